Background: an optimization exercise with open tools, aiming at small area. Do not read the settings as production practice. At most, simulation tests tie the RTL to the original design; equivalence was not proved. Order is by start time. A run may have started before the one above it ended, and the first run may already hold edits. Not every run is shown, and edits may drop behaviour that the tests do not exercise. The RTL of runs 3 to 5, 10, 11 and 18 was laid out without a check of its function. Power and IR drop assume default switching activity.

File: flow/design.v
module register (r, rst, data, clk);
	output reg r;
	input rst,clk;
	input data;
    always @(posedge clk or negedge rst)
    begin
      if (rst==0)
	       begin
 	        r<=0;
         end
      else
        begin
          r<=data;
        end
    end
endmodule
module register3b (r, rst, data, clk);
	output reg [2:0] r;
	input rst,clk;
	input [2:0] data;
    always @(posedge clk or negedge rst)
    begin
      if (rst==0)
	       begin
 	        r[2:0]<= 3'b0;
         end
      else
        begin
          r[2:0]<=data[2:0];
        end
    end
endmodule
module register4b (r, rst, data, clk);
	output reg [3:0] r;
	input rst,clk;
	input [3:0] data;
   always @(posedge clk or negedge rst)
    begin
      if (rst==0)
	       begin
 	        r[3:0]<= 4'b0;
         end
      else
        begin
          r[3:0]<=data[3:0];
        end
    end
endmodule
module register32b (r, rst, data, clk);
	output reg [31:0] r;
	input rst,clk;
	input [31:0] data;
    always @(posedge clk or negedge rst)
    begin
      if (rst==0)
	       begin
 	        r[31:0]<= 32'b0;
         end
      else
        begin
          r[31:0]<=data[31:0];
        end
    end
endmodule
module ALU (alu_out, zero, funct, data1, data2);
	output zero;
	output reg [31:0] alu_out;
	input [31:0] data1,data2;
	input [2:0] funct;
assign zero=~(|alu_out);
always @(funct,data1,data2)
begin
  case (funct)
    3'b001: alu_out=data1+data2;
    3'B010: alu_out=data1-data2;
    3'b011: alu_out=data1&data2;
    3'b100:  alu_out=data1|data2;
    3'b101: alu_out=~data1;
    3'b110: alu_out=data1^data2;
    default:alu_out=32'b0;
  endcase
end
endmodule
module signextend (entrada,salida,tipo);
  input [27:0] entrada;
  input [1:0] tipo;
  output reg [31:0] salida;
  always @(entrada,tipo)   
  begin                    
    case (tipo)
      2'b00:   
			salida=entrada[16]?{15'b111111111111111,entrada[16:0]}:{15'b0,entrada[16:0]};
      2'b01:   
			salida=entrada[19]?{12'b111111111111,entrada[19:0]}:{12'b0,entrada[19:0]};
      2'b10:   
			salida=entrada[23]?{8'b11111111,entrada[23:0]}:{8'b0,entrada[23:0]};
      2'b11:   
			salida=entrada[27]?{4'b1111,entrada[27:0]}:{4'b0,entrada[27:0]};
    endcase
  end
endmodule
module decoder (mbs,negar,functout,RegWrite,MemtoReg,MemWrite,Branch,tipo,ALUsrc,opcode,functin);
input [2:0] functin;
input [3:0] opcode;
output reg RegWrite,MemtoReg,MemWrite,Branch,ALUsrc,mbs,negar;
output reg [2:0] functout;
output reg [1:0] tipo;
always @(opcode,functin)
begin
  case (opcode)
    4'b0000: begin
            RegWrite<=0;MemtoReg<=0;MemWrite<=0;Branch<=1;functout<=3'b010;tipo<=2'b00;ALUsrc<=0;mbs<=1;negar<=1;
          end
    4'b0001: begin
            RegWrite<=0;MemtoReg<=0;MemWrite<=0;Branch<=1;functout<=3'b010;tipo<=2'b00;ALUsrc<=0;mbs<=1;negar<=1;  
          end
    4'b0010: begin
            RegWrite<=0;MemtoReg<=0;MemWrite<=0;Branch<=1;functout<=3'b010;tipo<=2'b00;ALUsrc<=0;mbs<=1;negar<=0;  
          end
    4'b0011: begin
            RegWrite<=0;MemtoReg<=0;MemWrite<=0;Branch<=1;functout<=3'b010;tipo<=2'b00;ALUsrc<=0;mbs<=1;negar<=0;  
          end
    4'b0100: begin
            RegWrite<=0;MemtoReg<=0;MemWrite<=0;Branch<=1;functout<=3'b010;tipo<=2'b00;ALUsrc<=0;mbs<=0;negar<=1;
          end
    4'b0101: begin
            RegWrite<=0;MemtoReg<=0;MemWrite<=0;Branch<=1;functout<=3'b010;tipo<=2'b00;ALUsrc<=0;mbs<=0;negar<=1;
          end
    4'b0110: begin
            RegWrite<=0;MemtoReg<=0;MemWrite<=0;Branch<=1;functout<=3'b010;tipo<=2'b00;ALUsrc<=0;mbs<=0;negar<=0;
          end
    4'b0111: begin
            RegWrite<=0;MemtoReg<=0;MemWrite<=0;Branch<=1;functout<=3'b010;tipo<=2'b00;ALUsrc<=0;mbs<=0;negar<=0;
          end
    4'b1000: begin
            RegWrite<=1;MemtoReg<=0;MemWrite<=0;Branch<=0;functout<=functin;tipo<=2'b00;ALUsrc<=0;mbs<=0;negar<=0;
          end 
    4'b1001: begin
            RegWrite<=1;MemtoReg<=0;MemWrite<=0;Branch<=0;functout<=functin;tipo<=2'b00;ALUsrc<=1;mbs<=0;negar<=0;
          end
    4'b1010: begin
            RegWrite<=1;MemtoReg<=1;MemWrite<=0;Branch<=0;functout<=3'b001;tipo<=2'b00;ALUsrc<=1;mbs<=0;negar<=0;
          end
    4'b1011: begin
            RegWrite<=0;MemtoReg<=0;MemWrite<=1;Branch<=0;functout<=3'b001;tipo<=2'b00;ALUsrc<=1;mbs<=0;negar<=0;
          end
    4'b1100: begin
            RegWrite<=0;MemtoReg<=0;MemWrite<=0;Branch<=0;functout<=3'b000;tipo<=2'b00;ALUsrc<=1;mbs<=0;negar<=0;
          end
    4'b1101: begin
            RegWrite<=0;MemtoReg<=0;MemWrite<=0;Branch<=0;functout<=3'b000;tipo<=2'b00;ALUsrc<=1;mbs<=0;negar<=0;
          end
    4'b1110: begin
            RegWrite<=0;MemtoReg<=0;MemWrite<=0;Branch<=1;functout<=3'b001;tipo<=2'b01;ALUsrc<=1;mbs<=0;negar<=0;  
          end
    4'b1111: begin
            RegWrite<=0;MemtoReg<=0;MemWrite<=0;Branch<=1;functout<=3'b001;tipo<=2'b10;ALUsrc<=0;mbs<=0;negar<=0;  
          end
  endcase    
end
endmodule
module bancoreg (addrr, addrw, write, datain, dataout,rst,clk);    
	input [3:0] addrr,addrw;
	input write,rst,clk;
	input [31:0] datain;
	output reg [31:0] dataout;
	reg [511:0] memo;
	 always @(posedge clk or negedge rst)
	   begin
	     if (rst==0)
	       memo <= 512'b0;
	     else if (write==1)
	       memo[addrw*32 +: 32] <= datain[31:0];
	   end
	 always @(posedge clk)
	   begin
	     if (rst==1)
	       dataout[31:0] <= (write==1 && addrw==addrr) ? datain[31:0] : memo[addrr*32 +: 32];
	   end
endmodule
module IF (PCout,PCin);  
  input [31:0] PCin;
  output reg [31:0] PCout; 
  always @(PCin)
  begin
    PCout=PCin+1;
  end
endmodule
module ID (mbs,negar,jump,dato1,dato2,destinoWrOut,inm_ext,RegWriteout,MemtoReg,MemWrite,Branch,ALUsrc,funct,PCout,Instruccion,PCin,RegWritein,dataWr,destinoWrIn,rst,clk);
  input RegWritein,rst,clk;
  input [3:0] destinoWrIn;
  input [31:0] Instruccion,PCin,dataWr;
  output [31:0] dato1,dato2,inm_ext,PCout;
  output [3:0] destinoWrOut;
  output RegWriteout,MemtoReg,MemWrite,Branch,ALUsrc,mbs,negar;
  output jump;  
  output [2:0] funct;
  wire [1:0] tipo;
  decoder decodificador (
  .mbs(mbs),
  .negar(negar),
  .functout(funct),
  .RegWrite(RegWriteout),
  .MemtoReg(MemtoReg),
  .MemWrite(MemWrite),
  .Branch(Branch),
  .tipo(tipo),
  .ALUsrc(ALUsrc),
  .opcode(Instruccion[31:28]),
  .functin(Instruccion[19:17]));
  bancoreg rs (
  .addrr((Instruccion[31:28]==4'b1110)?Instruccion[27:24]:Instruccion[23:20]), 
  .addrw(destinoWrIn), 
  .write(RegWritein), 
  .datain(dataWr), 
  .dataout(dato1),
  .rst(rst),
  .clk(clk));
  bancoreg rt (
  .addrr(((Instruccion[31:28]==4'b1011)||(~Instruccion[31]))?Instruccion[27:24]:Instruccion[16:13]),
  .addrw(destinoWrIn), 
  .write(RegWritein), 
  .datain(dataWr), 
  .dataout(dato2),
  .rst(rst),
  .clk(clk));
  signextend extensor (
  .entrada(Instruccion[27:0]),
  .salida(inm_ext),
  .tipo(tipo));
  assign jump=Instruccion[31];  
  assign destinoWrOut=Instruccion[27:24];
  assign PCout=PCin;
endmodule
module EX (PCout,dataWrMem,destinoWrOut,zeroOut,alu_out,RegWriteOut,MemtoRegOut,MemWriteOut,BranchOut,RegWriteIn,MemtoRegIn,MemWriteIn,BranchIn,funct,ALUsrc,dato1,dato2,destinoWrIn,inm_ext,jump,negar,mbs,PCin);
input [31:0] dato1,dato2,inm_ext,PCin;
input [3:0] destinoWrIn;
output [3:0] destinoWrOut; 
input negar,mbs,jump,RegWriteIn,MemtoRegIn,MemWriteIn,BranchIn,ALUsrc;
input [2:0] funct;
output RegWriteOut,MemtoRegOut,MemWriteOut,BranchOut;
output zeroOut;
output [31:0] alu_out,dataWrMem,PCout;
wire zero;
ALU alu (
.alu_out(alu_out), 
.zero(zero), 
.funct(funct), 
.data1(MemWriteIn?dato2:dato1), 
.data2(ALUsrc?inm_ext:dato2));
assign PCout=jump?(ALUsrc?(dato1+inm_ext):inm_ext):(PCin+inm_ext);  
assign dataWrMem=dato1;  
assign RegWriteOut=RegWriteIn;
assign MemtoRegOut=MemtoRegIn;
assign MemWriteOut=MemWriteIn;
assign BranchOut=BranchIn;
assign destinoWrOut=destinoWrIn;
assign zeroOut=mbs?(zero?~zero:(negar?~mbs:mbs)):(negar?~zero:zero);
endmodule
module MEM (PCout,alu_outWB,PCsrc,RegWriteOut,MemtoRegOut,destinoWrOut,zero,alu_outMEM,destinoWrIn,RegWriteIn,MemtoRegIn,BranchIn,PCin,jump);
  input jump,zero,RegWriteIn,MemtoRegIn,BranchIn;
  input [31:0] alu_outMEM,PCin;
  input [3:0] destinoWrIn;
  output RegWriteOut,MemtoRegOut,PCsrc;
  output [3:0] destinoWrOut;
  output [31:0] PCout,alu_outWB;
  assign alu_outWB=alu_outMEM;
  assign PCout=jump?alu_outMEM:PCin;
  assign PCsrc=jump?BranchIn:(BranchIn&zero);
  assign RegWriteOut=RegWriteIn;
  assign MemtoRegOut=MemtoRegIn;
  assign destinoWrOut=destinoWrIn;
endmodule
module WB (RegWriteOut,destinoWrOut,res,data_mem,alu_out,destinoWrIn,RegWriteIn,MemtoRegIn);
  input [31:0] alu_out,data_mem;
  input RegWriteIn,MemtoRegIn;
  input [3:0] destinoWrIn;
  output RegWriteOut;
  output [31:0] res;
  output [3:0] destinoWrOut;
  assign RegWriteOut=RegWriteIn;
  assign destinoWrOut=destinoWrIn;
  assign res=MemtoRegIn?data_mem:alu_out;
endmodule
module RISC (destinoWrWB,escribir,PCsrc,result,PCoutMEM,NReset,clk,alu_outMEM,WriteDataInMEM,datoMemOut,InstruccionIn,PCinIF,MemWriteInMEM);
  input [31:0] datoMemOut,InstruccionIn;
  input NReset,clk;
  output escribir,PCsrc,MemWriteInMEM;
  output [3:0] destinoWrWB;
  output [31:0] result,PCoutMEM,alu_outMEM,PCinIF,WriteDataInMEM;
  wire [31:0] InstruccionIn,PCoutIF,PCinIF;
  wire [31:0] InstruccionOut,inm_extID,PCinID,PCoutID;
  wire [3:0] destinoWrOutID;
  wire mbsID,negarID,jumpID,RegWriteoutID,MemtoRegID,MemWriteID,BranchID,ALUsrcID;
  wire [2:0] functID;
  wire [31:0] dato1EX,dato2EX,inm_extEX,PCinEX,PCoutEX,dataWrMemEX,alu_outEX;
  wire [3:0] destinoWrInEX,destinoWrOutEX;
  wire [2:0] functEX;
  wire RegWriteOutEX,RegWriteInEX,MemtoRegOutEX,MemtoRegInEX,MemWriteOutEX,MemWriteInEX,BranchOutEX,BranchInEX,ALUsrcEX,zeroEX,jumpEX,negarEX,mbsEX;
  wire BranchInMEM,jumpMEM,zeroMEM,MemWriteInMEM,MemWriteOutMEM,RegWriteInMEM,RegWriteOutMEM,MemtoRegInMEM,MemtoRegOutMEM;
  wire [3:0] destinoWrInMEM,destinoWrOutMEM;
  wire [31:0] datoMemOut,PCinMEM,WriteDataInMEM,alu_outWB1;
  wire [31:0] data_mem,alu_outWB2;
  wire [3:0] destinoWrInWB;
  wire RegWriteInWB,MemtoRegInWB;
  IF IF (
  .PCout(PCoutIF),
  .PCin(PCinIF));
  ID ID (
  .mbs(mbsID),
  .negar(negarID),
  .jump(jumpID),
  .dato1(dato1EX),
  .dato2(dato2EX),
  .destinoWrOut(destinoWrOutID),
  .inm_ext(inm_extID),
  .RegWriteout(RegWriteoutID),
  .MemtoReg(MemtoRegID),
  .MemWrite(MemWriteID),
  .Branch(BranchID),
  .ALUsrc(ALUsrcID),
  .funct(functID),
  .PCout(PCoutID),
  .Instruccion(InstruccionOut),
  .PCin(PCinID),
  .RegWritein(escribir),
  .dataWr(result),
  .destinoWrIn(destinoWrWB),
  .rst(NReset),
  .clk(clk));
  EX EX (
  .PCout(PCoutEX),
  .dataWrMem(dataWrMemEX),
  .destinoWrOut(destinoWrOutEX),
  .zeroOut(zeroEX),
  .alu_out(alu_outEX),
  .RegWriteOut(RegWriteOutEX),
  .MemtoRegOut(MemtoRegOutEX),
  .MemWriteOut(MemWriteOutEX),
  .BranchOut(BranchOutEX),
  .RegWriteIn(RegWriteInEX),
  .MemtoRegIn(MemtoRegInEX),
  .MemWriteIn(MemWriteInEX),
  .BranchIn(BranchInEX),
  .funct(functEX),
  .ALUsrc(ALUsrcEX),
  .dato1(dato1EX),
  .dato2(dato2EX),
  .destinoWrIn(destinoWrInEX),
  .inm_ext(inm_extEX),
  .jump(jumpEX),
  .negar(negarEX),
  .mbs(mbsEX),
  .PCin(PCinEX));
  MEM MEM(
  .PCout(PCoutMEM),
  .alu_outWB(alu_outWB1),
  .PCsrc(PCsrc),
  .RegWriteOut(RegWriteOutMEM),
  .MemtoRegOut(MemtoRegOutMEM),
  .destinoWrOut(destinoWrOutMEM),
  .zero(zeroMEM),
  .alu_outMEM(alu_outMEM),
  .destinoWrIn(destinoWrInMEM),
  .RegWriteIn(RegWriteInMEM),
  .MemtoRegIn(MemtoRegInMEM),
  .BranchIn(BranchInMEM),
  .PCin(PCinMEM),
  .jump(jumpMEM));
  WB WB(
  .RegWriteOut(escribir),
  .destinoWrOut(destinoWrWB),
  .res(result),
  .data_mem(data_mem),
  .alu_out(alu_outWB2),
  .destinoWrIn(destinoWrInWB),
  .RegWriteIn(RegWriteInWB),
  .MemtoRegIn(MemtoRegInWB));
  register32b regPC_IFtoIF(
  .r(PCinIF), 
  .rst(NReset),
  .data(PCsrc?PCoutMEM:PCoutIF), 
  .clk(clk));
  register32b regPC_IFtoID(
  .r(PCinID), 
  .rst(NReset),
  .data(PCoutIF), 
  .clk(clk));
  register32b regInstr_IFtoID(
  .r(InstruccionOut), 
  .rst(NReset),
  .data(InstruccionIn), 
  .clk(clk));
  register4b regdestinoWr_IDtoEX(
  .r(destinoWrInEX), 
  .rst(NReset),
  .data(destinoWrOutID), 
  .clk(clk));
  register32b regInmediato_IDtoEX(
  .r(inm_extEX), 
  .rst(NReset),
  .data(inm_extID), 
  .clk(clk));
  register32b regPC_IDtoEX(
  .r(PCinEX), 
  .rst(NReset),
  .data(PCoutID), 
  .clk(clk));
  register regmbs_IDtoEX(
  .r(mbsEX), 
  .rst(NReset),
  .data(mbsID), 
  .clk(clk));
  register regnegar_IDtoEX(
  .r(negarEX), 
  .rst(NReset),
  .data(negarID), 
  .clk(clk));
  register regjump_IDtoEX(
  .r(jumpEX), 
  .rst(NReset),
  .data(jumpID), 
  .clk(clk));
  register regRegWrite_IDtoEX(
  .r(RegWriteInEX), 
  .rst(NReset),
  .data(RegWriteoutID), 
  .clk(clk));
  register regMemtoReg_IDtoEX(
  .r(MemtoRegInEX), 
  .rst(NReset),
  .data(MemtoRegID), 
  .clk(clk));
  register regMemWrite_IDtoEX(
  .r(MemWriteInEX), 
  .rst(NReset),
  .data(MemWriteID), 
  .clk(clk));
  register regBranch_IDtoEX(
  .r(BranchInEX), 
  .rst(NReset),
  .data(BranchID), 
  .clk(clk));
  register regALUsrc_IDtoEX(
  .r(ALUsrcEX), 
  .rst(NReset),
  .data(ALUsrcID), 
  .clk(clk));
  register3b regfunct_IDtoEX(
  .r(functEX), 
  .rst(NReset),
  .data(functID), 
  .clk(clk));
  register32b regPC_EXtoMEM(
  .r(PCinMEM), 
  .rst(NReset),
  .data(PCoutEX), 
  .clk(clk));
  register32b regdataWrMem_EXtoMEM(
  .r(WriteDataInMEM), 
  .rst(NReset),
  .data(dataWrMemEX), 
  .clk(clk));
  register4b regdestinoWr_EXtoMEM(
  .r(destinoWrInMEM), 
  .rst(NReset),
  .data(destinoWrOutEX), 
  .clk(clk));
  register regJump_EXtoMEM(
  .r(jumpMEM), 
  .rst(NReset),
  .data(jumpEX), 
  .clk(clk));
  register regzero_EXtoMEM(
  .r(zeroMEM), 
  .rst(NReset),
  .data(zeroEX), 
  .clk(clk));
  register regRegWrite_EXtoMEM(
  .r(RegWriteInMEM), 
  .rst(NReset),
  .data(RegWriteOutEX), 
  .clk(clk));
  register regMemtoReg_EXtoMEM(
  .r(MemtoRegInMEM), 
  .rst(NReset),
  .data(MemtoRegOutEX), 
  .clk(clk));
  register regMemWrite_EXtoMEM(
  .r(MemWriteInMEM), 
  .rst(NReset),
  .data(MemWriteOutEX), 
  .clk(clk));
  register regBranch_EXtoMEM(
  .r(BranchInMEM), 
  .rst(NReset),
  .data(BranchOutEX), 
  .clk(clk));
  register32b regalu_out_EXtoMEM(
  .r(alu_outMEM), 
  .rst(NReset),
  .data(alu_outEX), 
  .clk(clk));
  register32b regALU_out_MEMtoWB(
  .r(alu_outWB2), 
  .rst(NReset),
  .data(alu_outWB1), 
  .clk(clk));
  register32b regData_mem_out_MEMtoWB(
  .r(data_mem), 
  .rst(NReset),
  .data(datoMemOut), 
  .clk(clk));
  register regRegWrite_MEMtoWB(
  .r(RegWriteInWB), 
  .rst(NReset),
  .data(RegWriteOutMEM), 
  .clk(clk));
  register regMemtoReg_MEMtoWB(
  .r(MemtoRegInWB), 
  .rst(NReset),
  .data(MemtoRegOutMEM), 
  .clk(clk));
  register4b regdestinoWr_MEMtoWB(
  .r(destinoWrInWB), 
  .rst(NReset),
  .data(destinoWrOutMEM), 
  .clk(clk));
endmodule
File: flow/run.sh
#!/bin/bash
# synth_recipe.tcl (not shown) runs the flow's synth.tcl, then flattens the netlist and writes it again
# the make line also repeats each setting of config.mk as NAME=value (left out here)
make -C /OpenROAD-flow-scripts/flow DESIGN_CONFIG=/design/flow/config.mk WORK_HOME=/design/flow/orfs CLKGATE_MAP_FILE= SYNTH_SCRIPT=/design/flow/synth_recipe.tcl finish
File: flow/config.mk
export PLATFORM = sky130hd
export DESIGN_NAME = RISC
export DESIGN_NICKNAME = RISC
export VERILOG_FILES = /design/flow/design.v
export SDC_FILE = /design/flow/constraint.sdc
export NUM_CORES = 4
export LEC_CHECK = 0
export CAP_MARGIN = 20
export CORE_MARGIN = 2
export CORE_UTILIZATION = 40
export SLEW_MARGIN = 20
File: flow/constraint.sdc
create_clock -name core_clock -period 8.0 [get_ports {clk}]
set_input_delay 1.6000 -clock core_clock [delete_from_list [all_inputs] [get_ports {clk}]]
set_output_delay 1.6000 -clock core_clock [all_outputs]
set_load 0.01 [all_outputs]
==> key figures, run 1 <==
Status
  • Status: timing/DRC/antenna clean

GRT
  • Initial antenna violation count: 9
  • Global routing usage summed across all routing layers: between 20% and 30%
  • Largest net degree at the start of global routing: 180
  • Wire length of the first global-routing pass: around 300000 um
  • Number of global-route vias before repair: between 40000 and 50000
  • Congestion Overflow GR: 0

Setup path
  • Crit-path slowest cell: sky130_fd_sc_hd__dfrtp_2
  • Largest driver fanout on the critical path: 20
  • Most used cell, CP: sky130_fd_sc_hd__o211ai_1
  • CP Capture Type: flip-flop
  • Highest cell delay on the worst timing path: about 0.74 ns
  • CP bufs+invs: 1
  • Cell breakdown of the critical path: mux2i_1, inv_2, nor2_1, nand3_1, nor3_1, nand2_1, o21ai_0, xnor2_1, ha_1, and4_1, nand2_1, o211ai_1, o31ai_1, o211ai_1, a221oi_1, xor2_1, o211ai_1, or3_1, nor3_2, mux2i_1, nor3_2
  • Required arrival time at the worst endpoint: just under 9 ns
  • Kind of cell adding the most delay to the critical path: simple AND/OR/NAND/NOR gates
  • Category of the critical setup timing path: flip-flop to flip-flop
  • Signal arrival time at the worst endpoint: approximately 7.2 ns
  • Type of origin of the critical path: flip-flop

Floorplan
  • I/O Pins: ~230
  • Die Footprint: ~170000 um^2
  • Site row count: between 100 and 150
  • Initial Utilization: about two fifths
  • Die extent in y: slightly above 400 um
  • Core area: 164000 um^2
  • Die X-Extent: 410 um

Clock network
  • Clock-pin slew reported for the worst setup and hold paths after clock tree synthesis: 0.06 ns
  • Cell at the root of the clock tree: sky130_fd_sc_hd__clkbuf_16
  • Resize count post-CTS: 0
  • CTS tree: done
  • Maximum level of the CTS H-tree: 4
  • Count of hold buffers inserted by post-cts repair: 0
  • Worst-skew pair later-pin latency: 0.80 ns
  • TritonCTS Buffers: around 160
  • Maximum clock path buffer count: 3
  • Setup bufs post-CTS: 0
  • Clock sinks: about 1400

Final layout
  • Finished Layout Cells: roughly 8600
  • Area added between synthesis and finish: 15.6%
  • Proportion of layout cells with a drive suffix above 1: a little under an eighth
  • Post-layout net count: between 6000 and 7000
  • Fillers: between 15000 and 20000

Logic synthesis
  • FFs w/ async S/R, synth: between 90% and 100%
  • Simple-gate area share of the yosys netlist: 11.8%
  • Dominant combinational cell family by area after synthesis: compound AO/OA/AOI/OAI gates
  • Top post-synthesis cells by count: sky130_fd_sc_hd__dfrtp_1, sky130_fd_sc_hd__nor2_1, sky130_fd_sc_hd__a21oi_1
  • Multiplexer fraction of the synthesized cell area: between 10% and 20%
  • Cell count after synthesis: 6279
  • Post-Syn Area: 66000 um^2
  • Biggest area consumer among synthesized cells: sky130_fd_sc_hd__dfrtp_1
  • Top FF cell, synth: sky130_fd_sc_hd__dfrtp_1
  • Register bit count reported by yosys: 1435
  • Sequential area share after synthesis: 54.9%
  • Post-Synth XOR/XNOR Area: 1.82%
  • Mapped Nets: between 6000 and 7000
  • Warning count from the yosys run: 9
  • Cell with the most instances after synthesis: sky130_fd_sc_hd__dfrtp_1
  • Top cells by area in the synthesized netlist: sky130_fd_sc_hd__dfrtp_1, sky130_fd_sc_hd__a21oi_1, sky130_fd_sc_hd__mux4_2, sky130_fd_sc_hd__nor2_1, sky130_fd_sc_hd__ha_1
  • Synthesized area per cell: ~11 um^2
  • Post-synth EDFFs: 64
  • Area fraction of the dominant cell type after synthesis: roughly 52%
  • Synthesized-area fraction occupied by ao, oa, aoi and oai cells: 13.5%
  • Count of unique library cells instantiated by Yosys: a little over 80
  • Share of synthesized cell area in full adder, half adder and majority cells: roughly 3.1%

Timing
  • Worst slew pin tran: between 1 and 1.5 ns
  • Sum of negative setup slack: 0 ns
  • Setup repair after global routing missed its margin: false
  • Final-report hold violation count: 0
  • Time the final worst path needs with I/O delays and setup: between 6 and 7 ns
  • Final setup vio count: 0
  • Fin Clk Skew: 0.0253 ns
  • Number of pins with negative max-slew slack in the final report: 0
  • Relative slew slack: between 20% and 30%
  • Maximum clock rate: between 150 and 200 MHz
  • Fin crit share: approximately four fifths
  • Minimum setup slack in the final design: 1.49 ns

Drt
  • Routed wire length: 205000 um
  • Residual antenna-violating net count after detailed routing: 0
  • Count of routing violations after the opening detailed-route iteration: between 4000 and 5000
  • Remaining DRCs: 0
  • Pre-Repair DR Iteration Count: 8
  • Number of vias per cell after detailed routing: 5.56
  • Routed length per placed instance: 23.7 um
  • Via count: roughly 48000

Power and ir drop
  • Highest ir drop seen on vdd: around 0.25 mV
  • Static Leak: 33.3 nW
  • Pwr per Cell Area: 331 nW/um^2

Placement
  • Worst setup timing slack at the placement stage: approximately 1.5 ns
  • DP Wirelength: approximately 130000 um
  • Cell count after placement: 8327
  • Placer congestion estimate: ~0.96
  • Count of input and output buffers: about 230

Min path
  • Worst min-delay path category: flip-flop to flip-flop

Flow run
  • MaxCap Viol Count: 0
[path summary, 6_finish.rpt]
path                                              startpoint  slack, ns                                 endpoint  cells after the start
worst max-delay path            regALUsrc_IDtoEX.r$_DFF_PN0_       1.49              regzero_EXtoMEM.r$_DFF_PN0_                     21
worst max register to register  regALUsrc_IDtoEX.r$_DFF_PN0_       1.49              regzero_EXtoMEM.r$_DFF_PN0_                     21
min in group asynchronous                             NReset       0.72  regData_mem_out_MEMtoWB.r[10]$_DFF_PN0_                      1
worst min register to register  regPC_IFtoID.r[19]$_DFF_PN0_       0.34             regPC_IDtoEX.r[19]$_DFF_PN0_                      0
max in group asynchronous                             NReset       5.29              ID.rt.memo[155]$_DFFE_PN0P_                      3
worst min-delay path            regPC_IFtoID.r[19]$_DFF_PN0_       0.34             regPC_IDtoEX.r[19]$_DFF_PN0_                      0
[layout make-up]
class | count | area (um^2) | share of cell area (%)
antenna | 6 | 15.0 | 0.0197
clock buffer | 230 | 4610 | 6.04
clock inverter | 57 | 694 | 0.910
inverter | 155 | 582 | 0.762
multi-input combinational | 4192 | 27900 | 36.6
sequential | 1435 | 36200 | 47.5
tap | 2189 | 2740 | 3.59
timing repair buffer | 359 | 3520 | 4.62
[flip-flops by register name, summed over array words and instances, names as in the netlist, 28 cells and up]
signal	flops
ID.rt.dataout	32
regData_mem_out_MEMtoWB.r	32
ID.rs.memo	512
regInstr_IFtoID.r	32
regPC_IFtoIF.r	32
regalu_out_EXtoMEM.r	32
regPC_IDtoEX.r	32
regPC_IFtoID.r	32
regdataWrMem_EXtoMEM.r	32
regInmediato_IDtoEX.r	28
ID.rs.dataout	32
regPC_EXtoMEM.r	32
regALU_out_MEMtoWB.r	32
ID.rt.memo	512
[report_power, final]
part / total [mW] / switching (mW) / internal [mW]
clock: 7.45 / 3.07 / 4.37
sequential: 10.7 / 1.33 / 9.36
combinational: 7.11 / 3.91 / 3.20
[layout by cell type, fill, tap and decap left out, types with 38 or more instances in the layout]
master                               n
sky130_fd_sc_hd__clkdlybuf4s50_1   231
sky130_fd_sc_hd__mux2i_1            53
sky130_fd_sc_hd__o21ai_0           116
sky130_fd_sc_hd__buf_4             110
sky130_fd_sc_hd__a21oi_1          1153
sky130_fd_sc_hd__clkbuf_16         163
sky130_fd_sc_hd__a211oi_1           49
sky130_fd_sc_hd__nor2_1           1221
sky130_fd_sc_hd__clkbuf_1           39
sky130_fd_sc_hd__edfxtp_1           64
sky130_fd_sc_hd__ha_1              161
sky130_fd_sc_hd__mux4_2            256
sky130_fd_sc_hd__xor2_1             47
sky130_fd_sc_hd__and2_1             42
sky130_fd_sc_hd__mux2_2             52
sky130_fd_sc_hd__dfrtp_1          1368
sky130_fd_sc_hd__a21o_1             64
sky130_fd_sc_hd__mux2i_4            38
sky130_fd_sc_hd__xnor2_1            90
sky130_fd_sc_hd__nand2_1           310
sky130_fd_sc_hd__nand3_1           130
sky130_fd_sc_hd__inv_1             145
[per-stage QoR]
stage	cell area (um^2)	power, mW	utilization [%]	hold slack, ns
2_1_floorplan	66000	15.0	-	0.331
3_3_place_gp	70900	17.6	43.1	0.332
3_5_place_dp	70900	17.8	43.1	0.335
4_1_cts	76200	25.3	46.4	0.339
5_1_grt	76300	26.6	46.4	0.355
6_report	76300	25.3	46.4	0.337
[logic make-up after synthesis]
| group | after synthesis |
|---|---|
| AOI/OAI and AO/OA | 1601 |
| xor gates and xnor gates | 137 |
| adders and majority gates | 164 |
| buffers and inverters | 652 |
| DFF | 1435 |
| muxes | 402 |
| and+or+nand+nor | 1888 |
[routing by layer]
| layer | GRT usage [%] | wire (um) |
|---|---|---|
| met1 | 34.7 | 91500 |
| met4 | 8.05 | 6720 |
| met2 | 37.4 | 92800 |
| met5 | 0 | 14 |
| met3 | 4.26 | 13700 |
==> run 2: changes to the inputs <==
==> flow/design.v (replaced) <==
module RISC (destinoWrWB,escribir,PCsrc,result,PCoutMEM,NReset,clk,alu_outMEM,WriteDataInMEM,datoMemOut,InstruccionIn,PCinIF,MemWriteInMEM);
  input  [31:0] datoMemOut,InstruccionIn;
  input         NReset,clk;
  output        escribir,PCsrc,MemWriteInMEM;
  output [3:0]  destinoWrWB;
  output [31:0] result,PCoutMEM,alu_outMEM,PCinIF,WriteDataInMEM;
  reg [31:0] pc;                  
  reg [3:0]  opD;                 
  reg [27:0] insD;                
  reg [31:0] pcD;                 
  reg [3:0]  opE;                 
  reg [27:0] insE;
  reg [31:0] pcE;
  reg [31:0] aluM;                
  reg [31:0] xM;                  
  reg        jumpM,pcsrcM,memwM,regwM,ldM;
  reg [3:0]  dstM;
  reg [31:0] resW;                
  reg        wrW;
  reg [3:0]  dstW;
  reg [31:0]  rf [0:15];          
  reg [15:0]  rfv;                
  reg [15:0]  selA, selB;         
  wire [31:0] pc1 = pc + 32'd1;
  assign PCinIF   = pc;
  assign PCsrc    = pcsrcM;
  assign PCoutMEM = jumpM ? aluM : xM;
  always @(posedge clk or negedge NReset)
    if (!NReset) pc <= 32'd0;
    else         pc <= pcsrcM ? PCoutMEM : pc1;
  always @(posedge clk or negedge NReset)
    if (!NReset) begin
      opD <= 4'b1100;
      opE <= 4'b1100;
    end else begin
      opD <= InstruccionIn[31:28];
      opE <= opD;
    end
  wire       isStD = (opD == 4'b1011);
  wire       isJiD = (opD == 4'b1110);
  wire [3:0] aA = (isStD | isJiD) ? insD[27:24] : insD[23:20];
  wire [3:0] aB = isStD ? insD[23:20] : (opD[3] ? insD[16:13] : insD[27:24]);
  wire [15:0] rfvN = rfv | ({15'd0, wrW} << dstW);
  always @(posedge clk) begin
    insD <= InstruccionIn[27:0];
    pcD  <= pc1;
    insE <= insD;
    pcE  <= pcD;
    selA <= (16'd1 << aA) & rfvN;
    selB <= (16'd1 << aB) & rfvN;
  end
  wire [3:0] rd = insE[27:24];
  wire isSt  = (opE == 4'b1011);
  wire isJi  = (opE == 4'b1110);
  reg [31:0] A, B;
  integer i;
  always @(*) begin
    A = 32'd0; B = 32'd0;
    for (i = 0; i < 16; i = i + 1) begin
      A = A | ({32{selA[i]}} & rf[i]);
      B = B | ({32{selB[i]}} & rf[i]);
    end
  end
  wire [31:0] imm17 = {{15{insE[16]}}, insE[16:0]};
  wire [31:0] imm   = isJi ? {{12{insE[19]}}, insE[19:0]} : imm17;
  wire useImm = opE[3] & ~(opE[2:0] == 3'b000) & ~(opE[2:0] == 3'b111);
  wire [31:0] d2 = useImm ? imm : B;
  reg [2:0] funct;
  always @(*)
    case (opE[3:1])
      3'b100:        funct = insE[19:17];
      3'b101, 3'b111: funct = 3'b001;
      3'b110:        funct = 3'b000;
      default:       funct = 3'b010;
    endcase
  reg [31:0] alu;
  always @(*)
    case (funct)
      3'b001:  alu = A + d2;
      3'b010:  alu = A - d2;
      3'b011:  alu = A & d2;
      3'b100:  alu = A | d2;
      3'b101:  alu = ~A;
      3'b110:  alu = A ^ d2;
      default: alu = 32'd0;
    endcase
  wire zero = ~|alu;
  wire taken = opE[3] ? (opE[2:1] == 2'b11)
                      : ((opE[2:1] == 2'b11) ? zero : ((opE[2:1] != 2'b00) & ~zero));
  wire [31:0] target = pcE + imm17;
  always @(posedge clk or negedge NReset)
    if (!NReset) begin
      pcsrcM <= 1'b0;
      memwM  <= 1'b0;
      regwM  <= 1'b0;
    end else begin
      pcsrcM <= taken;
      memwM  <= isSt;
      regwM  <= (opE[3:2] == 2'b10) & (opE[1:0] != 2'b11);
    end
  always @(posedge clk) begin
    aluM  <= alu;
    xM    <= opE[3] ? B : target;
    jumpM <= opE[3];
    ldM   <= (opE == 4'b1010);
    dstM  <= rd;
  end
  assign alu_outMEM     = aluM;
  assign MemWriteInMEM  = memwM;
  assign WriteDataInMEM = xM;
  always @(posedge clk or negedge NReset)
    if (!NReset) wrW <= 1'b0;
    else         wrW <= regwM;
  always @(posedge clk) begin
    resW <= ldM ? datoMemOut : aluM;
    dstW <= dstM;
  end
  assign escribir    = wrW;
  assign destinoWrWB = dstW;
  assign result      = resW;
  genvar g;
  generate
    for (g = 0; g < 16; g = g + 1) begin : RF
      always @(posedge clk)
        if (wrW && dstW == g) rf[g] <= resW;
    end
  endgenerate
  always @(posedge clk or negedge NReset)
    if (!NReset) rfv <= 16'd0;
    else         rfv <= rfvN;
endmodule
==> key figures, run 2 <==
Status
  • Status: timing/DRC/antenna clean

Drt
  • Remaining DRCs: 0 (unchanged)
  • Pre-Repair DR Iteration Count: 8 (unchanged)
  • Number of vias per cell after detailed routing: 6.51 (+17%)
  • Routed length per placed instance: 31.7 um (+34%)
  • Routed wire length: 141000 um (-31%)
  • Via count: 28916 (-40%)
  • Count of routing violations after the opening detailed-route iteration: 4122 (-7.1%)
  • Residual antenna-violating net count after detailed routing: 0 (unchanged)

Clock network
  • CTS tree: done
  • TritonCTS Buffers: 85 (-46%)
  • Clock sinks: 826 (-42%)
  • Resize count post-CTS: 0 (unchanged)
  • Maximum clock path buffer count: 3 (unchanged)
  • Clock-pin slew reported for the worst setup and hold paths after clock tree synthesis: 0.07 ns (about the same)
  • Setup bufs post-CTS: 0 (unchanged)
  • Worst-skew pair later-pin latency: 0.66 ns (-0.14 ns)
  • Maximum level of the CTS H-tree: 3 (-1)
  • Cell at the root of the clock tree: sky130_fd_sc_hd__clkbuf_16
  • Count of hold buffers inserted by post-cts repair: 0 (unchanged)

Power and ir drop
  • Fraction of power spent switching nets: 31.7% (-1.3 points)
  • Psw: 4.53 mW (-46%)
  • Static Leak: 16.0 nW (-52%)
  • Power after layout: 14.3 mW (-43%)
  • Pwr per Cell Area: 327 nW/um^2 (-1.3%)
  • P_int: 9.77 mW (-42%)
  • Clock network fraction of design power: 30.6% (+1.1 points)
  • Highest ir drop seen on vdd: 0.175 mV (-29%)
  • Gate power share: 26.0% (-2.1 points)
  • Flop pwr share: 43.4% (+1.0 points)

Setup path
  • Most used cell, CP: sky130_fd_sc_hd__buf_4
  • Type of origin of the critical path: flip-flop
  • Signal arrival time at the worst endpoint: 8.25 ns (+1.07 ns)
  • Largest driver fanout on the critical path: 14 (-30%)
  • CP Capture Type: flip-flop
  • Category of the critical setup timing path: flip-flop to flip-flop
  • Cell breakdown of the critical path: buf_4, a22o_1, a221oi_1, and4_1, a21oi_1, nor4_1, buf_4, nand2_1, buf_4, o41ai_1, xnor2_1, ha_1, nand2_1, or4_1, o22ai_1, buf_4, xnor2_1, o21ai_0, nand4bb_1, nor4_1, nand4_1, or4_1, a211o_1, a211oi_1
  • Crit-path slowest cell: sky130_fd_sc_hd__dfxtp_1
  • Required arrival time at the worst endpoint: 8.54 ns (-0.13 ns)
  • Highest cell delay on the worst timing path: 0.66 ns (-0.08 ns)

Floorplan
  • Core area: 90300 um^2 (-45%)
  • Site row count: 110 (-26%)
  • Die extent in y: 306 um (-25%)
  • Die X-Extent: 306 um (-25%)
  • Initial Utilization: 40.5% (+0.29 points)
  • I/O Pins: 233 (unchanged)
  • Die Footprint: 93800 um^2 (-44%)

Timing
  • Relative slew slack: 16.3% (-6.3 points)
  • Sum of negative setup slack: 0 ns (unchanged)
  • Final-report hold violation count: 0 (unchanged)
  • Maximum clock rate: 130 MHz (-16%)
  • Fin crit share: 96.4% (+15 points)
  • Time the final worst path needs with I/O delays and setup: 7.71 ns (+1.20 ns)
  • Fin Clk Skew: 0.0219 ns (-0.00346 ns)
  • Worst slew pin tran: 1.25 ns (+0.100 ns)
  • Setup repair after global routing missed its margin: false
  • Number of pins with negative max-slew slack in the final report: 0 (unchanged)
  • Final setup vio count: 0 (unchanged)
  • Worst Hold Slack: 0.321 ns (-0.0162 ns)

Flow run
  • MaxCap Viol Count: 0 (unchanged)

Final layout
  • Multi-input gate area: 13700 um^2 (-51%)
  • Register ranked first by flip-flop count: rf
  • Combined flip-flop and latch cell area: 22000 um^2 (-39%)
  • Most common cell after layout, fill and taps aside: sky130_fd_sc_hd__edfxtp_1
  • Commonest cells after routing, fill and taps aside: sky130_fd_sc_hd__edfxtp_1, sky130_fd_sc_hd__dfxtp_1, sky130_fd_sc_hd__clkdlybuf4s50_1, sky130_fd_sc_hd__a22oi_1, sky130_fd_sc_hd__a221oi_1
  • Proportion of layout cells with a drive suffix above 1: 11.9% (about the same)
  • Post-layout net count: 3392 (-48%)
  • Area added between synthesis and finish: 19.9%
  • Largest register FFs: a little over 500
  • Fillers: 7758 (-49%)

Logic synthesis
  • Synthesized area per cell: 12.5 um^2 (+19%)
  • Sequential area share after synthesis: 60.1% (+5.3 points)
  • Top post-synthesis cells by count: sky130_fd_sc_hd__edfxtp_1, sky130_fd_sc_hd__dfxtp_1, sky130_fd_sc_hd__a22oi_1
  • Post-Syn Area: 36500 um^2 (-45%)
  • Top cells by area in the synthesized netlist: sky130_fd_sc_hd__edfxtp_1, sky130_fd_sc_hd__dfxtp_1, sky130_fd_sc_hd__ha_1, sky130_fd_sc_hd__a22oi_1, sky130_fd_sc_hd__a221oi_1
  • Cell with the most instances after synthesis: sky130_fd_sc_hd__edfxtp_1
  • Warning count from the yosys run: 2 (-7)
  • Post-synth EDFFs: 512 (+700%)
  • FFs w/ async S/R, synth: 7.26% (-88 points)
  • Register bit count reported by yosys: 826 (-42%)
  • Cell count after synthesis: 2925 (-53%)
  • Area fraction of the dominant cell type after synthesis: 42.1% (-9.9 points)
  • Biggest area consumer among synthesized cells: sky130_fd_sc_hd__edfxtp_1
  • Top FF cell, synth: sky130_fd_sc_hd__edfxtp_1
  • Mapped Nets: 3127 (-52%)
  • Count of unique library cells instantiated by Yosys: 80 (-1.2%)

GRT
  • Initial antenna violation count: 3 (-6)
  • Wire length of the first global-routing pass: 200000 um (-35%)
  • Number of global-route vias before repair: 28411 (-40%)
  • Congestion Overflow GR: 0 (unchanged)
  • Global routing usage summed across all routing layers: 29.3% (+5.0 points)
  • Largest net degree at the start of global routing: 61 (-66%)

Min path
  • Worst min-delay path category: flip-flop to flip-flop

Placement
  • Count of input and output buffers: 232 (unchanged)
  • DP Wirelength: 92200 um (-30%)
  • Placer congestion estimate: 1.00 (+4.4%)
## run 2: cell types whose count changed after synthesis, sizes merged, moves of 49 or more
cell,change
nand2,-192
inv,-49
a221oi,+169
edfxtp,+448
a22oi,+196
mux4,-256
nand3,-55
dfrtp,-1315
clkbuf,-317
mux2i,-75
nor2,-1069
a22o,+144
a21oi,-1042
dfxtp,+254
## run 2: final cells by class
class,count,share of cell area [%]
Clock buffer,111,5.49
Multi-Input combinational cell,1839,31.3
Tap cell,1176,3.36
Sequential cell,826,50.2
Inverter,106,0.908
Antenna cell,2,0.0114
Clock inverter,47,1.64
Timing Repair Buffer,332,7.12
## run 2: power groups by stage
| stage | clock network [mW] | logic (mW) | registers, mW |
|---|---|---|---|
| finish | 4.38 | 3.72 | 6.20 |
| global route | 4.62 | 3.98 | 6.29 |
| global placement | 0 | 3.63 | 6.25 |
| floorplan | 0 | 1.86 | 6.06 |
| CTS | 4.43 | 3.68 | 6.20 |
| detailed placement | 0 | 3.65 | 6.28 |
## run 2: final timing paths
path / from / end / slack, ns / cells after the start
worst max-delay path: selB[5]$_DFF_P_ / pcsrcM$_DFF_PN0_ / 0.29 / 24
worst min-delay path: pcD[1]$_DFF_P_ / pcE[1]$_DFF_P_ / 0.32 / 0
worst max register to register: selB[5]$_DFF_P_ / pcsrcM$_DFF_PN0_ / 0.29 / 24
worst min register to register: pcD[1]$_DFF_P_ / pcE[1]$_DFF_P_ / 0.32 / 0
max in group asynchronous: NReset / rfv[0]$_DFF_PN0_ / 6.31 / 1
min in group asynchronous: NReset / pc[4]$_DFF_PN0_ / 1.08 / 1
## run 2: kinds of logic after synthesis
logic type	share of synthesized area, %
AND/OR/NAND/NOR	8.21
multiplexers	3.58
buffers and inverters	2.72
adder cells (fa/ha/maj)	4.70
XOR/XNOR	2.40
AO/OA/AOI/OAI	18.3
flip-flops	60.1
## run 2: layer usage
| metal | vias up | wire length [um] | GRT usage, % |
|---|---|---|---|
| li1 | 12022 | - | - |
| met2 | 2181 | 64100 | 46.6 |
| met1 | 14166 | 53800 | 37.6 |
| met3 | 545 | 15900 | 7.52 |
| met4 | 2 | 7060 | 13.0 |
| met5 | - | 10 | 0 |
## run 2: per-stage QoR
| step | setup slack [ns] | std cells | util (%) | area [um^2] |
|---|---|---|---|---|
| CTS | 0.507 | 4436 | 48.5 | 43800 |
| global route | 0.309 | 4437 | 48.5 | 43800 |
| global placement | 0.625 | 4278 | 45.0 | 40700 |
| finish | 0.291 | 4439 | 48.5 | 43800 |
| detailed placement | 0.577 | 4278 | 45.0 | 40700 |
| floorplan | 1.93 | 2925 | - | 36500 |
## run 2: critical path: cells and delay by family (launching register included)
kind,cells,cell delay [ns]
fa+ha+maj,1,0.38
buf+inv,4,0.92
compound gates,8,2.24
xor+xnor,2,0.31
simple gates,9,3.09
flops,1,0.66
==> run 3: changes to the inputs <==
--- a/flow/design.v
+++ b/flow/design.v
@@ -75,2 +75,4 @@
     endcase
+  wire        sub = (funct == 3'b010);
+  wire [32:0] sum = {A, 1'b1} + {d2 ^ {32{sub}}, sub};
   reg [31:0] alu;
@@ -78,4 +80,4 @@
     case (funct)
-      3'b001:  alu = A + d2;
-      3'b010:  alu = A - d2;
+      3'b001,
+      3'b010:  alu = sum[32:1];
       3'b011:  alu = A & d2;
--- a/flow/config.mk
+++ b/flow/config.mk
@@ -9,3 +9,4 @@
 export CORE_MARGIN = 2
-export CORE_UTILIZATION = 40
+export CORE_UTILIZATION = 60
+export CTS_BUF_LIST = sky130_fd_sc_hd__clkbuf_4 sky130_fd_sc_hd__clkbuf_8
 export SLEW_MARGIN = 20
==> key figures, run 3 <==
Drt
  • Count of routing violations after the opening detailed-route iteration: 4914 (+19%)
  • Remaining DRCs: 0 (unchanged)
  • Via count: 29509 (+2.1%)
  • Routed length per placed instance: 32.4 um (+2.1%)
  • Number of vias per cell after detailed routing: 7.17 (+10%)
  • Pre-Repair DR Iteration Count: 9 (+1)
  • Residual antenna-violating net count after detailed routing: 0 (unchanged)
  • Routed wire length: 133000 um (-5.4%)

Clock network
  • Maximum level of the CTS H-tree: 4 (+1)
  • CTS tree: done
  • TritonCTS Buffers: 133 (+56%)
  • Worst-skew pair later-pin latency: 0.81 ns (+0.15 ns)
  • Setup bufs post-CTS: 0 (unchanged)
  • Count of hold buffers inserted by post-cts repair: 0 (unchanged)
  • Maximum clock path buffer count: 3 (unchanged)
  • Resize count post-CTS: 0 (unchanged)
  • Clock-pin slew reported for the worst setup and hold paths after clock tree synthesis: 0.06 ns (about the same)
  • Clock sinks: 826 (unchanged)
  • Cell at the root of the clock tree: sky130_fd_sc_hd__clkbuf_8

Min path
  • Worst hold path cell count: 0 (unchanged)
  • HP Start: pcD[13]$_DFF_P_
  • Worst min-delay path category: flip-flop to flip-flop
  • Worst Hold Endpoint: pcE[13]$_DFF_P_

Timing
  • Setup repair after global routing missed its margin: false
  • Fin crit share: 82.8% (-14 points)
  • Number of pins with negative max-slew slack in the final report: 0 (unchanged)
  • Worst slew pin tran: 1.11 ns (-0.147 ns)
  • Final-report hold violation count: 0 (unchanged)
  • Fin Clk Skew: 0.0447 ns (+0.0228 ns)
  • Time the final worst path needs with I/O delays and setup: 6.63 ns (-1.08 ns)
  • Relative slew slack: 26.1% (+9.8 points)
  • Worst Hold Slack: 0.320 ns (-0.000791 ns)
  • Maximum clock rate: 151 MHz (+16%)
  • Sum of negative setup slack: 0 ns (unchanged)
  • Final setup vio count: 0 (unchanged)

Status
  • Status: timing/DRC/antenna clean

Floorplan
  • Core area: 60200 um^2 (-33%)
  • Die extent in y: 250 um (-18%)
  • Die Footprint: 62700 um^2 (-33%)
  • Initial Utilization: 60.5% (+20 points)
  • I/O Pins: 233 (unchanged)
  • Site row count: 90 (-18%)
  • Die X-Extent: 250 um (-18%)

Setup path
  • Highest cell delay on the worst timing path: 1.05 ns (+0.39 ns)
  • Largest driver fanout on the critical path: 20 (+6)
  • CP Capture Type: flip-flop
  • Startpoint of the worst-slack reg-to-reg timing path: selB[9]$_DFF_P_
  • Crit-path slowest cell: sky130_fd_sc_hd__dfxtp_1
  • Type of origin of the critical path: flip-flop
  • Required arrival time at the worst endpoint: 8.66 ns (+0.12 ns)
  • Capturing point of the worst reg2reg path: pcsrcM$_DFF_PN0_
  • Reg2Reg Depth: 20 (-17%)
  • Signal arrival time at the worst endpoint: 7.29 ns (-0.96 ns)
  • Reg-to-reg slack, setup: 1.37 ns (+1.08 ns)
  • Category of the critical setup timing path: flip-flop to flip-flop
  • Cell breakdown of the critical path: buf_4, a22oi_1, nand3_1, nor2_1, nand2_1, o21ai_0, xnor2_1, ha_1, or2_1, a31oi_2, a21oi_1, a32o_1, o31ai_2, a211oi_1, nand3b_1, or4_1, or4_1, or4_4, o31ai_2, nor3b_2

GRT
  • Wire length of the first global-routing pass: 190000 um (-5.3%)
  • Largest net degree at the start of global routing: 66 (+8.2%)
  • Congestion Overflow GR: 0 (unchanged)
  • Initial antenna violation count: 5 (+2)
  • Number of global-route vias before repair: 28861 (+1.6%)
  • Global routing usage summed across all routing layers: 41.8% (+13 points)

Logic synthesis
  • Top post-synthesis cells by count: sky130_fd_sc_hd__edfxtp_1, sky130_fd_sc_hd__a22oi_1, sky130_fd_sc_hd__dfxtp_1
  • Biggest area consumer among synthesized cells: sky130_fd_sc_hd__edfxtp_1
  • Top FF cell, synth: sky130_fd_sc_hd__edfxtp_1
  • Cell count after synthesis: 2951 (+0.89%)
  • Top cells by area in the synthesized netlist: sky130_fd_sc_hd__edfxtp_1, sky130_fd_sc_hd__dfxtp_1, sky130_fd_sc_hd__a22oi_1, sky130_fd_sc_hd__ha_1, sky130_fd_sc_hd__dfrtp_1
  • Register bit count reported by yosys: 826 (unchanged)
  • Mapped Nets: 3145 (+0.58%)
  • Post-Syn Area: 36400 um^2 (-0.25%)
  • Sequential area share after synthesis: 60.3% (+0.15 points)
  • Cell with the most instances after synthesis: sky130_fd_sc_hd__edfxtp_1
  • Warning count from the yosys run: 2 (unchanged)
  • Count of unique library cells instantiated by Yosys: 80 (unchanged)
  • FFs w/ async S/R, synth: 7.26% (unchanged)
  • Area fraction of the dominant cell type after synthesis: 42.2% (+0.11 points)
  • Synthesized area per cell: 12.3 um^2 (-1.1%)
  • Post-synth EDFFs: 512 (unchanged)

Final layout
  • Fin area: 42700 um^2 (-2.5%)
  • Most common cell after layout, fill and taps aside: sky130_fd_sc_hd__edfxtp_1
  • Register ranked first by flip-flop count: rf
  • Area added between synthesis and finish: 17.2%
  • Commonest cells after routing, fill and taps aside: sky130_fd_sc_hd__edfxtp_1, sky130_fd_sc_hd__a22oi_1, sky130_fd_sc_hd__dfxtp_1, sky130_fd_sc_hd__clkdlybuf4s50_1, sky130_fd_sc_hd__clkbuf_8
  • Finished Layout Cells: 4113 (-7.3%)
  • Proportion of layout cells with a drive suffix above 1: 13.6% (+1.7 points)
  • Largest register FFs: 512 (unchanged)
  • Post-layout net count: 3414 (+0.65%)

Power and ir drop
  • Pwr per Cell Area: 320 nW/um^2 (-2.1%)
  • Power after layout: 13.6 mW (-4.6%)
  • Highest ir drop seen on vdd: 0.236 mV (+35%)
  • Static Leak: 15.9 nW (-0.51%)

Placement
  • Placer congestion estimate: 0.957 (-4.8%)
  • DP Wirelength: 81400 um (-12%)
  • Cell count after placement: 3867 (-9.6%)
  • Count of input and output buffers: 232 (unchanged)
  • Placed cell areas: 39800 um^2 (-2.2%)

Flow run
  • MaxCap Viol Count: 0 (unchanged)
## run 3: metrics by stage
step | util (%) | setup slack [ns]
floorplan | - | 2.47
global placement | 66.0 | 1.82
detailed placement | 66.0 | 1.72
CTS | 70.9 | 1.68
global route | 70.9 | 1.21
finish | 70.9 | 1.37
## run 3: how the worst max path moves through the flow
stage                                start          endpoint  slack [ns]  cells after the start
after detailed placement  opE[1]$_DFF_PN0_  pcsrcM$_DFF_PN0_        1.72                     18
after CTS                  selB[9]$_DFF_P_  pcsrcM$_DFF_PN0_        1.68                     20
after floorplan           opE[1]$_DFF_PN0_  pcsrcM$_DFF_PN0_        2.47                     21
after global routing       selB[9]$_DFF_P_  pcsrcM$_DFF_PN0_        1.21                     20
final                      selB[9]$_DFF_P_  pcsrcM$_DFF_PN0_        1.37                     20
after global placement     selB[9]$_DFF_P_  pcsrcM$_DFF_PN0_        1.82                     20
## run 3: routing by layer
metal | vias to the layer above | share of wire (%) | global-route usage [%]
met4 | 4 | 7.7 | 28.2
li1 | 12137 | - | -
met2 | 2673 | 43 | 61.3
met5 | - | 0.020 | 0
met1 | 14066 | 35 | 53.2
met3 | 629 | 14 | 13.4
## run 3: cell type report
class / instances / area, um^2
sequential: 826 / 22000
fill: 4146 / 17600
multi-input combinational: 1841 / 13500
timing repair buffer: 305 / 2870
clock buffer: 198 / 2400
tap: 782 / 978
clock inverter: 46 / 504
inverter: 113 / 424
antenna: 2 / 5.00
## run 3: cell families after synthesis
family | share of synthesized area (%)
buf+inv | 2.93
compound gates | 18.0
xor+xnor | 2.43
mux | 3.58
fa+ha+maj | 4.42
flops | 60.3
simple gates | 8.35
## run 3: worst max-delay path, delay by kind of cell, from the launching register on
kind	cells	cell delay [ns]
and+or+nand+nor	9	2.32
AOI/OAI and AO/OA	8	1.87
DFF	1	1.05
buffers and inverters	1	0.56
adders and majority gates	1	0.45
xor gates and xnor gates	1	0.20
## run 3: power breakdown
group / internal (mW) / switching (mW)
Sequential: 5.42 / 0.743
Combinational: 1.63 / 1.94
Clock: 2.18 / 1.73
==> run 4: changes to the inputs <==
--- a/flow/design.v
+++ b/flow/design.v
@@ -9,9 +9,9 @@
   reg [27:0] insD;                
-  reg [31:0] pcD;                 
+  reg [11:0] extD;                
   reg [3:0]  opE;                 
   reg [27:0] insE;
-  reg [31:0] pcE;
+  reg [11:0] extE;
   reg [31:0] aluM;                
   reg [31:0] xM;                  
-  reg        jumpM,pcsrcM,memwM,regwM,ldM;
+  reg        jumpM,brJM,brEqM,brNeM,memwM,regwM,ldM;
   reg [3:0]  dstM;
@@ -23,3 +23,7 @@
   reg [15:0]  selA, selB;         
+  wire zeroM  = ~|aluM;
+  wire pcsrcM = brJM | (brEqM & zeroM) | (brNeM & ~zeroM);
   wire [31:0] pc1 = pc + 32'd1;
+  wire [31:0] tgtF = pc1 + {{15{InstruccionIn[16]}}, InstruccionIn[16:0]};
+  wire        brF  = ~InstruccionIn[31];
   assign PCinIF   = pc;
@@ -44,6 +48,6 @@
   always @(posedge clk) begin
-    insD <= InstruccionIn[27:0];
-    pcD  <= pc1;
+    insD <= {InstruccionIn[27:20], brF ? tgtF[19:0] : InstruccionIn[19:0]};
+    extD <= tgtF[31:20];
     insE <= insD;
-    pcE  <= pcD;
+    extE <= extD;
     selA <= (16'd1 << aA) & rfvN;
@@ -88,9 +92,11 @@
     endcase
-  wire zero = ~|alu;
-  wire taken = opE[3] ? (opE[2:1] == 2'b11)
-                      : ((opE[2:1] == 2'b11) ? zero : ((opE[2:1] != 2'b00) & ~zero));
-  wire [31:0] target = pcE + imm17;
+  wire brJ  = opE[3] & (opE[2:1] == 2'b11);
+  wire brEq = ~opE[3] & (opE[2:1] == 2'b11);
+  wire brNe = ~opE[3] & (opE[2:1] != 2'b11) & (opE[2:1] != 2'b00);
+  wire [31:0] target = {extE, insE[19:0]};
   always @(posedge clk or negedge NReset)
     if (!NReset) begin
-      pcsrcM <= 1'b0;
+      brJM   <= 1'b0;
+      brEqM  <= 1'b0;
+      brNeM  <= 1'b0;
       memwM  <= 1'b0;
@@ -98,3 +104,5 @@
     end else begin
-      pcsrcM <= taken;
+      brJM   <= brJ;
+      brEqM  <= brEq;
+      brNeM  <= brNe;
       memwM  <= isSt;
==> flow/flow/run.sh (new file) <==
#!/bin/bash
# Own flow: the standard layout, with its output logged here.
set -e
bash standard.sh > standard.log 2>&1
==> flow/standard.sh (new file) <==
#!/bin/bash
# synth_recipe.tcl (not shown) runs the flow's synth.tcl, then flattens the netlist and writes it again
# the make line also repeats each setting of config.mk as NAME=value (left out here)
make -C /OpenROAD-flow-scripts/flow DESIGN_CONFIG=/design/flow/config.mk WORK_HOME=/design/flow/orfs CLKGATE_MAP_FILE= SYNTH_SCRIPT=/design/flow/synth_recipe.tcl "${@:-finish}"
--- a/flow/config.mk
+++ b/flow/config.mk
@@ -10,3 +10,2 @@
 export CORE_UTILIZATION = 60
-export CTS_BUF_LIST = sky130_fd_sc_hd__clkbuf_4 sky130_fd_sc_hd__clkbuf_8
 export SLEW_MARGIN = 20
removed: flow/run.sh
==> key figures, run 4 <==
Drt
  • Routed wire length: 128000 um (-3.9%)
  • Pre-Repair DR Iteration Count: 10 (+1)
  • Remaining DRCs: 0 (unchanged)
  • Met1 wire length: 44900 um (-2.8%)
  • Met3 wire length: 18100 um (-5.9%)
  • Number of vias per cell after detailed routing: 7.21 (+0.51%)
  • Total length of routed met2 wires: 55000 um (-4.3%)
  • Via count: 28274 (-4.2%)
  • Count of routing violations after the opening detailed-route iteration: 4707 (-4.2%)
  • Residual antenna-violating net count after detailed routing: 0 (unchanged)
  • Routed length per placed instance: 32.7 um (+0.77%)
  • Top Layer Used: met4

Logic synthesis
  • Biggest area consumer among synthesized cells: sky130_fd_sc_hd__edfxtp_1
  • Sequential area share after synthesis: 60.3% (about the same)
  • Cell with the most instances after synthesis: sky130_fd_sc_hd__edfxtp_1
  • Top FF cell, synth: sky130_fd_sc_hd__edfxtp_1
  • Count of unique library cells instantiated by Yosys: 71 (-11%)
  • Warning count from the yosys run: 2 (unchanged)
  • Post-Syn Area: 35200 um^2 (-3.4%)
  • Post-synth EDFFs: 512 (unchanged)
  • FFs w/ async S/R, synth: 7.87% (+0.60 points)
  • Top post-synthesis cells by count: sky130_fd_sc_hd__edfxtp_1, sky130_fd_sc_hd__a22oi_1, sky130_fd_sc_hd__dfxtp_1
  • Area fraction of the dominant cell type after synthesis: 43.7% (+1.5 points)
  • Register bit count reported by yosys: 788 (-4.6%)
  • Mapped Nets: 3065 (-2.5%)
  • Synthesized area per cell: 12.3 um^2 (-0.73%)
  • Top cells by area in the synthesized netlist: sky130_fd_sc_hd__edfxtp_1, sky130_fd_sc_hd__dfxtp_1, sky130_fd_sc_hd__a22oi_1, sky130_fd_sc_hd__ha_1, sky130_fd_sc_hd__dfrtp_1
  • Cell count after synthesis: 2871 (-2.7%)

Clock network
  • Count of hold buffers inserted by post-cts repair: 0 (unchanged)
  • Clock-pin slew reported for the worst setup and hold paths after clock tree synthesis: 0.07 ns (about the same)
  • Resize count post-CTS: 0 (unchanged)
  • Setup bufs post-CTS: 0 (unchanged)
  • Maximum clock path buffer count: 3 (unchanged)
  • Cell at the root of the clock tree: sky130_fd_sc_hd__clkbuf_16
  • CTS tree: done
  • Maximum level of the CTS H-tree: 3 (-1)
  • Clock sinks: 788 (-4.6%)
  • Worst-skew pair later-pin latency: 0.65 ns (-0.16 ns)
  • TritonCTS Buffers: 79 (-41%)

Setup path
  • CP Capture Type: flip-flop
  • Signal arrival time at the worst endpoint: 6.05 ns (-1.24 ns)
  • Type of origin of the critical path: flip-flop
  • Crit-path slowest cell: sky130_fd_sc_hd__dfxtp_1
  • Required arrival time at the worst endpoint: 8.52 ns (-0.14 ns)
  • Largest driver fanout on the critical path: 19 (-5.0%)
  • Category of the critical setup timing path: flip-flop to flip-flop
  • Highest cell delay on the worst timing path: 1.10 ns (+0.05 ns)
  • Cell breakdown of the critical path: buf_4, a221oi_1, nand3_1, nor2_1, nand2_1, o21ai_0, xnor2_1, ha_1, a211o_1, a21o_1, a41oi_1, a31oi_1, a21oi_1, o21ai_1, a21o_1, a221oi_1, mux2i_1, nand3_1

Floorplan
  • Die extent in y: 246 um (-1.7%)
  • Die Footprint: 60600 um^2 (-3.4%)
  • Site row count: 88 (-2.2%)
  • Die X-Extent: 246 um (-1.7%)
  • Initial Utilization: 60.9% (+0.39 points)
  • I/O Pins: 233 (unchanged)
  • Core area: 57800 um^2 (-4.0%)

Flow run
  • MaxCap Viol Count: 0 (unchanged)

Timing
  • Worst slew pin tran: 1.17 ns (+0.0636 ns)
  • Time the final worst path needs with I/O delays and setup: 5.54 ns (-1.09 ns)
  • Final setup vio count: 0 (unchanged)
  • Maximum clock rate: 181 MHz (+20%)
  • Number of pins with negative max-slew slack in the final report: 0 (unchanged)
  • Sum of negative setup slack: 0 ns (unchanged)
  • Fin crit share: 69.2% (-14 points)
  • Setup repair after global routing missed its margin: false
  • Fin Clk Skew: 0.0258 ns (-0.0189 ns)
  • Minimum setup slack in the final design: 2.46 ns (+1.09 ns)
  • Final-report hold violation count: 0 (unchanged)
  • Relative slew slack: 21.8% (-4.3 points)

Final layout
  • Finished Layout Cells: 3921 (-4.7%)
  • Proportion of layout cells with a drive suffix above 1: 10.2% (-3.4 points)
  • Register ranked first by flip-flop count: rf
  • Fillers: 4043 (-2.5%)
  • Largest register FFs: 512 (unchanged)
  • Diodes inserted: 0 (-2)
  • Most common cell after layout, fill and taps aside: sky130_fd_sc_hd__edfxtp_1
  • Multi-input gate area: 13100 um^2 (-3.1%)
  • Commonest cells after routing, fill and taps aside: sky130_fd_sc_hd__edfxtp_1, sky130_fd_sc_hd__a22oi_1, sky130_fd_sc_hd__clkdlybuf4s50_1, sky130_fd_sc_hd__dfxtp_1, sky130_fd_sc_hd__nor2_1
  • Area added between synthesis and finish: 17.0% (about the same)
  • Post-layout net count: 3283 (-3.8%)
  • Fin area: 41200 um^2 (-3.5%)
  • Combined flip-flop and latch cell area: 21200 um^2 (-3.4%)

Min path
  • Worst min-delay path category: flip-flop to flip-flop

GRT
  • Number of global-route vias before repair: 27408 (-5.0%)
  • Global routing usage summed across all routing layers: 41.5% (-0.30 points)
  • Largest net degree at the start of global routing: 64 (-3.0%)
  • Wire length of the first global-routing pass: 180000 um (-4.8%)
  • Initial antenna violation count: 2 (-3)
  • Congestion Overflow GR: 0 (unchanged)

Power and ir drop
  • Static Leak: 15.1 nW (-5.0%)
  • Clock network fraction of design power: 26.7% (-1.9 points)
  • Gate power share: 29.9% (+3.7 points)
  • Flop pwr share: 43.4% (-1.8 points)
  • Highest ir drop seen on vdd: 0.272 mV (+15%)
  • Pwr per Cell Area: 345 nW/um^2 (+7.9%)
  • Fraction of power spent switching nets: 34.6% (+2.2 points)
  • Psw: 4.91 mW (+11%)
  • P_int: 9.29 mW (+0.69%)

Placement
  • Cell count after placement: 3773 (-2.4%)
  • Placed cell areas: 38500 um^2 (-3.2%)
  • Worst setup timing slack at the placement stage: 2.58 ns (+0.861 ns)
  • DP Wirelength: 77300 um (-5.1%)
  • Count of input and output buffers: 232 (unchanged)
  • Placer congestion estimate: 0.955 (-0.17%)

Status
  • Status: timing/DRC/antenna clean
==> run 4: cell count changes in the layout (fill, tap and decap cells not counted), sizes merged, moves of 16 or more <==
cell,before,now
clkbuf,198,109
xnor2,62,78
a22o,118,85
nand2,125,101
dfxtp,254,214
a22oi,283,369
a222oi,27,2
a221oi,119,90
o21ai,88,111
a21oi,98,121
==> run 4: logic make-up (layout without fill, tap and decap cells) <==
group	count (synthesis)	count (layout)	synth area share (%)
and+or+nand+nor	577	577	7.91
buffers and inverters	264	549	2.83
adders and majority gates	128	128	4.57
muxes	107	107	3.38
AOI/OAI and AO/OA	891	891	18.1
xor gates and xnor gates	116	116	2.89
DFF	788	788	60.3
==> run 4: worst max-delay path, delay by kind of cell (launching register included) <==
family,cells,cell delay [ns]
adder cells (fa/ha/maj),1,0.38
flip-flops,1,1.10
multiplexers,1,0.24
AND/OR/NAND/NOR,4,0.33
XOR/XNOR,1,0.19
buffers and inverters,1,0.52
AO/OA/AOI/OAI,10,2.61
==> run 4: power groups by stage <==
stage,combinational (mW),sequential [mW],clock (mW)
final,4.25,6.17,3.79
after global routing,4.53,6.22,3.97
after CTS,4.17,6.14,3.80
after detailed placement,4.14,6.22,0
after global placement,4.07,6.18,0
after floorplan,2.30,5.93,0
==> run 4: cell type report <==
type                            instances  share of cell area (%)
Sequential cell                       788                    51.5
Multi-Input combinational cell       1819                    31.9
Timing Repair Buffer                  297                    6.82
Clock buffer                          109                    5.44
Tap cell                              765                    2.32
Clock inverter                         39                    1.08
Inverter                              104                   0.948
==> run 4: metal layers <==
| metal | vias up | track usage (%) |
|---|---|---|
| met5 | - | 0.245 |
| met4 | 0 | 26.4 |
| met3 | 564 | 11.1 |
| met2 | 2452 | 61.0 |
| met1 | 13598 | 54.6 |
| li1 | 11660 | - |
==> run 4: through the flow <==
step / hold slack [ns] / utilization (%) / total power, mW
finish: 0.314 / 71.3 / 14.2
detailed placement: 0.312 / 66.6 / 10.4
floorplan: 0.310 / - / 8.23
CTS: 0.310 / 71.3 / 14.1
global route: 0.316 / 71.3 / 14.7
global placement: 0.310 / 66.6 / 10.3
==> run 4: final timing paths <==
path                             startpoint          endpoint  slack [ns]  cells past startpoint
max in group asynchronous            NReset  rfv[4]$_DFF_PN0_        6.17                      2
hold reg to reg            insD[18]$_DFF_P_  insE[18]$_DFF_P_        0.31                      0
setup / recovery            selB[2]$_DFF_P_  aluM[30]$_DFF_P_        2.46                     18
min in group asynchronous            NReset  pc[27]$_DFF_PN0_        0.79                      1
hold / removal             insD[18]$_DFF_P_  insE[18]$_DFF_P_        0.31                      0
setup reg to reg            selB[2]$_DFF_P_  aluM[30]$_DFF_P_        2.46                     18
==> run 5: changes to the inputs <==
==> flow/flow/run.sh (replaced) <==
#!/bin/bash
# Own flow: the standard layout (standard.sh), with two changes:
#  - the port buffers use the smallest buffer cell (buf_1) instead of the one
#    buffer_ports picks by default;
#  - clock tree synthesis does not add dummy loads.
# Each tool's output goes to the ORFS logs; standard.sh's output to standard.log.
set -e
export BUFFER_PORTS_ARGS="-buffer_cell sky130_fd_sc_hd__buf_1"
export CTS_ARGS="-sink_clustering_enable -repair_clock_nets -dont_use_dummy_load"
bash standard.sh > standard.log 2>&1
==> key figures, run 5 <==
Setup path
  • Category of the critical setup timing path: flip-flop to flip-flop
  • Most used cell, CP: sky130_fd_sc_hd__a21o_1
  • Required arrival time at the worst endpoint: 8.46 ns (-0.06 ns)
  • Crit-path slowest cell: sky130_fd_sc_hd__dfxtp_1
  • Type of origin of the critical path: flip-flop
  • Startpoint of the worst-slack reg-to-reg timing path: selB[14]$_DFF_P_
  • Largest driver fanout on the critical path: 17 (-2)
  • Cell breakdown of the critical path: buf_4, a22oi_1, nand4_1, nor2_1, nand2_1, o21ai_0, xnor2_1, ha_1, a211o_1, a21o_1, a41oi_1, a31oi_1, a21oi_1, o21ai_1, a21o_1, a221oi_1, mux2i_1, nand3_1
  • Highest cell delay on the worst timing path: 1.14 ns (+0.04 ns)
  • CP Launch Point: selB[14]$_DFF_P_
  • Reg-to-reg slack, setup: 2.29 ns (-0.17 ns)
  • CP Capture Type: flip-flop
  • Signal arrival time at the worst endpoint: 6.16 ns (+0.11 ns)

Final layout
  • Finished Layout Cells: 3851 (-1.8%)
  • Fin area: 39000 um^2 (-5.2%)
  • Largest register FFs: 512 (unchanged)
  • Commonest cells after routing, fill and taps aside: sky130_fd_sc_hd__edfxtp_1, sky130_fd_sc_hd__a22oi_1, sky130_fd_sc_hd__buf_1, sky130_fd_sc_hd__dfxtp_1, sky130_fd_sc_hd__nor2_1
  • Post-layout net count: 3281 (-0.061%)
  • Combined flip-flop and latch cell area: 21200 um^2 (unchanged)
  • Proportion of layout cells with a drive suffix above 1: 8.88% (-1.4 points)
  • Area added between synthesis and finish: 11.0%
  • Most common cell after layout, fill and taps aside: sky130_fd_sc_hd__edfxtp_1
  • Post-layout utilization of the core: 67.6% (-3.7 points)
  • Register ranked first by flip-flop count: rf
  • Multi-input gate area: 13100 um^2 (about the same)
  • Fillers: 4253 (+5.2%)

Power and ir drop
  • P_int: 8.42 mW (-9.4%)
  • Gate power share: 28.7% (-1.2 points)
  • Flop pwr share: 47.1% (+3.7 points)
  • Fraction of power spent switching nets: 35.7% (+1.2 points)
  • Psw: 4.68 mW (-4.7%)
  • Pwr per Cell Area: 335 nW/um^2 (-2.7%)
  • Static Leak: 14.2 nW (-6.4%)
  • Clock network fraction of design power: 24.2% (-2.5 points)
  • Highest ir drop seen on vdd: 0.273 mV (+0.49%)

Clock network
  • Setup bufs post-CTS: 0 (unchanged)
  • TritonCTS Buffers: 80 (+1.3%)
  • Cell at the root of the clock tree: sky130_fd_sc_hd__clkbuf_16
  • Count of hold buffers inserted by post-cts repair: 0 (unchanged)
  • Maximum clock path buffer count: 3 (unchanged)
  • Clock-pin slew reported for the worst setup and hold paths after clock tree synthesis: 0.06 ns (about the same)
  • Clock sinks: 788 (unchanged)
  • CTS tree: done
  • Worst-skew pair later-pin latency: 0.65 ns (about the same)
  • Maximum level of the CTS H-tree: 3 (unchanged)
  • Resize count post-CTS: 0 (unchanged)

Drt
  • Remaining DRCs: 0 (unchanged)
  • Via count: 28035 (-0.85%)
  • Pre-Repair DR Iteration Count: 9 (-1)
  • Routed wire length: 127000 um (-0.61%)
  • Routed length per placed instance: 33.0 um (+1.2%)
  • Number of vias per cell after detailed routing: 7.28 (+0.96%)
  • Residual antenna-violating net count after detailed routing: 0 (unchanged)
  • Count of routing violations after the opening detailed-route iteration: 4711 (+0.085%)

Placement
  • Placer congestion estimate: 0.973 (+1.9%)
  • Placed cell areas: 37000 um^2 (-3.8%)
  • Count of input and output buffers: 232 (unchanged)
  • DP Wirelength: 76900 um (-0.45%)
  • Cell count after placement: 3770 (-0.080%)

Floorplan
  • Die Footprint: 60600 um^2 (unchanged)
  • Core area: 57800 um^2 (unchanged)
  • Die X-Extent: 246 um (unchanged)
  • Site row count: 88 (unchanged)
  • I/O Pins: 233 (unchanged)
  • Initial Utilization: 60.9% (unchanged)
  • Die extent in y: 246 um (unchanged)

GRT
  • Number of global-route vias before repair: 27126 (-1.0%)
  • Wire length of the first global-routing pass: 180000 um (-0.19%)
  • Largest net degree at the start of global routing: 63 (-1.6%)
  • Initial antenna violation count: 3 (+1)
  • Congestion Overflow GR: 0 (unchanged)
  • Global routing usage summed across all routing layers: 41.5% (+0.045 points)

Timing
  • Fin crit share: 71.4% (+2.1 points)
  • Setup repair after global routing missed its margin: false
  • Number of pins with negative max-slew slack in the final report: 0 (unchanged)
  • Maximum clock rate: 175 MHz (-3.0%)
  • Worst slew pin tran: 1.24 ns (+0.0646 ns)
  • Final-report hold violation count: 0 (unchanged)
  • Final setup vio count: 0 (unchanged)
  • Time the final worst path needs with I/O delays and setup: 5.71 ns (+0.171 ns)
  • Relative slew slack: 17.5% (-4.3 points)
  • Sum of negative setup slack: 0 ns (unchanged)
  • Fin Clk Skew: 0.0726 ns (+0.0467 ns)

Logic synthesis
  • Cell with the most instances after synthesis: sky130_fd_sc_hd__edfxtp_1
  • Area fraction of the dominant cell type after synthesis: 43.7% (unchanged)
  • Top post-synthesis cells by count: sky130_fd_sc_hd__edfxtp_1, sky130_fd_sc_hd__a22oi_1, sky130_fd_sc_hd__dfxtp_1
  • Top FF cell, synth: sky130_fd_sc_hd__edfxtp_1
  • Simple-gate area share of the yosys netlist: 7.91% (unchanged)
  • Post-Syn Area: 35200 um^2 (unchanged)
  • Post-synth EDFFs: 512 (unchanged)
  • FFs w/ async S/R, synth: 7.87% (unchanged)
  • Post-Synth XOR/XNOR Area: 2.89% (unchanged)
  • Count of unique library cells instantiated by Yosys: 71 (unchanged)
  • Biggest area consumer among synthesized cells: sky130_fd_sc_hd__edfxtp_1
  • Multiplexer fraction of the synthesized cell area: 3.38% (unchanged)
  • Mapped Nets: 3065 (unchanged)
  • Dominant combinational cell family by area after synthesis: compound AO/OA/AOI/OAI gates
  • Top cells by area in the synthesized netlist: sky130_fd_sc_hd__edfxtp_1, sky130_fd_sc_hd__dfxtp_1, sky130_fd_sc_hd__a22oi_1, sky130_fd_sc_hd__ha_1, sky130_fd_sc_hd__dfrtp_1
  • Synthesized area per cell: 12.3 um^2 (unchanged)
  • Warning count from the yosys run: 2 (unchanged)
  • Sequential area share after synthesis: 60.3% (unchanged)
  • Cell count after synthesis: 2871 (unchanged)
  • Register bit count reported by yosys: 788 (unchanged)
  • Share of synthesized cell area in full adder, half adder and majority cells: 4.57% (unchanged)
  • Synthesized-area fraction occupied by ao, oa, aoi and oai cells: 18.1% (unchanged)

Min path
  • Worst min-delay path category: flip-flop to flip-flop
  • HP Start: insD[11]$_DFF_P_

Flow run
  • MaxCap Viol Count: 0 (unchanged)

Status
  • Status: timing/DRC/antenna clean
[run 5: power by group through the flow]
stage / Clock (mW) / Combinational (mW) / Sequential [mW]
floorplan: 0 / 2.30 / 5.93
global placement: 0 / 3.60 / 6.19
detailed placement: 0 / 3.66 / 6.22
CTS: 3.18 / 3.69 / 6.15
global route: 3.33 / 4.05 / 6.24
finish: 3.17 / 3.76 / 6.17
[run 5: worst paths after layout]
kind | to | depth (start not counted)
worst max-delay path | aluM[30]$_DFF_P_ | 18
worst min-delay path | insE[11]$_DFF_P_ | 0
worst max register to register | aluM[30]$_DFF_P_ | 18
worst min register to register | insE[11]$_DFF_P_ | 0
max in group asynchronous | opD[0]$_DFF_PN0_ | 2
min in group asynchronous | rfv[3]$_DFF_PN0_ | 1
[run 5: per-layer routing]
| metal | share of wire [%] | track usage (%) | vias to the layer above |
|---|---|---|---|
| met1 | 36 | 56.1 | 13475 |
| met5 | 0.0063 | 0 | - |
| met3 | 14 | 11.3 | 513 |
| li1 | - | - | 11574 |
| met2 | 43 | 60.4 | 2471 |
| met4 | 6.9 | 24.5 | 2 |
[run 5: kinds of logic after synthesis]
family,count (synthesis)
DFF,788
buffers and inverters,264
AOI/OAI and AO/OA,891
and+or+nand+nor,577
adders and majority gates,128
xor gates and xnor gates,116
muxes,107
[run 5: cell type report]
cell class | instances | area share [%]
Sequential cell | 788 | 54.3
Multi-Input combinational cell | 1819 | 33.6
Clock buffer | 80 | 5.13
Timing Repair Buffer | 294 | 3.43
Tap cell | 765 | 2.45
Inverter | 104 | 1.00
Antenna cell | 1 | 0.00641
[run 5: worst max-delay path, delay by kind of cell, from the launching register on]
family	cells	cell delay [ns]
AOI/OAI and AO/OA	10	2.65
DFF	1	1.14
buffers and inverters	1	0.52
and+or+nand+nor	4	0.37
adders and majority gates	1	0.37
muxes	1	0.24
xor gates and xnor gates	1	0.19
[run 5: per-stage QoR]
stage / hold slack [ns] / setup WS (ns) / total power [mW]
6_report: 0.315 / 2.29 / 13.1
5_1_grt: 0.330 / 2.18 / 13.6
4_1_cts: 0.320 / 2.61 / 13.0
3_5_place_dp: 0.312 / 2.70 / 9.88
3_3_place_gp: 0.310 / 2.78 / 9.79
2_1_floorplan: 0.310 / 3.63 / 8.23
==> run 6: changes to the inputs <==
--- a/flow/design.v
+++ b/flow/design.v
@@ -26,3 +26,42 @@
   wire [31:0] pc1 = pc + 32'd1;
-  wire [31:0] tgtF = pc1 + {{15{InstruccionIn[16]}}, InstruccionIn[16:0]};
+  wire [16:0] im  = InstruccionIn[16:0];
+  wire [16:0] tp  = pc[16:0] ^ im;
+  wire [16:0] tg  = pc[16:0] & im;
+  wire [16:0] ts0, tsm;
+  wire [4:0]  tbc;
+  assign tbc[0] = 1'b1;
+  genvar tk, tj;
+  generate
+    for (tk = 0; tk < 4; tk = tk + 1) begin : TBLK
+      localparam integer LO = 4*tk;
+      localparam integer W  = (tk == 3) ? 5 : 4;
+      wire [W:0] cc;
+      wire [W:0] t;
+      assign cc[0] = (tk == 0) ? 1'b1 : 1'b0;
+      assign t[0]  = (tk == 0) ? 1'b0 : tbc[tk];
+      for (tj = 0; tj < W; tj = tj + 1) begin : TBIT
+        assign ts0[LO+tj] = tp[LO+tj] ^ cc[tj];
+        assign cc[tj+1]   = tg[LO+tj] | (cc[tj] & tp[LO+tj]);
+        assign tsm[LO+tj] = ts0[LO+tj] ^ t[tj];
+        assign t[tj+1]    = t[tj] & ts0[LO+tj];
+      end
+      if (tk == 0) begin : C0
+        assign tbc[tk+1] = cc[W];
+      end else begin : CK
+        assign tbc[tk+1] = cc[W] | (tbc[tk] & (&ts0[LO+W-1:LO]));
+      end
+    end
+  endgenerate
+  wire        tinc = tbc[4] & ~im[16];
+  wire        tdec = ~tbc[4] & im[16];
+  wire [15:0] pa, pb;
+  assign pa[0] = 1'b1;
+  assign pb[0] = 1'b1;
+  generate
+    for (tk = 0; tk < 15; tk = tk + 1) begin : THI
+      assign pa[tk+1] = pa[tk] & pc[17+tk];
+      assign pb[tk+1] = pb[tk] & ~pc[17+tk];
+    end
+  endgenerate
+  wire [31:0] tgtF = {pc[31:17] ^ ({15{tinc}} & pa[14:0]) ^ ({15{tdec}} & pb[14:0]), tsm};
   wire        brF  = ~InstruccionIn[31];
@@ -79,15 +118,34 @@
     endcase
-  wire        sub = (funct == 3'b010);
-  wire [32:0] sum = {A, 1'b1} + {d2 ^ {32{sub}}, sub};
-  reg [31:0] alu;
-  always @(*)
-    case (funct)
-      3'b001,
-      3'b010:  alu = sum[32:1];
-      3'b011:  alu = A & d2;
-      3'b100:  alu = A | d2;
-      3'b101:  alu = ~A;
-      3'b110:  alu = A ^ d2;
-      default: alu = 32'd0;
-    endcase
+  wire sub = (funct == 3'b010);
+  wire fS  = (funct == 3'b001) | sub;                  
+  wire fP  = (funct == 3'b110) | (funct == 3'b100);    
+  wire fG  = (funct == 3'b011) | (funct == 3'b100);    
+  wire fN  = (funct == 3'b101);                        
+  wire [31:0] bx = d2 ^ {32{sub}};
+  wire [31:0] p  = A ^ bx;
+  wire [31:0] g  = A & bx;
+  wire [31:0] s0, sm;
+  wire [8:0]  bc;                 
+  assign bc[0] = sub;
+  genvar k, j;
+  generate
+    for (k = 0; k < 8; k = k + 1) begin : BLK
+      wire [4:0] cc;              
+      wire [4:0] t;               
+      assign cc[0] = (k == 0) ? sub : 1'b0;
+      assign t[0]  = (k == 0) ? 1'b0 : bc[k];
+      for (j = 0; j < 4; j = j + 1) begin : BIT
+        assign s0[4*k+j] = p[4*k+j] ^ cc[j];
+        assign cc[j+1]   = g[4*k+j] | (cc[j] & p[4*k+j]);
+        assign sm[4*k+j] = s0[4*k+j] ^ t[j];
+        assign t[j+1]    = t[j] & s0[4*k+j];
+      end
+      if (k == 0) begin : C0
+        assign bc[k+1] = cc[4];
+      end else begin : CK
+        assign bc[k+1] = cc[4] | (bc[k] & (&s0[4*k+3:4*k]));
+      end
+    end
+  endgenerate
+  wire [31:0] alu = ({32{fS}} & sm) | ({32{fP}} & p) | ({32{fG}} & g) | ({32{fN}} & ~A);
   wire brJ  = opE[3] & (opE[2:1] == 2'b11);
@@ -130,7 +188,7 @@
   assign result      = resW;
-  genvar g;
+  genvar r;
   generate
-    for (g = 0; g < 16; g = g + 1) begin : RF
+    for (r = 0; r < 16; r = r + 1) begin : RF
       always @(posedge clk)
-        if (wrW && dstW == g) rf[g] <= resW;
+        if (wrW && dstW == r) rf[r] <= resW;
     end
==> flow/flow/run.sh (replaced) <==
#!/bin/bash
# Own flow: the standard layout (standard.sh), with two changes:
#  - the port buffers use the smallest buffer cell (buf_1) instead of the one
#    buffer_ports picks by default;
#  - clock tree synthesis clusters more sinks per leaf buffer and adds no dummy loads.
# Each tool's output goes to the ORFS logs; standard.sh's output to standard.log.
set -e
export BUFFER_PORTS_ARGS="-buffer_cell sky130_fd_sc_hd__buf_1"
export CTS_ARGS="-sink_clustering_enable -repair_clock_nets -dont_use_dummy_load -sink_clustering_size 30 -sink_clustering_max_diameter 60"
bash standard.sh > standard.log 2>&1
==> key figures, run 6 <==
Status
  • Status: timing/DRC/antenna clean

Drt
  • Pre-Repair DR Iteration Count: 9 (unchanged)
  • Count of routing violations after the opening detailed-route iteration: 4124 (-12%)
  • Remaining DRCs: 0 (unchanged)
  • Routed length per placed instance: 34.9 um (+5.6%)
  • Number of vias per cell after detailed routing: 7.36 (+1.0%)
  • Routed wire length: 119000 um (-6.4%)
  • Residual antenna-violating net count after detailed routing: 0 (unchanged)
  • Via count: 25129 (-10%)

Timing
  • Maximum clock rate: 154 MHz (-12%)
  • Fin Clk Skew: 0.0647 ns (-0.00789 ns)
  • Time the final worst path needs with I/O delays and setup: 6.49 ns (+0.783 ns)
  • Worst Hold Slack: 0.302 ns (-0.0123 ns)
  • Sum of negative setup slack: 0 ns (unchanged)
  • Number of pins with negative max-slew slack in the final report: 0 (unchanged)
  • Relative slew slack: 19.3% (+1.8 points)
  • Fin crit share: 81.1% (+9.8 points)
  • Final-report hold violation count: 0 (unchanged)
  • Worst slew pin tran: 1.21 ns (-0.0272 ns)
  • Setup repair after global routing missed its margin: false
  • Final setup vio count: 0 (unchanged)

Logic synthesis
  • Area fraction of the dominant cell type after synthesis: 45.7% (+2.1 points)
  • Cell with the most instances after synthesis: sky130_fd_sc_hd__edfxtp_1
  • Top post-synthesis cells by count: sky130_fd_sc_hd__edfxtp_1, sky130_fd_sc_hd__dfxtp_1, sky130_fd_sc_hd__a221oi_1
  • Post-synth EDFFs: 512 (unchanged)
  • Top cells by area in the synthesized netlist: sky130_fd_sc_hd__edfxtp_1, sky130_fd_sc_hd__dfxtp_1, sky130_fd_sc_hd__a221oi_1, sky130_fd_sc_hd__a22o_1, sky130_fd_sc_hd__dfrtp_1
  • Mapped Nets: 2637 (-14%)
  • Top FF cell, synth: sky130_fd_sc_hd__edfxtp_1
  • Register bit count reported by yosys: 788 (unchanged)
  • Biggest area consumer among synthesized cells: sky130_fd_sc_hd__edfxtp_1
  • Post-Syn Area: 33600 um^2 (-4.5%)
  • FFs w/ async S/R, synth: 7.87% (unchanged)
  • Sequential area share after synthesis: 63.1% (+2.8 points)
  • Cell count after synthesis: 2466 (-14%)
  • Warning count from the yosys run: 2 (unchanged)
  • Synthesized area per cell: 13.6 um^2 (+11%)
  • Count of unique library cells instantiated by Yosys: 72 (+1.4%)

Power and ir drop
  • Pwr per Cell Area: 312 nW/um^2 (-6.9%)
  • Highest ir drop seen on vdd: 0.261 mV (-4.3%)
  • Static Leak: 12.9 nW (-8.7%)

Floorplan
  • Die extent in y: 241 um (-2.2%)
  • I/O Pins: 233 (unchanged)
  • Core area: 55200 um^2 (-4.5%)
  • Die Footprint: 57900 um^2 (-4.4%)
  • Initial Utilization: 60.9% (about the same)
  • Site row count: 86 (-2.3%)
  • Die X-Extent: 241 um (-2.2%)

Placement
  • Count of input and output buffers: 232 (unchanged)
  • Placer congestion estimate: 0.976 (+0.27%)
  • DP Wirelength: 74100 um (-3.7%)
  • Placed cell areas: 35500 um^2 (-4.1%)

Min path
  • Worst hold path cell count: 0 (unchanged)
  • Worst min-delay path category: flip-flop to flip-flop
  • HP Start: dstM[3]$_DFF_P_
  • Worst Hold Endpoint: dstW[3]$_DFF_P_

Clock network
  • Count of hold buffers inserted by post-cts repair: 0 (unchanged)
  • Maximum clock path buffer count: 3 (unchanged)
  • Clock sinks: 788 (unchanged)
  • Cell at the root of the clock tree: sky130_fd_sc_hd__clkbuf_16
  • Clock-pin slew reported for the worst setup and hold paths after clock tree synthesis: 0.10 ns (+0.04 ns)
  • Worst-skew pair later-pin latency: 0.65 ns (about the same)
  • Maximum level of the CTS H-tree: 2 (-1)
  • CTS tree: done
  • TritonCTS Buffers: 48 (-40%)
  • Setup bufs post-CTS: 0 (unchanged)
  • Resize count post-CTS: 0 (unchanged)

Flow run
  • MaxCap Viol Count: 0 (unchanged)

Final layout
  • Area added between synthesis and finish: 9.23%
  • Post-layout net count: 2841 (-13%)
  • Commonest cells after routing, fill and taps aside: sky130_fd_sc_hd__edfxtp_1, sky130_fd_sc_hd__buf_1, sky130_fd_sc_hd__dfxtp_1, sky130_fd_sc_hd__a221oi_1, sky130_fd_sc_hd__a22o_1
  • Register ranked first by flip-flop count: rf
  • Diodes inserted: 0 (-1)
  • Largest register FFs: 512 (unchanged)
  • Fin area: 36700 um^2 (-6.0%)
  • Proportion of layout cells with a drive suffix above 1: 10.4% (+1.5 points)
  • Most common cell after layout, fill and taps aside: sky130_fd_sc_hd__edfxtp_1

GRT
  • Largest net degree at the start of global routing: 63 (unchanged)
  • Initial antenna violation count: 0 (-3)
  • Global routing usage summed across all routing layers: 40.9% (-0.63 points)
  • Most utilized layer in the global route result: met2
  • Met3 Resource Use GR: 10.3% (-1.0 points)
  • Number of global-route vias before repair: 23989 (-12%)
  • Global-route met1 utilization: 56.0% (about the same)
  • Wire length of the first global-routing pass: 167000 um (-7.5%)
  • Congestion Overflow GR: 0 (unchanged)
  • Grt met2 use: 59.9% (-0.49 points)

Setup path
  • Startpoint of the worst-slack reg-to-reg timing path: selB[8]$_DFF_P_
  • Required arrival time at the worst endpoint: 8.49 ns (+0.03 ns)
  • Capturing point of the worst reg2reg path: aluM[31]$_DFF_P_
  • Signal arrival time at the worst endpoint: 6.98 ns (+0.82 ns)
  • Category of the critical setup timing path: flip-flop to flip-flop
  • Type of origin of the critical path: flip-flop
  • Reg-to-reg slack, setup: 1.51 ns (-0.78 ns)
  • CP Capture Type: flip-flop
  • Largest driver fanout on the critical path: 14 (-3)
  • Reg2Reg Depth: 24 (+6)
-- run 6: stage by stage --
step	util (%)	std cells	power, mW	setup slack, ns
after floorplan	-	2466	7.71	2.52
after global placement	64.3	3368	9.04	1.81
after detailed placement	64.3	3368	9.14	1.75
after CTS	66.5	3416	11.4	1.67
after global routing	66.5	3416	12.0	1.21
final	66.5	3416	11.5	1.51
-- run 6: cell type report --
class                   count  area, um^2
flip-flops and latches    788       21200
fillers                  4040       18500
multi-input cells        1433       11500
repair buffers            311        1490
clock buffers              48        1200
well taps                 748         936
inverters                  88         330
-- run 6: worst max-delay path: stages (launching register included) --
cell and delay (ns):
sky130_fd_sc_hd__dfxtp_1 1.12, sky130_fd_sc_hd__buf_4 0.41, sky130_fd_sc_hd__a221oi_1 0.13, sky130_fd_sc_hd__nand3_1 0.10
sky130_fd_sc_hd__nor2_1 0.07, sky130_fd_sc_hd__a21oi_1 0.17, sky130_fd_sc_hd__xor2_1 0.18, sky130_fd_sc_hd__ha_1 0.19
sky130_fd_sc_hd__inv_1 0.06, sky130_fd_sc_hd__fa_1 0.47, sky130_fd_sc_hd__fa_1 0.46, sky130_fd_sc_hd__fa_1 0.52
sky130_fd_sc_hd__or4b_1 0.55, sky130_fd_sc_hd__o21ai_0 0.17, sky130_fd_sc_hd__a21oi_1 0.12, sky130_fd_sc_hd__o21ai_1 0.26
sky130_fd_sc_hd__a21boi_1 0.16, sky130_fd_sc_hd__o21ai_1 0.18, sky130_fd_sc_hd__ha_1 0.16, sky130_fd_sc_hd__ha_1 0.15
sky130_fd_sc_hd__ha_1 0.16, sky130_fd_sc_hd__xnor2_1 0.14, sky130_fd_sc_hd__nor2_1 0.06, sky130_fd_sc_hd__a221oi_1 0.23
sky130_fd_sc_hd__o21ai_0 0.12
-- run 6: cells by family after synthesis --
kind of cell	Yosys count	synth area share [%]
multiplexers	114	3.80
AND/OR/NAND/NOR	411	6.33
adder cells (fa/ha/maj)	105	4.71
XOR/XNOR	102	2.66
buffers and inverters	245	2.93
AO/OA/AOI/OAI	701	16.4
flip-flops	788	63.1
-- run 6: power breakdown --
| part | internal [mW] | switching (mW) | total, mW |
|---|---|---|---|
| Combinational | 1.21 | 1.80 | 3.01 |
| Clock | 1.06 | 1.26 | 2.32 |
| Sequential | 5.21 | 0.923 | 6.13 |
-- run 6: worst max-delay path by stage --
stage	startpoint	to	depth (start not counted)
final	selB[8]$_DFF_P_	aluM[31]$_DFF_P_	24
after global routing	opE[3]$_DFF_PN1_	aluM[31]$_DFF_P_	22
after CTS	opE[3]$_DFF_PN1_	aluM[31]$_DFF_P_	22
after detailed placement	opE[3]$_DFF_PN1_	aluM[31]$_DFF_P_	22
after global placement	opE[3]$_DFF_PN1_	aluM[31]$_DFF_P_	22
after floorplan	opE[2]$_DFF_PN1_	aluM[31]$_DFF_P_	25
-- run 6: routing by layer --
| metal | up-vias | part of all wire (%) |
|---|---|---|
| met1 | 12320 | 36 |
| met5 | - | 0 |
| met3 | 419 | 14 |
| met4 | 0 | 6.7 |
| met2 | 2241 | 43 |
| li1 | 10149 | - |
==> run 7: changes to the inputs <==
--- a/flow/flow/run.sh
+++ b/flow/flow/run.sh
@@ -8,3 +8,3 @@
 export BUFFER_PORTS_ARGS="-buffer_cell sky130_fd_sc_hd__buf_1"
-export CTS_ARGS="-sink_clustering_enable -repair_clock_nets -dont_use_dummy_load -sink_clustering_size 30 -sink_clustering_max_diameter 60"
+export CTS_ARGS="-sink_clustering_enable -repair_clock_nets -dont_use_dummy_load -sink_clustering_size 35 -sink_clustering_max_diameter 70"
 bash standard.sh > standard.log 2>&1
--- a/flow/config.mk
+++ b/flow/config.mk
@@ -7,5 +7,5 @@
 export LEC_CHECK = 0
-export CAP_MARGIN = 20
+export CAP_MARGIN = 0
 export CORE_MARGIN = 2
 export CORE_UTILIZATION = 60
-export SLEW_MARGIN = 20
+export SLEW_MARGIN = 0
==> key figures, run 7 <==
Floorplan
  • Initial Utilization: 60.9% (unchanged)
  • Core area: 55200 um^2 (unchanged)
  • Site row count: 86 (unchanged)
  • I/O Pins: 233 (unchanged)
  • Die extent in y: 241 um (unchanged)
  • Die Footprint: 57900 um^2 (unchanged)
  • Die X-Extent: 241 um (unchanged)

Min path
  • Worst min-delay path category: flip-flop to flip-flop
  • HP Start: extD[0]$_DFF_P_
  • Worst Hold Endpoint: extE[0]$_DFF_P_
  • Worst hold path cell count: 0 (unchanged)

Setup path
  • Capturing point of the worst reg2reg path: aluM[31]$_DFF_P_
  • Type of origin of the critical path: flip-flop
  • Largest driver fanout on the critical path: 14 (unchanged)
  • Required arrival time at the worst endpoint: 8.49 ns (about the same)
  • Reg2Reg Depth: 24 (unchanged)
  • CP Capture Type: flip-flop
  • Startpoint of the worst-slack reg-to-reg timing path: selB[8]$_DFF_P_
  • Reg-to-reg slack, setup: 1.54 ns (+0.03 ns)
  • CP Launch Point: selB[8]$_DFF_P_
  • Category of the critical setup timing path: flip-flop to flip-flop
  • Signal arrival time at the worst endpoint: 6.95 ns (-0.03 ns)

Logic synthesis
  • Area fraction of the dominant cell type after synthesis: 45.7% (unchanged)
  • Post-synth EDFFs: 512 (unchanged)
  • FFs w/ async S/R, synth: 7.87% (unchanged)
  • Sequential area share after synthesis: 63.1% (unchanged)
  • Cell with the most instances after synthesis: sky130_fd_sc_hd__edfxtp_1
  • Cell count after synthesis: 2466 (unchanged)
  • Biggest area consumer among synthesized cells: sky130_fd_sc_hd__edfxtp_1
  • Top FF cell, synth: sky130_fd_sc_hd__edfxtp_1
  • Post-Syn Area: 33600 um^2 (unchanged)
  • Mapped Nets: 2637 (unchanged)
  • Synthesized area per cell: 13.6 um^2 (unchanged)
  • Warning count from the yosys run: 2 (unchanged)
  • Top post-synthesis cells by count: sky130_fd_sc_hd__edfxtp_1, sky130_fd_sc_hd__dfxtp_1, sky130_fd_sc_hd__a221oi_1
  • Count of unique library cells instantiated by Yosys: 72 (unchanged)
  • Top cells by area in the synthesized netlist: sky130_fd_sc_hd__edfxtp_1, sky130_fd_sc_hd__dfxtp_1, sky130_fd_sc_hd__a221oi_1, sky130_fd_sc_hd__a22o_1, sky130_fd_sc_hd__dfrtp_1
  • Register bit count reported by yosys: 788 (unchanged)

Final layout
  • Multi-input gate area: 11500 um^2 (unchanged)
  • Area added between synthesis and finish: 8.56%
  • Post-layout net count: 2832 (-0.32%)
  • Proportion of layout cells with a drive suffix above 1: 10.0% (-0.34 points)
  • Fillers: 4075 (+0.87%)
  • Finished Layout Cells: 3407 (-0.26%)
  • Most common cell after layout, fill and taps aside: sky130_fd_sc_hd__edfxtp_1
  • Register ranked first by flip-flop count: rf
  • Commonest cells after routing, fill and taps aside: sky130_fd_sc_hd__edfxtp_1, sky130_fd_sc_hd__buf_1, sky130_fd_sc_hd__dfxtp_1, sky130_fd_sc_hd__a221oi_1, sky130_fd_sc_hd__a22o_1
  • Diodes inserted: 0 (unchanged)
  • Largest register FFs: 512 (unchanged)
  • Combined flip-flop and latch cell area: 21200 um^2 (unchanged)

Clock network
  • Count of hold buffers inserted by post-cts repair: 0 (unchanged)
  • Clock sinks: 788 (unchanged)
  • Worst-skew pair later-pin latency: 0.61 ns (-0.04 ns)
  • Maximum level of the CTS H-tree: 2 (unchanged)
  • Setup bufs post-CTS: 0 (unchanged)
  • Clock-pin slew reported for the worst setup and hold paths after clock tree synthesis: 0.12 ns (+0.02 ns)
  • Resize count post-CTS: 0 (unchanged)
  • CTS tree: done
  • Maximum clock path buffer count: 3 (unchanged)
  • Cell at the root of the clock tree: sky130_fd_sc_hd__clkbuf_16
  • TritonCTS Buffers: 39 (-19%)

GRT
  • Wire length of the first global-routing pass: 166000 um (-0.17%)
  • Largest net degree at the start of global routing: 63 (unchanged)
  • Congestion Overflow GR: 0 (unchanged)
  • Number of global-route vias before repair: 23850 (-0.58%)
  • Global routing usage summed across all routing layers: 40.8% (-0.078 points)
  • Initial antenna violation count: 0 (unchanged)

Placement
  • Placer congestion estimate: 0.976 (unchanged)
  • Cell count after placement: 3368 (unchanged)
  • Count of input and output buffers: 232 (unchanged)
  • DP Wirelength: 74100 um (unchanged)

Timing
  • Maximum clock rate: 155 MHz (+0.40%)
  • Sum of negative setup slack: 0 ns (unchanged)
  • Worst slew pin tran: 1.26 ns (+0.0470 ns)
  • Final-report hold violation count: 0 (unchanged)
  • Final setup vio count: 0 (unchanged)
  • Time the final worst path needs with I/O delays and setup: 6.46 ns (-0.0261 ns)
  • Fin crit share: 80.8% (-0.33 points)
  • Fin Clk Skew: 0.0444 ns (-0.0203 ns)
  • Setup repair after global routing missed its margin: false
  • Relative slew slack: 16.3% (-3.0 points)
  • Number of pins with negative max-slew slack in the final report: 0 (unchanged)

Flow run
  • MaxCap Viol Count: 0 (unchanged)

Power and ir drop
  • Pwr per Cell Area: 308 nW/um^2 (-1.4%)
  • Power after layout: 11.2 mW (-2.1%)
  • Highest ir drop seen on vdd: 0.218 mV (-17%)
  • Static Leak: 12.8 nW (-0.86%)

Drt
  • Routed length per placed instance: 34.9 um (about the same)
  • Pre-Repair DR Iteration Count: 8 (-1)
  • Residual antenna-violating net count after detailed routing: 0 (unchanged)
  • Routed wire length: 119000 um (-0.21%)
  • Count of routing violations after the opening detailed-route iteration: 4328 (+4.9%)
  • Number of vias per cell after detailed routing: 7.32 (-0.55%)
  • Via count: 24924 (-0.82%)
  • Remaining DRCs: 0 (unchanged)

Status
  • Status: timing/DRC/antenna clean
run 7: cell counts after synthesis:
No cell type changed its count.
run 7: cells by family after synthesis:
kind of cell	count (synthesis)	synth area share, %
flip-flops	788	63.1
buffers and inverters	245	2.93
multiplexers	114	3.80
XOR/XNOR	102	2.66
AO/OA/AOI/OAI	701	16.4
AND/OR/NAND/NOR	411	6.33
adder cells (fa/ha/maj)	105	4.71
run 7: metrics by stage:
step	util (%)	setup slack, ns	instance area (um^2)	hold slack, ns
floorplan	-	2.52	33600	0.310
global placement	64.3	1.81	35500	0.314
detailed placement	64.3	1.75	35500	0.313
CTS	66.1	1.67	36500	0.330
global route	66.1	1.17	36500	0.337
finish	66.1	1.54	36500	0.328
run 7: routing by layer:
layer | vias to the layer above | track usage, % | share of wire, %
met2 | 2183 | 60.3 | 44
met3 | 438 | 9.49 | 14
met5 | - | 0 | 0
met1 | 12183 | 56.3 | 36
li1 | 10120 | - | -
met4 | 0 | 22.5 | 6.6
run 7: worst max-delay path, cell delays in order (launching register included):
cell                       delay, ns
sky130_fd_sc_hd__dfxtp_1        1.11
sky130_fd_sc_hd__buf_4          0.41
sky130_fd_sc_hd__a221oi_1       0.13
sky130_fd_sc_hd__nand3_1        0.10
sky130_fd_sc_hd__nor2_1         0.07
sky130_fd_sc_hd__a21oi_1        0.17
sky130_fd_sc_hd__xor2_1         0.18
sky130_fd_sc_hd__ha_1           0.19
sky130_fd_sc_hd__inv_1          0.06
sky130_fd_sc_hd__fa_1           0.47
sky130_fd_sc_hd__fa_1           0.46
sky130_fd_sc_hd__fa_1           0.52
sky130_fd_sc_hd__or4b_1         0.56
sky130_fd_sc_hd__o21ai_0        0.17
sky130_fd_sc_hd__a21oi_1        0.12
sky130_fd_sc_hd__o21ai_1        0.26
sky130_fd_sc_hd__a21boi_1       0.15
sky130_fd_sc_hd__o21ai_1        0.17
sky130_fd_sc_hd__ha_1           0.16
sky130_fd_sc_hd__ha_1           0.15
sky130_fd_sc_hd__ha_1           0.16
sky130_fd_sc_hd__xnor2_1        0.14
sky130_fd_sc_hd__nor2_1         0.06
sky130_fd_sc_hd__a221oi_1       0.23
sky130_fd_sc_hd__o21ai_0        0.12
run 7: worst max-delay path by stage:
stage	end	cells after the start	slack, ns
2_1_floorplan	aluM[31]$_DFF_P_	25	2.52
3_3_place_gp	aluM[31]$_DFF_P_	22	1.81
3_5_place_dp	aluM[31]$_DFF_P_	22	1.75
4_1_cts	aluM[31]$_DFF_P_	22	1.67
5_1_grt	aluM[26]$_DFF_P_	20	1.17
6_report	aluM[31]$_DFF_P_	24	1.54
run 7: area by class of cell:
type / count / share of cell area (%)
multi-input cells: 1433 / 31.6
flip-flops and latches: 788 / 58.1
repair buffers: 311 / 4.08
inverters: 88 / 0.905
well taps: 748 / 2.56
clock buffers: 39 / 2.67
run 7: power by group:
part,leakage [nW],switching [mW],total (mW),internal (mW)
clock network,0.481,1.22,2.10,0.876
logic,5.14,1.80,3.01,1.21
registers,7.20,0.915,6.12,5.21
==> run 8: changes to the inputs <==
--- a/flow/flow/run.sh
+++ b/flow/flow/run.sh
@@ -8,3 +8,3 @@
 export BUFFER_PORTS_ARGS="-buffer_cell sky130_fd_sc_hd__buf_1"
-export CTS_ARGS="-sink_clustering_enable -repair_clock_nets -dont_use_dummy_load -sink_clustering_size 35 -sink_clustering_max_diameter 70"
+export CTS_ARGS="-sink_clustering_enable -repair_clock_nets -dont_use_dummy_load -buf_list sky130_fd_sc_hd__clkbuf_8 -sink_clustering_size 20 -sink_clustering_max_diameter 50"
 bash standard.sh > standard.log 2>&1
==> key figures, run 8 <==
Floorplan
  • Die extent in y: 241 um (unchanged)
  • Core area: 55200 um^2 (unchanged)
  • Site row count: 86 (unchanged)
  • Die X-Extent: 241 um (unchanged)
  • Initial Utilization: 60.9% (unchanged)
  • Die Footprint: 57900 um^2 (unchanged)
  • I/O Pins: 233 (unchanged)

GRT
  • Initial antenna violation count: 2 (+2)
  • Wire length of the first global-routing pass: 167000 um (+0.38%)
  • Global routing usage summed across all routing layers: 41.1% (+0.23 points)
  • Largest net degree at the start of global routing: 63 (unchanged)
  • Congestion Overflow GR: 0 (unchanged)
  • Number of global-route vias before repair: 24086 (+0.99%)

Logic synthesis
  • Cell with the most instances after synthesis: sky130_fd_sc_hd__edfxtp_1
  • Mapped Nets: 2637 (unchanged)
  • Warning count from the yosys run: 2 (unchanged)
  • Post-Syn Area: 33600 um^2 (unchanged)
  • Area fraction of the dominant cell type after synthesis: 45.7% (unchanged)
  • Biggest area consumer among synthesized cells: sky130_fd_sc_hd__edfxtp_1
  • Count of unique library cells instantiated by Yosys: 72 (unchanged)
  • Top cells by area in the synthesized netlist: sky130_fd_sc_hd__edfxtp_1, sky130_fd_sc_hd__dfxtp_1, sky130_fd_sc_hd__a221oi_1, sky130_fd_sc_hd__a22o_1, sky130_fd_sc_hd__dfrtp_1
  • Top FF cell, synth: sky130_fd_sc_hd__edfxtp_1
  • Top post-synthesis cells by count: sky130_fd_sc_hd__edfxtp_1, sky130_fd_sc_hd__dfxtp_1, sky130_fd_sc_hd__a221oi_1
  • Synthesized area per cell: 13.6 um^2 (unchanged)
  • Register bit count reported by yosys: 788 (unchanged)
  • Cell count after synthesis: 2466 (unchanged)
  • FFs w/ async S/R, synth: 7.87% (unchanged)
  • Post-synth EDFFs: 512 (unchanged)
  • Sequential area share after synthesis: 63.1% (unchanged)

Setup path
  • CP Capture Type: flip-flop
  • CP bufs+invs: 2 (unchanged)
  • Crit-path slowest cell: sky130_fd_sc_hd__dfxtp_1
  • Kind of cell adding the most delay to the critical path: adder cells
  • Type of origin of the critical path: flip-flop
  • Largest driver fanout on the critical path: 14 (unchanged)
  • Required arrival time at the worst endpoint: 8.55 ns (+0.06 ns)
  • Most used cell, CP: sky130_fd_sc_hd__ha_1
  • Signal arrival time at the worst endpoint: 7.03 ns (+0.08 ns)
  • Highest cell delay on the worst timing path: 1.13 ns (+0.02 ns)
  • Category of the critical setup timing path: flip-flop to flip-flop
  • Reg-to-reg slack, setup: 1.51 ns (-0.02 ns)
  • Cell breakdown of the critical path: buf_4, a221oi_1, nand3_1, nor2_1, a21oi_1, xor2_1, ha_1, inv_1, fa_1, fa_1, fa_1, or4b_1, o21ai_0, a21oi_1, o21ai_1, a21boi_1, o21ai_1, ha_1, ha_1, ha_1, xnor2_1, nor2_1, a221oi_1, o21ai_0

Min path
  • Worst min-delay path category: flip-flop to flip-flop

Power and ir drop
  • Pwr per Cell Area: 307 nW/um^2 (-0.36%)
  • Highest ir drop seen on vdd: 0.284 mV (+30%)
  • Static Leak: 12.9 nW (+0.29%)

Timing
  • Relative slew slack: 15.4% (-0.92 points)
  • Setup repair after global routing missed its margin: false
  • Time the final worst path needs with I/O delays and setup: 6.49 ns (+0.0203 ns)
  • Worst slew pin tran: 1.27 ns (+0.0138 ns)
  • Final-report hold violation count: 0 (unchanged)
  • Final setup vio count: 0 (unchanged)
  • Worst Hold Slack: 0.306 ns (-0.0220 ns)
  • Sum of negative setup slack: 0 ns (unchanged)
  • Fin Clk Skew: 0.0734 ns (+0.0290 ns)
  • Maximum clock rate: 154 MHz (-0.31%)
  • Number of pins with negative max-slew slack in the final report: 0 (unchanged)
  • Fin crit share: 81.1% (+0.25 points)

Drt
  • Pre-Repair DR Iteration Count: 7 (-1)
  • Residual antenna-violating net count after detailed routing: 0 (unchanged)
  • Routed wire length: 119000 um (+0.49%)
  • Via count: 25282 (+1.4%)
  • Number of vias per cell after detailed routing: 7.35 (+0.40%)
  • Routed length per placed instance: 34.7 um (-0.53%)
  • Count of routing violations after the opening detailed-route iteration: 4301 (-0.62%)
  • Remaining DRCs: 0 (unchanged)

Placement
  • Cell count after placement: 3368 (unchanged)
  • Count of input and output buffers: 232 (unchanged)
  • Placer congestion estimate: 0.976 (unchanged)
  • DP Wirelength: 74100 um (unchanged)
  • Placed cell areas: 35500 um^2 (unchanged)

Clock network
  • Setup bufs post-CTS: 0 (unchanged)
  • Maximum level of the CTS H-tree: 3 (+1)
  • TritonCTS Buffers: 72 (+85%)
  • Cell at the root of the clock tree: sky130_fd_sc_hd__clkbuf_8
  • CTS tree: done
  • Count of hold buffers inserted by post-cts repair: 0 (unchanged)
  • Maximum clock path buffer count: 3 (unchanged)
  • Resize count post-CTS: 0 (unchanged)
  • Clock sinks: 788 (unchanged)
  • Clock-pin slew reported for the worst setup and hold paths after clock tree synthesis: 0.10 ns (-0.02 ns)
  • Worst-skew pair later-pin latency: 0.70 ns (+0.09 ns)

Final layout
  • Register ranked first by flip-flop count: rf
  • Most common cell after layout, fill and taps aside: sky130_fd_sc_hd__edfxtp_1
  • Fin area: 36500 um^2 (about the same)
  • Area added between synthesis and finish: 8.62% (about the same)
  • Largest register FFs: 512 (unchanged)
  • Commonest cells after routing, fill and taps aside: sky130_fd_sc_hd__edfxtp_1, sky130_fd_sc_hd__buf_1, sky130_fd_sc_hd__dfxtp_1, sky130_fd_sc_hd__a221oi_1, sky130_fd_sc_hd__a22o_1
  • Post-layout net count: 2865 (+1.2%)
  • Finished Layout Cells: 3442 (+1.0%)
  • Proportion of layout cells with a drive suffix above 1: 11.1% (+1.1 points)

Status
  • Status: timing/DRC/antenna clean

Flow run
  • MaxCap Viol Count: 0 (unchanged)
==> run 8: cell count changes in the layout (fill, tap and decap cells not counted) <==
| cell | change |
|---|---|
| sky130_fd_sc_hd__clkbuf_8 | +72 |
| sky130_fd_sc_hd__diode_2 | +2 |
| sky130_fd_sc_hd__clkbuf_16 | -39 |
==> run 8: area by class of cell <==
class	instances	area [um^2]
diodes	2	5.00
clock buffers	72	991
fillers	4088	18700
inverters	88	330
multi-input cells	1433	11500
flip-flops and latches	788	21200
well taps	748	936
repair buffers	311	1490
==> run 8: cells by family (layout without fill, tap and decap cells) <==
family / Yosys count / in the layout / share of synthesized area [%]
other: 0 / 2 / 0
XOR/XNOR: 102 / 102 / 2.66
adder cells (fa/ha/maj): 105 / 105 / 4.71
multiplexers: 114 / 114 / 3.80
buffers and inverters: 245 / 471 / 2.93
flip-flops: 788 / 788 / 63.1
AO/OA/AOI/OAI: 701 / 701 / 16.4
AND/OR/NAND/NOR: 411 / 411 / 6.33
==> run 8: worst reg2reg max path, stage by stage, from the launching register on <==
cell and delay (ns):
sky130_fd_sc_hd__dfxtp_1 1.13, sky130_fd_sc_hd__buf_4 0.42, sky130_fd_sc_hd__a221oi_1 0.13, sky130_fd_sc_hd__nand3_1 0.10, sky130_fd_sc_hd__nor2_1 0.07, sky130_fd_sc_hd__a21oi_1 0.17
sky130_fd_sc_hd__xor2_1 0.18, sky130_fd_sc_hd__ha_1 0.20, sky130_fd_sc_hd__inv_1 0.06, sky130_fd_sc_hd__fa_1 0.47, sky130_fd_sc_hd__fa_1 0.46, sky130_fd_sc_hd__fa_1 0.52
sky130_fd_sc_hd__or4b_1 0.55, sky130_fd_sc_hd__o21ai_0 0.17, sky130_fd_sc_hd__a21oi_1 0.12, sky130_fd_sc_hd__o21ai_1 0.25, sky130_fd_sc_hd__a21boi_1 0.15, sky130_fd_sc_hd__o21ai_1 0.18
sky130_fd_sc_hd__ha_1 0.16, sky130_fd_sc_hd__ha_1 0.15, sky130_fd_sc_hd__ha_1 0.17, sky130_fd_sc_hd__xnor2_1 0.15, sky130_fd_sc_hd__nor2_1 0.06, sky130_fd_sc_hd__a221oi_1 0.22
sky130_fd_sc_hd__o21ai_0 0.11
==> run 8: stage by stage <==
stage               power [mW]  util [%]  setup WS, ns
floorplan                 7.71         -          2.52
global placement          9.04      64.3          1.81
detailed placement        9.14      64.3          1.75
CTS                       11.2      66.1          1.67
global route              11.7      66.1          1.13
finish                    11.2      66.1          1.51
==> run 8: report_power, final <==
part	total, mW	switching, mW	leakage, nW	internal [mW]
sequential	6.13	0.920	7.20	5.21
combinational	3.01	1.80	5.14	1.20
clock	2.05	1.25	0.518	0.804
==> run 8: final timing paths <==
kind	end	cells after the start	startpoint
worst max-delay path	aluM[31]$_DFF_P_	24	selB[8]$_DFF_P_
worst min-delay path	insE[1]$_DFF_P_	0	insD[1]$_DFF_P_
worst max register to register	aluM[31]$_DFF_P_	24	selB[8]$_DFF_P_
worst min register to register	insE[1]$_DFF_P_	0	insD[1]$_DFF_P_
max in group asynchronous	pc[18]$_DFF_PN0_	2	NReset
min in group asynchronous	pc[8]$_DFF_PN0_	2	NReset
==> run 8: metal layers <==
layer  wire, um  share of wire [%]  vias to the layer above  global-route usage [%]
li1           -                  -                    10176                       -
met1      42600                 36                    12354                    55.8
met2      51400                 43                     2299                    59.9
met3      17300                 15                      453                    11.5
met4       8170                6.8                        0                    23.0
met5          0                  0                        -                       0
==> run 9: changes to the inputs <==
--- a/flow/flow/run.sh
+++ b/flow/flow/run.sh
@@ -8,3 +8,3 @@
 export BUFFER_PORTS_ARGS="-buffer_cell sky130_fd_sc_hd__buf_1"
-export CTS_ARGS="-sink_clustering_enable -repair_clock_nets -dont_use_dummy_load -buf_list sky130_fd_sc_hd__clkbuf_8 -sink_clustering_size 20 -sink_clustering_max_diameter 50"
+export CTS_ARGS="-sink_clustering_enable -repair_clock_nets -dont_use_dummy_load -sink_clustering_size 45 -sink_clustering_max_diameter 70"
 bash standard.sh > standard.log 2>&1
==> key figures, run 9 <==
Setup path
  • Reg2Reg Depth: 24 (unchanged)
  • Kind of cell adding the most delay to the critical path: adder cells
  • Type of origin of the critical path: flip-flop
  • Cell breakdown of the critical path: buf_4, a221oi_1, nand3_1, nor2_1, a21oi_1, xor2_1, ha_1, inv_1, fa_1, fa_1, fa_1, or4b_1, o21ai_0, a21oi_1, o21ai_1, a21boi_1, o21ai_1, ha_1, ha_1, ha_1, xnor2_1, nor2_1, a221oi_1, o21ai_0
  • Required arrival time at the worst endpoint: 8.49 ns (-0.06 ns)
  • Highest cell delay on the worst timing path: 1.11 ns (-0.02 ns)
  • Most used cell, CP: sky130_fd_sc_hd__ha_1
  • Crit-path slowest cell: sky130_fd_sc_hd__dfxtp_1
  • Largest driver fanout on the critical path: 14 (unchanged)
  • CP Capture Type: flip-flop
  • Signal arrival time at the worst endpoint: 6.95 ns (-0.08 ns)
  • Startpoint of the worst-slack reg-to-reg timing path: selB[8]$_DFF_P_
  • Reg-to-reg slack, setup: 1.54 ns (+0.02 ns)
  • Category of the critical setup timing path: flip-flop to flip-flop
  • Capturing point of the worst reg2reg path: aluM[31]$_DFF_P_
  • CP bufs+invs: 2 (unchanged)

Power and ir drop
  • Static Leak: 12.8 nW (-0.29%)
  • Power after layout: 11.2 mW (+0.31%)
  • Highest ir drop seen on vdd: 0.218 mV (-23%)
  • Pwr per Cell Area: 308 nW/um^2 (+0.37%)

Timing
  • Fin crit share: 80.8% (-0.25 points)
  • Time the final worst path needs with I/O delays and setup: 6.46 ns (-0.0203 ns)
  • Worst slew pin tran: 1.26 ns (-0.0138 ns)
  • Fin Clk Skew: 0.0444 ns (-0.0290 ns)
  • Relative slew slack: 16.3% (+0.92 points)
  • Maximum clock rate: 155 MHz (+0.31%)
  • Number of pins with negative max-slew slack in the final report: 0 (unchanged)
  • Final-report hold violation count: 0 (unchanged)
  • Setup repair after global routing missed its margin: false
  • Final setup vio count: 0 (unchanged)
  • Sum of negative setup slack: 0 ns (unchanged)
  • Worst Hold Slack: 0.328 ns (+0.0220 ns)

Logic synthesis
  • Top FF cell, synth: sky130_fd_sc_hd__edfxtp_1
  • Mapped Nets: 2637 (unchanged)
  • Biggest area consumer among synthesized cells: sky130_fd_sc_hd__edfxtp_1
  • Sequential area share after synthesis: 63.1% (unchanged)
  • Top post-synthesis cells by count: sky130_fd_sc_hd__edfxtp_1, sky130_fd_sc_hd__dfxtp_1, sky130_fd_sc_hd__a221oi_1
  • Synthesized area per cell: 13.6 um^2 (unchanged)
  • Cell with the most instances after synthesis: sky130_fd_sc_hd__edfxtp_1
  • Post-Syn Area: 33600 um^2 (unchanged)
  • Top cells by area in the synthesized netlist: sky130_fd_sc_hd__edfxtp_1, sky130_fd_sc_hd__dfxtp_1, sky130_fd_sc_hd__a221oi_1, sky130_fd_sc_hd__a22o_1, sky130_fd_sc_hd__dfrtp_1
  • Cell count after synthesis: 2466 (unchanged)
  • Warning count from the yosys run: 2 (unchanged)
  • Area fraction of the dominant cell type after synthesis: 45.7% (unchanged)
  • Count of unique library cells instantiated by Yosys: 72 (unchanged)
  • FFs w/ async S/R, synth: 7.87% (unchanged)
  • Post-synth EDFFs: 512 (unchanged)
  • Register bit count reported by yosys: 788 (unchanged)

Final layout
  • Register ranked first by flip-flop count: rf
  • Largest register FFs: 512 (unchanged)
  • Diodes inserted: 0 (-2)
  • Most common cell after layout, fill and taps aside: sky130_fd_sc_hd__edfxtp_1
  • Proportion of layout cells with a drive suffix above 1: 10.0% (-1.1 points)
  • Post-layout net count: 2832 (-1.2%)
  • Commonest cells after routing, fill and taps aside: sky130_fd_sc_hd__edfxtp_1, sky130_fd_sc_hd__buf_1, sky130_fd_sc_hd__dfxtp_1, sky130_fd_sc_hd__a221oi_1, sky130_fd_sc_hd__a22o_1
  • Fin area: 36500 um^2 (about the same)
  • Area added between synthesis and finish: 8.56% (about the same)
  • Post-layout utilization of the core: 66.1% (about the same)
  • Fillers: 4075 (-0.32%)

Placement
  • Placed cell areas: 35500 um^2 (unchanged)
  • Placer congestion estimate: 0.976 (unchanged)
  • DP Wirelength: 74100 um (unchanged)
  • Count of input and output buffers: 232 (unchanged)

Drt
  • Via count: 24924 (-1.4%)
  • Number of vias per cell after detailed routing: 7.32 (-0.40%)
  • Routed length per placed instance: 34.9 um (+0.54%)
  • Remaining DRCs: 0 (unchanged)
  • Count of routing violations after the opening detailed-route iteration: 4328 (+0.63%)
  • Residual antenna-violating net count after detailed routing: 0 (unchanged)
  • Routed wire length: 119000 um (-0.49%)
  • Pre-Repair DR Iteration Count: 8 (+1)

Floorplan
  • Initial Utilization: 60.9% (unchanged)
  • Die Footprint: 57900 um^2 (unchanged)
  • Site row count: 86 (unchanged)
  • Core area: 55200 um^2 (unchanged)
  • Die X-Extent: 241 um (unchanged)
  • I/O Pins: 233 (unchanged)
  • Die extent in y: 241 um (unchanged)

Clock network
  • TritonCTS Buffers: 39 (-46%)
  • Clock-pin slew reported for the worst setup and hold paths after clock tree synthesis: 0.12 ns (+0.02 ns)
  • Setup bufs post-CTS: 0 (unchanged)
  • Clock sinks: 788 (unchanged)
  • CTS tree: done
  • Count of hold buffers inserted by post-cts repair: 0 (unchanged)
  • Maximum level of the CTS H-tree: 2 (-1)
  • Worst-skew pair later-pin latency: 0.61 ns (-0.09 ns)
  • Resize count post-CTS: 0 (unchanged)
  • Maximum clock path buffer count: 3 (unchanged)
  • Cell at the root of the clock tree: sky130_fd_sc_hd__clkbuf_16

GRT
  • Largest net degree at the start of global routing: 63 (unchanged)
  • Congestion Overflow GR: 0 (unchanged)
  • Initial antenna violation count: 0 (-2)
  • Wire length of the first global-routing pass: 166000 um (-0.38%)
  • Global routing usage summed across all routing layers: 40.8% (-0.23 points)
  • Number of global-route vias before repair: 23850 (-0.98%)

Min path
  • HP Start: extD[0]$_DFF_P_
  • Worst min-delay path category: flip-flop to flip-flop
  • Worst Hold Endpoint: extE[0]$_DFF_P_
  • Worst hold path cell count: 0 (unchanged)

Flow run
  • MaxCap Viol Count: 0 (unchanged)

Status
  • Status: timing/DRC/antenna clean
-- run 9: cell counts after synthesis --
Identical to the previous run, type by type.
-- run 9: routing by layer --
| layer | vias to the layer above | track usage [%] | wire length [um] |
|---|---|---|---|
| met5 | - | 0 | 0 |
| met4 | 0 | 22.5 | 7860 |
| met3 | 438 | 9.49 | 16400 |
| met2 | 2183 | 60.3 | 51900 |
| met1 | 12183 | 56.3 | 42800 |
| li1 | 10120 | - | - |
-- run 9: cell families (layout without fill, tap and decap cells) --
family                   Yosys count  in the layout  synth area share [%]
multiplexers                     114            114                  3.80
flip-flops                       788            788                  63.1
AO/OA/AOI/OAI                    701            701                  16.4
XOR/XNOR                         102            102                  2.66
buffers and inverters            245            438                  2.93
AND/OR/NAND/NOR                  411            411                  6.33
adder cells (fa/ha/maj)          105            105                  4.71
-- run 9: area by class of cell --
cell class	instances	area, um^2	area share [%]
clock buffers	39	976	2.67
inverters	88	330	0.905
multi-input cells	1433	11500	31.6
flip-flops and latches	788	21200	58.1
well taps	748	936	2.56
repair buffers	311	1490	4.08
-- run 9: worst max path at each step --
stage                        to  cells past startpoint  slack, ns              from
6_report       aluM[31]$_DFF_P_                     24       1.54   selB[8]$_DFF_P_
5_1_grt        aluM[26]$_DFF_P_                     20       1.17  opE[3]$_DFF_PN1_
4_1_cts        aluM[31]$_DFF_P_                     22       1.67  opE[3]$_DFF_PN1_
3_5_place_dp   aluM[31]$_DFF_P_                     22       1.75  opE[3]$_DFF_PN1_
3_3_place_gp   aluM[31]$_DFF_P_                     22       1.81  opE[3]$_DFF_PN1_
2_1_floorplan  aluM[31]$_DFF_P_                     25       2.52  opE[2]$_DFF_PN1_
-- run 9: power by group --
| part | switching [mW] | internal [mW] |
|---|---|---|
| clock network | 1.22 | 0.876 |
| registers | 0.915 | 5.21 |
| logic | 1.80 | 1.21 |
-- run 9: metrics by stage --
stage	setup WS, ns	instances
2_1_floorplan	2.52	2466
3_3_place_gp	1.81	3368
3_5_place_dp	1.75	3368
4_1_cts	1.67	3407
5_1_grt	1.17	3407
6_report	1.54	3407
==> run 10: changes to the inputs <==
--- a/flow/design.v
+++ b/flow/design.v
@@ -15,3 +15,3 @@
   reg [31:0] xM;                  
-  reg        jumpM,brJM,brEqM,brNeM,memwM,regwM,ldM;
+  reg        brJM,brEqM,brNeM,memwM,regwM,ldM;
   reg [3:0]  dstM;
@@ -69,3 +69,3 @@
   assign PCsrc    = pcsrcM;
-  assign PCoutMEM = jumpM ? aluM : xM;
+  assign PCoutMEM = brJM ? aluM : xM;
   always @(posedge clk or negedge NReset)
@@ -171,3 +171,2 @@
     xM    <= opE[3] ? B : target;
-    jumpM <= opE[3];
     ldM   <= (opE == 4'b1010);
--- a/flow/flow/run.sh
+++ b/flow/flow/run.sh
@@ -8,3 +8,3 @@
 export BUFFER_PORTS_ARGS="-buffer_cell sky130_fd_sc_hd__buf_1"
-export CTS_ARGS="-sink_clustering_enable -repair_clock_nets -dont_use_dummy_load -sink_clustering_size 45 -sink_clustering_max_diameter 70"
+export CTS_ARGS="-sink_clustering_enable -repair_clock_nets -dont_use_dummy_load -sink_clustering_size 35 -sink_clustering_max_diameter 70"
 bash standard.sh > standard.log 2>&1
--- a/flow/config.mk
+++ b/flow/config.mk
@@ -7,5 +7,5 @@
 export LEC_CHECK = 0
-export CAP_MARGIN = 0
+export CAP_MARGIN = 20
 export CORE_MARGIN = 2
 export CORE_UTILIZATION = 60
-export SLEW_MARGIN = 0
+export SLEW_MARGIN = 20
==> key figures, run 10 <==
Setup path
  • Largest driver fanout on the critical path: 22 (+8)
  • Crit-path slowest cell: sky130_fd_sc_hd__dfxtp_1
  • CP Capture Type: flip-flop
  • Category of the critical setup timing path: flip-flop to flip-flop
  • Most used cell, CP: sky130_fd_sc_hd__ha_1
  • Type of origin of the critical path: flip-flop
  • Required arrival time at the worst endpoint: 8.47 ns (-0.02 ns)
  • Highest cell delay on the worst timing path: 0.83 ns (-0.28 ns)
  • Cell breakdown of the critical path: buf_4, a22oi_1, nand4_1, nor2_1, a21oi_1, xor2_1, ha_1, inv_1, fa_1, fa_1, fa_1, or4b_1, nor2_1, a21oi_1, o21ai_1, a21boi_1, o21ai_1, ha_1, ha_1, ha_1, xnor2_1, nor2_1, a222oi_1, o21ai_1
  • Signal arrival time at the worst endpoint: 6.99 ns (+0.04 ns)

GRT
  • Grt met2 use: 59.8% (-0.51 points)
  • Met3 Resource Use GR: 8.76% (-0.73 points)
  • Initial antenna violation count: 3 (+3)
  • Number of global-route vias before repair: 24363 (+2.2%)
  • Global-route met1 utilization: 54.9% (-1.4 points)
  • Global routing usage summed across all routing layers: 40.1% (-0.79 points)
  • Wire length of the first global-routing pass: 166000 um (-0.41%)
  • Most utilized layer in the global route result: met2
  • Largest net degree at the start of global routing: 63 (unchanged)
  • Congestion Overflow GR: 0 (unchanged)

Flow run
  • MaxCap Viol Count: 0 (unchanged)

Clock network
  • Clock-pin slew reported for the worst setup and hold paths after clock tree synthesis: 0.12 ns (about the same)
  • CTS tree: done
  • Maximum level of the CTS H-tree: 2 (unchanged)
  • Worst-skew pair later-pin latency: 0.63 ns (+0.02 ns)
  • Maximum clock path buffer count: 3 (unchanged)
  • Setup bufs post-CTS: 0 (unchanged)
  • TritonCTS Buffers: 40 (+2.6%)
  • Count of hold buffers inserted by post-cts repair: 0 (unchanged)
  • Clock sinks: 787 (-0.13%)
  • Cell at the root of the clock tree: sky130_fd_sc_hd__clkbuf_16
  • Resize count post-CTS: 0 (unchanged)

Timing
  • Fin crit share: 81.5% (+0.67 points)
  • Maximum clock rate: 153 MHz (-0.83%)
  • Final setup vio count: 0 (unchanged)
  • Relative slew slack: 14.3% (-2.0 points)
  • Setup repair after global routing missed its margin: false
  • Fin Clk Skew: 0.0765 ns (+0.0321 ns)
  • Worst Hold Slack: 0.283 ns (-0.0452 ns)
  • Final-report hold violation count: 0 (unchanged)
  • Number of pins with negative max-slew slack in the final report: 0 (unchanged)
  • Sum of negative setup slack: 0 ns (unchanged)
  • Worst slew pin tran: 1.27 ns (+0.0181 ns)
  • Time the final worst path needs with I/O delays and setup: 6.52 ns (+0.0540 ns)

Logic synthesis
  • Share of synthesized cell area in full adder, half adder and majority cells: 4.69% (-0.023 points)
  • Warning count from the yosys run: 2 (unchanged)
  • Area fraction of the dominant cell type after synthesis: 45.5% (-0.22 points)
  • Sequential area share after synthesis: 62.8% (-0.37 points)
  • Top FF cell, synth: sky130_fd_sc_hd__edfxtp_1
  • Cell with the most instances after synthesis: sky130_fd_sc_hd__edfxtp_1
  • Count of unique library cells instantiated by Yosys: 71 (-1.4%)
  • Post-synth EDFFs: 512 (unchanged)
  • FFs w/ async S/R, synth: 7.88% (+0.010 points)
  • Top cells by area in the synthesized netlist: sky130_fd_sc_hd__edfxtp_1, sky130_fd_sc_hd__dfxtp_1, sky130_fd_sc_hd__a22oi_1, sky130_fd_sc_hd__dfrtp_1, sky130_fd_sc_hd__mux2_2
  • Dominant combinational cell family by area after synthesis: compound AO/OA/AOI/OAI gates
  • Synthesized area per cell: 13.1 um^2 (-4.0%)
  • Post-Syn Area: 33800 um^2 (+0.49%)
  • Cell count after synthesis: 2582 (+4.7%)
  • Biggest area consumer among synthesized cells: sky130_fd_sc_hd__edfxtp_1
  • Mapped Nets: 2753 (+4.4%)
  • Simple-gate area share of the yosys netlist: 7.61% (+1.3 points)
  • Multiplexer fraction of the synthesized cell area: 3.78% (-0.026 points)
  • Synthesized-area fraction occupied by ao, oa, aoi and oai cells: 15.4% (-1.1 points)
  • Post-Synth XOR/XNOR Area: 2.64% (-0.013 points)
  • Register bit count reported by yosys: 787 (-0.13%)
  • Top post-synthesis cells by count: sky130_fd_sc_hd__edfxtp_1, sky130_fd_sc_hd__a22oi_1, sky130_fd_sc_hd__dfxtp_1

Final layout
  • Post-layout net count: 2957 (+4.4%)
  • Commonest cells after routing, fill and taps aside: sky130_fd_sc_hd__edfxtp_1, sky130_fd_sc_hd__a22oi_1, sky130_fd_sc_hd__buf_1, sky130_fd_sc_hd__dfxtp_1, sky130_fd_sc_hd__nand2_1
  • Area added between synthesis and finish: 8.76%
  • Post-layout utilization of the core: 66.3% (+0.19 points)
  • Proportion of layout cells with a drive suffix above 1: 9.30% (-0.74 points)
  • Finished Layout Cells: 3532 (+3.7%)
  • Register ranked first by flip-flop count: rf
  • Diodes inserted: 0 (unchanged)
  • Most common cell after layout, fill and taps aside: sky130_fd_sc_hd__edfxtp_1
  • Largest register FFs: 512 (unchanged)

Floorplan
  • Die X-Extent: 241 um (+0.24%)
  • Die Footprint: 58200 um^2 (+0.48%)
  • Initial Utilization: 61.0% (+0.062 points)
  • Die extent in y: 241 um (+0.24%)
  • Site row count: 86 (unchanged)
  • Core area: 55400 um^2 (+0.39%)
  • I/O Pins: 233 (unchanged)

Placement
  • Cell count after placement: 3492 (+3.7%)
  • DP Wirelength: 74300 um (+0.31%)
  • Placer congestion estimate: 0.957 (-1.9%)
  • Count of input and output buffers: 232 (unchanged)

Power and ir drop
  • Pwr per Cell Area: 300 nW/um^2 (-2.6%)
  • Static Leak: 13.4 nW (+4.5%)
  • Power after layout: 11.0 mW (-2.0%)
  • Highest ir drop seen on vdd: 0.242 mV (+11%)

Drt
  • Number of vias per cell after detailed routing: 7.13 (-2.5%)
  • Via count: 25198 (+1.1%)
  • Routed length per placed instance: 33.3 um (-4.7%)
  • Pre-Repair DR Iteration Count: 12 (+4)
  • Count of routing violations after the opening detailed-route iteration: 4185 (-3.3%)
  • Residual antenna-violating net count after detailed routing: 0 (unchanged)
  • Remaining DRCs: 0 (unchanged)
  • Routed wire length: 117000 um (-1.2%)

Min path
  • Worst min-delay path category: flip-flop to flip-flop

Status
  • Status: timing/DRC/antenna clean
## run 10: where the power goes
part	switching (mW)	internal [mW]	total [mW]	leakage [nW]
clock	1.23	0.896	2.12	0.493
combinational	1.72	1.07	2.79	5.72
sequential	0.899	5.19	6.09	7.19
## run 10: final timing paths
| path | from | cells past startpoint | slack, ns | end |
|---|---|---|---|---|
| max | selB[0]$_DFF_P_ | 24 | 1.48 | aluM[31]$_DFF_P_ |
| min | insE[27]$_DFF_P_ | 0 | 0.28 | dstM[3]$_DFF_P_ |
| max reg2reg | selB[0]$_DFF_P_ | 24 | 1.48 | aluM[31]$_DFF_P_ |
| min reg2reg | insE[27]$_DFF_P_ | 0 | 0.28 | dstM[3]$_DFF_P_ |
| max in group asynchronous | NReset | 2 | 6.15 | pc[31]$_DFF_PN0_ |
| min in group asynchronous | NReset | 2 | 1.19 | regwM$_DFF_PN0_ |
## run 10: per-stage QoR
stage	instance area, um^2	setup WS (ns)
finish	36700	1.48
global placement	35700	1.68
CTS	36700	1.56
floorplan	33800	2.54
global route	36700	1.09
detailed placement	35700	1.53
## run 10: logic make-up (layout without fill, tap and decap cells)
logic type,after synthesis,after routing
and+or+nand+nor,531,531
AOI/OAI and AO/OA,679,679
adders and majority gates,105,105
xor gates and xnor gates,102,102
DFF,787,787
buffers and inverters,264,466
muxes,114,114
## run 10: final cells by class
cell class              instances  area, um^2
clock buffers                  40        1000
repair buffers                317        1520
well taps                     748         936
inverters                     109         409
multi-input cells            1531       11700
flip-flops and latches        787       21200
fillers                      4167       18700
## run 10: critical path: cells and delay by family, from the launching register on
family | cells | cell delay, ns
buffers and inverters | 2 | 0.61
flip-flops | 1 | 0.83
XOR/XNOR | 2 | 0.32
adder cells (fa/ha/maj) | 7 | 2.11
AO/OA/AOI/OAI | 8 | 1.49
AND/OR/NAND/NOR | 5 | 1.00
## run 10: per-layer routing
metal	vias up	share of wire, %
met5	-	0
met3	403	13
li1	10341	-
met4	0	6.7
met2	2032	44
met1	12422	37
==> run 11: changes to the inputs <==
--- a/flow/config.mk
+++ b/flow/config.mk
@@ -9,3 +9,3 @@
 export CORE_MARGIN = 2
-export CORE_UTILIZATION = 60
+export CORE_UTILIZATION = 70
 export SLEW_MARGIN = 20
==> key figures, run 11 <==
Clock network
  • Cell at the root of the clock tree: sky130_fd_sc_hd__clkbuf_16
  • CTS tree: done
  • Maximum clock path buffer count: 3 (unchanged)
  • TritonCTS Buffers: 37 (-7.5%)
  • Maximum level of the CTS H-tree: 2 (unchanged)
  • Setup bufs post-CTS: 0 (unchanged)
  • Count of hold buffers inserted by post-cts repair: 0 (unchanged)
  • Clock-pin slew reported for the worst setup and hold paths after clock tree synthesis: 0.11 ns (about the same)
  • Clock sinks: 787 (unchanged)
  • Worst-skew pair later-pin latency: 0.62 ns (about the same)
  • Resize count post-CTS: 0 (unchanged)

Drt
  • Pre-Repair DR Iteration Count: 10 (-2)
  • Via count: 25589 (+1.6%)
  • Routed length per placed instance: 33.0 um (-0.88%)
  • Number of vias per cell after detailed routing: 7.55 (+5.8%)
  • Count of routing violations after the opening detailed-route iteration: 4734 (+13%)
  • Residual antenna-violating net count after detailed routing: 0 (unchanged)
  • Routed wire length: 112000 um (-4.8%)
  • Remaining DRCs: 0 (unchanged)

Floorplan
  • Site row count: 80 (-7.0%)
  • Die extent in y: 224 um (-7.3%)
  • Initial Utilization: 70.9% (+9.9 points)
  • Die Footprint: 50000 um^2 (-14%)
  • I/O Pins: 233 (unchanged)
  • Core area: 47600 um^2 (-14%)
  • Die X-Extent: 224 um (-7.3%)

Timing
  • Worst slew pin tran: 1.31 ns (+0.0383 ns)
  • Relative slew slack: 12.4% (-1.9 points)
  • Setup repair after global routing missed its margin: false
  • Fin crit share: 80.7% (-0.81 points)
  • Fin Clk Skew: 0.0770 ns (+0.000437 ns)
  • Number of pins with negative max-slew slack in the final report: 0 (unchanged)
  • Final-report hold violation count: 0 (unchanged)
  • Maximum clock rate: 155 MHz (+1.0%)
  • Time the final worst path needs with I/O delays and setup: 6.45 ns (-0.0645 ns)
  • Final setup vio count: 0 (unchanged)
  • Sum of negative setup slack: 0 ns (unchanged)

Logic synthesis
  • Cell with the most instances after synthesis: sky130_fd_sc_hd__edfxtp_1
  • Area fraction of the dominant cell type after synthesis: 45.5% (unchanged)
  • Sequential area share after synthesis: 62.8% (unchanged)
  • FFs w/ async S/R, synth: 7.88% (unchanged)
  • Warning count from the yosys run: 2 (unchanged)
  • Top cells by area in the synthesized netlist: sky130_fd_sc_hd__edfxtp_1, sky130_fd_sc_hd__dfxtp_1, sky130_fd_sc_hd__a22oi_1, sky130_fd_sc_hd__dfrtp_1, sky130_fd_sc_hd__mux2_2
  • Synthesized area per cell: 13.1 um^2 (unchanged)
  • Post-Syn Area: 33800 um^2 (unchanged)
  • Top FF cell, synth: sky130_fd_sc_hd__edfxtp_1
  • Post-synth EDFFs: 512 (unchanged)
  • Top post-synthesis cells by count: sky130_fd_sc_hd__edfxtp_1, sky130_fd_sc_hd__a22oi_1, sky130_fd_sc_hd__dfxtp_1
  • Count of unique library cells instantiated by Yosys: 71 (unchanged)
  • Cell count after synthesis: 2582 (unchanged)
  • Mapped Nets: 2753 (unchanged)
  • Biggest area consumer among synthesized cells: sky130_fd_sc_hd__edfxtp_1
  • Register bit count reported by yosys: 787 (unchanged)

GRT
  • Number of global-route vias before repair: 25011 (+2.7%)
  • Initial antenna violation count: 0 (-3)
  • Congestion Overflow GR: 0 (unchanged)
  • Global routing usage summed across all routing layers: 44.3% (+4.3 points)
  • Largest net degree at the start of global routing: 60 (-4.8%)
  • Wire length of the first global-routing pass: 160000 um (-3.6%)

Min path
  • Worst Hold Endpoint: insE[5]$_DFF_P_
  • Worst min-delay path category: flip-flop to flip-flop
  • HP Start: insD[5]$_DFF_P_
  • Worst hold path cell count: 0 (unchanged)

Setup path
  • Reg-to-reg slack, setup: 1.55 ns (+0.06 ns)
  • Crit-path slowest cell: sky130_fd_sc_hd__dfxtp_1
  • Highest cell delay on the worst timing path: 1.20 ns (+0.37 ns)
  • Reg2Reg Depth: 24 (unchanged)
  • Startpoint of the worst-slack reg-to-reg timing path: selB[6]$_DFF_P_
  • CP Capture Type: flip-flop
  • Cell breakdown of the critical path: buf_4, a221oi_1, and4_1, nand2_1, o21ai_1, xor2_1, fa_1, inv_1, fa_1, inv_1, fa_1, nor2_1, a41o_1, a21oi_1, o21ai_1, a21boi_1, o21ai_1, ha_1, ha_1, ha_1, xnor2_1, nor2_1, a222oi_1, o21ai_1
  • Required arrival time at the worst endpoint: 8.47 ns (about the same)
  • Capturing point of the worst reg2reg path: aluM[31]$_DFF_P_
  • Most used cell, CP: sky130_fd_sc_hd__o21ai_1
  • Type of origin of the critical path: flip-flop
  • Largest driver fanout on the critical path: 17 (-23%)
  • Signal arrival time at the worst endpoint: 6.93 ns (-0.06 ns)
  • Category of the critical setup timing path: flip-flop to flip-flop

Final layout
  • Commonest cells after routing, fill and taps aside: sky130_fd_sc_hd__edfxtp_1, sky130_fd_sc_hd__a22oi_1, sky130_fd_sc_hd__buf_1, sky130_fd_sc_hd__dfxtp_1, sky130_fd_sc_hd__nand2_1
  • Proportion of layout cells with a drive suffix above 1: 9.05% (-0.26 points)
  • Fin area: 36500 um^2 (-0.77%)
  • Most common cell after layout, fill and taps aside: sky130_fd_sc_hd__edfxtp_1
  • Area added between synthesis and finish: 7.92%
  • Largest register FFs: 512 (unchanged)
  • Post-layout utilization of the core: 76.5% (+10 points)
  • Register ranked first by flip-flop count: rf
  • Post-layout net count: 2948 (-0.30%)

Power and ir drop
  • Static Leak: 13.3 nW (-0.51%)
  • Power after layout: 10.9 mW (-1.2%)
  • Highest ir drop seen on vdd: 0.252 mV (+4.0%)
  • Pwr per Cell Area: 298 nW/um^2 (-0.45%)

Placement
  • DP Wirelength: 69300 um (-6.7%)
  • Placer congestion estimate: 0.968 (+1.1%)
  • Count of input and output buffers: 232 (unchanged)
  • Placed cell areas: 35500 um^2 (-0.61%)

Flow run
  • MaxCap Viol Count: 0 (unchanged)

Status
  • Status: timing/DRC/antenna clean
run 11: cell counts after synthesis:
No cell type changed its count.
run 11: cell type report:
cell class,count,area [um^2]
flip-flops and latches,787,21200
multi-input cells,1531,11700
fillers,2970,11200
repair buffers,311,1470
clock buffers,37,926
well taps,615,769
inverters,109,409
diodes,1,2.50
run 11: per-stage QoR:
step | hold slack [ns] | worst slack, ns | instances
finish | 0.300 | 1.55 | 3391
global route | 0.290 | 1.17 | 3390
CTS | 0.295 | 1.67 | 3390
detailed placement | 0.312 | 1.70 | 3353
global placement | 0.314 | 1.83 | 3353
floorplan | 0.310 | 2.54 | 2582
run 11: how the worst max path moves through the flow:
stage                     cells past startpoint                to              from  slack (ns)
after global placement                       20  aluM[31]$_DFF_P_  opE[3]$_DFF_PN1_        1.83
after global routing                         22  aluM[31]$_DFF_P_  opE[3]$_DFF_PN1_        1.17
after detailed placement                     20  aluM[31]$_DFF_P_  opE[3]$_DFF_PN1_        1.70
after CTS                                    21  aluM[31]$_DFF_P_  opE[3]$_DFF_PN1_        1.67
after floorplan                              25  aluM[31]$_DFF_P_  opE[1]$_DFF_PN0_        2.54
final                                        24  aluM[31]$_DFF_P_   selB[6]$_DFF_P_        1.55
run 11: critical path, delay by kind of cell, from the launching register on:
| kind | cells | cell delay (ns) |
|---|---|---|
| xor+xnor | 2 | 0.39 |
| simple gates | 4 | 0.54 |
| compound gates | 9 | 1.83 |
| flops | 1 | 1.20 |
| buf+inv | 3 | 0.65 |
| fa+ha+maj | 6 | 1.75 |
run 11: routing by layer:
| layer | up-vias | share of wire, % | track usage, % |
|---|---|---|---|
| li1 | 10336 | - | - |
| met1 | 12159 | 34 | 58.5 |
| met2 | 2476 | 43 | 65.7 |
| met3 | 618 | 15 | 11.5 |
| met4 | 0 | 8.4 | 29.4 |
| met5 | - | 0 | 0.0978 |
run 11: kinds of logic (layout without fill, tap and decap cells):
logic type / after synthesis / count (layout) / synth area share [%]
AND/OR/NAND/NOR: 531 / 531 / 7.61
buffers and inverters: 264 / 457 / 3.13
multiplexers: 114 / 114 / 3.78
adder cells (fa/ha/maj): 105 / 105 / 4.69
flip-flops: 787 / 787 / 62.8
other: 0 / 1 / 0
XOR/XNOR: 102 / 102 / 2.64
AO/OA/AOI/OAI: 679 / 679 / 15.4
run 11: where the power goes:
group / internal, mW / switching (mW)
clock network: 0.832 / 1.19
logic: 1.07 / 1.73
registers: 5.19 / 0.857
total: 7.10 / 3.77
==> run 12: changes to the inputs <==
--- a/flow/design.v
+++ b/flow/design.v
@@ -15,3 +15,3 @@
   reg [31:0] xM;                  
-  reg        brJM,brEqM,brNeM,memwM,regwM,ldM;
+  reg        jumpM,brJM,brEqM,brNeM,memwM,regwM,ldM;
   reg [3:0]  dstM;
@@ -69,3 +69,3 @@
   assign PCsrc    = pcsrcM;
-  assign PCoutMEM = brJM ? aluM : xM;
+  assign PCoutMEM = jumpM ? aluM : xM;
   always @(posedge clk or negedge NReset)
@@ -171,2 +171,3 @@
     xM    <= opE[3] ? B : target;
+    jumpM <= opE[3];
     ldM   <= (opE == 4'b1010);
--- a/flow/config.mk
+++ b/flow/config.mk
@@ -9,3 +9,4 @@
 export CORE_MARGIN = 2
-export CORE_UTILIZATION = 70
+export CORE_UTILIZATION = 60
+export PLACE_DENSITY = 0.75
 export SLEW_MARGIN = 20
==> key figures, run 12 <==
Placement
  • Placer congestion estimate: 0.973 (+0.53%)
  • Count of input and output buffers: 232 (unchanged)
  • Cell count after placement: 3370 (+0.51%)
  • DP Wirelength: 71500 um (+3.1%)

Timing
  • Number of pins with negative max-slew slack in the final report: 0 (unchanged)
  • Relative slew slack: 37.2% (+25 points)
  • Worst Hold Slack: 0.291 ns (-0.00952 ns)
  • Fin crit share: 84.8% (+4.1 points)
  • Maximum clock rate: 147 MHz (-4.8%)
  • Setup repair after global routing missed its margin: false
  • Fin Clk Skew: 0.0570 ns (-0.0199 ns)
  • Final-report hold violation count: 0 (unchanged)
  • Time the final worst path needs with I/O delays and setup: 6.78 ns (+0.328 ns)
  • Final setup vio count: 0 (unchanged)
  • Worst slew pin tran: 0.941 ns (-0.371 ns)
  • Sum of negative setup slack: 0 ns (unchanged)

Logic synthesis
  • Mapped Nets: 2637 (-4.2%)
  • Cell count after synthesis: 2466 (-4.5%)
  • Top FF cell, synth: sky130_fd_sc_hd__edfxtp_1
  • Register bit count reported by yosys: 788 (+0.13%)
  • Cell with the most instances after synthesis: sky130_fd_sc_hd__edfxtp_1
  • Count of unique library cells instantiated by Yosys: 72 (+1.4%)
  • Biggest area consumer among synthesized cells: sky130_fd_sc_hd__edfxtp_1
  • Sequential area share after synthesis: 63.1% (+0.37 points)
  • Multiplexer fraction of the synthesized cell area: 3.80% (+0.026 points)
  • Simple-gate area share of the yosys netlist: 6.33% (-1.3 points)
  • Area fraction of the dominant cell type after synthesis: 45.7% (+0.22 points)
  • Synthesized area per cell: 13.6 um^2 (+4.2%)
  • Synthesized-area fraction occupied by ao, oa, aoi and oai cells: 16.4% (+1.1 points)
  • Share of synthesized cell area in full adder, half adder and majority cells: 4.71% (+0.023 points)
  • Top post-synthesis cells by count: sky130_fd_sc_hd__edfxtp_1, sky130_fd_sc_hd__dfxtp_1, sky130_fd_sc_hd__a221oi_1
  • Top cells by area in the synthesized netlist: sky130_fd_sc_hd__edfxtp_1, sky130_fd_sc_hd__dfxtp_1, sky130_fd_sc_hd__a221oi_1, sky130_fd_sc_hd__a22o_1, sky130_fd_sc_hd__dfrtp_1
  • Post-Syn Area: 33600 um^2 (-0.49%)
  • Warning count from the yosys run: 2 (unchanged)
  • Dominant combinational cell family by area after synthesis: compound AO/OA/AOI/OAI gates
  • Post-synth EDFFs: 512 (unchanged)
  • FFs w/ async S/R, synth: 7.87% (-0.010 points)
  • Post-Synth XOR/XNOR Area: 2.66% (+0.013 points)

Clock network
  • Setup bufs post-CTS: 0 (unchanged)
  • TritonCTS Buffers: 38 (+2.7%)
  • Cell at the root of the clock tree: sky130_fd_sc_hd__clkbuf_16
  • Maximum clock path buffer count: 3 (unchanged)
  • Clock-pin slew reported for the worst setup and hold paths after clock tree synthesis: 0.11 ns (about the same)
  • Clock sinks: 788 (+0.13%)
  • Maximum level of the CTS H-tree: 2 (unchanged)
  • Count of hold buffers inserted by post-cts repair: 0 (unchanged)
  • CTS tree: done
  • Resize count post-CTS: 0 (unchanged)
  • Worst-skew pair later-pin latency: 0.63 ns (about the same)

Drt
  • Routed wire length: 116000 um (+4.0%)
  • Residual antenna-violating net count after detailed routing: 0 (unchanged)
  • Routed length per placed instance: 34.1 um (+3.5%)
  • Via count: 25304 (-1.1%)
  • Number of vias per cell after detailed routing: 7.42 (-1.6%)
  • Pre-Repair DR Iteration Count: 7 (-3)
  • Count of routing violations after the opening detailed-route iteration: 4813 (+1.7%)
  • Remaining DRCs: 0 (unchanged)

GRT
  • Largest net degree at the start of global routing: 63 (+5.0%)
  • Initial antenna violation count: 1 (+1)
  • Global routing usage summed across all routing layers: 39.7% (-4.6 points)
  • Congestion Overflow GR: 0 (unchanged)
  • Wire length of the first global-routing pass: 163000 um (+2.1%)
  • Number of global-route vias before repair: 23995 (-4.1%)

Setup path
  • Reg2Reg Depth: 21 (-13%)
  • Reg-to-reg slack, setup: 1.22 ns (-0.33 ns)
  • CP Launch Point: opE[3]$_DFF_PN1_
  • Crit-path slowest cell: sky130_fd_sc_hd__dfstp_2
  • Category of the critical setup timing path: flip-flop to flip-flop
  • Most used cell, CP: sky130_fd_sc_hd__ha_1
  • Termination of the worst setup path: aluM[31]$_DFF_P_
  • Type of origin of the critical path: flip-flop
  • Cell breakdown of the critical path: nand3_2, a21oi_1, xor2_1, ha_1, inv_1, fa_1, fa_1, fa_1, or4b_2, nor2_1, a21oi_1, o21ai_1, a21boi_1, o21ai_1, ha_1, ha_1, ha_1, xnor2_1, nor2_1, a221oi_1, o21ai_0
  • Capturing point of the worst reg2reg path: aluM[31]$_DFF_P_
  • Signal arrival time at the worst endpoint: 7.23 ns (+0.30 ns)
  • Highest cell delay on the worst timing path: 0.95 ns (-0.25 ns)
  • Required arrival time at the worst endpoint: 8.45 ns (-0.02 ns)
  • CP Capture Type: flip-flop
  • Largest driver fanout on the critical path: 35 (+18)
  • Startpoint of the worst-slack reg-to-reg timing path: opE[3]$_DFF_PN1_

Final layout
  • Register ranked first by flip-flop count: rf
  • Post-layout utilization of the core: 66.0% (-10 points)
  • Most common cell after layout, fill and taps aside: sky130_fd_sc_hd__edfxtp_1
  • Fillers: 4035 (+36%)
  • Post-layout net count: 2833 (-3.9%)
  • Finished Layout Cells: 3409 (+0.53%)
  • Largest register FFs: 512 (unchanged)
  • Area added between synthesis and finish: 8.46%
  • Commonest cells after routing, fill and taps aside: sky130_fd_sc_hd__edfxtp_1, sky130_fd_sc_hd__buf_1, sky130_fd_sc_hd__dfxtp_1, sky130_fd_sc_hd__a221oi_1, sky130_fd_sc_hd__a22o_1
  • Proportion of layout cells with a drive suffix above 1: 10.1% (+1.0 points)

Floorplan
  • Die Footprint: 57900 um^2 (+16%)
  • Initial Utilization: 60.9% (-10 points)
  • I/O Pins: 233 (unchanged)
  • Die extent in y: 241 um (+7.6%)
  • Die X-Extent: 241 um (+7.6%)
  • Site row count: 86 (+7.5%)
  • Core area: 55200 um^2 (+16%)

Power and ir drop
  • Fraction of power spent switching nets: 35.1% (+0.43 points)
  • Static Leak: 12.8 nW (-3.9%)
  • Highest ir drop seen on vdd: 0.208 mV (-17%)
  • Psw: 3.94 mW (+4.4%)
  • P_int: 7.27 mW (+2.5%)
  • Gate power share: 27.0% (+1.2 points)
  • Pwr per Cell Area: 308 nW/um^2 (+3.1%)
  • Clock network fraction of design power: 18.3% (-0.3 points)
  • Flop pwr share: 54.7% (-1.0 points)

Status
  • Status: timing/DRC/antenna clean

Flow run
  • MaxCap Viol Count: 0 (unchanged)

Min path
  • Worst min-delay path category: flip-flop to flip-flop
[run 12: changes by cell type after synthesis, moves of 20 or more]
cell / delta
sky130_fd_sc_hd__o21ai_0: +21
sky130_fd_sc_hd__inv_1: -21
sky130_fd_sc_hd__nand2_1: -113
sky130_fd_sc_hd__a22oi_1: -155
sky130_fd_sc_hd__a22o_1: +78
sky130_fd_sc_hd__mux2_2: +22
sky130_fd_sc_hd__a221oi_1: +79
sky130_fd_sc_hd__mux2_1: -20
[run 12: metrics by stage]
| stage | power [mW] | setup slack [ns] | area, um^2 |
|---|---|---|---|
| final | 11.2 | 1.22 | 36500 |
| after CTS | 11.1 | 1.31 | 36500 |
| after detailed placement | 9.14 | 1.36 | 35500 |
| after global routing | 11.7 | 0.894 | 36500 |
| after global placement | 9.03 | 1.47 | 35500 |
| after floorplan | 7.71 | 2.52 | 33600 |
[run 12: how the worst min path moves through the flow]
stage                                start              end  slack (ns)  depth (start not counted)
final                      insD[9]$_DFF_P_  insE[9]$_DFF_P_        0.29                          0
after global routing       insD[9]$_DFF_P_  insE[9]$_DFF_P_        0.28                          0
after CTS                  insD[9]$_DFF_P_  insE[9]$_DFF_P_        0.29                          0
after detailed placement   dstM[2]$_DFF_P_  dstW[2]$_DFF_P_        0.31                          0
after global placement     extD[4]$_DFF_P_  extE[4]$_DFF_P_        0.31                          0
after floorplan           insE[24]$_DFF_P_  dstM[0]$_DFF_P_        0.31                          0
[run 12: metal layers]
layer / GRT usage, % / up-vias / part of all wire, %
li1: - / 10133 / -
met1: 54.1 / 12220 / 35
met2: 57.4 / 2433 / 43
met3: 9.88 / 516 / 15
met4: 24.9 / 2 / 7.5
met5: 0 / - / 0.011
[run 12: power by group through the flow]
stage	sequential, mW	clock, mW	combinational (mW)
after global routing	6.20	2.19	3.27
after detailed placement	6.19	0	2.95
after CTS	6.10	2.06	2.98
after global placement	6.17	0	2.86
after floorplan	5.87	0	1.84
final	6.13	2.05	3.03
[run 12: worst max-delay path: cells and delay by family, from the launching register on]
family	cells	cell delay [ns]
DFF	1	0.95
buffers and inverters	1	0.06
AOI/OAI and AO/OA	7	1.54
and+or+nand+nor	4	1.62
adders and majority gates	7	2.11
xor gates and xnor gates	2	0.32
[run 12: logic make-up after synthesis]
logic type | count (synthesis)
mux | 114
fa+ha+maj | 105
buf+inv | 245
xor+xnor | 102
compound gates | 701
flops | 788
simple gates | 411
[run 12: final cells by class]
class / count / area (um^2) / area share [%]
inverters: 88 / 330 / 0.906
multi-input cells: 1433 / 11500 / 31.7
well taps: 748 / 936 / 2.57
diodes: 1 / 2.50 / 0.00686
flip-flops and latches: 788 / 21200 / 58.2
clock buffers: 38 / 951 / 2.61
repair buffers: 313 / 1480 / 4.06
==> run 13: changes to the inputs <==
--- a/flow/config.mk
+++ b/flow/config.mk
@@ -10,3 +10,2 @@
 export CORE_UTILIZATION = 60
-export PLACE_DENSITY = 0.75
 export SLEW_MARGIN = 20
==> key figures, run 13 <==
Clock network
  • Clock-pin slew reported for the worst setup and hold paths after clock tree synthesis: 0.12 ns (about the same)
  • Cell at the root of the clock tree: sky130_fd_sc_hd__clkbuf_16
  • Resize count post-CTS: 0 (unchanged)
  • Setup bufs post-CTS: 0 (unchanged)
  • Maximum clock path buffer count: 3 (unchanged)
  • Maximum level of the CTS H-tree: 2 (unchanged)
  • Clock sinks: 788 (unchanged)
  • CTS tree: done
  • Worst-skew pair later-pin latency: 0.61 ns (-0.02 ns)
  • Count of hold buffers inserted by post-cts repair: 0 (unchanged)
  • TritonCTS Buffers: 39 (+2.6%)

GRT
  • Congestion Overflow GR: 0 (unchanged)
  • Number of global-route vias before repair: 23850 (-0.60%)
  • Wire length of the first global-routing pass: 166000 um (+2.0%)
  • Initial antenna violation count: 0 (-1)
  • Global routing usage summed across all routing layers: 40.8% (+1.1 points)
  • Largest net degree at the start of global routing: 63 (unchanged)

Placement
  • Count of input and output buffers: 232 (unchanged)
  • Placed cell areas: 35500 um^2 (about the same)
  • Cell count after placement: 3368 (-0.059%)
  • Placer congestion estimate: 0.976 (+0.32%)
  • DP Wirelength: 74100 um (+3.6%)
  • Worst setup timing slack at the placement stage: 1.75 ns (+0.384 ns)

Floorplan
  • Site row count: 86 (unchanged)
  • Die extent in y: 241 um (unchanged)
  • Die X-Extent: 241 um (unchanged)
  • Core area: 55200 um^2 (unchanged)
  • Initial Utilization: 60.9% (unchanged)
  • Die Footprint: 57900 um^2 (unchanged)
  • I/O Pins: 233 (unchanged)

Setup path
  • Crit-path slowest cell: sky130_fd_sc_hd__dfxtp_1
  • Largest driver fanout on the critical path: 14 (-60%)
  • Most used cell, CP: sky130_fd_sc_hd__ha_1
  • Signal arrival time at the worst endpoint: 7.00 ns (-0.23 ns)
  • Type of origin of the critical path: flip-flop
  • Category of the critical setup timing path: flip-flop to flip-flop
  • Kind of cell adding the most delay to the critical path: adder cells
  • CP Capture Type: flip-flop
  • Required arrival time at the worst endpoint: 8.49 ns (+0.04 ns)
  • Highest cell delay on the worst timing path: 1.14 ns (+0.19 ns)
  • Cell breakdown of the critical path: buf_4, a221oi_1, nand3_1, nor2_1, a21oi_1, xor2_1, ha_1, inv_1, fa_1, fa_1, fa_1, or4b_1, o21ai_0, a21oi_1, o21ai_1, a21boi_1, o21ai_1, ha_1, ha_1, ha_1, xnor2_1, nor2_1, a221oi_1, o21ai_0
  • CP bufs+invs: 2 (+1)

Power and ir drop
  • Flop pwr share: 54.6% (about the same)
  • Fraction of power spent switching nets: 35.1% (-0.041 points)
  • Static Leak: 12.8 nW (about the same)
  • Clock network fraction of design power: 18.7% (+0.4 points)
  • Power after layout: 11.2 mW (+0.16%)
  • Pwr per Cell Area: 308 nW/um^2 (about the same)
  • Psw: 3.94 mW (about the same)
  • P_int: 7.29 mW (+0.22%)
  • Highest ir drop seen on vdd: 0.218 mV (+4.8%)
  • Gate power share: 26.8% (-0.2 points)

Drt
  • Count of routing violations after the opening detailed-route iteration: 4324 (-10%)
  • Routed length per placed instance: 34.9 um (+2.4%)
  • Routed wire length: 119000 um (+2.4%)
  • Via count: 24945 (-1.4%)
  • Pre-Repair DR Iteration Count: 8 (+1)
  • Number of vias per cell after detailed routing: 7.32 (-1.4%)
  • Residual antenna-violating net count after detailed routing: 0 (unchanged)
  • Remaining DRCs: 0 (unchanged)

Final layout
  • Most common cell after layout, fill and taps aside: sky130_fd_sc_hd__edfxtp_1
  • Diodes inserted: 0 (-1)
  • Post-layout utilization of the core: 66.1% (about the same)
  • Fillers: 4075 (+0.99%)
  • Largest register FFs: 512 (unchanged)
  • Fin area: 36500 um^2 (about the same)
  • Register ranked first by flip-flop count: rf
  • Area added between synthesis and finish: 8.56% (about the same)
  • Post-layout net count: 2832 (-0.035%)
  • Commonest cells after routing, fill and taps aside: sky130_fd_sc_hd__edfxtp_1, sky130_fd_sc_hd__buf_1, sky130_fd_sc_hd__dfxtp_1, sky130_fd_sc_hd__a221oi_1, sky130_fd_sc_hd__a22o_1
  • Proportion of layout cells with a drive suffix above 1: 10.1% (about the same)
  • Finished Layout Cells: 3407 (-0.059%)

Logic synthesis
  • Count of unique library cells instantiated by Yosys: 72 (unchanged)
  • Top cells by area in the synthesized netlist: sky130_fd_sc_hd__edfxtp_1, sky130_fd_sc_hd__dfxtp_1, sky130_fd_sc_hd__a221oi_1, sky130_fd_sc_hd__a22o_1, sky130_fd_sc_hd__dfrtp_1
  • Cell with the most instances after synthesis: sky130_fd_sc_hd__edfxtp_1
  • Post-Syn Area: 33600 um^2 (unchanged)
  • Biggest area consumer among synthesized cells: sky130_fd_sc_hd__edfxtp_1
  • Mapped Nets: 2637 (unchanged)
  • FFs w/ async S/R, synth: 7.87% (unchanged)
  • Top post-synthesis cells by count: sky130_fd_sc_hd__edfxtp_1, sky130_fd_sc_hd__dfxtp_1, sky130_fd_sc_hd__a221oi_1
  • Cell count after synthesis: 2466 (unchanged)
  • Top FF cell, synth: sky130_fd_sc_hd__edfxtp_1
  • Area fraction of the dominant cell type after synthesis: 45.7% (unchanged)
  • Sequential area share after synthesis: 63.1% (unchanged)
  • Warning count from the yosys run: 2 (unchanged)
  • Post-synth EDFFs: 512 (unchanged)
  • Register bit count reported by yosys: 788 (unchanged)
  • Synthesized area per cell: 13.6 um^2 (unchanged)

Timing
  • Setup repair after global routing missed its margin: false
  • Fin crit share: 81.4% (-3.3 points)
  • Fin Clk Skew: 0.0445 ns (-0.0126 ns)
  • Time the final worst path needs with I/O delays and setup: 6.52 ns (-0.267 ns)
  • Sum of negative setup slack: 0 ns (unchanged)
  • Worst slew pin tran: 1.21 ns (+0.271 ns)
  • Final setup vio count: 0 (unchanged)
  • Number of pins with negative max-slew slack in the final report: 0 (unchanged)
  • Worst Hold Slack: 0.328 ns (+0.0370 ns)
  • Final-report hold violation count: 0 (unchanged)
  • Minimum setup slack in the final design: 1.48 ns (+0.267 ns)
  • Relative slew slack: 19.1% (-18 points)
  • Maximum clock rate: 153 MHz (+4.1%)

Flow run
  • MaxCap Viol Count: 0 (unchanged)

Status
  • Status: timing/DRC/antenna clean

Min path
  • Worst min-delay path category: flip-flop to flip-flop
-- run 13: changes by cell type in the layout (fill, tap and decap cells not counted) --
cell,previous run,this run
sky130_fd_sc_hd__buf_12,0,2
sky130_fd_sc_hd__or3b_1,1,0
sky130_fd_sc_hd__buf_4,81,77
sky130_fd_sc_hd__or3b_2,1,2
sky130_fd_sc_hd__diode_2,1,0
sky130_fd_sc_hd__clkbuf_16,38,39
-- run 13: kinds of logic after synthesis --
| logic type | count (synthesis) | share of synthesized area (%) |
|---|---|---|
| multiplexers | 114 | 3.80 |
| AND/OR/NAND/NOR | 411 | 6.33 |
| buffers and inverters | 245 | 2.93 |
| flip-flops | 788 | 63.1 |
| adder cells (fa/ha/maj) | 105 | 4.71 |
| AO/OA/AOI/OAI | 701 | 16.4 |
| XOR/XNOR | 102 | 2.66 |
-- run 13: area by class of cell --
class | count | area, um^2 | share of cell area, %
inverter | 88 | 330 | 0.905
tap | 748 | 936 | 2.56
multi-input combinational | 1433 | 11500 | 31.6
sequential | 788 | 21200 | 58.1
timing repair buffer | 311 | 1490 | 4.08
clock buffer | 39 | 976 | 2.67
-- run 13: layer usage --
| metal | vias to the layer above | GRT usage (%) | part of all wire [%] |
|---|---|---|---|
| met5 | - | 0 | 0 |
| met4 | 0 | 22.5 | 6.7 |
| met3 | 423 | 9.49 | 14 |
| met2 | 2165 | 60.3 | 44 |
| met1 | 12238 | 56.3 | 36 |
| li1 | 10119 | - | - |
-- run 13: worst paths after layout --
path                                       from               end  slack [ns]  cells after the start
worst max-delay path            selB[8]$_DFF_P_  aluM[31]$_DFF_P_        1.48                     24
worst min-delay path            extD[0]$_DFF_P_   extE[0]$_DFF_P_        0.33                      0
worst max register to register  selB[8]$_DFF_P_  aluM[31]$_DFF_P_        1.48                     24
worst min register to register  extD[0]$_DFF_P_   extE[0]$_DFF_P_        0.33                      0
max in group asynchronous                NReset  pc[20]$_DFF_PN0_        6.16                      2
min in group asynchronous                NReset   regwM$_DFF_PN0_        1.20                      2
-- run 13: power by group through the flow --
stage	sequential (mW)	combinational (mW)	clock, mW
final	6.13	3.00	2.10
after global routing	6.20	3.27	2.23
after CTS	6.11	2.97	2.10
after detailed placement	6.20	2.95	0
after global placement	6.17	2.87	0
after floorplan	5.87	1.84	0
==> run 14: changes to the inputs <==
--- a/flow/design.v
+++ b/flow/design.v
@@ -22,3 +22,3 @@
   reg [15:0]  rfv;                
-  reg [15:0]  selA, selB;         
+  reg [3:0]   raE, rbE;           
   wire zeroM  = ~|aluM;
@@ -91,4 +91,4 @@
     extE <= extD;
-    selA <= (16'd1 << aA) & rfvN;
-    selB <= (16'd1 << aB) & rfvN;
+    raE  <= aA;
+    rbE  <= aB;
   end
@@ -97,2 +97,5 @@
   wire isJi  = (opE == 4'b1110);
+  wire [15:0] selA, selB;
+  regsel dA (.a(raE), .v(rfv), .sel(selA));
+  regsel dB (.a(rbE), .v(rfv), .sel(selB));
   reg [31:0] A, B;
@@ -199 +202,7 @@
 endmodule
+module regsel (a, v, sel);
+  input  [3:0]  a;
+  input  [15:0] v;
+  output [15:0] sel;
+  assign sel = (16'd1 << a) & v;
+endmodule
--- a/flow/config.mk
+++ b/flow/config.mk
@@ -11 +11,3 @@
 export SLEW_MARGIN = 20
+export SYNTH_HIERARCHICAL = 1
+export SYNTH_MINIMUM_KEEP_SIZE = 0
==> key figures, run 14 <==
Timing
  • Number of pins with negative max-slew slack in the final report: 0 (unchanged)
  • Minimum setup slack in the final design: 0.819 ns (-0.666 ns)
  • Time the final worst path needs with I/O delays and setup: 7.18 ns (+0.666 ns)
  • Final-report hold violation count: 0 (unchanged)
  • Worst slew pin tran: 1.18 ns (-0.0345 ns)
  • Fin Clk Skew: 0.0878 ns (+0.0433 ns)
  • Final setup vio count: 0 (unchanged)
  • Sum of negative setup slack: 0 ns (unchanged)
  • Worst Hold Slack: 0.285 ns (-0.0432 ns)
  • Relative slew slack: 21.5% (+2.4 points)
  • Maximum clock rate: 139 MHz (-9.3%)
  • Fin crit share: 89.8% (+8.3 points)
  • Setup repair after global routing missed its margin: false

Clock network
  • Cell at the root of the clock tree: sky130_fd_sc_hd__clkbuf_16
  • Maximum level of the CTS H-tree: 2 (unchanged)
  • TritonCTS Buffers: 39 (unchanged)
  • Worst-skew pair later-pin latency: 0.66 ns (+0.05 ns)
  • Maximum clock path buffer count: 3 (unchanged)
  • CTS tree: done
  • Count of hold buffers inserted by post-cts repair: 0 (unchanged)
  • Setup bufs post-CTS: 0 (unchanged)
  • Clock-pin slew reported for the worst setup and hold paths after clock tree synthesis: 0.12 ns (about the same)
  • Resize count post-CTS: 0 (unchanged)
  • Clock sinks: 764 (-3.0%)

Setup path
  • CP bufs+invs: 3 (+1)
  • Capturing point of the worst reg2reg path: aluM[31]$_DFF_P_
  • Worst path depth: 26 (+8.3%)
  • Required arrival time at the worst endpoint: 8.47 ns (-0.02 ns)
  • CP Capture Type: flip-flop
  • CP Launch Point: rbE[1]$_DFF_P_
  • Kind of cell adding the most delay to the critical path: compound AO/OA/AOI/OAI gates
  • Crit-path slowest cell: sky130_fd_sc_hd__and3_1
  • Startpoint of the worst-slack reg-to-reg timing path: rbE[1]$_DFF_P_
  • Termination of the worst setup path: aluM[31]$_DFF_P_
  • Largest driver fanout on the critical path: 11 (-3)
  • Reg-to-reg slack, setup: 0.82 ns (-0.67 ns)
  • Most used cell, CP: sky130_fd_sc_hd__o21ai_0
  • Type of origin of the critical path: flip-flop
  • Signal arrival time at the worst endpoint: 7.65 ns (+0.65 ns)
  • Reg2Reg Depth: 26 (+8.3%)
  • Category of the critical setup timing path: flip-flop to flip-flop
  • Highest cell delay on the worst timing path: 0.86 ns (-0.28 ns)

Logic synthesis
  • Cell count after synthesis: 2522 (+2.3%)
  • Sequential area share after synthesis: 62.5% (-0.61 points)
  • Mapped Nets: 2693 (+2.1%)
  • Top post-synthesis cells by count: sky130_fd_sc_hd__edfxtp_1, sky130_fd_sc_hd__a22oi_1, sky130_fd_sc_hd__dfxtp_1
  • Top cells by area in the synthesized netlist: sky130_fd_sc_hd__edfxtp_1, sky130_fd_sc_hd__dfxtp_1, sky130_fd_sc_hd__a22oi_1, sky130_fd_sc_hd__dfrtp_1, sky130_fd_sc_hd__mux2_2
  • Top FF cell, synth: sky130_fd_sc_hd__edfxtp_1
  • Area fraction of the dominant cell type after synthesis: 46.3% (+0.61 points)
  • Warning count from the yosys run: 8 (+6)
  • Register bit count reported by yosys: 764 (-3.0%)
  • Post-Syn Area: 33200 um^2 (-1.3%)
  • FFs w/ async S/R, synth: 8.12% (+0.25 points)
  • Count of unique library cells instantiated by Yosys: 62 (-14%)
  • Biggest area consumer among synthesized cells: sky130_fd_sc_hd__edfxtp_1
  • Synthesized area per cell: 13.2 um^2 (-3.5%)
  • Post-synth EDFFs: 512 (unchanged)
  • Cell with the most instances after synthesis: sky130_fd_sc_hd__edfxtp_1

Floorplan
  • Die X-Extent: 239 um (-0.65%)
  • Die extent in y: 239 um (-0.65%)
  • Site row count: 86 (unchanged)
  • I/O Pins: 233 (unchanged)
  • Core area: 54900 um^2 (-0.58%)
  • Initial Utilization: 60.4% (-0.44 points)
  • Die Footprint: 57200 um^2 (-1.3%)

Final layout
  • Fin area: 36200 um^2 (-0.84%)
  • Register ranked first by flip-flop count: rf
  • Most common cell after layout, fill and taps aside: sky130_fd_sc_hd__edfxtp_1
  • Largest register FFs: 512 (unchanged)
  • Combined flip-flop and latch cell area: 20700 um^2 (-2.3%)
  • Post-layout net count: 2901 (+2.4%)
  • Multi-input gate area: 11700 um^2 (+1.3%)
  • Post-layout utilization of the core: 65.9% (-0.17 points)
  • Commonest cells after routing, fill and taps aside: sky130_fd_sc_hd__edfxtp_1, sky130_fd_sc_hd__a22oi_1, sky130_fd_sc_hd__buf_1, sky130_fd_sc_hd__dfxtp_1, sky130_fd_sc_hd__nand2_1
  • Fillers: 4110 (+0.86%)
  • Finished Layout Cells: 3433 (+0.76%)
  • Proportion of layout cells with a drive suffix above 1: 10.9% (+0.84 points)
  • Area added between synthesis and finish: 9.08%

Min path
  • Worst min-delay path category: flip-flop to flip-flop

Placement
  • Worst setup timing slack at the placement stage: 1.07 ns (-0.672 ns)
  • Cell count after placement: 3393 (+0.74%)
  • Placer congestion estimate: 1.01 (+3.2%)
  • Count of input and output buffers: 232 (unchanged)
  • Placed cell areas: 35200 um^2 (-0.89%)
  • DP Wirelength: 75200 um (+1.5%)

GRT
  • Congestion Overflow GR: 0 (unchanged)
  • Number of global-route vias before repair: 24104 (+1.1%)
  • Initial antenna violation count: 0 (unchanged)
  • Global routing usage summed across all routing layers: 40.2% (-0.62 points)
  • Largest net degree at the start of global routing: 61 (-3.2%)
  • Wire length of the first global-routing pass: 164000 um (-1.4%)

Drt
  • Residual antenna-violating net count after detailed routing: 0 (unchanged)
  • Routed length per placed instance: 33.8 um (-3.3%)
  • Pre-Repair DR Iteration Count: 14 (+6)
  • Routed wire length: 116000 um (-2.6%)
  • Via count: 25021 (+0.30%)
  • Number of vias per cell after detailed routing: 7.29 (-0.45%)
  • Count of routing violations after the opening detailed-route iteration: 3744 (-13%)
  • Remaining DRCs: 0 (unchanged)

Power and ir drop
  • Psw: 3.84 mW (-2.7%)
  • Fraction of power spent switching nets: 35.0% (-0.080 points)
  • Power after layout: 11.0 mW (-2.4%)
  • Gate power share: 26.8% (about the same)
  • Clock network fraction of design power: 18.7% (about the same)
  • Pwr per Cell Area: 303 nW/um^2 (-1.6%)
  • Static Leak: 13.3 nW (+3.9%)
  • Highest ir drop seen on vdd: 0.248 mV (+14%)
  • Flop pwr share: 54.4% (-0.2 points)
  • P_int: 7.12 mW (-2.3%)

Flow run
  • MaxCap Viol Count: 0 (unchanged)

Status
  • Status: timing/DRC/antenna clean
run 14: worst min-delay path by stage:
stage                     startpoint              end  slack [ns]  depth (start not counted)
global route         dstM[0]$_DFF_P_  dstW[0]$_DFF_P_        0.28                          0
global placement    insE[26]$_DFF_P_  dstM[2]$_DFF_P_        0.31                          0
finish               dstM[0]$_DFF_P_  dstW[0]$_DFF_P_        0.28                          0
CTS                  dstM[0]$_DFF_P_  dstW[0]$_DFF_P_        0.29                          0
detailed placement   extD[3]$_DFF_P_  extE[3]$_DFF_P_        0.31                          0
floorplan           insE[24]$_DFF_P_  dstM[0]$_DFF_P_        0.31                          0
run 14: layout make-up:
cell class | count | area share [%]
Antenna cell | 1 | 0.00692
Multi-Input combinational cell | 1518 | 32.3
Sequential cell | 764 | 57.3
Inverter | 83 | 0.861
Timing Repair Buffer | 324 | 4.39
Clock buffer | 39 | 2.70
Tap cell | 704 | 2.43
run 14: worst reg2reg max path, stage by stage, from the launching register on:
cell and delay (ns):
sky130_fd_sc_hd__dfxtp_1 0.37, sky130_fd_sc_hd__nor2b_1 0.25, sky130_fd_sc_hd__and3_1 0.86, sky130_fd_sc_hd__buf_4 0.36
sky130_fd_sc_hd__a22o_1 0.17, sky130_fd_sc_hd__a221oi_1 0.05, sky130_fd_sc_hd__and4_1 0.31, sky130_fd_sc_hd__nand2_1 0.11
sky130_fd_sc_hd__o21ai_0 0.16, sky130_fd_sc_hd__xor2_1 0.20, sky130_fd_sc_hd__fa_1 0.40, sky130_fd_sc_hd__inv_1 0.10
sky130_fd_sc_hd__fa_1 0.18, sky130_fd_sc_hd__inv_1 0.06, sky130_fd_sc_hd__fa_1 0.52, sky130_fd_sc_hd__o41ai_1 0.60
sky130_fd_sc_hd__a31oi_1 0.36, sky130_fd_sc_hd__o21ai_0 0.40, sky130_fd_sc_hd__a21boi_0 0.22, sky130_fd_sc_hd__o21ai_0 0.23
sky130_fd_sc_hd__ha_1 0.19, sky130_fd_sc_hd__ha_1 0.16, sky130_fd_sc_hd__ha_1 0.16, sky130_fd_sc_hd__xnor2_1 0.15
sky130_fd_sc_hd__nor2_1 0.06, sky130_fd_sc_hd__a222oi_1 0.28, sky130_fd_sc_hd__o21ai_0 0.17
run 14: cells by family (layout without fill, tap and decap cells):
kind of cell | after synthesis | count (layout) | share of synthesized area (%)
other | 0 | 1 | 0
buffers and inverters | 240 | 446 | 2.75
multiplexers | 120 | 120 | 4.04
AO/OA/AOI/OAI | 659 | 659 | 15.3
flip-flops | 764 | 764 | 62.5
AND/OR/NAND/NOR | 531 | 531 | 7.92
adder cells (fa/ha/maj) | 105 | 105 | 4.78
XOR/XNOR | 103 | 103 | 2.72
run 14: routing by layer:
layer	track usage, %	vias up	part of all wire (%)
met1	53.5	12321	37
met4	23.5	0	7.0
li1	-	10181	-
met3	8.12	471	12
met2	61.8	2048	45
met5	0.173	-	0
run 14: Yosys stat by module, one instance, submodules excluded:
| module | copies in the design | flops+latches | cell area (um^2) | cells inside |
|---|---|---|---|---|
| RISC | 1 | 764 | 32900 | 2474 |
| regsel | 2 | 0 | 146 | 24 |
run 14: power by group through the flow:
stage | registers (mW) | clock network [mW] | logic, mW
final | 5.97 | 2.05 | 2.94
after global routing | 6.04 | 2.20 | 3.21
after CTS | 5.96 | 2.06 | 2.90
after detailed placement | 6.05 | 0 | 2.87
after global placement | 6.02 | 0 | 2.80
after floorplan | 5.76 | 0 | 1.73
==> run 15: changes to the inputs <==
--- a/flow/design.v
+++ b/flow/design.v
@@ -100,11 +100,15 @@
   regsel dB (.a(rbE), .v(rfv), .sel(selB));
-  reg [31:0] A, B;
-  integer i;
-  always @(*) begin
-    A = 32'd0; B = 32'd0;
-    for (i = 0; i < 16; i = i + 1) begin
-      A = A | ({32{selA[i]}} & rf[i]);
-      B = B | ({32{selB[i]}} & rf[i]);
-    end
-  end
+  wire [31:0] A, B;
+  genvar q;
+  generate
+    for (q = 0; q < 32; q = q + 1) begin : RD
+      wire [15:0] col;
+      genvar r2;
+      for (r2 = 0; r2 < 16; r2 = r2 + 1) begin : C
+        assign col[r2] = rf[r2][q];
+      end
+      rdbit pa (.sel(selA), .d(col), .y(A[q]));
+      rdbit pb (.sel(selB), .d(col), .y(B[q]));
+    end
+  endgenerate
   wire [31:0] imm17 = {{15{insE[16]}}, insE[16:0]};
@@ -208 +212,18 @@
 endmodule
+module rdbit (sel, d, y);
+  input  [15:0] sel, d;
+  output        y;
+  wire   [5:0]  n;
+  aoi222 g0 (.a1(sel[0]),  .a2(d[0]),  .b1(sel[1]),  .b2(d[1]),  .c1(sel[2]),  .c2(d[2]),  .y(n[0]));
+  aoi222 g1 (.a1(sel[3]),  .a2(d[3]),  .b1(sel[4]),  .b2(d[4]),  .c1(sel[5]),  .c2(d[5]),  .y(n[1]));
+  aoi222 g2 (.a1(sel[6]),  .a2(d[6]),  .b1(sel[7]),  .b2(d[7]),  .c1(sel[8]),  .c2(d[8]),  .y(n[2]));
+  aoi222 g3 (.a1(sel[9]),  .a2(d[9]),  .b1(sel[10]), .b2(d[10]), .c1(sel[11]), .c2(d[11]), .y(n[3]));
+  aoi222 g4 (.a1(sel[12]), .a2(d[12]), .b1(sel[13]), .b2(d[13]), .c1(sel[14]), .c2(d[14]), .y(n[4]));
+  assign n[5] = ~(sel[15] & d[15]);
+  assign y = ~(n[0] & n[1] & n[2]) | ~(n[3] & n[4] & n[5]);
+endmodule
+module aoi222 (a1, a2, b1, b2, c1, c2, y);
+  input  a1, a2, b1, b2, c1, c2;
+  output y;
+  assign y = ~((a1 & a2) | (b1 & b2) | (c1 & c2));
+endmodule
==> key figures, run 15 <==
Floorplan
  • I/O Pins: 233 (unchanged)
  • Die X-Extent: 235 um (-1.8%)
  • Die extent in y: 235 um (-1.8%)
  • Site row count: 84 (-2.3%)
  • Initial Utilization: 60.7% (+0.24 points)
  • Die Footprint: 55100 um^2 (-3.6%)
  • Core area: 52700 um^2 (-4.0%)

Timing
  • Fin crit share: 84.6% (-5.1 points)
  • Maximum clock rate: 148 MHz (+6.1%)
  • Sum of negative setup slack: 0 ns (unchanged)
  • Worst slew pin tran: 1.17 ns (-0.0118 ns)
  • Setup repair after global routing missed its margin: false
  • Minimum setup slack in the final design: 1.23 ns (+0.410 ns)
  • Final setup vio count: 0 (unchanged)
  • Final-report hold violation count: 0 (unchanged)
  • Time the final worst path needs with I/O delays and setup: 6.77 ns (-0.410 ns)
  • Fin Clk Skew: 0.0791 ns (-0.00865 ns)
  • Number of pins with negative max-slew slack in the final report: 0 (unchanged)
  • Relative slew slack: 22.3% (+0.78 points)

Placement
  • Worst setup timing slack at the placement stage: 1.38 ns (+0.308 ns)
  • Placer congestion estimate: 0.904 (-10%)
  • DP Wirelength: 64500 um (-14%)
  • Count of input and output buffers: 232 (unchanged)

Clock network
  • Setup bufs post-CTS: 0 (unchanged)
  • Resize count post-CTS: 0 (unchanged)
  • Clock-pin slew reported for the worst setup and hold paths after clock tree synthesis: 0.09 ns (-0.03 ns)
  • CTS tree: done
  • TritonCTS Buffers: 39 (unchanged)
  • Cell at the root of the clock tree: sky130_fd_sc_hd__clkbuf_16
  • Maximum clock path buffer count: 3 (unchanged)
  • Count of hold buffers inserted by post-cts repair: 0 (unchanged)
  • Worst-skew pair later-pin latency: 0.65 ns (about the same)
  • Maximum level of the CTS H-tree: 2 (unchanged)
  • Clock sinks: 764 (unchanged)

Final layout
  • Most common cell after layout, fill and taps aside: sky130_fd_sc_hd__edfxtp_1
  • Register ranked first by flip-flop count: rf
  • Proportion of layout cells with a drive suffix above 1: 12.6% (+1.7 points)
  • Fillers: 3761 (-8.5%)
  • Area added between synthesis and finish: 10.0%
  • Largest register FFs: 512 (unchanged)
  • Diodes inserted: 0 (-1)
  • Post-layout net count: 2597 (-10%)
  • Commonest cells after routing, fill and taps aside: sky130_fd_sc_hd__edfxtp_1, sky130_fd_sc_hd__a222oi_1, sky130_fd_sc_hd__buf_1, sky130_fd_sc_hd__dfxtp_1, sky130_fd_sc_hd__mux2_2

Logic synthesis
  • Biggest area consumer among synthesized cells: sky130_fd_sc_hd__edfxtp_1
  • Top cells by area in the synthesized netlist: sky130_fd_sc_hd__edfxtp_1, sky130_fd_sc_hd__dfxtp_1, sky130_fd_sc_hd__a222oi_1, sky130_fd_sc_hd__mux2_2, sky130_fd_sc_hd__dfrtp_1
  • Warning count from the yosys run: 8 (unchanged)
  • Cell count after synthesis: 2134 (-15%)
  • Post-synth EDFFs: 512 (unchanged)
  • Top post-synthesis cells by count: sky130_fd_sc_hd__edfxtp_1, sky130_fd_sc_hd__a222oi_1, sky130_fd_sc_hd__dfxtp_1
  • FFs w/ async S/R, synth: 8.12% (unchanged)
  • Area fraction of the dominant cell type after synthesis: 48.1% (+1.8 points)
  • Top FF cell, synth: sky130_fd_sc_hd__edfxtp_1
  • Sequential area share after synthesis: 64.9% (+2.4 points)
  • Mapped Nets: 2305 (-14%)
  • Synthesized area per cell: 15.0 um^2 (+14%)
  • Count of unique library cells instantiated by Yosys: 66 (+6.5%)
  • Post-Syn Area: 32000 um^2 (-3.7%)
  • Cell with the most instances after synthesis: sky130_fd_sc_hd__edfxtp_1
  • Register bit count reported by yosys: 764 (unchanged)

Min path
  • Worst min-delay path category: flip-flop to flip-flop

Setup path
  • Most used cell, CP: sky130_fd_sc_hd__ha_1
  • Signal arrival time at the worst endpoint: 7.19 ns (-0.46 ns)
  • Cell breakdown of the critical path: nor2b_1, and3_1, buf_4, a222oi_1, and3_1, nand4_1, mux2i_1, xnor2_1, ha_1, fa_1, fa_1, fa_1, and3_1, a31oi_1, o31ai_1, a31oi_1, o21bai_1, ha_1, ha_1, ha_1, xnor2_1, xnor2_1, o21ai_0
  • Type of origin of the critical path: flip-flop
  • Required arrival time at the worst endpoint: 8.41 ns (-0.06 ns)
  • Category of the critical setup timing path: flip-flop to flip-flop
  • Largest driver fanout on the critical path: 18 (+7)
  • Crit-path slowest cell: sky130_fd_sc_hd__and3_1
  • CP Capture Type: flip-flop
  • Highest cell delay on the worst timing path: 0.73 ns (-0.13 ns)

GRT
  • Wire length of the first global-routing pass: 141000 um (-14%)
  • Global routing usage summed across all routing layers: 34.2% (-6.0 points)
  • Largest net degree at the start of global routing: 47 (-23%)
  • Congestion Overflow GR: 0 (unchanged)
  • Initial antenna violation count: 1 (+1)
  • Number of global-route vias before repair: 21359 (-11%)

Power and ir drop
  • Gate power share: 28.6% (+1.8 points)
  • P_int: 7.33 mW (+3.0%)
  • Highest ir drop seen on vdd: 0.279 mV (+12%)
  • Psw: 3.80 mW (-1.0%)
  • Pwr per Cell Area: 316 nW/um^2 (+4.5%)
  • Flop pwr share: 52.9% (-1.5 points)
  • Power after layout: 11.1 mW (+1.6%)
  • Clock network fraction of design power: 18.5% (-0.2 points)
  • Fraction of power spent switching nets: 34.1% (-0.89 points)
  • Static Leak: 12.1 nW (-9.4%)

Flow run
  • MaxCap Viol Count: 0 (unchanged)

Drt
  • Pre-Repair DR Iteration Count: 12 (-2)
  • Residual antenna-violating net count after detailed routing: 0 (unchanged)
  • Routed wire length: 96300 um (-17%)
  • Via count: 22375 (-11%)
  • Number of vias per cell after detailed routing: 7.19 (-1.4%)
  • Routed length per placed instance: 30.9 um (-8.4%)
  • Remaining DRCs: 0 (unchanged)
  • Count of routing violations after the opening detailed-route iteration: 4262 (+14%)

Status
  • Status: timing/DRC/antenna clean
[run 15: metal layers]
layer	GRT usage (%)	vias up	share of wire [%]
li1	-	9549	-
met1	46.9	11067	38
met2	55.4	1539	47
met3	4.59	220	10
met4	14.8	0	4.9
met5	0	-	0
[run 15: worst paths after layout]
kind,start,to,slack (ns),depth (start not counted)
worst max-delay path,rbE[1]$_DFF_P_,aluM[31]$_DFF_P_,1.23,23
worst min-delay path,extD[4]$_DFF_P_,extE[4]$_DFF_P_,0.33,0
worst min register to register,extD[4]$_DFF_P_,extE[4]$_DFF_P_,0.33,0
min in group asynchronous,NReset,rfv[2]$_DFF_PN0_,0.96,1
max in group asynchronous,NReset,pc[9]$_DFF_PN0_,5.97,2
worst max register to register,rbE[1]$_DFF_P_,aluM[31]$_DFF_P_,1.23,23
[run 15: layout make-up]
class | count | area [um^2] | area share (%)
inverter | 58 | 218 | 0.619
timing repair buffer | 303 | 1440 | 4.10
multi-input combinational | 1260 | 10900 | 31.1
clock buffer | 39 | 976 | 2.78
tap | 688 | 861 | 2.45
sequential | 764 | 20700 | 59.0
[run 15: critical path, delay by kind of cell, from the launching register on]
kind / cells / cell delay (ns)
adders and majority gates: 7 / 2.15
and+or+nand+nor: 5 / 1.58
xor gates and xnor gates: 3 / 0.41
buffers and inverters: 1 / 0.40
AOI/OAI and AO/OA: 6 / 1.56
DFF: 1 / 0.38
muxes: 1 / 0.09
[run 15: Yosys stat by module (local to each module, per instance)]
module / times used / area, um^2 / flip-flops and latches
regsel: 2 / 146 / 0
aoi222: 320 / 10.0 / 0
rdbit: 64 / 16.3 / 0
RISC: 1 / 27400 / 764
[run 15: through the flow]
| stage | area [um^2] | utilization [%] | hold slack (ns) | cells |
|---|---|---|---|---|
| after global placement | 34100 | 64.8 | 0.313 | 3071 |
| after floorplan | 32000 | - | 0.310 | 2134 |
| after global routing | 35200 | 66.8 | 0.331 | 3112 |
| after CTS | 35200 | 66.8 | 0.330 | 3112 |
| final | 35200 | 66.8 | 0.325 | 3112 |
| after detailed placement | 34200 | 64.9 | 0.312 | 3073 |
[run 15: power by group through the flow]
| stage | clock [mW] | sequential (mW) | combinational (mW) |
|---|---|---|---|
| 5_1_grt | 2.20 | 5.97 | 3.47 |
| 4_1_cts | 2.07 | 5.88 | 3.17 |
| 6_report | 2.05 | 5.89 | 3.18 |
| 2_1_floorplan | 0 | 5.78 | 1.88 |
| 3_3_place_gp | 0 | 5.95 | 3.10 |
| 3_5_place_dp | 0 | 5.97 | 3.15 |
[run 15: logic make-up after synthesis]
| logic type | Yosys count | share of synthesized area, % |
|---|---|---|
| muxes | 166 | 5.77 |
| adders and majority gates | 105 | 4.96 |
| AOI/OAI and AO/OA | 445 | 12.8 |
| and+or+nand+nor | 450 | 7.66 |
| xor gates and xnor gates | 94 | 2.58 |
| buffers and inverters | 110 | 1.37 |
| DFF | 764 | 64.9 |
==> run 16: changes to the inputs <==
--- a/flow/design.v
+++ b/flow/design.v
@@ -69,6 +69,10 @@
   assign PCsrc    = pcsrcM;
-  assign PCoutMEM = jumpM ? aluM : xM;
+  wire jumpMn = ~jumpM;
+  mux32 mPCo (.s(jumpM), .sn(jumpMn), .a(aluM), .b(xM), .y(PCoutMEM));
+  wire [31:0] pcN;
+  wire pcsrcMn = ~pcsrcM;
+  mux32 mPC (.s(pcsrcM), .sn(pcsrcMn), .a(PCoutMEM), .b(pc1), .y(pcN));
   always @(posedge clk or negedge NReset)
     if (!NReset) pc <= 32'd0;
-    else         pc <= pcsrcM ? PCoutMEM : pc1;
+    else         pc <= pcN;
   always @(posedge clk or negedge NReset)
@@ -116,3 +120,5 @@
   wire useImm = opE[3] & ~(opE[2:0] == 3'b000) & ~(opE[2:0] == 3'b111);
-  wire [31:0] d2 = useImm ? imm : B;
+  wire [31:0] d2;
+  wire useImmn = ~useImm;
+  mux32 mD2 (.s(useImm), .sn(useImmn), .a(imm), .b(B), .y(d2));
   reg [2:0] funct;
@@ -175,5 +181,8 @@
     end
+  wire [31:0] xMN;
+  wire opE3n = ~opE[3];
+  mux32 mXM (.s(opE[3]), .sn(opE3n), .a(B), .b(target), .y(xMN));
   always @(posedge clk) begin
     aluM  <= alu;
-    xM    <= opE[3] ? B : target;
+    xM    <= xMN;
     jumpM <= opE[3];
@@ -188,4 +197,7 @@
     else         wrW <= regwM;
+  wire [31:0] resN;
+  wire ldMn = ~ldM;
+  mux32 mRes (.s(ldM), .sn(ldMn), .a(datoMemOut), .b(aluM), .y(resN));
   always @(posedge clk) begin
-    resW <= ldM ? datoMemOut : aluM;
+    resW <= resN;
     dstW <= dstM;
@@ -229 +241,17 @@
 endmodule
+module mux32 (s, sn, a, b, y);
+  input         s, sn;
+  input  [31:0] a, b;
+  output [31:0] y;
+  genvar i;
+  generate
+    for (i = 0; i < 32; i = i + 1) begin : M
+      ao22 g (.a1(s), .a2(a[i]), .b1(sn), .b2(b[i]), .y(y[i]));
+    end
+  endgenerate
+endmodule
+module ao22 (a1, a2, b1, b2, y);
+  input  a1, a2, b1, b2;
+  output y;
+  assign y = (a1 & a2) | (b1 & b2);
+endmodule
==> key figures, run 16 <==
Final layout
  • Multi-input gate area: 10600 um^2 (-2.8%)
  • Largest register FFs: 512 (unchanged)
  • Post-layout net count: 2586 (-0.42%)
  • Combined flip-flop and latch cell area: 20700 um^2 (unchanged)
  • Fin area: 34900 um^2 (-0.72%)
  • Fillers: 3740 (-0.56%)
  • Register ranked first by flip-flop count: rf
  • Area added between synthesis and finish: 10.6%
  • Proportion of layout cells with a drive suffix above 1: 8.50% (-4.1 points)
  • Commonest cells after routing, fill and taps aside: sky130_fd_sc_hd__edfxtp_1, sky130_fd_sc_hd__a222oi_1, sky130_fd_sc_hd__buf_1, sky130_fd_sc_hd__dfxtp_1, sky130_fd_sc_hd__a22o_1
  • Post-layout utilization of the core: 66.8% (about the same)
  • Diodes inserted: 0 (unchanged)
  • Most common cell after layout, fill and taps aside: sky130_fd_sc_hd__edfxtp_1

Placement
  • Placed cell areas: 34000 um^2 (-0.66%)
  • Worst setup timing slack at the placement stage: 1.45 ns (+0.0668 ns)
  • Count of input and output buffers: 232 (unchanged)
  • DP Wirelength: 64500 um (-0.12%)
  • Placer congestion estimate: 0.909 (+0.60%)

Clock network
  • TritonCTS Buffers: 38 (-2.6%)
  • Maximum clock path buffer count: 3 (unchanged)
  • Count of hold buffers inserted by post-cts repair: 0 (unchanged)
  • Cell at the root of the clock tree: sky130_fd_sc_hd__clkbuf_16
  • Setup bufs post-CTS: 0 (unchanged)
  • Clock-pin slew reported for the worst setup and hold paths after clock tree synthesis: 0.08 ns (about the same)
  • Maximum level of the CTS H-tree: 2 (unchanged)
  • Resize count post-CTS: 0 (unchanged)
  • CTS tree: done
  • Worst-skew pair later-pin latency: 0.64 ns (about the same)
  • Clock sinks: 764 (unchanged)

GRT
  • Initial antenna violation count: 4 (+3)
  • Number of global-route vias before repair: 21270 (-0.42%)
  • Congestion Overflow GR: 0 (unchanged)
  • Wire length of the first global-routing pass: 138000 um (-2.3%)
  • Largest net degree at the start of global routing: 63 (+34%)
  • Global routing usage summed across all routing layers: 34.4% (+0.20 points)

Setup path
  • Largest driver fanout on the critical path: 21 (+3)
  • Type of origin of the critical path: flip-flop
  • Required arrival time at the worst endpoint: 8.47 ns (+0.06 ns)
  • Most used cell, CP: sky130_fd_sc_hd__ha_1
  • Crit-path slowest cell: sky130_fd_sc_hd__fa_1
  • Kind of cell adding the most delay to the critical path: adder cells
  • Cell breakdown of the critical path: and2b_1, and3_1, buf_4, a222oi_1, and3_1, nand4_1, a22o_1, xor2_1, ha_1, fa_1, fa_1, fa_1, and3_1, a31o_2, a21o_1, a21o_1, a31o_2, a21o_1, ha_1, ha_1, ha_1, xor2_1, xnor2_1, a221o_1
  • CP bufs+invs: 1 (unchanged)
  • Category of the critical setup timing path: flip-flop to flip-flop
  • Highest cell delay on the worst timing path: 0.47 ns (-0.26 ns)
  • Signal arrival time at the worst endpoint: 7.12 ns (-0.07 ns)
  • CP Capture Type: flip-flop

Drt
  • Number of vias per cell after detailed routing: 7.30 (+1.6%)
  • Pre-Repair DR Iteration Count: 12 (unchanged)
  • Met3 wire length: 12600 um (+28%)
  • Routed wire length: 95700 um (-0.63%)
  • Count of routing violations after the opening detailed-route iteration: 4435 (+4.1%)
  • Via count: 22645 (+1.2%)
  • Residual antenna-violating net count after detailed routing: 0 (unchanged)
  • Routed length per placed instance: 30.8 um (-0.28%)
  • Total length of routed met2 wires: 43000 um (-5.6%)
  • Met1 wire length: 37300 um (+3.2%)
  • Remaining DRCs: 0 (unchanged)
  • Top Layer Used: met5

Floorplan
  • Die X-Extent: 233 um (-0.61%)
  • Die extent in y: 233 um (-0.61%)
  • Site row count: 84 (unchanged)
  • Die Footprint: 54400 um^2 (-1.2%)
  • Initial Utilization: 60.4% (-0.27 points)
  • I/O Pins: 233 (unchanged)
  • Core area: 52200 um^2 (-0.80%)

Timing
  • Sum of negative setup slack: 0 ns (unchanged)
  • Final setup vio count: 0 (unchanged)
  • Fin crit share: 83.2% (-1.4 points)
  • Worst Hold Slack: 0.333 ns (+0.00825 ns)
  • Relative slew slack: 20.7% (-1.6 points)
  • Worst slew pin tran: 1.19 ns (+0.0243 ns)
  • Maximum clock rate: 150 MHz (+1.7%)
  • Minimum setup slack in the final design: 1.34 ns (+0.113 ns)
  • Setup repair after global routing missed its margin: false
  • Final-report hold violation count: 0 (unchanged)
  • Fin Clk Skew: 0.0745 ns (-0.00459 ns)
  • Number of pins with negative max-slew slack in the final report: 0 (unchanged)
  • Time the final worst path needs with I/O delays and setup: 6.66 ns (-0.113 ns)

Power and ir drop
  • Gate power share: 27.2% (-1.4 points)
  • Static Leak: 12.2 nW (+1.4%)
  • Clock network fraction of design power: 18.7% (+0.2 points)
  • Pwr per Cell Area: 308 nW/um^2 (-2.6%)
  • Psw: 3.63 mW (-4.4%)
  • Fraction of power spent switching nets: 33.7% (-0.40 points)
  • Highest ir drop seen on vdd: 0.219 mV (-21%)
  • Flop pwr share: 54.1% (+1.2 points)
  • P_int: 7.13 mW (-2.7%)

Logic synthesis
  • Biggest area consumer among synthesized cells: sky130_fd_sc_hd__edfxtp_1
  • Count of unique library cells instantiated by Yosys: 72 (+9.1%)
  • Synthesized area per cell: 15.1 um^2 (+0.84%)
  • Area fraction of the dominant cell type after synthesis: 48.7% (+0.60 points)
  • FFs w/ async S/R, synth: 8.12% (unchanged)
  • Top FF cell, synth: sky130_fd_sc_hd__edfxtp_1
  • Post-synth EDFFs: 512 (unchanged)
  • Mapped Nets: 2261 (-1.9%)
  • Top cells by area in the synthesized netlist: sky130_fd_sc_hd__edfxtp_1, sky130_fd_sc_hd__dfxtp_1, sky130_fd_sc_hd__a222oi_1, sky130_fd_sc_hd__dfrtp_1, sky130_fd_sc_hd__a22o_1
  • Top post-synthesis cells by count: sky130_fd_sc_hd__edfxtp_1, sky130_fd_sc_hd__a222oi_1, sky130_fd_sc_hd__dfxtp_1
  • Register bit count reported by yosys: 764 (unchanged)
  • Warning count from the yosys run: 8 (unchanged)
  • Cell count after synthesis: 2090 (-2.1%)
  • Cell with the most instances after synthesis: sky130_fd_sc_hd__edfxtp_1
  • Sequential area share after synthesis: 65.7% (+0.82 points)
  • Post-Syn Area: 31600 um^2 (-1.2%)

Status
  • Status: timing/DRC/antenna clean

Min path
  • Worst min-delay path category: flip-flop to flip-flop

Flow run
  • MaxCap Viol Count: 0 (unchanged)
run 16: cells by family after synthesis:
group | synth area share [%]
flops | 65.7
mux | 0.833
simple gates | 7.80
compound gates | 17.1
buf+inv | 0.983
xor+xnor | 2.60
fa+ha+maj | 5.02
run 16: path summary, 6_finish.rpt:
kind,start,to,slack [ns],cells past startpoint
max in group asynchronous,NReset,rfv[6]$_DFF_PN0_,6.20,2
worst max register to register,rbE[0]$_DFF_P_,aluM[31]$_DFF_P_,1.34,24
worst min register to register,extD[0]$_DFF_P_,extE[0]$_DFF_P_,0.33,0
min in group asynchronous,NReset,rfv[3]$_DFF_PN0_,1.20,2
worst min-delay path,extD[0]$_DFF_P_,extE[0]$_DFF_P_,0.33,0
worst max-delay path,rbE[0]$_DFF_P_,aluM[31]$_DFF_P_,1.34,24
run 16: metrics by stage:
stage               cells  power (mW)
floorplan            2090        7.39
global placement     3059        8.66
detailed placement   3063        8.73
CTS                  3101        10.7
global route         3101        11.2
finish               3101        10.8
run 16: power by group through the flow:
stage | Sequential [mW] | Combinational, mW | Clock [mW]
floorplan | 5.75 | 1.63 | 0
global placement | 5.86 | 2.80 | 0
detailed placement | 5.87 | 2.86 | 0
CTS | 5.80 | 2.88 | 2.04
global route | 5.88 | 3.18 | 2.16
finish | 5.82 | 2.92 | 2.02
run 16: worst reg2reg max path: cells and delay by family (launching register included):
kind                     cells  cell delay [ns]
AO/OA/AOI/OAI                8             1.97
XOR/XNOR                     3             0.43
adder cells (fa/ha/maj)      7             2.10
buffers and inverters        1             0.35
flip-flops                   1             0.35
AND/OR/NAND/NOR              5             1.32
run 16: routing by layer:
layer	vias to the layer above	global-route usage (%)
met5	-	0
met4	4	9.81
met3	196	8.42
met2	1591	52.9
met1	11231	49.1
li1	9623	-
run 16: final cells by class:
type | count | area share [%]
sequential | 764 | 59.4
multi-input combinational | 1249 | 30.4
timing repair buffer | 317 | 4.47
tap | 688 | 2.47
inverter | 45 | 0.498
clock buffer | 38 | 2.72
run 16: modules after synthesis (local to each module, per instance), excerpt:
module  cells inside  cell area (um^2)  copies in the design
rdbit              3              16.3                    64
RISC            1370             25600                     1
regsel            24               146                     2
ao22               1              8.76                   160
aoi222             1              10.0                   320
==> run 17: changes to the inputs <==
--- a/flow/flow/run.sh
+++ b/flow/flow/run.sh
@@ -8,3 +8,3 @@
 export BUFFER_PORTS_ARGS="-buffer_cell sky130_fd_sc_hd__buf_1"
-export CTS_ARGS="-sink_clustering_enable -repair_clock_nets -dont_use_dummy_load -sink_clustering_size 35 -sink_clustering_max_diameter 70"
+export CTS_ARGS="-sink_clustering_enable -repair_clock_nets -dont_use_dummy_load -root_buf sky130_fd_sc_hd__clkbuf_16 -buf_list {sky130_fd_sc_hd__clkbuf_8 sky130_fd_sc_hd__clkbuf_16} -sink_clustering_buffer sky130_fd_sc_hd__clkbuf_8 -sink_clustering_size 25 -sink_clustering_max_diameter 50"
 bash standard.sh > standard.log 2>&1
==> key figures, run 17 <==
Floorplan
  • Core area: 52200 um^2 (unchanged)
  • Site row count: 84 (unchanged)
  • Die Footprint: 54400 um^2 (unchanged)
  • I/O Pins: 233 (unchanged)
  • Die X-Extent: 233 um (unchanged)
  • Initial Utilization: 60.4% (unchanged)
  • Die extent in y: 233 um (unchanged)

GRT
  • Congestion Overflow GR: 0 (unchanged)
  • Grt met2 use: 53.0% (+0.093 points)
  • Global-route met1 utilization: 49.4% (+0.26 points)
  • Wire length of the first global-routing pass: 138000 um (+0.41%)
  • Met3 Resource Use GR: 8.45% (+0.024 points)
  • Most utilized layer in the global route result: met2
  • Initial antenna violation count: 4 (unchanged)
  • Largest net degree at the start of global routing: 63 (unchanged)
  • Global routing usage summed across all routing layers: 34.7% (+0.26 points)
  • Number of global-route vias before repair: 21540 (+1.3%)

Setup path
  • CP Capture Type: flip-flop
  • Category of the critical setup timing path: flip-flop to flip-flop
  • Reg2Reg Depth: 24 (unchanged)
  • Signal arrival time at the worst endpoint: 7.15 ns (+0.03 ns)
  • Capturing point of the worst reg2reg path: aluM[31]$_DFF_P_
  • Reg-to-reg slack, setup: 1.31 ns (-0.03 ns)
  • Required arrival time at the worst endpoint: 8.46 ns (about the same)
  • Largest driver fanout on the critical path: 21 (unchanged)
  • Type of origin of the critical path: flip-flop
  • Startpoint of the worst-slack reg-to-reg timing path: rbE[0]$_DFF_P_

Min path
  • Worst min-delay path category: flip-flop to flip-flop
  • Worst Hold Endpoint: extE[3]$_DFF_P_
  • HP Start: extD[3]$_DFF_P_
  • Worst hold path cell count: 0 (unchanged)

Power and ir drop
  • P_int: 7.13 mW (about the same)
  • Fraction of power spent switching nets: 34.0% (+0.28 points)
  • Static Leak: 12.3 nW (+0.58%)
  • Flop pwr share: 53.9% (-0.2 points)
  • Power after layout: 10.8 mW (+0.48%)
  • Highest ir drop seen on vdd: 0.223 mV (+2.0%)
  • Pwr per Cell Area: 309 nW/um^2 (+0.23%)
  • Psw: 3.68 mW (+1.3%)
  • Clock network fraction of design power: 19.1% (+0.4 points)
  • Gate power share: 27.0% (-0.2 points)

Drt
  • Pre-Repair DR Iteration Count: 15 (+3)
  • Routed length per placed instance: 30.7 um (-0.43%)
  • Routed wire length: 96200 um (+0.53%)
  • Remaining DRCs: 0 (unchanged)
  • Via count: 22948 (+1.3%)
  • Count of routing violations after the opening detailed-route iteration: 4465 (+0.68%)
  • Residual antenna-violating net count after detailed routing: 0 (unchanged)
  • Number of vias per cell after detailed routing: 7.33 (+0.37%)

Timing
  • Number of pins with negative max-slew slack in the final report: 0 (unchanged)
  • Relative slew slack: 20.0% (-0.69 points)
  • Maximum clock rate: 150 MHz (-0.45%)
  • Worst Hold Slack: 0.307 ns (-0.0266 ns)
  • Fin Clk Skew: 0.0784 ns (+0.00392 ns)
  • Final setup vio count: 0 (unchanged)
  • Setup repair after global routing missed its margin: false
  • Worst slew pin tran: 1.20 ns (+0.0104 ns)
  • Final-report hold violation count: 0 (unchanged)
  • Fin crit share: 83.6% (+0.38 points)
  • Sum of negative setup slack: 0 ns (unchanged)
  • Time the final worst path needs with I/O delays and setup: 6.69 ns (+0.0304 ns)

Final layout
  • Most common cell after layout, fill and taps aside: sky130_fd_sc_hd__edfxtp_1
  • Post-layout net count: 2616 (+1.2%)
  • Register ranked first by flip-flop count: rf
  • Proportion of layout cells with a drive suffix above 1: 9.62% (+1.1 points)
  • Diodes inserted: 0 (unchanged)
  • Area added between synthesis and finish: 10.9%
  • Commonest cells after routing, fill and taps aside: sky130_fd_sc_hd__edfxtp_1, sky130_fd_sc_hd__a222oi_1, sky130_fd_sc_hd__buf_1, sky130_fd_sc_hd__dfxtp_1, sky130_fd_sc_hd__a22o_1
  • Largest register FFs: 512 (unchanged)

Clock network
  • CTS tree: done
  • Maximum level of the CTS H-tree: 3 (+1)
  • Setup bufs post-CTS: 0 (unchanged)
  • Clock-pin slew reported for the worst setup and hold paths after clock tree synthesis: 0.11 ns (+0.03 ns)
  • TritonCTS Buffers: 67 (+76%)
  • Clock sinks: 764 (unchanged)
  • Cell at the root of the clock tree: sky130_fd_sc_hd__clkbuf_16
  • Worst-skew pair later-pin latency: 0.62 ns (-0.02 ns)
  • Maximum clock path buffer count: 3 (unchanged)
  • Resize count post-CTS: 0 (unchanged)
  • Count of hold buffers inserted by post-cts repair: 0 (unchanged)

Flow run
  • MaxCap Viol Count: 0 (unchanged)

Placement
  • DP Wirelength: 64500 um (unchanged)
  • Placer congestion estimate: 0.909 (unchanged)
  • Count of input and output buffers: 232 (unchanged)

Logic synthesis
  • Count of unique library cells instantiated by Yosys: 72 (unchanged)
  • Cell count after synthesis: 2090 (unchanged)
  • Mapped Nets: 2261 (unchanged)
  • Post-synth EDFFs: 512 (unchanged)
  • Top cells by area in the synthesized netlist: sky130_fd_sc_hd__edfxtp_1, sky130_fd_sc_hd__dfxtp_1, sky130_fd_sc_hd__a222oi_1, sky130_fd_sc_hd__dfrtp_1, sky130_fd_sc_hd__a22o_1
  • FFs w/ async S/R, synth: 8.12% (unchanged)
  • Top post-synthesis cells by count: sky130_fd_sc_hd__edfxtp_1, sky130_fd_sc_hd__a222oi_1, sky130_fd_sc_hd__dfxtp_1
  • Top FF cell, synth: sky130_fd_sc_hd__edfxtp_1
  • Area fraction of the dominant cell type after synthesis: 48.7% (unchanged)
  • Warning count from the yosys run: 8 (unchanged)
  • Cell with the most instances after synthesis: sky130_fd_sc_hd__edfxtp_1
  • Register bit count reported by yosys: 764 (unchanged)
  • Post-Syn Area: 31600 um^2 (unchanged)
  • Sequential area share after synthesis: 65.7% (unchanged)
  • Synthesized area per cell: 15.1 um^2 (unchanged)
  • Biggest area consumer among synthesized cells: sky130_fd_sc_hd__edfxtp_1

Status
  • Status: timing/DRC/antenna clean
-- run 17: metal layers --
layer / part of all wire (%) / wire [um]
met5: 0.044 / 42
met3: 14 / 13000
met1: 39 / 37200
met2: 45 / 43000
met4: 3.1 / 2960
-- run 17: cell type report --
| class | instances | area (um^2) |
|---|---|---|
| sequential | 764 | 20700 |
| fill | 3760 | 17200 |
| multi-input combinational | 1249 | 10600 |
| timing repair buffer | 318 | 1580 |
| clock buffer | 67 | 1020 |
| tap | 688 | 861 |
| inverter | 45 | 174 |
-- run 17: worst max-delay path by stage --
stage / startpoint / end / slack, ns / cells after the start
final: rbE[0]$_DFF_P_ / aluM[31]$_DFF_P_ / 1.31 / 24
after global routing: rbE[0]$_DFF_P_ / aluM[31]$_DFF_P_ / 1.05 / 24
after CTS: rbE[0]$_DFF_P_ / aluM[31]$_DFF_P_ / 1.38 / 24
after detailed placement: rbE[0]$_DFF_P_ / aluM[31]$_DFF_P_ / 1.45 / 24
after global placement: rbE[0]$_DFF_P_ / aluM[31]$_DFF_P_ / 1.57 / 24
after floorplan: opE[3]$_DFF_PN1_ / aluM[31]$_DFF_P_ / 1.64 / 20
-- run 17: kinds of logic (layout without fill, tap and decap cells) --
kind of cell | count (synthesis) | after routing | share of synthesized area (%)
adders and majority gates | 105 | 105 | 5.02
muxes | 24 | 24 | 0.833
DFF | 764 | 764 | 65.7
xor gates and xnor gates | 93 | 93 | 2.60
AOI/OAI and AO/OA | 584 | 584 | 17.1
and+or+nand+nor | 443 | 443 | 7.80
buffers and inverters | 77 | 430 | 0.983
-- run 17: power by group through the flow --
stage	Combinational, mW	Clock, mW	Sequential, mW
after floorplan	1.63	0	5.75
after global placement	2.80	0	5.86
after detailed placement	2.86	0	5.87
after CTS	2.88	2.09	5.80
after global routing	3.17	2.22	5.89
final	2.92	2.07	5.83
-- run 17: worst max-delay path: stages, from the launching register on --
cell and delay, ns:
sky130_fd_sc_hd__dfxtp_1 0.37, sky130_fd_sc_hd__and2b_1 0.23, sky130_fd_sc_hd__and3_1 0.40, sky130_fd_sc_hd__buf_4 0.35, sky130_fd_sc_hd__a222oi_1 0.35, sky130_fd_sc_hd__and3_1 0.27
sky130_fd_sc_hd__nand4_1 0.23, sky130_fd_sc_hd__a22o_1 0.26, sky130_fd_sc_hd__xor2_1 0.16, sky130_fd_sc_hd__ha_1 0.25, sky130_fd_sc_hd__fa_1 0.38, sky130_fd_sc_hd__fa_1 0.40
sky130_fd_sc_hd__fa_1 0.47, sky130_fd_sc_hd__and3_1 0.20, sky130_fd_sc_hd__a31o_2 0.25, sky130_fd_sc_hd__a21o_1 0.18, sky130_fd_sc_hd__a21o_1 0.24, sky130_fd_sc_hd__a31o_2 0.26
sky130_fd_sc_hd__a21o_1 0.16, sky130_fd_sc_hd__ha_1 0.19, sky130_fd_sc_hd__ha_1 0.20, sky130_fd_sc_hd__ha_1 0.19, sky130_fd_sc_hd__xor2_1 0.15, sky130_fd_sc_hd__xnor2_1 0.12
sky130_fd_sc_hd__a221o_1 0.28
-- run 17: per-stage QoR --
| step | instances | area [um^2] | worst slack [ns] | utilization [%] |
|---|---|---|---|---|
| finish | 3131 | 35000 | 1.31 | 67.0 |
| global route | 3131 | 35000 | 1.05 | 67.0 |
| CTS | 3130 | 35000 | 1.38 | 67.0 |
| detailed placement | 3063 | 34000 | 1.45 | 65.0 |
| global placement | 3059 | 33900 | 1.57 | 64.8 |
| floorplan | 2090 | 31600 | 1.64 | - |
-- run 17: modules after synthesis, one instance, submodules excluded, a selection --
module  cells inside  times used  flops+latches  cell area, um^2
ao22               1         160              0             8.76
aoi222             1         320              0             10.0
RISC            1370           1            764            25600
regsel            24           2              0              146
rdbit              3          64              0             16.3
==> run 18: changes to the inputs <==
--- a/flow/design.v
+++ b/flow/design.v
@@ -15,3 +15,3 @@
   reg [31:0] xM;                  
-  reg        jumpM,brJM,brEqM,brNeM,memwM,regwM,ldM;
+  reg        brJM,brEqM,brNeM,memwM,regwM,ldM;
   reg [3:0]  dstM;
@@ -22,3 +22,2 @@
   reg [15:0]  rfv;                
-  reg [3:0]   raE, rbE;           
   wire zeroM  = ~|aluM;
@@ -69,4 +68,4 @@
   assign PCsrc    = pcsrcM;
-  wire jumpMn = ~jumpM;
-  mux32 mPCo (.s(jumpM), .sn(jumpMn), .a(aluM), .b(xM), .y(PCoutMEM));
+  wire brJMn = ~brJM;
+  mux32 mPCo (.s(brJM), .sn(brJMn), .a(aluM), .b(xM), .y(PCoutMEM));
   wire [31:0] pcN;
@@ -85,6 +84,2 @@
     end
-  wire       isStD = (opD == 4'b1011);
-  wire       isJiD = (opD == 4'b1110);
-  wire [3:0] aA = (isStD | isJiD) ? insD[27:24] : insD[23:20];
-  wire [3:0] aB = isStD ? insD[23:20] : (opD[3] ? insD[16:13] : insD[27:24]);
   wire [15:0] rfvN = rfv | ({15'd0, wrW} << dstW);
@@ -95,4 +90,2 @@
     extE <= extD;
-    raE  <= aA;
-    rbE  <= aB;
   end
@@ -101,5 +94,7 @@
   wire isJi  = (opE == 4'b1110);
+  wire [3:0] aA = (isSt | isJi) ? rd : insE[23:20];
+  wire [3:0] aB = isSt ? insE[23:20] : (opE[3] ? insE[16:13] : rd);
   wire [15:0] selA, selB;
-  regsel dA (.a(raE), .v(rfv), .sel(selA));
-  regsel dB (.a(rbE), .v(rfv), .sel(selB));
+  regsel dA (.a(aA), .v(rfv), .sel(selA));
+  regsel dB (.a(aB), .v(rfv), .sel(selB));
   wire [31:0] A, B;
@@ -187,3 +182,2 @@
     xM    <= xMN;
-    jumpM <= opE[3];
     ldM   <= (opE == 4'b1010);
--- a/flow/flow/run.sh
+++ b/flow/flow/run.sh
@@ -8,3 +8,3 @@
 export BUFFER_PORTS_ARGS="-buffer_cell sky130_fd_sc_hd__buf_1"
-export CTS_ARGS="-sink_clustering_enable -repair_clock_nets -dont_use_dummy_load -root_buf sky130_fd_sc_hd__clkbuf_16 -buf_list {sky130_fd_sc_hd__clkbuf_8 sky130_fd_sc_hd__clkbuf_16} -sink_clustering_buffer sky130_fd_sc_hd__clkbuf_8 -sink_clustering_size 25 -sink_clustering_max_diameter 50"
+export CTS_ARGS="-sink_clustering_enable -repair_clock_nets -dont_use_dummy_load -sink_clustering_size 35 -sink_clustering_max_diameter 70"
 bash standard.sh > standard.log 2>&1
==> key figures, run 18 <==
Logic synthesis
  • Biggest area consumer among synthesized cells: sky130_fd_sc_hd__edfxtp_1
  • Area fraction of the dominant cell type after synthesis: 48.9% (+0.23 points)
  • Mapped Nets: 2259 (-0.088%)
  • Top cells by area in the synthesized netlist: sky130_fd_sc_hd__edfxtp_1, sky130_fd_sc_hd__dfxtp_1, sky130_fd_sc_hd__a222oi_1, sky130_fd_sc_hd__dfrtp_1, sky130_fd_sc_hd__a22o_1
  • FFs w/ async S/R, synth: 8.17% (+0.053 points)
  • Top FF cell, synth: sky130_fd_sc_hd__edfxtp_1
  • Warning count from the yosys run: 8 (unchanged)
  • Top post-synthesis cells by count: sky130_fd_sc_hd__edfxtp_1, sky130_fd_sc_hd__a222oi_1, sky130_fd_sc_hd__dfxtp_1
  • Sequential area share after synthesis: 65.7% (about the same)
  • Register bit count reported by yosys: 759 (-0.65%)
  • Post-Syn Area: 31400 um^2 (-0.47%)
  • Cell count after synthesis: 2088 (-0.096%)
  • Synthesized area per cell: 15.0 um^2 (-0.37%)
  • Post-synth EDFFs: 512 (unchanged)
  • Count of unique library cells instantiated by Yosys: 62 (-14%)
  • Cell with the most instances after synthesis: sky130_fd_sc_hd__edfxtp_1

Timing
  • Number of pins with negative max-slew slack in the final report: 0 (unchanged)
  • Sum of negative setup slack: 0 ns (unchanged)
  • Setup repair after global routing missed its margin: false
  • Fin Clk Skew: 0.0678 ns (-0.0106 ns)
  • Maximum clock rate: 132 MHz (-12%)
  • Time the final worst path needs with I/O delays and setup: 7.59 ns (+0.902 ns)
  • Relative slew slack: 32.1% (+12 points)
  • Fin crit share: 94.9% (+11 points)
  • Worst slew pin tran: 1.02 ns (-0.184 ns)
  • Worst Hold Slack: 0.315 ns (+0.00850 ns)
  • Final setup vio count: 0 (unchanged)
  • Final-report hold violation count: 0 (unchanged)

GRT
  • Largest net degree at the start of global routing: 63 (unchanged)
  • Wire length of the first global-routing pass: 142000 um (+2.5%)
  • Met3 Resource Use GR: 7.55% (-0.90 points)
  • Grt met2 use: 55.2% (+2.2 points)
  • Initial antenna violation count: 4 (unchanged)
  • Most utilized layer in the global route result: met2
  • Global routing usage summed across all routing layers: 35.7% (+1.0 points)
  • Global-route met1 utilization: 51.6% (+2.2 points)
  • Number of global-route vias before repair: 21501 (-0.18%)
  • Congestion Overflow GR: 0 (unchanged)

Drt
  • Routed length per placed instance: 31.7 um (+3.2%)
  • Count of routing violations after the opening detailed-route iteration: 4209 (-5.7%)
  • Via count: 22936 (-0.052%)
  • Pre-Repair DR Iteration Count: 13 (-2)
  • Number of vias per cell after detailed routing: 7.42 (+1.2%)
  • Residual antenna-violating net count after detailed routing: 0 (unchanged)
  • Routed wire length: 98000 um (+1.9%)
  • Remaining DRCs: 0 (unchanged)

Floorplan
  • Die extent in y: 233 um (-0.23%)
  • Initial Utilization: 61.0% (+0.56 points)
  • Site row count: 83 (-1.2%)
  • Core area: 51500 um^2 (-1.4%)
  • Die X-Extent: 233 um (-0.23%)
  • Die Footprint: 54200 um^2 (-0.46%)
  • I/O Pins: 233 (unchanged)

Setup path
  • Type of origin of the critical path: flip-flop
  • Largest driver fanout on the critical path: 20 (-4.8%)
  • Required arrival time at the worst endpoint: 8.45 ns (about the same)
  • CP Capture Type: flip-flop
  • Category of the critical setup timing path: flip-flop to flip-flop
  • Signal arrival time at the worst endpoint: 8.04 ns (+0.89 ns)
  • Reg2Reg Depth: 25 (+4.2%)

Power and ir drop
  • Highest ir drop seen on vdd: 0.210 mV (-5.8%)
  • Static Leak: 12.2 nW (-1.2%)
  • Pwr per Cell Area: 305 nW/um^2 (-1.2%)

Min path
  • Worst hold path cell count: 0 (unchanged)
  • Worst min-delay path category: flip-flop to flip-flop

Final layout
  • Largest register FFs: 512 (unchanged)
  • Fillers: 3663 (-2.6%)
  • Commonest cells after routing, fill and taps aside: sky130_fd_sc_hd__edfxtp_1, sky130_fd_sc_hd__a222oi_1, sky130_fd_sc_hd__buf_1, sky130_fd_sc_hd__dfxtp_1, sky130_fd_sc_hd__a22o_1
  • Diodes inserted: 0 (unchanged)
  • Proportion of layout cells with a drive suffix above 1: 8.37% (-1.2 points)
  • Area added between synthesis and finish: 10.8%
  • Register ranked first by flip-flop count: rf
  • Combined flip-flop and latch cell area: 20600 um^2 (-0.48%)
  • Post-layout net count: 2586 (-1.1%)
  • Multi-input gate area: 10600 um^2 (-0.33%)
  • Most common cell after layout, fill and taps aside: sky130_fd_sc_hd__edfxtp_1

Flow run
  • MaxCap Viol Count: 0 (unchanged)

Placement
  • Count of input and output buffers: 232 (unchanged)
  • DP Wirelength: 65500 um (+1.6%)
  • Placer congestion estimate: 0.958 (+5.4%)

Clock network
  • Clock sinks: 759 (-0.65%)
  • Maximum clock path buffer count: 3 (unchanged)
  • Maximum level of the CTS H-tree: 2 (-1)
  • Count of hold buffers inserted by post-cts repair: 0 (unchanged)
  • Worst-skew pair later-pin latency: 0.63 ns (about the same)
  • CTS tree: done
  • TritonCTS Buffers: 38 (-43%)
  • Cell at the root of the clock tree: sky130_fd_sc_hd__clkbuf_16
  • Clock-pin slew reported for the worst setup and hold paths after clock tree synthesis: 0.09 ns (-0.02 ns)

Status
  • Status: timing/DRC/antenna clean
-- run 18: cell types whose count changed after synthesis, sizes merged, moves of 5 or more --
cell    delta
dfxtp      -5
a221o     -21
inv        +7
a22oi     +21
o21ai     -20
o211ai    +20
-- run 18: final cells by class --
type / instances / area share [%]
sequential: 759 / 59.3
multi-input combinational: 1247 / 30.4
timing repair buffer: 318 / 4.52
clock buffer: 38 / 2.73
tap: 680 / 2.45
inverter: 51 / 0.550
-- run 18: logic make-up after synthesis --
group                      share of synthesized area, %
buffers and inverters                              1.04
muxes                                             0.836
adders and majority gates                          5.04
DFF                                                65.7
and+or+nand+nor                                    7.70
xor gates and xnor gates                           2.51
AOI/OAI and AO/OA                                  17.2
-- run 18: layer usage --
layer  vias up  share of wire, %
met1     11285                39
met4         6               3.0
met2      1814                45
li1       9619                 -
met3       212                13
met5         -             0.037
-- run 18: per-module statistics from Yosys (local to each module, per instance), excerpt --
module,cell area [um^2],times used,cells
RISC,25500,1,1368
regsel,146,2,24
rdbit,16.3,64,3
aoi222,10.0,320,1
ao22,8.76,160,1
-- run 18: worst max-delay path, cell delays in order, from the launching register on --
cell and delay (ns):
sky130_fd_sc_hd__dfstp_2 0.70, sky130_fd_sc_hd__nand4b_1 0.43, sky130_fd_sc_hd__a21oi_1 0.39, sky130_fd_sc_hd__nor2b_1 0.32, sky130_fd_sc_hd__and3_1 0.68, sky130_fd_sc_hd__buf_4 0.44
sky130_fd_sc_hd__a222oi_1 0.14, sky130_fd_sc_hd__and3_1 0.19, sky130_fd_sc_hd__nand4_1 0.18, sky130_fd_sc_hd__a22o_1 0.24, sky130_fd_sc_hd__mux2_2 0.37, sky130_fd_sc_hd__fa_1 0.38
sky130_fd_sc_hd__fa_1 0.39, sky130_fd_sc_hd__fa_1 0.42, sky130_fd_sc_hd__a31o_2 0.24, sky130_fd_sc_hd__a21o_1 0.17, sky130_fd_sc_hd__a21o_1 0.23, sky130_fd_sc_hd__a31o_2 0.26
sky130_fd_sc_hd__a21o_1 0.17, sky130_fd_sc_hd__ha_1 0.19, sky130_fd_sc_hd__ha_1 0.20, sky130_fd_sc_hd__ha_1 0.19, sky130_fd_sc_hd__xor2_1 0.19, sky130_fd_sc_hd__nor2_1 0.06
sky130_fd_sc_hd__a22oi_1 0.13, sky130_fd_sc_hd__o221ai_1 0.13
-- run 18: worst paths after layout --
check / start / to / slack, ns
worst min register to register: insD[6]$_DFF_P_ / insE[6]$_DFF_P_ / 0.32
max in group asynchronous: NReset / rfv[1]$_DFF_PN0_ / 6.16
min in group asynchronous: NReset / pc[24]$_DFF_PN0_ / 1.18
worst min-delay path: insD[6]$_DFF_P_ / insE[6]$_DFF_P_ / 0.32
worst max register to register: opE[3]$_DFF_PN1_ / aluM[31]$_DFF_P_ / 0.41
worst max-delay path: opE[3]$_DFF_PN1_ / aluM[31]$_DFF_P_ / 0.41
-- run 18: per-stage QoR --
step / power, mW / worst slack, ns / util, % / cells / area, um^2
after floorplan: 7.26 / 1.21 / - / 2088 / 31400
after global placement: 8.51 / 0.563 / 65.5 / 3051 / 33800
after detailed placement: 8.59 / 0.483 / 65.6 / 3053 / 33800
after CTS: 10.6 / 0.445 / 67.5 / 3091 / 34800
after global routing: 11.1 / 0.0424 / 67.5 / 3093 / 34800
final: 10.6 / 0.410 / 67.5 / 3093 / 34800
-- run 18: power by group --
group / leakage (nW) / switching [mW] / internal (mW)
clock: 0.468 / 1.16 / 0.853
sequential: 6.97 / 0.783 / 5.03
combinational: 4.73 / 1.65 / 1.14
total: 12.2 / 3.59 / 7.03
-- run 18: what timing repair did --
| item | CTS | global route |
|---|---|---|
| setup buffers | 0 | 0 |
| gates resized for setup | 0 | 1 |
| setup endpoints to repair | 0 | 1 |
| endpoints found under the hold margin | 0 | 0 |
==> run 19: changes to the inputs <==
--- a/flow/design.v
+++ b/flow/design.v
@@ -15,3 +15,3 @@
   reg [31:0] xM;                  
-  reg        brJM,brEqM,brNeM,memwM,regwM,ldM;
+  reg        jumpM,brJM,brEqM,brNeM,memwM,regwM,ldM;
   reg [3:0]  dstM;
@@ -22,2 +22,3 @@
   reg [15:0]  rfv;                
+  reg [3:0]   raE, rbE;           
   wire zeroM  = ~|aluM;
@@ -68,4 +69,4 @@
   assign PCsrc    = pcsrcM;
-  wire brJMn = ~brJM;
-  mux32 mPCo (.s(brJM), .sn(brJMn), .a(aluM), .b(xM), .y(PCoutMEM));
+  wire jumpMn = ~jumpM;
+  mux32 mPCo (.s(jumpM), .sn(jumpMn), .a(aluM), .b(xM), .y(PCoutMEM));
   wire [31:0] pcN;
@@ -84,2 +85,6 @@
     end
+  wire       isStD = (opD == 4'b1011);
+  wire       isJiD = (opD == 4'b1110);
+  wire [3:0] aA = (isStD | isJiD) ? insD[27:24] : insD[23:20];
+  wire [3:0] aB = isStD ? insD[23:20] : (opD[3] ? insD[16:13] : insD[27:24]);
   wire [15:0] rfvN = rfv | ({15'd0, wrW} << dstW);
@@ -90,2 +95,4 @@
     extE <= extD;
+    raE  <= aA;
+    rbE  <= aB;
   end
@@ -94,7 +101,5 @@
   wire isJi  = (opE == 4'b1110);
-  wire [3:0] aA = (isSt | isJi) ? rd : insE[23:20];
-  wire [3:0] aB = isSt ? insE[23:20] : (opE[3] ? insE[16:13] : rd);
   wire [15:0] selA, selB;
-  regsel dA (.a(aA), .v(rfv), .sel(selA));
-  regsel dB (.a(aB), .v(rfv), .sel(selB));
+  regsel dA (.a(raE), .v(rfv), .sel(selA));
+  regsel dB (.a(rbE), .v(rfv), .sel(selB));
   wire [31:0] A, B;
@@ -182,2 +187,3 @@
     xM    <= xMN;
+    jumpM <= opE[3];
     ldM   <= (opE == 4'b1010);
--- a/flow/config.mk
+++ b/flow/config.mk
@@ -9,3 +9,3 @@
 export CORE_MARGIN = 2
-export CORE_UTILIZATION = 60
+export CORE_UTILIZATION = 70
 export SLEW_MARGIN = 20
==> key figures, run 19 <==
Status
  • Status: timing/DRC/antenna clean

Drt
  • Number of vias per cell after detailed routing: 7.84 (+5.7%)
  • Routed length per placed instance: 31.4 um (-0.86%)
  • Pre-Repair DR Iteration Count: 15 (+2)
  • Residual antenna-violating net count after detailed routing: 0 (unchanged)
  • Routed wire length: 93900 um (-4.2%)
  • Remaining DRCs: 0 (unchanged)
  • Count of routing violations after the opening detailed-route iteration: 5555 (+32%)
  • Via count: 23428 (+2.1%)

Logic synthesis
  • Top FF cell, synth: sky130_fd_sc_hd__edfxtp_1
  • Share of synthesized cell area in full adder, half adder and majority cells: 5.02% (-0.024 points)
  • Top post-synthesis cells by count: sky130_fd_sc_hd__edfxtp_1, sky130_fd_sc_hd__a222oi_1, sky130_fd_sc_hd__dfxtp_1
  • Register bit count reported by yosys: 764 (+0.66%)
  • Synthesized-area fraction occupied by ao, oa, aoi and oai cells: 17.1% (-0.12 points)
  • Dominant combinational cell family by area after synthesis: compound AO/OA/AOI/OAI gates
  • Top cells by area in the synthesized netlist: sky130_fd_sc_hd__edfxtp_1, sky130_fd_sc_hd__dfxtp_1, sky130_fd_sc_hd__a222oi_1, sky130_fd_sc_hd__dfrtp_1, sky130_fd_sc_hd__a22o_1
  • Warning count from the yosys run: 8 (unchanged)
  • Post-synth EDFFs: 512 (unchanged)
  • Sequential area share after synthesis: 65.7% (about the same)
  • Biggest area consumer among synthesized cells: sky130_fd_sc_hd__edfxtp_1
  • Post-Syn Area: 31600 um^2 (+0.47%)
  • Cell with the most instances after synthesis: sky130_fd_sc_hd__edfxtp_1
  • Cell count after synthesis: 2090 (+0.096%)
  • Synthesized area per cell: 15.1 um^2 (+0.37%)
  • Multiplexer fraction of the synthesized cell area: 0.833% (-0.0039 points)
  • FFs w/ async S/R, synth: 8.12% (-0.053 points)
  • Count of unique library cells instantiated by Yosys: 72 (+16%)
  • Post-Synth XOR/XNOR Area: 2.60% (+0.095 points)
  • Mapped Nets: 2261 (+0.089%)
  • Area fraction of the dominant cell type after synthesis: 48.7% (-0.23 points)
  • Simple-gate area share of the yosys netlist: 7.80% (+0.099 points)

GRT
  • Global-route met1 utilization: 57.5% (+6.0 points)
  • Wire length of the first global-routing pass: 137000 um (-3.2%)
  • Initial antenna violation count: 3 (-1)
  • Most utilized layer in the global route result: met2
  • Met3 Resource Use GR: 8.49% (+0.94 points)
  • Largest net degree at the start of global routing: 63 (unchanged)
  • Congestion Overflow GR: 0 (unchanged)
  • Grt met2 use: 60.2% (+5.1 points)
  • Number of global-route vias before repair: 21711 (+0.98%)
  • Global routing usage summed across all routing layers: 39.3% (+3.7 points)

Timing
  • Setup repair after global routing missed its margin: false
  • Relative slew slack: 22.6% (-9.5 points)
  • Fin Clk Skew: 0.0528 ns (-0.0150 ns)
  • Time the final worst path needs with I/O delays and setup: 6.66 ns (-0.931 ns)
  • Final setup vio count: 0 (unchanged)
  • Maximum clock rate: 150 MHz (+14%)
  • Number of pins with negative max-slew slack in the final report: 0 (unchanged)
  • Sum of negative setup slack: 0 ns (unchanged)
  • Final-report hold violation count: 0 (unchanged)
  • Worst slew pin tran: 1.16 ns (+0.144 ns)
  • Fin crit share: 83.2% (-12 points)

Final layout
  • Area added between synthesis and finish: 10.0%
  • Most common cell after layout, fill and taps aside: sky130_fd_sc_hd__edfxtp_1
  • Fillers: 2644 (-28%)
  • Finished Layout Cells: 2989 (-3.4%)
  • Combined flip-flop and latch cell area: 20700 um^2 (+0.49%)
  • Commonest cells after routing, fill and taps aside: sky130_fd_sc_hd__edfxtp_1, sky130_fd_sc_hd__a222oi_1, sky130_fd_sc_hd__buf_1, sky130_fd_sc_hd__dfxtp_1, sky130_fd_sc_hd__a22o_1
  • Proportion of layout cells with a drive suffix above 1: 7.84% (-0.53 points)
  • Fin area: 34700 um^2 (-0.20%)
  • Post-layout net count: 2570 (-0.62%)
  • Largest register FFs: 512 (unchanged)
  • Multi-input gate area: 10600 um^2 (+0.32%)
  • Register ranked first by flip-flop count: rf
  • Diodes inserted: 0 (unchanged)

Min path
  • Worst min-delay path category: flip-flop to flip-flop
  • Worst hold path cell count: 0 (unchanged)
  • Worst Hold Endpoint: extE[6]$_DFF_P_
  • HP Start: extD[6]$_DFF_P_

Clock network
  • Resize count post-CTS: 0 (unchanged)
  • Clock-pin slew reported for the worst setup and hold paths after clock tree synthesis: 0.11 ns (+0.02 ns)
  • Clock sinks: 764 (+0.66%)
  • Maximum clock path buffer count: 3 (unchanged)
  • Maximum level of the CTS H-tree: 2 (unchanged)
  • Cell at the root of the clock tree: sky130_fd_sc_hd__clkbuf_16
  • CTS tree: done
  • Count of hold buffers inserted by post-cts repair: 0 (unchanged)
  • TritonCTS Buffers: 37 (-2.6%)
  • Setup bufs post-CTS: 0 (unchanged)
  • Worst-skew pair later-pin latency: 0.61 ns (-0.02 ns)

Power and ir drop
  • Highest ir drop seen on vdd: 0.256 mV (+22%)
  • Gate power share: 26.5% (+0.2 points)
  • Psw: 3.64 mW (+1.3%)
  • P_int: 7.10 mW (+1.0%)
  • Fraction of power spent switching nets: 33.9% (+0.045 points)
  • Clock network fraction of design power: 18.5% (-0.4 points)
  • Pwr per Cell Area: 309 nW/um^2 (+1.3%)
  • Static Leak: 12.2 nW (about the same)
  • Flop pwr share: 55.0% (+0.2 points)

Setup path
  • Category of the critical setup timing path: flip-flop to flip-flop
  • Cell breakdown of the critical path: nor2b_1, and3_1, buf_4, a222oi_1, and3_1, nand4_1, a22o_1, mux2_2, fa_1, fa_1, fa_1, a31o_2, a21o_1, a21o_1, a31o_2, a21o_1, ha_1, ha_1, ha_1, xor2_1, xnor2_1, a221o_1
  • Reg2Reg Depth: 22 (-12%)
  • Largest driver fanout on the critical path: 20 (unchanged)
  • Signal arrival time at the worst endpoint: 7.12 ns (-0.92 ns)
  • Required arrival time at the worst endpoint: 8.46 ns (about the same)
  • CP Capture Type: flip-flop
  • Reg-to-reg slack, setup: 1.34 ns (+0.93 ns)
  • Type of origin of the critical path: flip-flop
  • Crit-path slowest cell: sky130_fd_sc_hd__and3_1
  • Highest cell delay on the worst timing path: 0.89 ns (+0.19 ns)
  • Capturing point of the worst reg2reg path: aluM[31]$_DFF_P_
  • Startpoint of the worst-slack reg-to-reg timing path: rbE[0]$_DFF_P_

Placement
  • Placer congestion estimate: 0.980 (+2.3%)
  • Count of input and output buffers: 232 (unchanged)
  • Placed cell areas: 33600 um^2 (-0.51%)
  • Cell count after placement: 2945 (-3.5%)
  • DP Wirelength: 62400 um (-4.7%)

Floorplan
  • Die extent in y: 216 um (-7.1%)
  • I/O Pins: 233 (unchanged)
  • Die Footprint: 46800 um^2 (-14%)
  • Die X-Extent: 216 um (-7.1%)
  • Initial Utilization: 71.2% (+10 points)
  • Site row count: 77 (-7.2%)
  • Core area: 44300 um^2 (-14%)

Flow run
  • MaxCap Viol Count: 0 (unchanged)
run 19: power by group through the flow:
| stage | sequential, mW | combinational (mW) | clock, mW |
|---|---|---|---|
| floorplan | 5.75 | 1.63 | 0 |
| global placement | 5.90 | 2.67 | 0 |
| detailed placement | 5.93 | 2.75 | 0 |
| CTS | 5.85 | 2.78 | 1.99 |
| global route | 5.95 | 3.06 | 2.10 |
| finish | 5.90 | 2.84 | 1.99 |
run 19: kinds of logic after synthesis:
family	after synthesis
mux	24
compound gates	584
buf+inv	77
flops	764
simple gates	443
xor+xnor	93
fa+ha+maj	105
run 19: worst max-delay path: cells and delay by family, from the launching register on:
kind | cells | cell delay [ns]
simple gates | 4 | 1.60
buf+inv | 1 | 0.37
compound gates | 8 | 1.70
mux | 1 | 0.37
xor+xnor | 2 | 0.28
fa+ha+maj | 6 | 1.82
flops | 1 | 0.38
run 19: final cells by class:
cell class,count,share of cell area [%]
clock buffer,37,2.67
tap,592,2.13
inverter,45,0.501
multi-input combinational,1249,30.6
timing repair buffer,302,4.38
sequential,764,59.7
run 19: Yosys stat by module, one instance, submodules excluded, a selection:
module	times used	cells inside	flops+latches
rdbit	64	3	0
regsel	2	24	0
RISC	1	1370	764
ao22	160	1	0
aoi222	320	1	0
run 19: worst max-delay path by stage:
stage	slack, ns	cells past startpoint	startpoint	end
floorplan	1.64	20	opE[3]$_DFF_PN1_	aluM[31]$_DFF_P_
CTS	1.51	22	rbE[1]$_DFF_P_	aluM[31]$_DFF_P_
finish	1.34	22	rbE[0]$_DFF_P_	aluM[31]$_DFF_P_
global placement	1.71	23	rbE[0]$_DFF_P_	aluM[31]$_DFF_P_
global route	1.14	22	rbE[1]$_DFF_P_	aluM[31]$_DFF_P_
detailed placement	1.56	22	rbE[1]$_DFF_P_	aluM[31]$_DFF_P_
run 19: metrics by stage:
step / power, mW / hold slack (ns) / setup slack [ns] / utilization, %
6_report: 10.7 / 0.300 / 1.34 / 78.3
5_1_grt: 11.1 / 0.304 / 1.14 / 78.3
4_1_cts: 10.6 / 0.299 / 1.51 / 78.0
3_5_place_dp: 8.68 / 0.312 / 1.56 / 75.9
3_3_place_gp: 8.57 / 0.310 / 1.71 / 75.8
2_1_floorplan: 7.39 / 0.310 / 1.64 / -
run 19: per-layer routing:
layer / part of all wire [%] / vias to the layer above
met5: 0.040 / -
met4: 3.4 / 6
met3: 15 / 256
met2: 45 / 2208
met1: 37 / 11371
li1: - / 9587
==> run 20: changes to the inputs <==
--- a/flow/design.v
+++ b/flow/design.v
@@ -15,3 +15,3 @@
   reg [31:0] xM;                  
-  reg        jumpM,brJM,brEqM,brNeM,memwM,regwM,ldM;
+  reg        brJM,brEqM,brNeM,memwM,regwM,ldM;
   reg [3:0]  dstM;
@@ -25,3 +25,12 @@
   wire pcsrcM = brJM | (brEqM & zeroM) | (brNeM & ~zeroM);
-  wire [31:0] pc1 = pc + 32'd1;
+  wire [32:0] ic;
+  wire [31:0] pc1;
+  assign ic[0] = 1'b1;
+  genvar ik;
+  generate
+    for (ik = 0; ik < 32; ik = ik + 1) begin : INC
+      assign pc1[ik]  = pc[ik] ^ ic[ik];
+      assign ic[ik+1] = pc[ik] & ic[ik];
+    end
+  endgenerate
   wire [16:0] im  = InstruccionIn[16:0];
@@ -69,4 +78,4 @@
   assign PCsrc    = pcsrcM;
-  wire jumpMn = ~jumpM;
-  mux32 mPCo (.s(jumpM), .sn(jumpMn), .a(aluM), .b(xM), .y(PCoutMEM));
+  wire brJMn = ~brJM;
+  mux32 mPCo (.s(brJM), .sn(brJMn), .a(aluM), .b(xM), .y(PCoutMEM));
   wire [31:0] pcN;
@@ -187,3 +196,2 @@
     xM    <= xMN;
-    jumpM <= opE[3];
     ldM   <= (opE == 4'b1010);
==> key figures, run 20 <==
Status
  • Status: timing/DRC/antenna clean

Power and ir drop
  • Power after layout: 10.5 mW (-1.9%)
  • Pwr per Cell Area: 305 nW/um^2 (-1.3%)
  • Highest ir drop seen on vdd: 0.301 mV (+17%)
  • Static Leak: 12.3 nW (+1.2%)

Timing
  • Fin Clk Skew: 0.0545 ns (+0.00166 ns)
  • Final-report hold violation count: 0 (unchanged)
  • Minimum setup slack in the final design: 1.26 ns (-0.0821 ns)
  • Worst slew pin tran: 1.09 ns (-0.0701 ns)
  • Sum of negative setup slack: 0 ns (unchanged)
  • Setup repair after global routing missed its margin: false
  • Fin crit share: 84.3% (+1.0 points)
  • Relative slew slack: 27.3% (+4.7 points)
  • Number of pins with negative max-slew slack in the final report: 0 (unchanged)
  • Final setup vio count: 0 (unchanged)
  • Time the final worst path needs with I/O delays and setup: 6.74 ns (+0.0821 ns)
  • Maximum clock rate: 148 MHz (-1.2%)

Clock network
  • Maximum clock path buffer count: 3 (unchanged)
  • Resize count post-CTS: 0 (unchanged)
  • TritonCTS Buffers: 36 (-2.7%)
  • Clock sinks: 763 (-0.13%)
  • Cell at the root of the clock tree: sky130_fd_sc_hd__clkbuf_16
  • Count of hold buffers inserted by post-cts repair: 0 (unchanged)
  • CTS tree: done
  • Maximum level of the CTS H-tree: 2 (unchanged)
  • Worst-skew pair later-pin latency: 0.61 ns (about the same)
  • Clock-pin slew reported for the worst setup and hold paths after clock tree synthesis: 0.12 ns (about the same)
  • Setup bufs post-CTS: 0 (unchanged)

Logic synthesis
  • Multiplexer fraction of the synthesized cell area: 0.837% (+0.0042 points)
  • Synthesized area per cell: 15.3 um^2 (+1.5%)
  • Cell with the most instances after synthesis: sky130_fd_sc_hd__edfxtp_1
  • Area fraction of the dominant cell type after synthesis: 49.0% (+0.25 points)
  • Top post-synthesis cells by count: sky130_fd_sc_hd__edfxtp_1, sky130_fd_sc_hd__a222oi_1, sky130_fd_sc_hd__dfxtp_1
  • FFs w/ async S/R, synth: 8.13% (+0.011 points)
  • Count of unique library cells instantiated by Yosys: 62 (-14%)
  • Synthesized-area fraction occupied by ao, oa, aoi and oai cells: 17.1% (+0.075 points)
  • Register bit count reported by yosys: 763 (-0.13%)
  • Top FF cell, synth: sky130_fd_sc_hd__edfxtp_1
  • Post-Syn Area: 31400 um^2 (-0.51%)
  • Warning count from the yosys run: 8 (unchanged)
  • Dominant combinational cell family by area after synthesis: compound AO/OA/AOI/OAI gates
  • Post-Synth XOR/XNOR Area: 1.73% (-0.88 points)
  • Biggest area consumer among synthesized cells: sky130_fd_sc_hd__edfxtp_1
  • Simple-gate area share of the yosys netlist: 7.16% (-0.63 points)
  • Share of synthesized cell area in full adder, half adder and majority cells: 6.20% (+1.2 points)
  • Top cells by area in the synthesized netlist: sky130_fd_sc_hd__edfxtp_1, sky130_fd_sc_hd__dfxtp_1, sky130_fd_sc_hd__a222oi_1, sky130_fd_sc_hd__dfrtp_1, sky130_fd_sc_hd__a22o_1
  • Cell count after synthesis: 2049 (-2.0%)
  • Mapped Nets: 2249 (-0.53%)
  • Sequential area share after synthesis: 66.0% (+0.27 points)
  • Post-synth EDFFs: 512 (unchanged)

GRT
  • Global routing usage summed across all routing layers: 39.7% (+0.37 points)
  • Number of global-route vias before repair: 21930 (+1.0%)
  • Initial antenna violation count: 2 (-1)
  • Largest net degree at the start of global routing: 63 (unchanged)
  • Wire length of the first global-routing pass: 138000 um (+0.53%)
  • Congestion Overflow GR: 0 (unchanged)

Placement
  • DP Wirelength: 61400 um (-1.5%)
  • Worst setup timing slack at the placement stage: 1.54 ns (-0.0207 ns)
  • Count of input and output buffers: 232 (unchanged)
  • Placer congestion estimate: 0.931 (-5.0%)

Drt
  • Met1 wire length: 33100 um (-3.6%)
  • Number of vias per cell after detailed routing: 7.82 (-0.21%)
  • Routed wire length: 93700 um (-0.24%)
  • Total length of routed met2 wires: 42400 um (+0.55%)
  • Via count: 23114 (-1.3%)
  • Met3 wire length: 14900 um (+5.5%)
  • Pre-Repair DR Iteration Count: 13 (-2)
  • Top Layer Used: met5
  • Residual antenna-violating net count after detailed routing: 0 (unchanged)
  • Remaining DRCs: 0 (unchanged)
  • Count of routing violations after the opening detailed-route iteration: 5454 (-1.8%)
  • Routed length per placed instance: 31.7 um (+0.91%)

Final layout
  • Area added between synthesis and finish: 9.95% (about the same)
  • Most common cell after layout, fill and taps aside: sky130_fd_sc_hd__edfxtp_1
  • Largest register FFs: 512 (unchanged)
  • Post-layout utilization of the core: 78.1% (-0.28 points)
  • Post-layout net count: 2565 (-0.19%)
  • Register ranked first by flip-flop count: rf
  • Commonest cells after routing, fill and taps aside: sky130_fd_sc_hd__edfxtp_1, sky130_fd_sc_hd__a222oi_1, sky130_fd_sc_hd__buf_1, sky130_fd_sc_hd__dfxtp_1, sky130_fd_sc_hd__a22o_1
  • Diodes inserted: 0 (unchanged)
  • Proportion of layout cells with a drive suffix above 1: 7.58% (-0.27 points)

Flow run
  • MaxCap Viol Count: 0 (unchanged)

Floorplan
  • Core area: 44200 um^2 (-0.22%)
  • Initial Utilization: 71.0% (-0.21 points)
  • Site row count: 77 (unchanged)
  • Die X-Extent: 216 um (-0.25%)
  • Die extent in y: 216 um (-0.25%)
  • Die Footprint: 46600 um^2 (-0.50%)
  • I/O Pins: 233 (unchanged)

Setup path
  • CP Capture Type: flip-flop
  • Signal arrival time at the worst endpoint: 7.18 ns (+0.06 ns)
  • Type of origin of the critical path: flip-flop
  • Required arrival time at the worst endpoint: 8.44 ns (-0.02 ns)
  • Category of the critical setup timing path: flip-flop to flip-flop
  • Largest driver fanout on the critical path: 18 (-10%)

Min path
  • Worst min-delay path category: flip-flop to flip-flop
run 20: changes by cell type after synthesis, moves of 6 or more:
cell and delta:
sky130_fd_sc_hd__ha_1 +29, sky130_fd_sc_hd__a221o_1 -26, sky130_fd_sc_hd__nand4_1 -6, sky130_fd_sc_hd__a22oi_1 +25, sky130_fd_sc_hd__o21ai_0 -24, sky130_fd_sc_hd__o211ai_1 +24
sky130_fd_sc_hd__xnor2_1 -25, sky130_fd_sc_hd__nand3_1 -11
run 20: power breakdown:
| group | switching (mW) | leakage, nW | internal [mW] |
|---|---|---|---|
| Clock | 1.15 | 0.444 | 0.811 |
| Sequential | 0.750 | 7.00 | 5.06 |
| Combinational | 1.65 | 4.88 | 1.11 |
run 20: path summary, 6_finish.rpt:
kind / from / to / depth (start not counted) / slack [ns]
min in group asynchronous: NReset / pc[29]$_DFF_PN0_ / 2 / 1.20
setup reg to reg: rbE[1]$_DFF_P_ / aluM[31]$_DFF_P_ / 23 / 1.26
hold / removal: extD[11]$_DFF_P_ / extE[11]$_DFF_P_ / 0 / 0.31
hold reg to reg: extD[11]$_DFF_P_ / extE[11]$_DFF_P_ / 0 / 0.31
setup / recovery: rbE[1]$_DFF_P_ / aluM[31]$_DFF_P_ / 23 / 1.26
max in group asynchronous: NReset / rfv[9]$_DFF_PN0_ / 2 / 6.10
run 20: per-layer routing:
metal	vias to the layer above	GRT usage, %
li1	9470	-
met1	11180	57.8
met2	2182	60.4
met3	278	8.88
met4	4	12.7
met5	-	0
run 20: worst max-delay path, cell delays in order, from the launching register on:
cell,delay (ns)
sky130_fd_sc_hd__dfxtp_1,0.38
sky130_fd_sc_hd__nor2b_1,0.27
sky130_fd_sc_hd__and3_1,0.76
sky130_fd_sc_hd__buf_4,0.42
sky130_fd_sc_hd__a222oi_1,0.13
sky130_fd_sc_hd__and3_1,0.30
sky130_fd_sc_hd__nand4_1,0.17
sky130_fd_sc_hd__a22o_1,0.23
sky130_fd_sc_hd__mux2_2,0.37
sky130_fd_sc_hd__fa_1,0.42
sky130_fd_sc_hd__fa_1,0.43
sky130_fd_sc_hd__fa_1,0.43
sky130_fd_sc_hd__a31o_2,0.24
sky130_fd_sc_hd__a21o_1,0.18
sky130_fd_sc_hd__a21o_1,0.24
sky130_fd_sc_hd__a31o_2,0.26
sky130_fd_sc_hd__a21o_1,0.16
sky130_fd_sc_hd__ha_1,0.18
sky130_fd_sc_hd__ha_1,0.18
sky130_fd_sc_hd__ha_1,0.21
sky130_fd_sc_hd__xor2_1,0.20
sky130_fd_sc_hd__nor2_1,0.06
sky130_fd_sc_hd__a221oi_1,0.22
sky130_fd_sc_hd__o21ai_0,0.12
run 20: stage by stage:
step,std cells,hold WS [ns],cell area [um^2]
after global placement,2915,0.310,33500
after detailed placement,2918,0.312,33600
after global routing,2955,0.308,34500
final,2955,0.307,34500
after floorplan,2049,0.310,31400
after CTS,2954,0.307,34500
run 20: cell type report:
| class | instances | area [um^2] |
|---|---|---|
| flip-flops and latches | 763 | 20700 |
| multi-input cells | 1214 | 10500 |
| fillers | 2620 | 9700 |
| repair buffers | 303 | 1470 |
| clock buffers | 36 | 901 |
| well taps | 592 | 741 |
| inverters | 47 | 176 |
run 20: per-module statistics from Yosys, one instance, submodules excluded, excerpt:
| module | flops+latches | cell area (um^2) | cells inside |
|---|---|---|---|
| aoi222 | 0 | 10.0 | 1 |
| regsel | 0 | 146 | 24 |
| RISC | 763 | 25500 | 1329 |
| rdbit | 0 | 16.3 | 3 |
| ao22 | 0 | 8.76 | 1 |
run 20: logic make-up (layout without fill, tap and decap cells):
logic type,count (synthesis),after routing
compound gates,586,586
xor+xnor,62,62
fa+ha+maj,134,134
buf+inv,72,386
flops,763,763
mux,24,24
simple gates,408,408

[separate check: timing with driven ports]
Ports are ideal in the flow. The routed layouts listed here were re-timed in OpenROAD.
Step 1 assumes that a clkbuf_16 drives the clock port and a buf_2 every other input.
Step 2 moves the port delays by t, midway between the first and last clock arrival at a register: inputs arrive t later, outputs are due t later. That takes back most of the time a late clock gives input paths.
Slacks: no drivers / after step 1 / after step 2; pairs: no drivers / after step 1.
| run | t, ns | setup WS [ns] | worst setup path after step 2 | clock arrival spread, ns | worst data-port slew with drivers (ns) |
|---|---|---|---|---|---|
| run 1 | 0.866 | 1.491 / 1.491 / 1.491 | register to register | 0.027 / 0.026 | 0.11 |
| run 2 | 0.716 | 0.291 / 0.291 / 0.291 | register to register | 0.022 / 0.022 | 0.06 |
| run 3 | 0.845 | 1.373 / 1.373 / 1.373 | register to register | 0.048 / 0.047 | 0.07 |
| run 4 | 0.710 | 2.462 / 2.462 / 2.349 | input to register | 0.029 / 0.029 | 0.10 |
| run 5 | 0.681 | 2.292 / 2.292 / 2.292 | register to register | 0.072 / 0.072 | 0.09 |
| run 6 | 0.688 | 1.509 / 1.509 / 1.509 | register to register | 0.064 / 0.065 | 0.06 |
| run 7 | 0.659 | 1.535 / 1.535 / 1.535 | register to register | 0.045 / 0.045 | 0.06 |
| run 8 | 0.727 | 1.515 / 1.515 / 1.515 | register to register | 0.084 / 0.084 | 0.06 |
| run 9 | 0.659 | 1.535 / 1.535 / 1.535 | register to register | 0.045 / 0.045 | 0.06 |
| run 10 | 0.660 | 1.481 / 1.481 / 1.481 | register to register | 0.077 / 0.076 | 0.06 |
| run 11 | 0.655 | 1.546 / 1.546 / 1.546 | register to register | 0.078 / 0.078 | 0.05 |
| run 12 | 0.658 | 1.218 / 1.218 / 1.218 | register to register | 0.066 / 0.065 | 0.07 |
| run 13 | 0.660 | 1.485 / 1.485 / 1.485 | register to register | 0.045 / 0.044 | 0.06 |
| run 14 | 0.677 | 0.819 / 0.819 / 0.819 | register to register | 0.089 / 0.089 | 0.07 |
| run 15 | 0.667 | 1.229 / 1.229 / 1.229 | register to register | 0.088 / 0.087 | 0.06 |
| run 16 | 0.664 | 1.343 / 1.343 / 1.343 | register to register | 0.075 / 0.076 | 0.06 |
| run 17 | 0.645 | 1.312 / 1.312 / 1.312 | register to register | 0.079 / 0.079 | 0.06 |
| run 18 | 0.652 | 0.410 / 0.410 / 0.410 | register to register | 0.071 / 0.072 | 0.06 |
| run 19 | 0.643 | 1.341 / 1.341 / 1.341 | register to register | 0.053 / 0.053 | 0.06 |
| run 20 | 0.643 | 1.259 / 1.259 / 1.259 | register to register | 0.056 / 0.056 | 0.06 |
After both steps setup and hold are still met in every run listed. For run 4, which loses most, drivers alone change the setup slack by 0.000 ns; drivers and shift together by -0.113 ns.
